Source: an optimization exercise on an open RTL-to-GDS flow (aim: small area, a short achievable clock period and few clock cycles per item). Production flows keep margins and buffers that such runs may drop. At most, simulation tests tie the RTL to the original design; equivalence was not proved. The runs stand in the order in which they began. Some may have run side by side, so a run need not build on the results above it, and the first need not be the original design. Some runs may be left out. An edit can pass the tests and still lose a function that they never use. Function not checked in runs 1 to 11, 13 to 19, 26, 27 and 31: the RTL went through the layout flow alone.

<file path="flow/config.mk">
export PLATFORM = sky130hd
export DESIGN_NAME = booth_multiplier
export DESIGN_NICKNAME = booth_multiplier
export VERILOG_FILES = /design/flow/design.v
export SDC_FILE = /design/flow/constraint.sdc
export NUM_CORES = 4
export LEC_CHECK = 0
export CAP_MARGIN = 20
export CORE_MARGIN = 2
export CORE_UTILIZATION = 40
export SLEW_MARGIN = 20
</file>
<file path="flow/constraint.sdc">
create_clock -name core_clock -period 6.0 [get_ports {clk}]
set_input_delay 1.2000 -clock core_clock [delete_from_list [all_inputs] [get_ports {clk}]]
set_output_delay 1.2000 -clock core_clock [all_outputs]
set_load 0.01 [all_outputs]
</file>
<file path="flow/design.v">
module _inv(a,y);  
input a;  
output y;  
assign y = ~a;  
endmodule  
module _nand2(a,b,y);  
input a,b;  
output y;  
assign y = ~(a&b);  
endmodule  
module _and2(a,b,y);  
input a,b;  
output y;  
assign y = a & b;  
endmodule  
module _or2(a,b,y);  
input a,b;  
output y;  
assign y = a | b;  
endmodule  
module _xor2(a,b,y);  
input a,b;  
output y;  
wire inv_a, inv_b;  
wire w0, w1;  
_inv U0_inv(.a(a), .y(inv_a));  
_inv U1_inv(.a(b), .y(inv_b));  
_and2 U2_and2(.a(inv_a), .b(b), .y(w0));  
_and2 U3_and2(.a(a), .b(inv_b), .y(w1));  
_or2 U4_or2(.a(w0), .b(w1), .y(y));  
endmodule  
module _and3(a,b,c,y);  
input a,b,c;  
output y;  
assign y = a & b & c;  
endmodule  
module _and4(a,b,c,d,y);  
input a,b,c,d;  
output y;  
assign y = a & b & c & d;  
endmodule  
module _and5(a,b,c,d,e,y);  
input a,b,c,d,e;  
output y;  
assign y = a & b & c & d & e;  
endmodule  
module _or3(a,b,c,y); 
input a,b,c;  
output y;  
assign y= a | b | c;  
endmodule  
module _or4(a,b,c,d,y);  
input a,b,c,d;  
output y;  
assign y = a | b | c | d;  
endmodule  
module _or5(a,b,c,d,e,y);  
input a,b,c,d,e;  
output y;  
assign y = a | b | c | d | e;  
endmodule  
module _inv_4bits(a,y);  
input [3:0] a;  
output [3:0] y;  
assign y = ~a;  
endmodule  
module _and2_4bits(a,b,y);  
input [3:0] a,b;  
output [3:0] y;  
assign y = a&b;  
endmodule  
module _or2_4bits(a,b,y);  
input [3:0] a,b;  
output [3:0] y;  
assign y =a|b;  
endmodule  
module _xor2_4bits(a,b,y);  
input [3:0] a,b;  
output [3:0] y;  
	_xor2 U0_xor2(  
	.a(a[0]),
	.b(b[0]), 
	.y(y[0])
	);
	_xor2 U1_xor2(  
	.a(a[1]),
	.b(b[1]),
	.y(y[1])
	);
	_xor2 U2_xor2(  
	.a(a[2]),
	.b(b[2]),
	.y(y[2])
	);
	_xor2 U3_xor2(  
	.a(a[3]),
	.b(b[3]),
	.y(y[3])
	);
endmodule  
module _xnor2_4bits(a,b,y);  
input [3:0] a,b;  
output [3:0] y;  
wire [3:0] w0;  
	_xor2_4bits U0_xor2_4bits(  
	.a(a),
	.b(b),
	.y(w0)
	);
	_inv_4bits U1_inv_4bits(  
	.a(w0),
	.y(y)
	);
endmodule  
module _inv_32bits(a,y);  
input [31:0] a;  
output [31:0] y;  
assign y = ~a;  
endmodule  
module _and2_32bits(a,b,y);  
input [31:0] a,b;  
output [31:0] y;  
assign y = a&b;  
endmodule  
module _or2_32bits(a,b,y);  
input [31:0] a,b;  
output [31:0] y;  
assign y = a|b;  
endmodule  
module _xor2_32bits(a,b,y);  
input [31:0] a,b;  
output [31:0] y;  
_xor2_4bits U0_xor2_4bits(  
	.a(a[3:0]),
	.b(b[3:0]),
	.y(y[3:0])
	);
_xor2_4bits U1_xor2_4bits(  
	.a(a[7:4]),
	.b(b[3:0]),
	.y(y[7:4])
	);
_xor2_4bits U2_xor2_4bits(  
	.a(a[11:8]),
	.b(b[11:8]),
	.y(y[11:8])
	);
_xor2_4bits U3_xor2_4bits(  
	.a(a[15:12]),
	.b(b[15:12]),
	.y(y[15:12])
	);
_xor2_4bits U4_xor2_4bits(  
	.a(a[19:16]),
	.b(b[19:16]),
	.y(y[19:16])
	);
_xor2_4bits U5_xor2_4bits(  
	.a(a[23:20]),
	.b(b[23:20]),
	.y(y[23:20])
	);
_xor2_4bits U6_xor2_4bits(  
	.a(a[27:24]),
	.b(b[27:24]),
	.y(y[27:24])
	);
_xor2_4bits U7_xor2_4bits(  
	.a(a[31:28]),
	.b(b[31:28]),
	.y(y[31:28])
	);
endmodule  
module _xnor2_32bits(a,b,y);  
input [31:0] a,b;  
output [31:0] y;  
_xnor2_4bits U0_xnor2_4bits(  
	.a(a[3:0]),
	.b(b[3:0]),
	.y(y[3:0])
	);
_xnor2_4bits U1_xnor2_4bits(  
	.a(a[7:4]),
	.b(b[7:4]),
	.y(y[7:4])
	);
_xnor2_4bits U2_xnor2_4bits(  
	.a(a[11:8]),
	.b(b[11:8]),
	.y(y[11:8])
	);
_xnor2_4bits U3_xnor2_4bits(  
	.a(a[15:12]),
	.b(b[15:12]),
	.y(y[15:12])
	);
_xnor2_4bits U4_xnor2_4bits(  
	.a(a[19:16]),
	.b(b[19:16]),
	.y(y[19:16])
	);
_xnor2_4bits U5_xnor2_4bits(  
	.a(a[23:20]),
	.b(b[23:20]),
	.y(y[23:20])
	);
_xnor2_4bits U6_xnor2_4bits(  
	.a(a[27:24]),
	.b(b[27:24]),
	.y(y[27:24])
	);
_xnor2_4bits U7_xnor2_4bits(  
	.a(a[31:28]),
	.b(b[31:28]),
	.y(y[31:28])
	);
endmodule  
module fa_v2(a,b,ci,s);  
input a,b,ci;  
output s;  
wire w0;  
	_xor2 U0_xor2(  
	.a(a),  
	.b(b),  
	.y(w0)  
	);
	_xor2 U1_xor2(  
	.a(w0),  
	.b(ci),  
	.y(s)  
	);
endmodule  
module clb4(a,b,ci,c1,c2,c3,co);  
input [3:0] a,b;  
input ci;  
output c1,c2,c3,co;  
wire [3:0] g,p;  
wire w0_c1;  
wire w0_c2, w1_c2;  
wire w0_c3, w1_c3, w2_c3;  
wire w0_co, w1_co, w2_co, w3_co;  
	_and2 U0_and2(  
	.a(a[0]),
	.b(b[0]),
	.y(g[0])
	);
	_and2 U1_and2(  
	.a(a[1]),
	.b(b[1]),
	.y(g[1])
	);
	_and2 U2_and2(  
	.a(a[2]),
	.b(b[2]),
	.y(g[2])
	);
	_and2 U3_and2(  
	.a(a[3]),
	.b(b[3]),
	.y(g[3])
	);
	_or2 U4_or2(  
	.a(a[0]),
	.b(b[0]),
	.y(p[0])
	);
	_or2 U5_or2(  
	.a(a[1]),
	.b(b[1]),
	.y(p[1])
	);
	_or2 U6_or2(  
	.a(a[2]),
	.b(b[2]),
	.y(p[2])
	);
	_or2 U7_or2(  
	.a(a[3]),
	.b(b[3]),
	.y(p[3])
	);
	_and2 U8_and2(  
	.a(p[0]),
	.b(ci),
	.y(w0_c1)
	);
	_or2 U9_or2(  
	.a(g[0]),
	.b(w0_c1),
	.y(c1)
	);
	_and2 U10_and2(  
	.a(p[1]),
	.b(g[0]),
	.y(w0_c2)
	);
	_and3 U11_and3(  
	.a(p[1]),
	.b(p[0]),
	.c(ci),
	.y(w1_c2)
	);
	_or3 U12_or3(  
	.a(g[1]),
	.b(w0_c2),
	.c(w1_c2),
	.y(c2)
	);
	_and2 U13_and2(  
	.a(p[2]),
	.b(g[1]),
	.y(w0_c3)
	);
	_and3 U14_and3(  
	.a(p[2]),
	.b(p[1]),
	.c(g[0]),
	.y(w1_c3)
	);
	_and4 U15_and4(  
	.a(p[2]),
	.b(p[1]),
	.c(p[0]),
	.d(ci),
	.y(w2_c3)
	);
	_or4 U16_or4(  
	.a(g[2]),
	.b(w0_c3),
	.c(w1_c3),
	.d(w2_c3),
	.y(c3)
	);
	_and2 U17_and2(  
	.a(p[3]),
	.b(g[2]),
	.y(w0_co)
	);
	_and3 U18_and3(  
	.a(p[3]),
	.b(p[2]),
	.c(g[1]),
	.y(w1_co)
	);
	_and4 U19_and4(  
	.a(p[3]),
	.b(p[2]),
	.c(p[1]),
	.d(g[0]),
	.y(w2_co)
	);
	_and5 U20_and5(  
	.a(p[3]),
	.b(p[2]),
	.c(p[1]),
	.d(p[0]),
	.e(ci),
	.y(w3_co)
	);
	_or5 U21_or5(  
	.a(g[3]),
	.b(w0_co),
	.c(w1_co),
	.d(w2_co),
	.e(w3_co),
	.y(co)
	);
endmodule  
module cla4(a,b,ci,s,co);  
input [3:0] a,b;  
input ci;  
output [3:0] s;  
output co;  
wire c1, c2, c3;  
	fa_v2 U0_fa_v2(  
	.a(a[0]),  
	.b(b[0]),  
	.ci(ci),  
	.s(s[0])  
	);
	fa_v2 U1_fa_v2(  
	.a(a[1]),  
	.b(b[1]),  
	.ci(c1),  
	.s(s[1])  
	);
	fa_v2 U2_fa_v2(  
	.a(a[2]),  
	.b(b[2]),  
	.ci(c2),  
	.s(s[2])  
	);
	fa_v2 U3_fa_v2(  
	.a(a[3]),  
	.b(b[3]),  
	.ci(c3),  
	.s(s[3])  
	);
	clb4 U4_clb4(  
	.a(a),  
	.b(b),  
	.ci(ci),  
	.c1(c1),  
	.c2(c2),  
	.c3(c3),  
	.co(co)  
	);
endmodule  
module cla8(a,b,ci,s,co);  
input [7:0] a,b;  
input ci;
output [7:0] s;  
output co;  
wire c1;  
assign {co, s} = a + b + ci;
endmodule  
module cla64(a,b,ci,s,co);  
input [63:0] a,b;  
input ci;  
output [63:0] s;  
output co;  
wire c1, c2, c3, c4, c5, c6, c7;  
assign {co, s} = a + b + ci;
endmodule  
module ns_logic(clk, reset_n, op_start, op_clear, op_done, state, counter);  
input clk, reset_n;  
input op_start, op_clear, op_done;  
output [1:0] state;  
output [6:0] counter;  
parameter start_state = 2'b00;  
parameter multiple_state = 2'b01;  
parameter clear_state = 2'b10;  
reg [1:0] state, next_state;  
reg [6:0] counter, next_counter;  
reg [6:0] temp;  
wire [6:0] temp_counter;  
wire co;  
cla8 U0_cla8(  
	.a({1'b0, next_counter}),  
	.b(8'b00000001),
	.ci(1'b0),
	.s(temp_counter),
	.co(co)
	);
always @(posedge clk or negedge reset_n)
begin
	if(reset_n == 1'b0) 
	begin
		temp = 7'b0000000;
		state <= start_state;
		counter <= 7'b0000000;
	end
	else
	begin
		temp = temp_counter[6:0];
		state <= next_state;
		counter <= next_counter;
	end
end
always @(op_start, op_clear, op_done, state, counter, temp)
begin
	if(op_clear == 1'b1)  
	begin
		next_state <= start_state;
		next_counter <= 7'b0000000;
	end
	else
	begin
		case(state)
			start_state:  
			begin
				if(op_start == 1'b1 && op_clear == 1'b0 && op_done == 1'b0)  
				begin
					next_state <= multiple_state;
					next_counter <= counter;
				end
				else
				begin
					next_state <= start_state;
					next_counter <= counter;
				end
			end
			multiple_state:  
			begin
				if(counter == 7'b1000000)  
				begin
					next_state <= clear_state;
					next_counter <= counter;
				end
				else if(op_clear == 1'b1)
				begin
					next_state <= start_state;
					next_counter <= 7'b0000000;
				end
				else
				begin
					next_state <= multiple_state;
					next_counter <= temp; 
				end
			end
			clear_state:  
			begin
				if(op_clear == 1'b1)  
				begin
					next_state <= start_state; 
					next_counter <= 7'b0000000;
				end
				else  
				begin
					next_state <= clear_state;
					next_counter <= counter;
				end
			end
			default:
			begin
				next_state <= 2'bx;
				next_counter <= 7'bx;
			end
		endcase  
	end
end
endmodule  
module o_logic(clk, reset_n, multiplier, multiplicand, counter, state, op_done, result);  
	input clk, reset_n;  
	input [63:0] multiplier;  
	input [63:0] multiplicand;  
	input [6:0] counter;  
	input [1:0] state;  
	output op_done;  
	output [127:0] result;  
	parameter start_state = 2'b00;  
	parameter multiple_state = 2'b01;  
	parameter clear_state = 2'b10;  
	reg op_done;  
	reg [127:0] result;  
	reg [127:0] next_result;  
	reg [127:0] temp;  
	reg [63:0] addition_store, subtraction_store;  
	reg last_result;  
	reg last_q;  
	wire [63:0] addition, subtraction;  
	always @(posedge clk or negedge reset_n)
	begin
		if(reset_n == 1'b0)  
		begin
			addition_store = 64'b0;
			subtraction_store = 64'b0;
			result = 128'b0;
			last_q <= 1'b0;
		end
		else
		begin
			addition_store = addition;
			subtraction_store = subtraction;
			result <= next_result;
			last_q <= last_result;
		end
	end
	always @(multiplier, multiplicand, counter, state, result, last_q, addition_store, subtraction_store)
	begin
		case(state)
			start_state:  
			begin
				next_result = {64'b0,multiplier}; 
				op_done = 1'b0;
				last_result = 1'b0;
				temp = 128'b0;
			end
			multiple_state:  
			begin
				if(counter == 7'b1000000)  
				begin 
					op_done = 1'b1;
					next_result = result;
					last_result = 1'b0;
					temp = 128'b0; 
				end
				else
				begin
					op_done = 1'b0;
					if(result[0] == 1'b0 && last_q == 1'b0)  
					begin
						temp = result;
						last_result = result[0];
						next_result = {result[127], result[127:1]};  
					end
					else if(result[0] == 1'b0 && last_q == 1'b1)  
					begin
						temp[127:64] = addition_store;
						temp[63:0] = result[63:0];
						last_result = result[0];
						next_result = {((result[127] == multiplicand[63]) ? result[127] : temp[127]), temp[127:1]};  
					end
					else if(result[0] == 1'b1 && last_q == 1'b0)  
					begin
						temp[127:64] = subtraction_store;
						temp[63:0] = result[63:0];
						last_result = result[0];
						next_result = {((result[127] != multiplicand[63]) ? result[127] : temp[127]), temp[127:1]};  
					end
					else if(result[0] == 1'b1 && last_q == 1'b1)  
					begin
						temp = result;
						last_result = result[0];
						next_result = {result[127], result[127:1]};  
					end
					else 
					begin
						temp = result;
						next_result = 128'b0;
						op_done = 1'b0;
						last_result = 1'b0;
					end
				end
			end
			clear_state:  
			begin
				next_result = result;
				op_done = 1'b1;
				last_result = 1'b0;
				temp = 128'b0;
			end
			default:
			begin
				next_result = 128'bx;
				op_done = 1'bx;
				last_result = 1'bx;
				temp = 128'bx;
			end
		endcase  
	end
	cla64 U0_cla64(  
		.a(next_result[127:64]),
		.b(multiplicand[63:0]),
		.ci(1'b0),
		.s(addition),
		.co()
		);
	cla64 U1_cla64(  
		.a(next_result[127:64]),
		.b(~multiplicand[63:0]),
		.ci(1'b1),
		.s(subtraction),
		.co()
		);
endmodule  
module booth_multiplier(clk, reset_n, multiplier, multiplicand, op_start, op_clear, op_done, result);
	input clk, reset_n;  
	input [63:0] multiplier;  
	input [63:0] multiplicand;  
	input op_start, op_clear;  
	output op_done;  
	output [127:0] result;  
	wire [1:0] state;
	wire [6:0] cycle_counter;
	wire [63:0] addition ,subtraction;
	ns_logic U0_ns_logic(  
		.clk(clk),
		.reset_n(reset_n),
		.op_start(op_start),
		.op_clear(op_clear),
		.op_done(op_done),
		.state(state),
		.counter(cycle_counter)
		);
	o_logic U1_o_logic(  
		.clk(clk),
		.reset_n(reset_n),
		.multiplier(multiplier),
		.multiplicand(multiplicand),
		.state(state),
		.counter(cycle_counter),
		.op_done(op_done),
		.result(result)
		);
	endmodule  
</file>
<file path="flow/run.sh">
#!/bin/bash
# synth_recipe.tcl (not shown) runs the flow's synth.tcl, then flattens the netlist and writes it again
# the make line also repeats each setting of config.mk as NAME=value (left out here)
make -C /OpenROAD-flow-scripts/flow DESIGN_CONFIG=/design/flow/config.mk WORK_HOME=/design/flow/orfs CLKGATE_MAP_FILE= SYNTH_SCRIPT=/design/flow/synth_recipe.tcl finish
</file>
==> results.txt, run 1 <==
outcome - finished clean
CTS sink cnt - 272
Final TNS setup - 0 ns
clock transition at the registers of the reported paths - 0.06 ns
Mapped Avg Cell Area - 8.890 um2
Post-DP HPWL - 46150 um
Die X - 222.0 um
type of the worst setup path - reg -> reg
total vias in the final route - 16870
Netlist cell types - 83
Worst Path Buf+Inv - 3
Die Span Y - 222.0 um
Clk Latency, worst-skew pair - 0.56 ns
die area - 0.04928 mm2
CP peak stage delay - 0.89 ns
Fin. Hold Viols - 0
GRT Overall Usage - 24.54%
Crit Path Max Fanout - 13
Period Utilization, post-route - 91.65%
initial DRC count - 1188
Area Overhead vs Synth - 23.20%
FP Rows - 79
CTS buffer count - 35
Slew Viols, Final - 0
routed len/inst - 20.59 um
Hold Path Depth - 2
WP data required - 6.43 ns
first-pass GRT wire length - 96270 um
Setup Fix Bufs, Post-CTS - 0
Routed Antenna Nets - 0
I/O pins - 261
PortBufs - 260
CP Depth - 18
CTS Buffer Depth - 3
RePlAce Congestion - 0.9080
routed wire length - 61270 um
Post-synth ARST share - 100.0%
number of max-cap violations - 0
Area contributors post-synth - dfrtp_1 (36%), ha_1 (10%), a21oi_1 (7.5%)
Setup Skew - 0.02008 ns
vias in the first global route - 16740
Max Fclk - 181.9 MHz
core area - 0.04675 mm2
time the worst path needs with I/O delays and setup - 5.499 ns
Crit. End Element - flop
root buf cell - clkbuf_16
register area - 0.006814 mm2
Fillers - 4456
total congestion overflow - 0
YS warnings - 3
residual DRC count - 0
Final nets - 2634
layout cells sized above 1 - 5.572%
Synth top area share - 35.81%
Slew @ Worst Pin - 1.004 ns
Syn Inst Count - 2138
final core utilization - 50.08%
hold crit path type - reg -> reg
Arr. time, crit path - 5.93 ns
CTS tree - yes
Hold Buf Count CTS - 0
CTS-repair resized insts - 0
cell mode on critical path - inv_1
ANT cells - 0
FF+latch count, synth - 272
multi-input logic area - 0.01118 mm2
critical path cell sequence - nor4b_1, nand2_1, inv_1, a21oi_4, nor2_4, buf_4, a22o_1, ha_1, inv_1, a21oi_1, a211oi_1, a2111oi_0, a211oi_2, nor3_2, nor2_1, a31oi_1, o311ai_0, xnor2_1
Critical Path Source Type - flop
EDFF count, synth - 0
R2R cell count - 18
Slew HR - 31.33%
Via density - 5.669
RSZ-0062 raised after global routing - false
endpoints failing setup - 0
Initial Util - 40.65%
Initial DRT Pass Iterations - 6
ys flop type - dfrtp_1
register area share after synthesis - 35.81%
largest area contributor in the netlist - dfrtp_1
Top Family by Delay on Critical Path - compound AO/OA/AOI/OAI gates
Mapped Area - 0.01901 mm2
H-tree Lvls - 2
pin count of the biggest net entering global routing - 106
initial antenna violation count - 1
slowest stage cell, crit path - a2111oi_0
[stage by stage]
step | hold slack (ns) | setup slack, ns | cells | area (um2)
global route | 0.5718 | 0.03114 | 2976 | 23420
global placement | 0.5413 | 0.6095 | 2917 | 22250
floorplan | 0.5264 | 1.433 | 2138 | 19010
CTS | 0.5595 | 0.4183 | 2976 | 23420
finish | 0.5531 | 0.5010 | 2976 | 23420
detailed placement | 0.5475 | 0.4460 | 2917 | 22250
[placed cells by master (no fill, tap or decap), types with 66 or more instances in the layout]
master,synthesis,routed
a22oi_1,66,66
a211oi_1,67,67
mux2i_1,66,66
dfrtp_1,272,270
inv_1,141,140
nor2_1,179,178
a21oi_1,285,284
clkdlybuf4s50_1,0,259
nand2_1,76,76
nor2b_1,86,86
ha_1,153,153
xnor2_1,100,100
[state kept, by name, summed over array words and instances, names as in the netlist]
name	flops
U0_ns_logic.state	2
U0_ns_logic.temp	7
U0_ns_logic.counter	7
U1_o_logic.addition_store	64
U1_o_logic.subtraction_store	63
U1_o_logic.result	128
U1_o_logic.last_q	1
[metal layers]
metal  track usage, %  part of all wire [%]  up-vias
li1                 -                     -     8097
met1            33.56                    46     8194
met2            40.05                    46      494
met3            4.413                   5.2       84
met4            6.430                   2.4        2
met5                0                 0.021        -
[logic make-up after synthesis]
group	share of synthesized area, %
compound gates	25.69
simple gates	13.33
flops	35.81
mux	3.535
buf+inv	5.503
fa+ha+maj	10.28
xor+xnor	5.852
[final cells by class]
type | count | share of cell area [%]
Multi-Input combinational cell | 1594 | 47.74
Sequential cell | 272 | 29.10
Inverter | 142 | 2.276
Timing Repair Buffer | 302 | 12.64
Clock inverter | 10 | 0.8229
Tap cell | 607 | 3.243
Clock buffer | 49 | 4.178
[tightest hold or removal path: stages, from the launching register on]
cell and delay, ns:
dfrtp_1 0.36, nor2_1 0.05, a21oi_1 0.10
[worst paths after layout]
| path | slack [ns] | endpoint | start |
|---|---|---|---|
| max in group asynchronous | 4.22 | U1_o_logic.subtraction_store[36]$_DFF_PN0_ | reset_n |
| min in group asynchronous | 0.62 | U1_o_logic.result[30]$_DFFE_PN0P_ | reset_n |
| min reg2reg | 0.55 | U1_o_logic.result[47]$_DFFE_PN0P_ | U1_o_logic.result[47]$_DFFE_PN0P_ |
| min | 0.55 | U1_o_logic.result[47]$_DFFE_PN0P_ | U1_o_logic.result[47]$_DFFE_PN0P_ |
| max reg2reg | 0.50 | U1_o_logic.addition_store[63]$_DFF_PN0_ | U0_ns_logic.counter[3]$_DFF_PN0_ |
| max | 0.50 | U1_o_logic.addition_store[63]$_DFF_PN0_ | U0_ns_logic.counter[3]$_DFF_PN0_ |
[cell usage after synthesis (6+ instances only)]
| library cell | n |
|---|---|
| a21oi_1 | 285 |
| dfrtp_1 | 272 |
| nor2_1 | 179 |
| ha_1 | 153 |
| inv_1 | 141 |
| clkbuf_1 | 105 |
| xnor2_1 | 100 |
| nor2b_1 | 86 |
| nand2_1 | 76 |
| a211oi_1 | 67 |
| a22oi_1 | 66 |
| mux2i_1 | 66 |
| o21ai_0 | 65 |
| a22o_1 | 58 |
| o21bai_1 | 39 |
| nor3_1 | 35 |
| nand4_1 | 27 |
| xor2_1 | 27 |
| a21o_1 | 25 |
| nand3_1 | 25 |
| nor4_1 | 18 |
| o31ai_1 | 16 |
| and3_1 | 15 |
| a31oi_1 | 13 |
| nand2b_1 | 12 |
| buf_1 | 11 |
| buf_2 | 10 |
| o211ai_1 | 10 |
| or2_2 | 9 |
| o21a_1 | 8 |
| o31a_1 | 7 |
| or4_1 | 7 |
| o311ai_0 | 6 |
Power of run 1 is not shown: the default activity estimate is doubtful for this run.
==> inputs of run 2 (changes only) <==
--- a/flow/design.v
+++ b/flow/design.v
@@ -646,31 +646,102 @@
 endmodule  
 module booth_multiplier(clk, reset_n, multiplier, multiplicand, op_start, op_clear, op_done, result);
-	input clk, reset_n;  
-	input [63:0] multiplier;  
-	input [63:0] multiplicand;  
-	input op_start, op_clear;  
-	output op_done;  
-	output [127:0] result;  
-	wire [1:0] state;
-	wire [6:0] cycle_counter;
-	wire [63:0] addition ,subtraction;
-	ns_logic U0_ns_logic(  
-		.clk(clk),
-		.reset_n(reset_n),
-		.op_start(op_start),
-		.op_clear(op_clear),
-		.op_done(op_done),
-		.state(state),
-		.counter(cycle_counter)
-		);
-	o_logic U1_o_logic(  
-		.clk(clk),
-		.reset_n(reset_n),
-		.multiplier(multiplier),
-		.multiplicand(multiplicand),
-		.state(state),
-		.counter(cycle_counter),
-		.op_done(op_done),
-		.result(result)
-		);
-	endmodule  
+	input clk, reset_n;
+	input [63:0] multiplier;
+	input [63:0] multiplicand;
+	input op_start, op_clear;
+	output op_done;
+	output [127:0] result;
+	localparam IDLE = 2'd0, BUSY = 2'd1, DONE = 2'd2;
+	reg [1:0] state;
+	reg [3:0] cnt;
+	reg op_done;
+	reg [63:0] m;       
+	reg [63:0] lo;      
+	reg        xprev;   
+	reg [64:0] acc_s, acc_c;   
+	reg [7:0]  pend_s, pend_c;  
+	reg        pend_n;   
+	reg [1:0]  cin;      
+	wire [8:0] xb = {lo[7:0], xprev};
+	wire [72:0] row [0:3];
+	wire [3:0] neg;
+	genvar t;
+	generate
+		for (t = 0; t < 4; t = t + 1) begin : g_row
+			wire b0 = xb[2*t];
+			wire b1 = xb[2*t+1];
+			wire b2 = xb[2*t+2];
+			wire one = b1 ^ b0;
+			wire two = (b2 & ~b1 & ~b0) | (~b2 & b1 & b0);
+			wire ng = b2 & ~(b1 & b0);
+			wire [64:0] mag = ({65{one}} & {m[63], m}) | ({65{two}} & {m, 1'b0});
+			wire [64:0] pat = mag ^ {65{ng}};
+			assign neg[t] = ng;
+			assign row[t] = {{(73-66-2*t){1'b0}}, 1'b1, ~pat[64], pat[63:0], {(2*t){1'b0}}};
+		end
+	endgenerate
+	wire [72:0] r0 = row[0];
+	wire [72:0] r1 = row[1] | {72'b0, neg[0]};
+	wire [72:0] r2 = row[2] | {70'b0, neg[1], 2'b0};
+	wire [72:0] r3 = row[3] | {68'b0, neg[2], 4'b0};
+	wire [72:0] as = {8'b0, acc_s};
+	wire [72:0] ac = {8'b0, acc_c};
+	wire [72:0] l1a_s = as ^ ac ^ r0;
+	wire [72:0] l1a_c = {((as & ac) | (as & r0) | (ac & r0)), 1'b0};
+	wire [72:0] l1b_s = r1 ^ r2 ^ r3;
+	wire [72:0] l1b_c = {((r1 & r2) | (r1 & r3) | (r2 & r3)), 1'b0};
+	wire [72:0] l2_s = l1a_s ^ l1a_c ^ l1b_s;
+	wire [72:0] l2_c = {((l1a_s & l1a_c) | (l1a_s & l1b_s) | (l1a_c & l1b_s)), 1'b0};
+	wire [72:0] l3_s = l2_s ^ l2_c ^ l1b_c;
+	wire [72:0] l3_c = {((l2_s & l2_c) | (l2_s & l1b_c) | (l2_c & l1b_c)), 1'b0};
+	wire [9:0] lsum = {2'b0, pend_s} + {2'b0, pend_c} + {3'b0, pend_n, 6'b0} + {8'b0, cin};
+	wire [63:0] hsum = acc_s[63:0] + acc_c[63:0] + {62'b0, lsum[9:8]};
+	wire start = (state == IDLE) & op_start & ~op_clear;
+	wire step = (state == BUSY) & ~cnt[3];
+	wire fin = (state == BUSY) & cnt[3];
+	always @(posedge clk or negedge reset_n) begin
+		if (!reset_n) begin
+			state <= IDLE;
+			cnt <= 4'd0;
+			op_done <= 1'b0;
+		end else if (op_clear) begin
+			state <= IDLE;
+			op_done <= 1'b0;
+		end else begin
+			case (state)
+				IDLE: if (op_start) begin state <= BUSY; cnt <= 4'd0; end
+				BUSY: begin
+					cnt <= cnt + 4'd1;
+					if (cnt[3]) begin state <= DONE; op_done <= 1'b1; end
+				end
+				default: ;
+			endcase
+		end
+	end
+	always @(posedge clk) begin
+		m <= multiplicand;
+		if (state == IDLE) begin
+			lo <= multiplier;
+			xprev <= 1'b0;
+			acc_s <= {1'b1, 64'b0};
+			acc_c <= 65'b0;
+			pend_s <= 8'b0;
+			pend_c <= 8'b0;
+			pend_n <= 1'b0;
+			cin <= 2'b0;
+		end else if (step) begin
+			lo <= {lsum[7:0], lo[63:8]};
+			xprev <= lo[7];
+			acc_s <= l3_s[72:8];
+			acc_c <= l3_c[72:8];
+			pend_s <= l3_s[7:0];
+			pend_c <= l3_c[7:0];
+			pend_n <= neg[3];
+			cin <= lsum[9:8];
+		end else if (fin) begin
+			lo <= {lsum[7:0], lo[63:8]};
+			acc_s[63:0] <= hsum;
+		end
+	end
+	assign result = {acc_s[63:0], lo};
+endmodule
==> run 2 against run 1 <==
Compared with the run above:
- routed wire length rose by 28%
- fmax shrank 0.34%
- cell area up 29%
- clock skew increased by 0.0091 ns
- critical endpoint is now acc_s[55]$_SDFFE_PP0P_
- core utilization decreased by 3.5 points
- register-to-register slack got worse by 0.02 ns
- sequential cell count is 10 higher
- global-route usage is 1.2 points lower
==> results.txt, run 2 <==
endpoints failing setup - 0
routed wire length - 78380 um
RSZ-0062 raised after global routing - false
Area Overhead vs Synth - 14.74%
Worst Path Buf+Inv - 3
H-tree Lvls - 2
Arr. time, crit path - 6.02 ns
PortBufs - 260
clock transition at the registers of the reported paths - 0.06 ns
layout cells sized above 1 - 6.267%
routed len/inst - 20.76 um
Initial DRT Pass Iterations - 6
Initial Util - 40.56%
vias in the first global route - 21760
CTS Buffer Depth - 3
total vias in the final route - 20650
CP peak stage delay - 0.50 ns
commonest non-fill, non-tap cell in the layout - inv_1
WP data required - 6.50 ns
Synth top area share - 19.53%
initial antenna violation count - 1
die area - 0.06766 mm2
Syn Inst Count - 2861
ys flop type - dfxtp_1
Via density - 5.469
Fin. Hold Viols - 0
Post-synth ARST share - 2.482%
Post-DP HPWL - 60750 um
pin count of the biggest net entering global routing - 151
Area contributors post-synth - fa_1 (20%), dfxtp_1 (16%), a22oi_1 (7.9%)
Fillers - 6232
residual DRC count - 0
core area - 0.06470 mm2
CTS tree - yes
initial DRC count - 1728
Critical Path Source Type - flop
first-pass GRT wire length - 124700 um
ANT cells - 0
Die X - 260.1 um
YS warnings - 1
type of the worst setup path - reg -> reg
outcome - finished clean
Hold Buf Count CTS - 0
root buf cell - clkbuf_16
Final TNS setup - 0 ns
Netlist cell types - 71
crit path from - pend_s[1]$_SDFFE_PP0P_
total congestion overflow - 0
hold crit path type - reg -> reg
max reg flops - 65
Crit. End Element - flop
Slew HR - 25.70%
most common cell in the netlist - inv_1
register area share after synthesis - 24.09%
CTS buffer count - 39
Mapped Avg Cell Area - 9.171 um2
Period Utilization, post-route - 91.97%
time the worst path needs with I/O delays and setup - 5.518 ns
FF+latch count, synth - 282
CTS sink cnt - 282
RePlAce Congestion - 0.8977
Slew Viols, Final - 0
GRT Overall Usage - 23.37%
I/O pins - 261
Die Span Y - 260.1 um
slowest stage cell, crit path - fa_1
Crit Path Max Fanout - 4
FP Rows - 93
largest area contributor in the netlist - fa_1
commonest non-fill, non-tap cells in the layout - inv_1 (347), nand2_1 (275), a22oi_1 (275), clkdlybuf4s50_1 (260), fa_1 (256)
Top reg by flops - acc_s
number of max-cap violations - 0
Clk Latency, worst-skew pair - 0.59 ns
Top Family by Delay on Critical Path - compound AO/OA/AOI/OAI gates
Setup Skew - 0.02922 ns
most frequent cells after synthesis - inv_1 (347), nand2_1 (276), a22oi_1 (275), fa_1 (256), xor2_1 (214)
Slew @ Worst Pin - 1.110 ns
Mapped Area - 0.02624 mm2
Max Fclk - 181.2 MHz
reg2reg start - pend_s[1]$_SDFFE_PP0P_
Worst Hold Launch - acc_s[64]$_SDFFE_PP1P_
Final nets - 3435
Routed Antenna Nets - 0
EDFF count, synth - 64
-- run 2: worst reg2reg max path, delay by kind of cell, from the launching register on --
family	cells	cell delay, ns
AOI/OAI and AO/OA	11	2.20
xor gates and xnor gates	1	0.17
and+or+nand+nor	5	0.69
DFF	1	0.32
buffers and inverters	3	0.21
adders and majority gates	6	1.84
-- run 2: layout make-up --
type,instances,area (um2),area share (%)
Multi-Input combinational cell,1930,17220,57.20
Sequential cell,282,6324,21.00
Timing Repair Buffer,287,2868,9.525
Inverter,350,1315,4.368
Clock buffer,49,1074,3.566
Tap cell,855,1070,3.553
Clock inverter,22,236.5,0.7854
-- run 2: worst paths after layout --
kind	endpoint	slack (ns)	cells past startpoint
setup / recovery	acc_s[55]$_SDFFE_PP0P_	0.48	26
hold / removal	acc_s[64]$_SDFFE_PP1P_	0.46	2
setup reg to reg	acc_s[55]$_SDFFE_PP0P_	0.48	26
hold reg to reg	acc_s[64]$_SDFFE_PP1P_	0.46	2
max in group asynchronous	cnt[3]$_DFFE_PN0P_	4.84	1
min in group asynchronous	op_done$_DFFE_PN0P_	0.88	1
-- run 2: through the flow --
step                setup WS (ns)  instances  hold slack [ns]  cell area (um2)  utilization (%)
finish                     0.4821       3775           0.4553            30110            46.54
global route              0.01170       3775           0.4794            30110            46.54
CTS                        0.3728       3775           0.4586            30100            46.53
detailed placement         0.4018       3704           0.4495            28790            44.51
global placement           0.4190       3704           0.4388            28790            44.51
floorplan                   1.118       2861           0.4268            26240                -
-- run 2: routing by layer --
metal	track usage (%)	wire length, um
met5	0	0
met2	38.19	36870
met4	6.540	1923
met3	3.509	4455
met1	32.16	35130
-- run 2: cells by family after synthesis --
| family | after synthesis | synth area share (%) |
|---|---|---|
| fa+ha+maj | 413 | 27.02 |
| flops | 282 | 24.09 |
| buf+inv | 649 | 10.67 |
| simple gates | 432 | 7.062 |
| mux | 79 | 3.295 |
| xor+xnor | 319 | 10.65 |
| compound gates | 687 | 17.21 |
-- run 2: timing repair --
| item | 4_1_cts | 5_1_grt |
|---|---|---|
| resized for setup | 0 | 1 |
| setup buffers | 0 | 0 |
| endpoints found under the setup margin | 0 | 5 |
Power of run 2 is not shown: the default activity estimate is doubtful for this run.
==> inputs of run 3 (changes only) <==
--- a/flow/design.v
+++ b/flow/design.v
@@ -656,33 +656,45 @@
 	reg [3:0] cnt;
 	reg op_done;
-	reg [63:0] m;       
-	reg [63:0] lo;      
-	reg        xprev;   
-	reg [64:0] acc_s, acc_c;   
+	reg [63:0] m;               
+	reg [63:0] lo;              
+	reg [64:0] acc_s, acc_c;    
 	reg [7:0]  pend_s, pend_c;  
-	reg        pend_n;   
-	reg [1:0]  cin;      
-	wire [8:0] xb = {lo[7:0], xprev};
-	wire [72:0] row [0:3];
-	wire [3:0] neg;
+	reg        cin;             
+	reg [3:0]  sel1, sel2, neg;  
+	wire [8:0] win_ld = {multiplier[7:0], 1'b0};
+	wire [8:0] win_nx = lo[15:7];
+	wire [8:0] win = (state == IDLE) ? win_ld : win_nx;
+	wire [3:0] e1, e2, en;
 	genvar t;
 	generate
+		for (t = 0; t < 4; t = t + 1) begin : g_enc
+			wire b0 = win[2*t];
+			wire b1 = win[2*t+1];
+			wire b2 = win[2*t+2];
+			assign e1[t] = b1 ^ b0;
+			assign e2[t] = (b2 & ~b1 & ~b0) | (~b2 & b1 & b0);
+			assign en[t] = b2 & ~(b1 & b0);
+		end
+	endgenerate
+	wire [63:0] nvec;
+	generate
+		for (t = 0; t < 32; t = t + 1) begin : g_neg
+			wire xm1 = (t == 0) ? 1'b0 : multiplier[2*t-1];
+			assign nvec[2*t] = multiplier[2*t+1] & ~(multiplier[2*t] & xm1);
+			assign nvec[2*t+1] = 1'b0;
+		end
+	endgenerate
+	wire [72:0] row [0:3];
+	generate
 		for (t = 0; t < 4; t = t + 1) begin : g_row
-			wire b0 = xb[2*t];
-			wire b1 = xb[2*t+1];
-			wire b2 = xb[2*t+2];
-			wire one = b1 ^ b0;
-			wire two = (b2 & ~b1 & ~b0) | (~b2 & b1 & b0);
-			wire ng = b2 & ~(b1 & b0);
-			wire [64:0] mag = ({65{one}} & {m[63], m}) | ({65{two}} & {m, 1'b0});
-			wire [64:0] pat = mag ^ {65{ng}};
-			assign neg[t] = ng;
+			wire [64:0] mag = ({65{sel1[t]}} & {m[63], m}) | ({65{sel2[t]}} & {m, 1'b0});
+			wire [64:0] pat = mag ^ {65{neg[t]}};
 			assign row[t] = {{(73-66-2*t){1'b0}}, 1'b1, ~pat[64], pat[63:0], {(2*t){1'b0}}};
 		end
 	endgenerate
 	wire [72:0] r0 = row[0];
-	wire [72:0] r1 = row[1] | {72'b0, neg[0]};
-	wire [72:0] r2 = row[2] | {70'b0, neg[1], 2'b0};
-	wire [72:0] r3 = row[3] | {68'b0, neg[2], 4'b0};
+	wire [72:0] r1 = row[1];
+	wire [72:0] r2 = row[2];
+	wire [72:0] r3 = row[3];
 	wire [72:0] as = {8'b0, acc_s};
 	wire [72:0] ac = {8'b0, acc_c};
@@ -695,7 +707,7 @@
 	wire [72:0] l3_s = l2_s ^ l2_c ^ l1b_c;
 	wire [72:0] l3_c = {((l2_s & l2_c) | (l2_s & l1b_c) | (l2_c & l1b_c)), 1'b0};
-	wire [9:0] lsum = {2'b0, pend_s} + {2'b0, pend_c} + {3'b0, pend_n, 6'b0} + {8'b0, cin};
-	wire [63:0] hsum = acc_s[63:0] + acc_c[63:0] + {62'b0, lsum[9:8]};
-	wire start = (state == IDLE) & op_start & ~op_clear;
+	wire [72:0] sum = {acc_s[64:0], pend_s} + {acc_c[64:0], pend_c} + {72'b0, cin};
+	wire c8 = sum[8] ^ acc_s[0] ^ acc_c[0];
+	wire idle = (state == IDLE);
 	wire step = (state == BUSY) & ~cnt[3];
 	wire fin = (state == BUSY) & cnt[3];
@@ -721,25 +733,26 @@
 	always @(posedge clk) begin
 		m <= multiplicand;
-		if (state == IDLE) begin
+		if (idle | step) begin
+			sel1 <= e1;
+			sel2 <= e2;
+			neg <= en;
+		end
+		if (idle) begin
 			lo <= multiplier;
-			xprev <= 1'b0;
 			acc_s <= {1'b1, 64'b0};
-			acc_c <= 65'b0;
+			acc_c <= {1'b0, nvec};
 			pend_s <= 8'b0;
 			pend_c <= 8'b0;
-			pend_n <= 1'b0;
-			cin <= 2'b0;
+			cin <= 1'b0;
 		end else if (step) begin
-			lo <= {lsum[7:0], lo[63:8]};
-			xprev <= lo[7];
+			lo <= {sum[7:0], lo[63:8]};
 			acc_s <= l3_s[72:8];
 			acc_c <= l3_c[72:8];
 			pend_s <= l3_s[7:0];
 			pend_c <= l3_c[7:0];
-			pend_n <= neg[3];
-			cin <= lsum[9:8];
+			cin <= c8;
 		end else if (fin) begin
-			lo <= {lsum[7:0], lo[63:8]};
-			acc_s[63:0] <= hsum;
+			lo <= {sum[7:0], lo[63:8]};
+			acc_s[63:0] <= sum[71:8];
 		end
 	end
==> run 3 against run 2 <==
Compared with the run above:
- cell area shrank 1.2%
- sequential cell count grew 8
- non-clock buffer count grew 8
- worst hold slack gained 0.0049 ns
- critical endpoint is now acc_c[54]$_DFFE_PP_
- clock skew shrank 0.010 ns
- setup slack gained 1.8 ns
- fmax grew 49%
- sequential share of layout area grew 2.3 points
- via count grew 2.2%
- synthesized cell count shrank 6.0%
- routed wire length grew 18%
- count of clock-buffer cells in the layout is the same
==> results.txt, run 3 <==
layout cells sized above 1 - 6.623%
RePlAce Congestion - 0.9784
Mapped Area - 0.02580 mm2
number of max-cap violations - 0
Slew HR - 25.26%
Slew @ Worst Pin - 1.121 ns
time the worst path needs with I/O delays and setup - 3.705 ns
CTS-repair resized insts - 0
pin count of the biggest net entering global routing - 69
register area share after synthesis - 26.83%
PortBufs - 260
CTS tree - yes
Initial Util - 40.24%
Syn Inst Count - 2688
WP data required - 6.33 ns
routed wire length - 92180 um
Initial DRT Pass Iterations - 6
routed len/inst - 25.47 um
total vias in the final route - 21100
initial antenna violation count - 4
Fin. Hold Viols - 0
Mapped Avg Cell Area - 9.597 um2
Die Span Y - 258.0 um
H-tree Lvls - 2
Max Fclk - 269.9 MHz
CTS Buffer Depth - 3
Final nets - 3204
total congestion overflow - 0
Netlist cell types - 70
EDFF count, synth - 108
FP Rows - 93
Post-synth ARST share - 2.414%
type of the worst setup path - reg -> reg
Period Utilization, post-route - 61.75%
Post-DP HPWL - 69650 um
FF+latch count, synth - 290
root buf cell - clkbuf_16
Top reg by flops - acc_s
Arr. time, crit path - 4.03 ns
placed cells - 3545
final core utilization - 46.38%
Via density - 5.829
die area - 0.06654 mm2
most frequent cells after synthesis - a22oi_1 (291), inv_1 (261), fa_1 (250), nand2_1 (222), xor2_1 (217)
CTS sink cnt - 290
clock transition at the registers of the reported paths - 0.06 ns
ys flop type - dfxtp_1
Clk Latency, worst-skew pair - 0.58 ns
vias in the first global route - 21790
RSZ-0062 raised after global routing - false
Crit Path Max Fanout - 35
GRT Overall Usage - 27.57%
post-route cell area - 0.02974 mm2
largest area contributor in the netlist - fa_1
endpoints failing setup - 0
Die X - 258.0 um
post-route insts no fill - 3619
Area contributors post-synth - fa_1 (19%), dfxtp_1 (14%), edfxtp_1 (13%)
placed cell area - 0.02844 mm2
Routed Antenna Nets - 0
Slew Viols, Final - 0
Hold Buf Count CTS - 0
core area - 0.06412 mm2
commonest non-fill, non-tap cells in the layout - a22oi_1 (291), inv_1 (260), clkdlybuf4s50_1 (260), fa_1 (250), nand2_1 (221)
first-pass GRT wire length - 139200 um
YS warnings - 1
Crit. End Element - flop
initial DRC count - 2293
residual DRC count - 0
Area Overhead vs Synth - 15.27%
Synth top area share - 19.40%
most common cell in the netlist - a22oi_1
Critical Path Source Type - flop
Final TNS setup - 0 ns
commonest non-fill, non-tap cell in the layout - a22oi_1
I/O pins - 261
Setup Skew - 0.01925 ns
max reg flops - 65
CTS buffer count - 40
Fillers - 6002
outcome - finished clean
Setup Fix Bufs, Post-CTS - 0
hold crit path type - reg -> reg
-- run 3: changes by cell type in the layout (fill, tap and decap cells not counted), moves of 11 or more --
cell,before,now
nand2_1,275,221
ha_1,153,90
a211oi_1,15,4
a32o_1,1,32
o21ai_0,93,113
a21oi_1,165,143
nand4_1,21,32
dfxtp_1,211,175
inv_1,347,260
edfxtp_1,64,108
a22oi_1,275,291
-- run 3: stage by stage --
step | hold WS [ns] | worst slack, ns
4_1_cts | 0.4606 | 2.388
3_3_place_gp | 0.4472 | 2.401
2_1_floorplan | 0.4333 | 2.333
3_5_place_dp | 0.4536 | 2.398
5_1_grt | 0.4796 | 2.220
6_report | 0.4601 | 2.295
-- run 3: cell families after synthesis --
| kind of cell | Yosys count | synth area share [%] |
|---|---|---|
| fa+ha+maj | 340 | 23.77 |
| mux | 82 | 3.448 |
| buf+inv | 554 | 9.390 |
| flops | 290 | 26.83 |
| compound gates | 711 | 18.73 |
| simple gates | 380 | 6.601 |
| xor+xnor | 331 | 11.24 |
-- run 3: path summary, 6_finish.rpt --
kind                                         from                endpoint  slack (ns)  cells past startpoint
min reg2reg                pend_c[5]$_SDFFE_PP0P_  pend_c[5]$_SDFFE_PP0P_        0.46                      2
max reg2reg                     sel1[1]$_DFFE_PP_     acc_c[54]$_DFFE_PP_        2.29                      8
max                             sel1[1]$_DFFE_PP_     acc_c[54]$_DFFE_PP_        2.29                      8
min in group asynchronous                 reset_n      cnt[2]$_DFFE_PN0P_        0.93                      1
max in group asynchronous                 reset_n    state[1]$_DFFE_PN0P_        4.74                      1
min                        pend_c[5]$_SDFFE_PP0P_  pend_c[5]$_SDFFE_PP0P_        0.46                      2
-- run 3: cell type report --
type	count	area [um2]	area share [%]
antenna	1	2.502	0.008415
clock buffer	49	1095	3.682
clock inverter	24	193.9	0.6522
inverter	261	980.9	3.299
multi-input combinational	1844	16480	55.44
sequential	290	6924	23.29
tap	855	1070	3.598
timing repair buffer	295	2985	10.04
-- run 3: critical path: stages (launching register included) --
cell,delay (ns)
edfxtp_1,0.65
buf_4,0.59
a22oi_1,0.18
xor2_1,0.19
fa_1,0.51
fa_1,0.55
inv_1,0.05
fa_1,0.44
a32o_1,0.26
-- run 3: metal layers --
metal  track usage [%]  share of wire [%]  routed length [um]
met2             43.87                 46               42220
met5                 0              0.046                  42
met4             10.20                3.7                3428
met3             5.997                9.5                8749
met1             36.86                 41               37730
Power of run 3 is not shown: the default activity estimate is doubtful for this run.
==> inputs of run 4 (changes only) <==
--- a/flow/config.mk
+++ b/flow/config.mk
@@ -9,3 +9,4 @@
 export CORE_MARGIN = 2
 export CORE_UTILIZATION = 40
+export SETUP_SLACK_MARGIN = 3.6
 export SLEW_MARGIN = 20
==> run 4 against run 3 <==
Compared with the run above:
- still clean
- count of clock-buffer cells in the layout is 3 higher
- routed wire length rose by 12%
- via count grew 7.8%
- fmax increased by 16%
- non-clock buffer count increased by 237
- core utilization increased by 8.6 points
- cell area up 19%
- synthesized area stayed put
- largest cell class unchanged
==> results.txt, run 4 <==
Max Fclk - 312.0 MHz
layout cells sized above 1 - 38.26%
Arr. time, crit path - 3.64 ns
FF+latch count, synth - 290
Initial Util - 40.24%
RSZ-0062 raised after global routing - true
Area contributors post-synth - fa_1 (19%), dfxtp_1 (14%), edfxtp_1 (13%)
Fin. Hold Viols - 0
routed wire length - 103000 um
number of max-cap violations - 0
Via density - 5.896
root buf cell - clkbuf_16
Setup Skew - 0.01579 ns
Mapped Area - 0.02580 mm2
Crit Path Max Fanout - 11
Synth top area share - 19.40%
Final nets - 3440
post-route cell area - 0.03526 mm2
die area - 0.06654 mm2
vias in the first global route - 22770
Period Utilization, post-route - 53.42%
core area - 0.06412 mm2
PortBufs - 260
initial DRC count - 2421
most frequent cells after synthesis - a22oi_1 (291), inv_1 (261), fa_1 (250), nand2_1 (222), xor2_1 (217)
commonest non-fill, non-tap cell in the layout - inv_1
clock transition at the registers of the reported paths - 0.06 ns
Die Span Y - 258.0 um
ys flop type - dfxtp_1
worst hold slack - 0.4641 ns
outcome - finished clean
hold crit path type - reg -> reg
residual DRC count - 0
Slew HR - 41.16%
Syn Inst Count - 2688
Initial DRT Pass Iterations - 8
pin count of the biggest net entering global routing - 68
initial antenna violation count - 5
CTS buffer count - 38
CTS tree - yes
Mapped Avg Cell Area - 9.597 um2
register area - 0.007164 mm2
Area Overhead vs Synth - 36.66%
multi-input logic area - 0.01936 mm2
H-tree Lvls - 2
Clk Latency, worst-skew pair - 0.58 ns
RePlAce Congestion - 0.9636
Critical Path Source Type - flop
Die X - 258.0 um
Post-DP HPWL - 70970 um
largest area contributor in the netlist - fa_1
Fillers - 5422
Final TNS setup - 0 ns
FP Rows - 93
EDFF count, synth - 108
YS warnings - 1
most common cell in the netlist - a22oi_1
I/O pins - 261
Place WS - 2.272 ns
placed cell area - 0.02935 mm2
endpoints failing setup - 0
max reg flops - 65
register area share after synthesis - 26.83%
commonest non-fill, non-tap cells in the layout - inv_1 (230), a22oi_2 (223), nand2_1 (197), xor2_1 (194), fa_1 (183)
time the worst path needs with I/O delays and setup - 3.205 ns
total vias in the final route - 22730
WP data required - 6.44 ns
Post-synth ARST share - 2.414%
routed len/inst - 26.72 um
Slew Viols, Final - 0
Crit. End Element - flop
GRT Overall Usage - 29.05%
first-pass GRT wire length - 146300 um
CTS Buffer Depth - 3
Routed Antenna Nets - 0
Top reg by flops - acc_s
min setup slack post-route - 2.795 ns
total congestion overflow - 0
Hold Buf Count CTS - 0
Slew @ Worst Pin - 0.8767 ns
R2R cell count - 11
type of the worst setup path - reg -> reg
Hold Path Depth - 1
Netlist cell types - 70
CTS sink cnt - 290
==> run 4: cell families after synthesis <==
group / synth area share (%)
buf+inv: 9.390
flops: 26.83
fa+ha+maj: 23.77
simple gates: 6.601
mux: 3.448
xor+xnor: 11.24
compound gates: 18.73
==> run 4: routing by layer <==
| layer | share of wire [%] | GRT usage, % |
|---|---|---|
| met1 | 41 | 40.18 |
| met2 | 45 | 45.59 |
| met3 | 10 | 6.311 |
| met4 | 3.9 | 8.751 |
| met5 | 0.031 | 0 |
==> run 4: final cells by class <==
class | instances | share of cell area (%)
timing repair inverter | 1 | 0.01420
clock inverter | 18 | 0.4010
multi-input combinational | 1844 | 54.91
sequential | 290 | 20.32
tap | 855 | 3.034
timing repair buffer | 532 | 15.44
clock buffer | 52 | 3.077
inverter | 261 | 2.790
antenna | 2 | 0.01420
==> run 4: worst paths after layout <==
path | from | end | slack [ns]
worst max-delay path | sel1[2]$_DFFE_PP_ | acc_s[30]$_SDFFE_PP0P_ | 2.79
worst min-delay path | acc_s[64]$_SDFFE_PP1P_ | acc_s[64]$_SDFFE_PP1P_ | 0.46
worst max register to register | sel1[2]$_DFFE_PP_ | acc_s[30]$_SDFFE_PP0P_ | 2.79
worst min register to register | acc_s[64]$_SDFFE_PP1P_ | acc_s[64]$_SDFFE_PP1P_ | 0.46
max in group asynchronous | reset_n | state[1]$_DFFE_PN0P_ | 4.83
min in group asynchronous | reset_n | cnt[2]$_DFFE_PN0P_ | 0.90
==> run 4: metrics by stage <==
stage | util [%] | instances
final | 54.99 | 3855
after global placement | 45.78 | 3548
after detailed placement | 45.78 | 3548
after floorplan | - | 2688
after global routing | 54.98 | 3853
after CTS | 51.93 | 3781
==> run 4: timing repair <==
item / 4_1_cts / 5_1_grt
buffers inserted: 157 / 53
gates cloned: 6 / 19
pin swaps: 129 / 186
endpoints found under the hold margin: 0 / 0
gates resized for setup: 1010 / 274
endpoints found under the setup margin: 312 / 199
==> run 4: worst max-delay path, stage by stage, from the launching register on <==
cell	delay (ns)
edfxtp_1	0.50
buf_12	0.21
buf_12	0.15
buf_4	0.13
a22oi_2	0.16
xor2_1	0.11
fa_1	0.52
inv_1	0.05
fa_1	0.55
fa_2	0.46
a22oi_2	0.13
o21ai_1	0.10
Power of run 4 is not shown: the default activity estimate is doubtful for this run.
==> inputs of run 5 (changes only) <==
--- a/flow/design.v
+++ b/flow/design.v
@@ -733,23 +733,24 @@
 	always @(posedge clk) begin
 		m <= multiplicand;
-		if (idle | step) begin
-			sel1 <= e1;
-			sel2 <= e2;
-			neg <= en;
-		end
+		sel1 <= e1;
+		sel2 <= e2;
+		neg <= en;
 		if (idle) begin
-			lo <= multiplier;
-			acc_s <= {1'b1, 64'b0};
 			acc_c <= {1'b0, nvec};
 			pend_s <= 8'b0;
 			pend_c <= 8'b0;
 			cin <= 1'b0;
-		end else if (step) begin
-			lo <= {sum[7:0], lo[63:8]};
-			acc_s <= l3_s[72:8];
+		end else begin
 			acc_c <= l3_c[72:8];
 			pend_s <= l3_s[7:0];
 			pend_c <= l3_c[7:0];
 			cin <= c8;
+		end
+		if (idle) begin
+			lo <= multiplier;
+			acc_s <= {1'b1, 64'b0};
+		end else if (step) begin
+			lo <= {sum[7:0], lo[63:8]};
+			acc_s <= l3_s[72:8];
 		end else if (fin) begin
 			lo <= {sum[7:0], lo[63:8]};
--- a/flow/config.mk
+++ b/flow/config.mk
@@ -9,4 +9,3 @@
 export CORE_MARGIN = 2
 export CORE_UTILIZATION = 40
-export SETUP_SLACK_MARGIN = 3.6
 export SLEW_MARGIN = 20
==> run 5 against run 4 <==
Compared with the run above:
- core utilization decreased by 8.7 points
- synthesized area decreased by 1.0%
- die area decreased by 1.0%
- non-clock buffer count decreased by 245
- critical path type unchanged
- critical endpoint is now acc_s[39]$_SDFFE_PP0P_
==> results.txt, run 5 <==
slowest stage cell, crit path - dfxtp_2
CP peak stage delay - 1.02 ns
Clk Latency, worst-skew pair - 0.58 ns
most frequent cells after synthesis - nand2_1 (372), inv_1 (342), a22oi_1 (290), fa_1 (250), dfxtp_1 (219)
outcome - finished clean
total congestion overflow - 0
Post-DP HPWL - 66610 um
CTS tree - yes
Synth top area share - 19.60%
pin count of the biggest net entering global routing - 72
register area share after synthesis - 25.38%
Die X - 256.7 um
GRT Overall Usage - 26.65%
routed wire length - 87510 um
hold crit path type - reg -> reg
core area - 0.06308 mm2
Syn Inst Count - 2856
Via density - 5.511
worst hold path endpoint - acc_s[64]$_SDFFE_PP1P_
CTS Buffer Depth - 3
initial DRC count - 1607
Period Utilization, post-route - 66.04%
Initial Util - 40.48%
Max Fclk - 252.4 MHz
Top reg by flops - acc_s
Final TNS setup - 0 ns
type of the worst setup path - reg -> reg
Hold Buf Count CTS - 0
EDFF count, synth - 64
layout cells sized above 1 - 4.463%
Fin. Hold Viols - 0
Arr. time, crit path - 4.37 ns
Area contributors post-synth - fa_1 (20%), dfxtp_1 (17%), a22oi_1 (8.5%)
first-pass GRT wire length - 135800 um
Slew HR - 29.79%
RePlAce Congestion - 0.9461
time the worst path needs with I/O delays and setup - 3.963 ns
Slew @ Worst Pin - 1.053 ns
post-route insts no fill - 3760
residual DRC count - 0
Crit. End Element - flop
Routed Antenna Nets - 0
initial antenna violation count - 7
Mapped Area - 0.02554 mm2
CTS-repair resized insts - 0
largest area contributor in the netlist - fa_1
FF+latch count, synth - 290
Die Span Y - 256.7 um
root buf cell - clkbuf_16
endpoints failing setup - 0
worst r2r dst - acc_s[39]$_SDFFE_PP0P_
Setup Fix Bufs, Post-CTS - 0
post-route cell area - 0.02923 mm2
cell mode on critical path - fa_1
Area Overhead vs Synth - 14.45%
placed cell area - 0.02793 mm2
YS warnings - 1
final core utilization - 46.33%
CTS sink cnt - 290
R2R cell count - 9
RSZ-0062 raised after global routing - false
Mapped Avg Cell Area - 8.941 um2
commonest non-fill, non-tap cells in the layout - nand2_1 (371), inv_1 (341), a22oi_1 (290), clkdlybuf4s50_1 (260), fa_1 (250)
R2R setup slack - 2.04 ns
Hold Path Depth - 2
die area - 0.06588 mm2
Worst Hold Launch - acc_s[64]$_SDFFE_PP1P_
vias in the first global route - 21700
WP data required - 6.41 ns
Netlist cell types - 80
critical path cell sequence - buf_4, a22oi_1, xor2_1, fa_1, fa_1, inv_1, fa_1, a22oi_1, o21ai_0
commonest non-fill, non-tap cell in the layout - nand2_1
reg2reg start - sel1[3]$_DFF_P_
CTS buffer count - 38
Setup Skew - 0.02144 ns
Slew Viols, Final - 0
number of max-cap violations - 0
max reg flops - 65
FP Rows - 92
most common cell in the netlist - nand2_1
Post-synth ARST share - 2.414%
Critical Path Source Type - flop
placed cells - 3691
routed len/inst - 23.27 um
Initial DRT Pass Iterations - 5
H-tree Lvls - 2
ys flop type - dfxtp_1
Crit Path Max Fanout - 37
clock transition at the registers of the reported paths - 0.06 ns
I/O pins - 261
Final nets - 3357
PortBufs - 260
total vias in the final route - 20720
==> run 5: cell types whose count changed after synthesis, sizes merged, moves of 44 or more <==
cell,delta
mux2,-55
nand2,+149
dfxtp,+44
and2,+48
edfxtp,-44
a21oi,-58
inv,+81
==> run 5: critical path, delay by kind of cell, from the launching register on <==
family                     cells  cell delay [ns]
buffers and inverters          2             0.51
DFF                            1             1.02
AOI/OAI and AO/OA              3             0.45
xor gates and xnor gates       1             0.21
adders and majority gates      3             1.60
==> run 5: worst max path at each step <==
stage | start | end
CTS | sel1[3]$_DFF_P_ | acc_s[39]$_SDFFE_PP0P_
global placement | sel1[3]$_DFF_P_ | acc_s[39]$_SDFFE_PP0P_
floorplan | neg[2]$_DFF_P_ | acc_s[3]$_SDFFE_PP0P_
detailed placement | sel1[3]$_DFF_P_ | acc_s[39]$_SDFFE_PP0P_
finish | sel1[3]$_DFF_P_ | acc_s[39]$_SDFFE_PP0P_
global route | sel1[3]$_DFF_P_ | acc_s[39]$_SDFFE_PP0P_
==> run 5: through the flow <==
| stage | hold slack, ns | setup slack [ns] |
|---|---|---|
| floorplan | 0.4441 | 2.828 |
| global placement | 0.4560 | 2.174 |
| detailed placement | 0.4592 | 2.144 |
| CTS | 0.4688 | 2.107 |
| global route | 0.5468 | 1.880 |
| finish | 0.4707 | 2.037 |
==> run 5: final cells by class <==
type | count | area, um2
diodes | 1 | 2.502
repair buffers | 287 | 2818
clock inverters | 12 | 190.2
fillers | 6153 | 33860
inverters | 342 | 1285
multi-input cells | 1926 | 16260
well taps | 846 | 1059
flip-flops and latches | 290 | 6507
clock buffers | 56 | 1104
==> run 5: kinds of logic (layout without fill, tap and decap cells) <==
group                      Yosys count  count (layout)  synth area share, %
buffers and inverters              640             697                11.02
and+or+nand+nor                    597             597                10.46
muxes                               21              21               0.8232
AOI/OAI and AO/OA                  640             640                17.06
xor gates and xnor gates           328             328                11.25
adders and majority gates          340             340                24.01
other                                0               1                    0
DFF                                290             290                25.38
==> run 5: routing by layer <==
| layer | up-vias | track usage (%) | part of all wire [%] |
|---|---|---|---|
| met4 | 10 | 7.865 | 2.9 |
| li1 | 9411 | - | - |
| met3 | 147 | 5.368 | 7.3 |
| met5 | - | 0 | 0.073 |
| met2 | 838 | 43.11 | 46 |
| met1 | 10310 | 35.99 | 44 |
Power of run 5 is not shown: the default activity estimate is doubtful for this run.
==> inputs of run 6 (changes only) <==
==> flow/flow/run.sh (new file) <==
#!/bin/bash
# Standard ORFS layout, with the port buffers made of the smallest buffer cell.
set -euo pipefail
cd "$(dirname "$0")/.."
bash standard.sh 'BUFFER_PORTS_ARGS=-buffer_cell sky130_fd_sc_hd__buf_1' finish > standard_flow.log 2>&1
==> flow/standard.sh (new file) <==
#!/bin/bash
# synth_recipe.tcl (not shown) runs the flow's synth.tcl, then flattens the netlist and writes it again
# the make line also repeats each setting of config.mk as NAME=value (left out here)
make -C /OpenROAD-flow-scripts/flow DESIGN_CONFIG=/design/flow/config.mk WORK_HOME=/design/flow/orfs CLKGATE_MAP_FILE= SYNTH_SCRIPT=/design/flow/synth_recipe.tcl "${@:-finish}"
--- a/flow/config.mk
+++ b/flow/config.mk
@@ -9,3 +9,4 @@
 export CORE_MARGIN = 2
 export CORE_UTILIZATION = 40
+export CTS_BUF_LIST = sky130_fd_sc_hd__clkbuf_4 sky130_fd_sc_hd__clkbuf_8
 export SLEW_MARGIN = 20
removed: flow/run.sh
==> run 6 against run 5 <==
Compared with the run above:
- still clean on timing, DRC and antenna
- first-iteration DRC count rose by 21%
- worst hold slack improved by 0.0098 ns
- global-route usage is 0.41 points lower
- sequential cell count is the same
- routed wire length is essentially flat
- synthesized area is the same
- clock skew grew 0.032 ns
- cell count up 0.72%
- critical path type unchanged
- highest routed layer unchanged
==> results.txt, run 6 <==
endpoints failing setup - 0
root buf cell - clkbuf_8
first-pass GRT wire length - 133300 um
H-tree Lvls - 2
EDFF count, synth - 64
R2R cell count - 10
routed wire length - 87420 um
WP data required - 6.60 ns
register area share after synthesis - 25.38%
RSZ-0062 raised after global routing - false
Max Fclk - 248.2 MHz
I/O pins - 261
Initial DRT Pass Iterations - 5
Synth top area share - 19.60%
Final TNS setup - 0 ns
Crit Path Max Fanout - 37
layout cells sized above 1 - 5.712%
ANT cells - 0
routed len/inst - 23.09 um
Mapped Area - 0.02554 mm2
die area - 0.06588 mm2
worst r2r dst - acc_s[0]$_SDFFE_PP0P_
CTS buffer count - 55
CTS-repair resized insts - 0
Die X - 256.7 um
post-route insts no fill - 3787
Arr. time, crit path - 4.63 ns
Fin. Hold Viols - 0
Setup Skew - 0.05379 ns
YS warnings - 1
CTS tree - yes
Slew Viols, Final - 0
routing usage on met3 - 7.048%
Post-synth ARST share - 2.414%
type of the worst setup path - reg -> reg
Slew @ Worst Pin - 1.149 ns
Via density - 5.568
core area - 0.06308 mm2
hold crit path type - in -> async
Slew HR - 23.40%
reg2reg start - sel1[0]$_DFF_P_
RePlAce Congestion - 0.9365
commonest non-fill, non-tap cell in the layout - nand2_1
Hold Buf Count CTS - 0
initial DRC count - 1944
ys flop type - dfxtp_1
outcome - finished clean
PortBufs - 260
total congestion overflow - 0
Netlist cell types - 80
Area Overhead vs Synth - 8.090%
R2R setup slack - 1.97 ns
Critical Path Source Type - flop
Syn Inst Count - 2856
residual DRC count - 0
GR Util met1 - 34.85%
max reg flops - 65
GR Util met2 - 40.57%
placed cell area - 0.02625 mm2
total vias in the final route - 21090
Top reg by flops - acc_s
Crit. End Element - flop
vias in the first global route - 21670
most common cell in the netlist - nand2_1
Post-DP HPWL - 65890 um
Clk Latency, worst-skew pair - 0.68 ns
CTS sink cnt - 290
post-route cell area - 0.02760 mm2
Initial Util - 40.48%
number of max-cap violations - 0
Final nets - 3369
largest area contributor in the netlist - fa_1
time the worst path needs with I/O delays and setup - 4.029 ns
Die Span Y - 256.7 um
Setup Fix Bufs, Post-CTS - 0
initial antenna violation count - 4
Mapped Avg Cell Area - 8.941 um2
Routed Antenna Nets - 0
placed cells - 3686
CTS Buffer Depth - 3
commonest non-fill, non-tap cells in the layout - nand2_1 (371), inv_1 (341), a22oi_1 (290), buf_1 (260), fa_1 (250)
GRT Overall Usage - 26.24%
busiest grt layer - met2
pin count of the biggest net entering global routing - 76
FF+latch count, synth - 290
most frequent cells after synthesis - nand2_1 (372), inv_1 (342), a22oi_1 (290), fa_1 (250), dfxtp_1 (219)
clock transition at the registers of the reported paths - 0.07 ns
Period Utilization, post-route - 67.15%
Area contributors post-synth - fa_1 (20%), dfxtp_1 (17%), a22oi_1 (8.5%)
FP Rows - 92
-- run 6: cell counts after synthesis --
Identical to the previous run, type by type.
-- run 6: kinds of logic after synthesis --
| kind of cell | count (synthesis) | synth area share (%) |
|---|---|---|
| buf+inv | 640 | 11.02 |
| compound gates | 640 | 17.06 |
| flops | 290 | 25.38 |
| fa+ha+maj | 340 | 24.01 |
| simple gates | 597 | 10.46 |
| mux | 21 | 0.8232 |
| xor+xnor | 328 | 11.25 |
-- run 6: worst max-delay path by stage --
| stage | start | to | slack (ns) | depth (start not counted) |
|---|---|---|---|---|
| 3_3_place_gp | sel1[0]$_DFF_P_ | acc_s[1]$_SDFFE_PP0P_ | 2.18 | 10 |
| 5_1_grt | sel2[2]$_DFF_P_ | acc_s[18]$_SDFFE_PP0P_ | 1.85 | 9 |
| 3_5_place_dp | sel1[0]$_DFF_P_ | acc_s[1]$_SDFFE_PP0P_ | 2.14 | 10 |
| 4_1_cts | sel2[3]$_DFF_P_ | acc_s[17]$_SDFFE_PP0P_ | 2.07 | 9 |
| 2_1_floorplan | neg[2]$_DFF_P_ | acc_s[3]$_SDFFE_PP0P_ | 2.83 | 9 |
| 6_report | sel1[0]$_DFF_P_ | acc_s[0]$_SDFFE_PP0P_ | 1.97 | 10 |
-- run 6: layout make-up --
cell class                 count  area, um2
clock buffer                  82       1054
clock inverter                19      295.3
fill                        6340      35480
inverter                     342       1285
multi-input combinational   1926      16260
sequential                   290       6507
tap                          846       1059
timing repair buffer         282       1141
-- run 6: stage by stage --
step	hold WS (ns)	worst slack (ns)	utilization [%]
final	0.4805	1.971	43.76
after global routing	0.4748	1.854	43.76
after CTS	0.4255	2.074	43.76
after detailed placement	0.4876	2.144	41.62
after global placement	0.4551	2.180	41.62
after floorplan	0.4441	2.828	-
-- run 6: worst max-delay path, stage by stage, from the launching register on --
cell	delay, ns
dfxtp_2	1.07
buf_4	0.52
a22oi_1	0.18
xnor2_1	0.17
fa_1	0.56
inv_1	0.06
fa_1	0.48
inv_1	0.06
fa_1	0.54
mux2i_1	0.08
o21ai_0	0.20
-- run 6: layer usage --
layer  wire [um]  vias to the layer above  share of wire [%]
li1            -                     9445                  -
met1       35890                    10310                 41
met2       38910                     1143                 45
met3        9190                      186                 11
met4        3400                        6                3.9
met5          29                        -              0.033
Power of run 6 is not shown: the default activity estimate is doubtful for this run.
==> inputs of run 7 (changes only) <==
--- a/flow/config.mk
+++ b/flow/config.mk
@@ -9,4 +9,5 @@
 export CORE_MARGIN = 2
 export CORE_UTILIZATION = 40
-export CTS_BUF_LIST = sky130_fd_sc_hd__clkbuf_4 sky130_fd_sc_hd__clkbuf_8
+export SETUP_SLACK_MARGIN = 2.8
 export SLEW_MARGIN = 20
+export TNS_END_PERCENT = 5
==> run 7 against run 6 <==
Compared with the run above:
- cell area rose by 4.3%
- clock skew shrank 0.014 ns
- core utilization increased by 1.9 points
- fmax grew 24%
- still clean
- critical path depth rose by 1
- routed wire length rose by 8.4%
- largest cell class unchanged
==> results.txt, run 7 <==
FF+latch count, synth - 290
most frequent cells after synthesis - nand2_1 (372), inv_1 (342), a22oi_1 (290), fa_1 (250), dfxtp_1 (219)
critical path cell sequence - ha_1, and2_1, nand4_1, or4_1, o221ai_2, and3_4, o21ai_0, and2b_1, o31ai_2, xnor2_1, o21ai_1
CTS tree - yes
RSZ-0062 raised after global routing - true
commonest non-fill, non-tap cell in the layout - nand2_1
Final nets - 3408
Slew @ Worst Pin - 1.048 ns
register area share after synthesis - 25.38%
Post-DP HPWL - 65890 um
ys flop type - dfxtp_1
slowest stage cell, crit path - ha_1
Die Span Y - 256.7 um
endpoints failing setup - 0
commonest non-fill, non-tap cells in the layout - nand2_1 (371), inv_1 (341), a22oi_1 (288), buf_1 (260), fa_1 (250)
Period Utilization, post-route - 53.96%
vias in the first global route - 22210
number of max-cap violations - 0
CTS buffer count - 37
YS warnings - 1
clock transition at the registers of the reported paths - 0.07 ns
Initial DRT Pass Iterations - 5
Mapped Area - 0.02554 mm2
GRT Overall Usage - 28.35%
Arr. time, crit path - 3.66 ns
routed wire length - 94730 um
Slew Viols, Final - 0
WP data required - 6.43 ns
Fillers - 6216
Netlist cell types - 80
Mapped Avg Cell Area - 8.941 um2
layout cells sized above 1 - 8.668%
PortBufs - 260
initial antenna violation count - 0
EDFF count, synth - 64
CTS Buffer Depth - 3
CP peak stage delay - 0.50 ns
most common cell in the netlist - nand2_1
ANT cells - 0
Hold Buf Count CTS - 0
initial DRC count - 2121
routed len/inst - 24.86 um
Slew HR - 30.13%
Initial Util - 40.48%
Fin. Hold Viols - 0
die area - 0.06588 mm2
Setup Skew - 0.03954 ns
largest area contributor in the netlist - fa_1
type of the worst setup path - reg -> reg
RePlAce Congestion - 0.9365
Synth top area share - 19.60%
Crit Path Max Fanout - 7
first-pass GRT wire length - 141900 um
Syn Inst Count - 2856
Critical Path Source Type - flop
pin count of the biggest net entering global routing - 76
Area contributors post-synth - fa_1 (20%), dfxtp_1 (17%), a22oi_1 (8.5%)
Routed Antenna Nets - 0
Area Overhead vs Synth - 12.70%
outcome - finished clean
time the worst path needs with I/O delays and setup - 3.237 ns
H-tree Lvls - 2
max reg flops - 65
FP Rows - 92
Max Fclk - 308.9 MHz
Via density - 5.683
total vias in the final route - 21660
Die X - 256.7 um
Clk Latency, worst-skew pair - 0.60 ns
I/O pins - 261
Crit. End Element - flop
core area - 0.06308 mm2
Final TNS setup - 0 ns
residual DRC count - 0
total congestion overflow - 0
Post-synth ARST share - 2.414%
R2R setup slack - 2.76 ns
CTS sink cnt - 290
Top reg by flops - acc_s
root buf cell - clkbuf_16
hold crit path type - reg -> reg
-- run 7: cell counts after synthesis --
Identical to the previous run, type by type.
-- run 7: critical path, delay by kind of cell (launching register included) --
kind / cells / cell delay (ns)
AO/OA/AOI/OAI: 4 / 0.70
XOR/XNOR: 1 / 0.16
AND/OR/NAND/NOR: 5 / 1.34
adder cells (fa/ha/maj): 1 / 0.50
flip-flops: 1 / 0.39
-- run 7: worst paths after layout --
kind / from / depth (start not counted) / to
min in group asynchronous: reset_n / 1 / cnt[2]$_DFFE_PN0P_
min: acc_s[64]$_SDFFE_PP1P_ / 2 / acc_s[64]$_SDFFE_PP1P_
min reg2reg: acc_s[64]$_SDFFE_PP1P_ / 2 / acc_s[64]$_SDFFE_PP1P_
max: acc_s[21]$_SDFFE_PP0P_ / 11 / acc_s[56]$_SDFFE_PP0P_
max reg2reg: acc_s[21]$_SDFFE_PP0P_ / 11 / acc_s[56]$_SDFFE_PP0P_
max in group asynchronous: reset_n / 1 / state[1]$_DFFE_PN0P_
-- run 7: cell families after synthesis --
| family | synth area share [%] |
|---|---|
| DFF | 25.38 |
| and+or+nand+nor | 10.46 |
| xor gates and xnor gates | 11.25 |
| muxes | 0.8232 |
| buffers and inverters | 11.02 |
| AOI/OAI and AO/OA | 17.06 |
| adders and majority gates | 24.01 |
-- run 7: layout make-up --
| class | instances | area, um2 | share of cell area [%] |
|---|---|---|---|
| clock buffer | 46 | 979.7 | 3.404 |
| clock inverter | 22 | 287.8 | 1.000 |
| inverter | 342 | 1285 | 4.465 |
| multi-input combinational | 1926 | 16690 | 57.99 |
| sequential | 290 | 6544 | 22.74 |
| tap | 846 | 1059 | 3.678 |
| timing repair buffer | 339 | 1936 | 6.726 |
-- run 7: timing repair --
action                     in CTS  in global routing
hold endpoints to repair        0                  0
setup endpoints to repair     132                 58
gates resized for setup        64                 73
buffers inserted               40                 17
pin swaps                       6                 20
-- run 7: stage by stage --
step | worst slack (ns) | instances | hold WS [ns] | utilization, % | area [um2]
2_1_floorplan | 2.828 | 2856 | 0.4441 | - | 25540
3_3_place_gp | 2.180 | 3686 | 0.4551 | 41.62 | 26250
3_5_place_dp | 2.144 | 3686 | 0.4876 | 41.62 | 26250
4_1_cts | 2.759 | 3794 | 0.4886 | 44.91 | 28330
5_1_grt | 2.675 | 3811 | 0.5047 | 45.62 | 28780
6_report | 2.763 | 3811 | 0.4931 | 45.62 | 28780
-- run 7: routing by layer --
layer	global-route usage, %	routed length (um)	up-vias
li1	-	-	9534
met1	37.59	38230	10660
met2	44.11	42440	1257
met3	7.028	9947	213
met4	11.79	4116	0
met5	0	0	-
Power of run 7 is not shown: the default activity estimate is doubtful for this run.
==> inputs of run 8 (changes only) <==
--- a/flow/config.mk
+++ b/flow/config.mk
@@ -9,5 +9,5 @@
 export CORE_MARGIN = 2
 export CORE_UTILIZATION = 40
-export SETUP_SLACK_MARGIN = 2.8
+export SETUP_SLACK_MARGIN = 2.2
 export SLEW_MARGIN = 20
 export TNS_END_PERCENT = 5
==> run 8 against run 7 <==
Compared with the run above:
- register-to-register slack lost 0.64 ns
- routed wire length shrank 7.7%
- critical path depth grew 1
- highest routed layer unchanged
- cell count shrank 1.5%
- critical endpoint is now acc_s[63]$_SDFFE_PP0P_
- first-iteration DRC count shrank 8.7%
==> results.txt, run 8 <==
Top reg by flops - acc_s
routed wire length - 87400 um
RSZ-0062 raised after global routing - true
PortBufs - 260
core area - 0.06308 mm2
R2R cell count - 12
vias in the first global route - 21480
Fin. Hold Viols - 0
Arr. time, crit path - 4.27 ns
Area contributors post-synth - fa_1 (20%), dfxtp_1 (17%), a22oi_1 (8.5%)
number of max-cap violations - 0
placed cells - 3686
pin count of the biggest net entering global routing - 76
Mapped Area - 0.02554 mm2
outcome - finished clean
max reg flops - 65
largest area contributor in the netlist - fa_1
Setup Fix Bufs, Post-CTS - 0
Routed Antenna Nets - 0
initial DRC count - 1937
FP Rows - 92
commonest non-fill, non-tap cells in the layout - nand2_1 (371), inv_1 (341), a22oi_1 (290), buf_1 (260), fa_1 (250)
CTS sink cnt - 290
layout cells sized above 1 - 4.367%
Via density - 5.564
reg2reg start - acc_s[24]$_SDFFE_PP0P_
ANT cells - 0
Max Fclk - 258.1 MHz
worst hold slack - 0.4889 ns
Hold Buf Count CTS - 0
Initial DRT Pass Iterations - 8
Period Utilization, post-route - 64.59%
RePlAce Congestion - 0.9365
Final TNS setup - 0 ns
total congestion overflow - 0
Area Overhead vs Synth - 7.840%
clock transition at the registers of the reported paths - 0.07 ns
ys flop type - dfxtp_1
YS warnings - 1
Die X - 256.7 um
Critical Path Source Type - flop
CTS Buffer Depth - 3
Synth top area share - 19.60%
worst r2r dst - acc_s[63]$_SDFFE_PP0P_
Slew Viols, Final - 0
Hold Path Depth - 2
CTS buffer count - 37
CTS tree - yes
most common cell in the netlist - nand2_1
register area share after synthesis - 25.38%
GRT Overall Usage - 26.30%
placed cell area - 0.02625 mm2
hold crit path type - reg -> reg
die area - 0.06588 mm2
first-pass GRT wire length - 133800 um
commonest non-fill, non-tap cell in the layout - nand2_1
FF+latch count, synth - 290
post-route cell area - 0.02754 mm2
Die Span Y - 256.7 um
I/O pins - 261
residual DRC count - 0
Worst Hold Launch - acc_s[64]$_SDFFE_PP1P_
endpoints failing setup - 0
post-route insts no fill - 3754
Slew HR - 30.17%
Netlist cell types - 80
Final nets - 3351
WP data required - 6.39 ns
Mapped Avg Cell Area - 8.941 um2
Post-DP HPWL - 65890 um
worst hold path endpoint - acc_s[64]$_SDFFE_PP1P_
R2R setup slack - 2.12 ns
Initial Util - 40.48%
Crit Path Max Fanout - 11
initial antenna violation count - 1
Setup Skew - 0.03169 ns
total vias in the final route - 20890
slowest stage cell, crit path - a311oi_1
time the worst path needs with I/O delays and setup - 3.875 ns
H-tree Lvls - 2
Post-synth ARST share - 2.414%
Syn Inst Count - 2856
routed len/inst - 23.28 um
cell mode on critical path - o21ai_1
Slew @ Worst Pin - 1.047 ns
most frequent cells after synthesis - nand2_1 (372), inv_1 (342), a22oi_1 (290), fa_1 (250), dfxtp_1 (219)
root buf cell - clkbuf_16
Clk Latency, worst-skew pair - 0.59 ns
CP peak stage delay - 0.70 ns
EDFF count, synth - 64
Crit. End Element - flop
critical path cell sequence - ha_1, a21o_1, a31oi_1, a311oi_1, a311oi_1, nand3_1, o21ai_1, o21ai_1, a221oi_1, o21ai_1, xnor2_1, a31oi_1
type of the worst setup path - reg -> reg
-- run 8: cell counts after synthesis --
No cell type changed its count.
-- run 8: logic make-up after synthesis --
kind of cell	count (synthesis)	synth area share, %
AND/OR/NAND/NOR	597	10.46
adder cells (fa/ha/maj)	340	24.01
XOR/XNOR	328	11.25
AO/OA/AOI/OAI	640	17.06
buffers and inverters	640	11.02
multiplexers	21	0.8232
flip-flops	290	25.38
-- run 8: repair_timing --
action / CTS / global route
gates resized for setup: 4 / 3
setup endpoints to repair: 22 / 54
gates cloned: 0 / 0
-- run 8: area by class of cell --
| type | count | area, um2 |
|---|---|---|
| Clock buffer | 46 | 979.7 |
| Clock inverter | 22 | 287.8 |
| Fill cell | 6321 | 35540 |
| Inverter | 342 | 1285 |
| Multi-Input combinational cell | 1926 | 16260 |
| Sequential cell | 290 | 6525 |
| Tap cell | 846 | 1059 |
| Timing Repair Buffer | 282 | 1141 |
-- run 8: through the flow --
stage	setup WS [ns]	utilization, %
floorplan	2.828	-
global placement	2.180	41.62
detailed placement	2.144	41.62
CTS	2.157	43.64
global route	1.975	43.65
finish	2.125	43.65
-- run 8: how the worst max path moves through the flow --
stage / start / endpoint / slack (ns) / cells past startpoint
floorplan: neg[2]$_DFF_P_ / acc_s[3]$_SDFFE_PP0P_ / 2.83 / 9
global placement: sel1[0]$_DFF_P_ / acc_s[1]$_SDFFE_PP0P_ / 2.18 / 10
detailed placement: sel1[0]$_DFF_P_ / acc_s[1]$_SDFFE_PP0P_ / 2.14 / 10
CTS: sel1[1]$_DFF_P_ / acc_s[42]$_SDFFE_PP0P_ / 2.16 / 9
global route: acc_s[24]$_SDFFE_PP0P_ / acc_s[63]$_SDFFE_PP0P_ / 1.97 / 12
finish: acc_s[24]$_SDFFE_PP0P_ / acc_s[63]$_SDFFE_PP0P_ / 2.12 / 12
-- run 8: worst max-delay path: cells and delay by family (launching register included) --
family          cells  cell delay (ns)
simple gates        1             0.16
flops               1             0.47
fa+ha+maj           1             0.41
xor+xnor            1             0.15
compound gates      9             2.51
-- run 8: metal layers --
| metal | share of wire [%] | vias up | wire length [um] | GRT usage (%) |
|---|---|---|---|---|
| li1 | - | 9408 | - | - |
| met1 | 42 | 10250 | 36940 | 35.84 |
| met2 | 45 | 1080 | 39720 | 41.64 |
| met3 | 9.2 | 153 | 8004 | 5.645 |
| met4 | 3.1 | 0 | 2735 | 8.349 |
| met5 | 0 | - | 0 | 0 |
Power of run 8 is not shown: the default activity estimate is doubtful for this run.
==> inputs of run 9 (changes only) <==
--- a/flow/config.mk
+++ b/flow/config.mk
@@ -9,5 +9,5 @@
 export CORE_MARGIN = 2
 export CORE_UTILIZATION = 40
-export SETUP_SLACK_MARGIN = 2.2
+export SETUP_SLACK_MARGIN = 3.2
 export SLEW_MARGIN = 20
 export TNS_END_PERCENT = 5
==> run 9 against run 8 <==
Compared with the run above:
- setup slack improved by 0.74 ns
- clock skew down 0.0014 ns
- routed wire length rose by 9.7%
- count of clock-buffer cells in the layout rose by 6
- fmax up 24%
- die area did not move
- worst hold slack worse by 0.014 ns
- sequential share of layout area down 1.4 points
- core utilization up 3.1 points
- register-to-register slack better by 0.74 ns
- largest cell class unchanged
==> results.txt, run 9 <==
GRT Overall Usage - 28.88%
Slew HR - 27.84%
CTS buffer count - 37
Area contributors post-synth - fa_1 (20%), dfxtp_1 (17%), a22oi_1 (8.5%)
largest area contributor in the netlist - fa_1
R2R setup slack - 2.87 ns
Period Utilization, post-route - 52.23%
cell mode on critical path - fa_1
worst r2r dst - acc_s[0]$_SDFFE_PP0P_
residual DRC count - 0
CTS sink cnt - 290
CTS Buffer Depth - 3
Critical Path Source Type - flop
Final TNS setup - 0 ns
vias in the first global route - 22630
total congestion overflow - 0
first-pass GRT wire length - 143900 um
CTS tree - yes
Initial Util - 40.48%
Synth top area share - 19.60%
core area - 0.06308 mm2
number of max-cap violations - 0
Crit. End Element - flop
die area - 0.06588 mm2
Syn Inst Count - 2856
Post-synth ARST share - 2.414%
clock transition at the registers of the reported paths - 0.06 ns
slowest stage cell, crit path - fa_1
initial DRC count - 1875
FP Rows - 92
register area share after synthesis - 25.38%
PortBufs - 260
Top reg by flops - acc_s
ys flop type - dfxtp_1
Die Span Y - 256.7 um
EDFF count, synth - 64
routed len/inst - 25.06 um
hold crit path type - reg -> reg
Arr. time, crit path - 3.63 ns
total vias in the final route - 21730
root buf cell - clkbuf_16
Post-DP HPWL - 66250 um
critical path cell sequence - bufbuf_16, a22oi_1, xor2_1, fa_1, fa_1, inv_1, fa_1, mux2i_1, o21ai_0
H-tree Lvls - 2
Fin. Hold Viols - 0
Max Fclk - 319.1 MHz
Area Overhead vs Synth - 15.53%
most frequent cells after synthesis - nand2_1 (372), inv_1 (342), a22oi_1 (290), fa_1 (250), dfxtp_1 (219)
ANT cells - 0
endpoints failing setup - 0
Netlist cell types - 80
layout cells sized above 1 - 11.27%
RePlAce Congestion - 0.9048
FF+latch count, synth - 290
commonest non-fill, non-tap cell in the layout - nand2_1
reg2reg start - sel1[1]$_DFF_P_
pin count of the biggest net entering global routing - 71
routed wire length - 95890 um
Hold Path Depth - 2
Setup Skew - 0.03032 ns
time the worst path needs with I/O delays and setup - 3.134 ns
worst setup path end - acc_s[0]$_SDFFE_PP0P_
Routed Antenna Nets - 0
Slew @ Worst Pin - 1.082 ns
Crit Path Max Fanout - 15
Worst Hold Launch - acc_s[64]$_SDFFE_PP1P_
initial antenna violation count - 4
RSZ-0062 raised after global routing - true
Mapped Avg Cell Area - 8.941 um2
Slew Viols, Final - 0
CP peak stage delay - 0.56 ns
commonest non-fill, non-tap cells in the layout - nand2_1 (370), inv_1 (341), buf_1 (260), a22oi_1 (253), fa_1 (250)
Final nets - 3424
crit path from - sel1[1]$_DFF_P_
R2R cell count - 9
I/O pins - 261
Clk Latency, worst-skew pair - 0.58 ns
type of the worst setup path - reg -> reg
outcome - finished clean
Via density - 5.679
Hold Buf Count CTS - 0
max reg flops - 65
WP data required - 6.49 ns
Initial DRT Pass Iterations - 6
Die X - 256.7 um
most common cell in the netlist - nand2_1
Mapped Area - 0.02554 mm2
YS warnings - 1
==> run 9: worst min-delay path by stage <==
stage	end	slack, ns
floorplan	acc_s[64]$_SDFFE_PP1P_	0.44
global placement	acc_s[64]$_SDFFE_PP1P_	0.46
detailed placement	acc_s[64]$_SDFFE_PP1P_	0.47
CTS	acc_s[64]$_SDFFE_PP1P_	0.48
global route	acc_s[10]$_SDFFE_PP0P_	0.53
finish	acc_s[64]$_SDFFE_PP1P_	0.48
==> run 9: cell type report <==
| cell class | count | area, um2 |
|---|---|---|
| Fill cell | 6163 | 33580 |
| Multi-Input combinational cell | 1926 | 17080 |
| Sequential cell | 290 | 6578 |
| Timing Repair Buffer | 355 | 2316 |
| Inverter | 342 | 1287 |
| Tap cell | 846 | 1059 |
| Clock buffer | 52 | 1044 |
| Clock inverter | 16 | 136.4 |
==> run 9: what timing repair did <==
action                                 in CTS  in global routing
gates resized for setup                   189                 64
endpoints found under the hold margin       0                  0
setup buffers                              59                  8
cloned                                      6                  0
setup endpoints to repair                 136                129
pin swaps                                  45                 54
==> run 9: logic make-up after synthesis <==
kind of cell             Yosys count  synth area share (%)
AO/OA/AOI/OAI                    640                 17.06
buffers and inverters            640                 11.02
AND/OR/NAND/NOR                  597                 10.46
adder cells (fa/ha/maj)          340                 24.01
XOR/XNOR                         328                 11.25
flip-flops                       290                 25.38
multiplexers                      21                0.8232
==> run 9: layer usage <==
layer  vias up  track usage [%]  part of all wire, %
met3       208            7.088                  9.6
met5         -                0                0.021
li1       9567                -                    -
met4         2            11.68                  4.3
met1     10850            37.45                   40
met2      1107            46.16                   46
==> run 9: critical path, delay by kind of cell (launching register included) <==
kind | cells | cell delay (ns)
fa+ha+maj | 3 | 1.63
buf+inv | 2 | 0.39
flops | 1 | 0.45
mux | 1 | 0.09
compound gates | 2 | 0.29
xor+xnor | 1 | 0.19
==> run 9: per-stage QoR <==
| step | setup slack, ns | hold WS (ns) | utilization, % | area [um2] | std cells |
|---|---|---|---|---|---|
| floorplan | 3.165 | 0.4441 | - | 25650 | 2856 |
| finish | 2.866 | 0.4754 | 46.77 | 29500 | 3827 |
| global route | 2.760 | 0.5322 | 46.77 | 29500 | 3827 |
| CTS | 2.894 | 0.4755 | 46.32 | 29220 | 3819 |
| detailed placement | 1.999 | 0.4669 | 41.66 | 26280 | 3686 |
| global placement | 2.037 | 0.4583 | 41.66 | 26280 | 3686 |
Power of run 9 is not shown: the default activity estimate is doubtful for this run.
==> inputs of run 10 (changes only) <==
--- a/flow/config.mk
+++ b/flow/config.mk
@@ -9,5 +9,5 @@
 export CORE_MARGIN = 2
 export CORE_UTILIZATION = 40
-export SETUP_SLACK_MARGIN = 3.2
+export SETUP_SLACK_MARGIN = 3.6
 export SLEW_MARGIN = 20
 export TNS_END_PERCENT = 5
==> run 10 against run 9 <==
Compared with the run above:
- critical endpoint is now acc_s[61]$_SDFFE_PP0P_
- clock skew shrank 0.0068 ns
- die area is the same
- sequential cell count is the same
- synthesized cell count is the same
- cell area grew 3.6%
- via count grew 3.2%
- highest routed layer unchanged
- worst hold slack gained 0.020 ns
- critical path type unchanged
- cell count grew 0.97%
==> results.txt, run 10 <==
Setup Skew - 0.02352 ns
vias in the first global route - 22710
max reg flops - 65
endpoints failing setup - 0
Die X - 256.7 um
Period Utilization, post-route - 53.83%
R2R cell count - 13
Crit. End Element - flop
Slew HR - 28.62%
Slew @ Worst Pin - 1.071 ns
FF+latch count, synth - 290
Initial Util - 40.48%
Hold Buf Count CTS - 0
routed len/inst - 26.40 um
total congestion overflow - 0
Critical Path Source Type - flop
Slew Viols, Final - 0
layout cells sized above 1 - 15.68%
CTS buffer count - 38
Final nets - 3459
worst r2r dst - acc_s[61]$_SDFFE_PP0P_
Area Overhead vs Synth - 19.72%
Via density - 5.804
Die Span Y - 256.7 um
root buf cell - clkbuf_16
routed wire length - 102000 um
Area contributors post-synth - fa_1 (20%), dfxtp_1 (17%), a22oi_1 (8.5%)
pin count of the biggest net entering global routing - 70
CTS Buffer Depth - 3
Clk Latency, worst-skew pair - 0.59 ns
placed cell area - 0.02662 mm2
Top reg by flops - acc_s
Final TNS setup - 0 ns
most common cell in the netlist - nand2_1
post-route cell area - 0.03057 mm2
Fin. Hold Viols - 0
register area share after synthesis - 25.38%
reg2reg start - pend_s[3]$_SDFF_PP0_
initial DRC count - 2564
Post-synth ARST share - 2.414%
CTS tree - yes
largest area contributor in the netlist - fa_1
CTS sink cnt - 290
die area - 0.06588 mm2
RSZ-0062 raised after global routing - true
time the worst path needs with I/O delays and setup - 3.230 ns
Post-DP HPWL - 69210 um
Mapped Area - 0.02554 mm2
initial antenna violation count - 2
ys flop type - dfxtp_1
clock transition at the registers of the reported paths - 0.06 ns
GR Util met2 - 46.93%
first-pass GRT wire length - 149400 um
commonest non-fill, non-tap cells in the layout - nand2_1 (369), inv_1 (341), buf_1 (260), fa_1 (248), a22oi_1 (216)
post-route insts no fill - 3864
Routed Antenna Nets - 0
hold crit path type - in -> async
GRT Overall Usage - 30.16%
number of max-cap violations - 0
R2R setup slack - 2.77 ns
Syn Inst Count - 2856
FP Rows - 92
Crit Path Max Fanout - 3
outcome - finished clean
most frequent cells after synthesis - nand2_1 (372), inv_1 (342), a22oi_1 (290), fa_1 (250), dfxtp_1 (219)
Mapped Avg Cell Area - 8.941 um2
H-tree Lvls - 2
Netlist cell types - 80
RePlAce Congestion - 0.9469
total vias in the final route - 22430
core area - 0.06308 mm2
YS warnings - 1
Initial DRT Pass Iterations - 6
type of the worst setup path - reg -> reg
Synth top area share - 19.60%
busiest grt layer - met2
Arr. time, crit path - 3.66 ns
Max Fclk - 309.6 MHz
residual DRC count - 0
Fillers - 5951
commonest non-fill, non-tap cell in the layout - nand2_1
PortBufs - 260
routing usage on met3 - 7.177%
placed cells - 3688
worst hold slack - 0.4952 ns
I/O pins - 261
WP data required - 6.43 ns
GR Util met1 - 39.52%
EDFF count, synth - 64
## run 10: cell count changes in the layout (fill, tap and decap cells not counted), moves of 8 or more
cell,before,now
a22oi_1,253,216
buf_4,48,60
ha_4,19,34
dfxtp_1,175,151
a22oi_2,37,74
ha_1,61,48
dfxtp_2,28,46
a21oi_1,84,76
buf_6,5,20
## run 10: layout make-up
class                           instances  area [um2]  area share, %
Clock buffer                           51        1040          3.401
Sequential cell                       290        6623          21.66
Tap cell                              846        1059          3.462
Timing Repair Buffer                  389        2685          8.783
Inverter                              342        1287          4.211
Multi-Input combinational cell       1926       17660          57.77
Clock inverter                         19       214.0         0.6998
Antenna cell                            1       2.502       0.008185
## run 10: worst max-delay path by stage
stage                         startpoint                endpoint
detailed placement       sel1[3]$_DFF_P_  acc_s[31]$_SDFFE_PP0P_
global route        pend_s[3]$_SDFF_PP0_  acc_s[61]$_SDFFE_PP0P_
CTS                 pend_s[0]$_SDFF_PP0_  acc_s[56]$_SDFFE_PP0P_
floorplan                sel2[2]$_DFF_P_  acc_s[35]$_SDFFE_PP0P_
finish              pend_s[3]$_SDFF_PP0_  acc_s[61]$_SDFFE_PP0P_
global placement         sel1[1]$_DFF_P_  acc_s[29]$_SDFFE_PP0P_
## run 10: per-stage QoR
stage / utilization, % / worst slack (ns)
after floorplan: - / 3.224
after global placement: 42.19 / 1.955
after detailed placement: 42.20 / 1.948
after CTS: 47.11 / 2.913
after global routing: 48.46 / 2.726
final: 48.46 / 2.770
## run 10: routing by layer
metal,wire length (um),vias to the layer above
li1,-,9642
met1,39730,11130
met2,45380,1316
met3,10780,332
met4,6115,2
met5,9,-
## run 10: cell families after synthesis
| family | Yosys count | synth area share [%] |
|---|---|---|
| compound gates | 640 | 17.06 |
| buf+inv | 640 | 11.02 |
| simple gates | 597 | 10.46 |
| fa+ha+maj | 340 | 24.01 |
| xor+xnor | 328 | 11.25 |
| flops | 290 | 25.38 |
| mux | 21 | 0.8232 |
## run 10: critical path, cell delays in order (launching register included)
cell      delay (ns)
dfxtp_2         0.33
ha_4            0.27
nand4_1         0.21
a211oi_4        0.32
o211ai_1        0.13
buf_4           0.18
a32oi_4         0.28
a221o_2         0.32
nand2b_4        0.17
a31oi_4         0.14
buf_6           0.17
o31ai_4         0.29
xnor2_1         0.16
o21ai_1         0.07
## run 10: what timing repair did
item / CTS / global route
endpoints found under the setup margin: 224 / 229
gates cloned: 4 / 4
pin swaps: 48 / 53
gates resized for setup: 179 / 139
buffers inserted: 78 / 19
Power of run 10 is not shown: the default activity estimate is doubtful for this run.
==> inputs of run 11 (changes only) <==
--- a/flow/design.v
+++ b/flow/design.v
@@ -685,26 +685,13 @@
 		end
 	endgenerate
-	wire [72:0] row [0:3];
+	wire [64:0] pat [0:3];
 	generate
 		for (t = 0; t < 4; t = t + 1) begin : g_row
 			wire [64:0] mag = ({65{sel1[t]}} & {m[63], m}) | ({65{sel2[t]}} & {m, 1'b0});
-			wire [64:0] pat = mag ^ {65{neg[t]}};
-			assign row[t] = {{(73-66-2*t){1'b0}}, 1'b1, ~pat[64], pat[63:0], {(2*t){1'b0}}};
+			assign pat[t] = mag ^ {65{neg[t]}};
 		end
 	endgenerate
-	wire [72:0] r0 = row[0];
-	wire [72:0] r1 = row[1];
-	wire [72:0] r2 = row[2];
-	wire [72:0] r3 = row[3];
-	wire [72:0] as = {8'b0, acc_s};
-	wire [72:0] ac = {8'b0, acc_c};
-	wire [72:0] l1a_s = as ^ ac ^ r0;
-	wire [72:0] l1a_c = {((as & ac) | (as & r0) | (ac & r0)), 1'b0};
-	wire [72:0] l1b_s = r1 ^ r2 ^ r3;
-	wire [72:0] l1b_c = {((r1 & r2) | (r1 & r3) | (r2 & r3)), 1'b0};
-	wire [72:0] l2_s = l1a_s ^ l1a_c ^ l1b_s;
-	wire [72:0] l2_c = {((l1a_s & l1a_c) | (l1a_s & l1b_s) | (l1a_c & l1b_s)), 1'b0};
-	wire [72:0] l3_s = l2_s ^ l2_c ^ l1b_c;
-	wire [72:0] l3_c = {((l2_s & l2_c) | (l2_s & l1b_c) | (l2_c & l1b_c)), 1'b0};
+	wire [72:0] l3_s, l3_c;
+	csa_tree u_tree(.as(acc_s), .ac(acc_c), .p0(pat[0]), .p1(pat[1]), .p2(pat[2]), .p3(pat[3]), .s(l3_s), .c(l3_c));
 	wire [72:0] sum = {acc_s[64:0], pend_s} + {acc_c[64:0], pend_c} + {72'b0, cin};
 	wire c8 = sum[8] ^ acc_s[0] ^ acc_c[0];
@@ -760,2 +747,20 @@
 	assign result = {acc_s[63:0], lo};
 endmodule
+module csa_tree(as, ac, p0, p1, p2, p3, s, c);
+	input [64:0] as, ac, p0, p1, p2, p3;
+	output [72:0] s, c;
+	wire [72:0] a0 = {8'b0, as};
+	wire [72:0] a1 = {8'b0, ac};
+	wire [72:0] r0 = {7'b0, 1'b1, ~p0[64], p0[63:0]};
+	wire [72:0] r1 = {5'b0, 1'b1, ~p1[64], p1[63:0], 2'b0};
+	wire [72:0] r2 = {3'b0, 1'b1, ~p2[64], p2[63:0], 4'b0};
+	wire [72:0] r3 = {1'b0, 1'b1, ~p3[64], p3[63:0], 6'b0};
+	wire [72:0] l1a_s = a0 ^ a1 ^ r0;
+	wire [72:0] l1a_c = {((a0 & a1) | (a0 & r0) | (a1 & r0)), 1'b0};
+	wire [72:0] l1b_s = r1 ^ r2 ^ r3;
+	wire [72:0] l1b_c = {((r1 & r2) | (r1 & r3) | (r2 & r3)), 1'b0};
+	wire [72:0] l2_s = l1a_s ^ l1a_c ^ l1b_s;
+	wire [72:0] l2_c = {((l1a_s & l1a_c) | (l1a_s & l1b_s) | (l1a_c & l1b_s)), 1'b0};
+	assign s = l2_s ^ l2_c ^ l1b_c;
+	assign c = {((l2_s & l2_c) | (l2_s & l1b_c) | (l2_c & l1b_c)), 1'b0};
+endmodule
--- a/flow/config.mk
+++ b/flow/config.mk
@@ -9,5 +9,6 @@
 export CORE_MARGIN = 2
 export CORE_UTILIZATION = 40
-export SETUP_SLACK_MARGIN = 3.6
+export SETUP_SLACK_MARGIN = 3.2
 export SLEW_MARGIN = 20
+export SYNTH_HIERARCHICAL = 1
 export TNS_END_PERCENT = 5
==> run 11 against run 10 <==
Compared with the run above:
- synthesized cell count decreased by 8.7%
- highest routed layer is now met4
- first-iteration DRC count decreased by 16%
- setup slack improved by 0.11 ns
- non-clock buffer count decreased by 11
- still clean on timing, DRC and antenna
- clock skew increased by 0.012 ns
- sequential share of layout area increased by 1.4 points
- critical path depth decreased by 4
- count of clock-buffer cells in the layout increased by 1
- die area decreased by 3.6%
- critical path type unchanged
- cell area decreased by 5.7%
- routed wire length decreased by 7.8%
- synthesized area decreased by 3.6%
==> results.txt, run 11 <==
PortBufs - 260
type of the worst setup path - reg -> reg
routed len/inst - 26.61 um
Mapped Avg Cell Area - 9.436 um2
root buf cell - clkbuf_16
time the worst path needs with I/O delays and setup - 3.124 ns
Fin. Hold Viols - 0
Syn Inst Count - 2608
Initial DRT Pass Iterations - 6
Die Span Y - 252.0 um
Crit. End Element - flop
commonest non-fill, non-tap cells in the layout - nand2_1 (361), xnor2_1 (292), a22oi_1 (282), buf_1 (260), fa_1 (249)
endpoints failing setup - 0
RSZ-0062 raised after global routing - true
Fillers - 5654
initial antenna violation count - 1
Synth top area share - 20.58%
register area share after synthesis - 26.66%
CTS sink cnt - 294
largest area contributor in the netlist - fa_1
Final TNS setup - 0 ns
Place WS - 2.143 ns
hold crit path type - reg -> reg
Area Overhead vs Synth - 17.17%
initial DRC count - 2160
Clk Latency, worst-skew pair - 0.58 ns
pin count of the biggest net entering global routing - 71
Slew @ Worst Pin - 1.053 ns
Area contributors post-synth - fa_1 (21%), dfxtp_1 (18%), xnor2_1 (10%)
Initial Util - 40.62%
Setup Skew - 0.03559 ns
YS warnings - 7
min setup slack post-route - 2.876 ns
H-tree Lvls - 2
GRT Overall Usage - 29.00%
ANT cells - 0
Slew Viols, Final - 0
Routed Antenna Nets - 0
Netlist cell types - 74
WP data required - 6.43 ns
EDFF count, synth - 64
outcome - finished clean
Period Utilization, post-route - 52.07%
Crit Path Max Fanout - 8
vias in the first global route - 21310
final core utilization - 47.59%
first-pass GRT wire length - 137500 um
Post-synth ARST share - 2.381%
clock transition at the registers of the reported paths - 0.06 ns
total congestion overflow - 0
most common cell in the netlist - nand2_1
FP Rows - 90
number of max-cap violations - 0
core area - 0.06058 mm2
Via density - 5.948
Slew HR - 29.83%
CTS buffer count - 38
I/O pins - 261
Mapped Area - 0.02461 mm2
Arr. time, crit path - 3.55 ns
Final nets - 3197
CTS Buffer Depth - 3
RePlAce Congestion - 0.9709
die area - 0.06352 mm2
commonest non-fill, non-tap cell in the layout - nand2_1
most frequent cells after synthesis - nand2_1 (362), xnor2_1 (295), a22oi_1 (293), fa_1 (253), dfxtp_1 (223)
Critical Path Source Type - flop
Die X - 252.0 um
CTS tree - yes
Max Fclk - 320.1 MHz
routed wire length - 94100 um
ys flop type - dfxtp_1
residual DRC count - 0
total vias in the final route - 21030
FF+latch count, synth - 294
layout cells sized above 1 - 12.67%
Post-DP HPWL - 64080 um
==> run 11: cell count changes after synthesis, sizes merged, moves of 6 or more <==
cell	previous run	this run
o211ai	2	8
a21oi	90	99
nand2	372	362
inv	342	67
xnor2	113	295
nor2	47	64
nor3	7	13
clkbuf	176	183
xor2	215	33
==> run 11: per-module statistics from Yosys, one instance, submodules excluded <==
| module | cells inside | flops+latches | times used | cell area (um2) |
|---|---|---|---|---|
| booth_multiplier | 2299 | 294 | 1 | 19230 |
| csa_tree | 309 | 0 | 1 | 5379 |
==> run 11: final cells by class <==
class	count	area, um2	share of cell area, %
repair buffers	378	2599	9.013
inverters	67	255.2	0.8852
multi-input cells	1945	17020	59.02
clock buffers	52	1110	3.849
clock inverters	18	216.5	0.7507
well taps	782	978.4	3.393
flip-flops and latches	294	6656	23.09
==> run 11: final timing paths <==
kind                            slack [ns]  depth (start not counted)                   from                endpoint
min in group asynchronous             0.52                          1                reset_n     op_done$_DFFE_PN0P_
worst max register to register        2.88                          9        sel1[1]$_DFF_P_  acc_s[13]$_SDFFE_PP0P_
worst max-delay path                  2.88                          9        sel1[1]$_DFF_P_  acc_s[13]$_SDFFE_PP0P_
worst min register to register        0.50                          2  acc_s[4]$_SDFFE_PP0P_   acc_s[4]$_SDFFE_PP0P_
max in group asynchronous             5.18                          1                reset_n    state[1]$_DFFE_PN0P_
worst min-delay path                  0.50                          2  acc_s[4]$_SDFFE_PP0P_   acc_s[4]$_SDFFE_PP0P_
==> run 11: cells by family after synthesis <==
logic type / after synthesis / share of synthesized area [%]
mux: 19 / 0.7779
buf+inv: 373 / 7.123
compound gates: 646 / 17.83
fa+ha+maj: 341 / 25.06
flops: 294 / 26.66
other cells: 2 / 0.03052
simple gates: 605 / 10.85
xor+xnor: 328 / 11.67
==> run 11: worst max-delay path, stage by stage, from the launching register on <==
cell	delay, ns
dfxtp_4	0.49
buf_12	0.19
clkbuf_16	0.18
a22oi_1	0.10
xnor2_1	0.26
fa_1	0.46
fa_1	0.59
fa_1	0.45
mux2i_1	0.14
o21ai_0	0.08
==> run 11: per-stage QoR <==
| stage | std cells | area [um2] | hold slack (ns) |
|---|---|---|---|
| final | 3536 | 28830 | 0.4992 |
| after detailed placement | 3373 | 25320 | 0.4828 |
| after global placement | 3373 | 25320 | 0.4744 |
| after floorplan | 2612 | 24720 | 0.4648 |
| after global routing | 3536 | 28830 | 0.5254 |
| after CTS | 3518 | 28140 | 0.5001 |
==> run 11: per-layer routing <==
metal / up-vias / GRT usage (%) / routed length, um
met4: 0 / 12.97 / 4563
met1: 10430 / 38.20 / 37490
met2: 1232 / 45.78 / 42620
met3: 246 / 6.293 / 9417
met5: - / 0 / 0
li1: 9124 / - / -
==> run 11: repair_timing <==
action,in CTS,in global routing
gates resized for setup,126,121
endpoints found under the setup margin,135,132
setup buffers,67,14
gates cloned,8,4
pin swaps,43,97
hold buffers,0,0
Power of run 11 is not shown: the default activity estimate is doubtful for this run.
==> inputs of run 12 (changes only) <==
--- a/flow/design.v
+++ b/flow/design.v
@@ -656,5 +656,4 @@
 	reg [3:0] cnt;
 	reg op_done;
-	reg [63:0] m;               
 	reg [63:0] lo;              
 	reg [64:0] acc_s, acc_c;    
@@ -688,5 +687,5 @@
 	generate
 		for (t = 0; t < 4; t = t + 1) begin : g_row
-			wire [64:0] mag = ({65{sel1[t]}} & {m[63], m}) | ({65{sel2[t]}} & {m, 1'b0});
+			wire [64:0] mag = ({65{sel1[t]}} & {multiplicand[63], multiplicand}) | ({65{sel2[t]}} & {multiplicand, 1'b0});
 			assign pat[t] = mag ^ {65{neg[t]}};
 		end
@@ -719,5 +718,4 @@
 	end
 	always @(posedge clk) begin
-		m <= multiplicand;
 		sel1 <= e1;
 		sel2 <= e2;
==> run 12 against run 11 <==
Compared with the run above:
- sequential share of layout area decreased by 2.9 points
- die area decreased by 4.6%
- worst hold slack improved by 0.012 ns
- global-route usage decreased by 0.49 points
==> results.txt, run 12 <==
EDFF count, synth - 64
RePlAce Congestion - 0.8899
vias in the first global route - 20300
WP data required - 6.44 ns
Via density - 5.872
Die Span Y - 246.1 um
critical path cell sequence - buf_1, a22oi_1, xnor2_1, fa_1, fa_1, fa_1, a22oi_1, o21ai_0
ys flop type - dfxtp_1
commonest non-fill, non-tap cell in the layout - nand2_1
H-tree Lvls - 1
YS warnings - 7
die area - 0.06058 mm2
root buf cell - clkbuf_16
worst r2r dst - acc_s[42]$_SDFFE_PP0P_
initial DRC count - 1795
clock transition at the registers of the reported paths - 0.06 ns
Slew @ Worst Pin - 1.108 ns
endpoints failing setup - 0
Period Utilization, post-route - 53.00%
CTS tree - yes
type of the worst setup path - in -> reg
ANT cells - 0
Max Fclk - 314.5 MHz
pin count of the biggest net entering global routing - 71
Hold Path Depth - 2
GRT Overall Usage - 28.51%
CTS buffer count - 30
Fin. Hold Viols - 0
PortBufs - 260
Clk Latency, worst-skew pair - 0.58 ns
cell mode on critical path - fa_1
Final nets - 3079
Syn Inst Count - 2531
Initial DRT Pass Iterations - 7
slowest stage cell, crit path - fa_1
worst hold path endpoint - op_done$_DFFE_PN0P_
residual DRC count - 0
number of max-cap violations - 0
Mapped Area - 0.02345 mm2
Final TNS setup - 0 ns
Post-DP HPWL - 62120 um
Initial Util - 40.56%
commonest non-fill, non-tap cells in the layout - nand2_1 (367), xnor2_1 (285), fa_1 (251), a22oi_1 (248), buf_1 (203)
Routed Antenna Nets - 0
routed len/inst - 25.65 um
Setup Skew - 0.01506 ns
Arr. time, crit path - 3.62 ns
Hold Buf Count CTS - 0
FF+latch count, synth - 230
Place WS - 2.039 ns
core area - 0.05781 mm2
outcome - finished clean
Die X - 246.1 um
Critical Path Source Type - primary input
Post-synth ARST share - 3.043%
CTS sink cnt - 230
routed wire length - 87070 um
CP peak stage delay - 0.57 ns
reg2reg start - pend_s[0]$_SDFF_PP0_
Netlist cell types - 86
Slew Viols, Final - 0
Crit Path Max Fanout - 8
Top Family by Delay on Critical Path - adder cells
Synth top area share - 21.60%
Mapped Avg Cell Area - 9.265 um2
total congestion overflow - 0
initial antenna violation count - 1
FP Rows - 88
total vias in the final route - 19940
Slew HR - 25.88%
CTS Buffer Depth - 3
most frequent cells after synthesis - nand2_1 (367), xnor2_1 (295), a22oi_1 (284), fa_1 (253), dfxtp_1 (159)
layout cells sized above 1 - 12.17%
R2R cell count - 12
Crit. End Element - flop
I/O pins - 261
RSZ-0062 raised after global routing - true
largest area contributor in the netlist - fa_1
Area Overhead vs Synth - 12.98%
register area share after synthesis - 22.52%
hold crit path type - reg -> reg
Worst Path Buf+Inv - 1
Worst Hold Launch - op_done$_DFFE_PN0P_
Area contributors post-synth - fa_1 (22%), dfxtp_1 (14%), xnor2_1 (11%)
min setup slack post-route - 2.820 ns
first-pass GRT wire length - 129800 um
most common cell in the netlist - nand2_1
time the worst path needs with I/O delays and setup - 3.180 ns
R2R setup slack - 2.84 ns
==> run 12: kinds of logic (layout without fill, tap and decap cells) <==
logic type | after synthesis | after routing | share of synthesized area [%]
adders and majority gates | 341 | 341 | 26.30
and+or+nand+nor | 612 | 612 | 11.64
other | 2 | 6 | 0.03203
muxes | 31 | 31 | 1.329
xor gates and xnor gates | 326 | 326 | 12.18
buffers and inverters | 356 | 451 | 7.353
AOI/OAI and AO/OA | 633 | 633 | 18.66
DFF | 230 | 230 | 22.52
==> run 12: worst reg2reg max path, delay by kind of cell (launching register included) <==
| family | cells | cell delay, ns |
|---|---|---|
| AND/OR/NAND/NOR | 2 | 0.37 |
| AO/OA/AOI/OAI | 7 | 1.39 |
| XOR/XNOR | 1 | 0.15 |
| flip-flops | 1 | 0.32 |
| adder cells (fa/ha/maj) | 2 | 0.78 |
==> run 12: routing by layer <==
metal	up-vias	track usage, %	share of wire, %
met1	10050	38.48	42
met5	-	0	0
met2	897	45.98	46
li1	8821	-	-
met4	0	10.21	4.1
met3	167	4.749	7.5
==> run 12: worst max-delay path by stage <==
stage / startpoint / endpoint / slack, ns / cells past startpoint
6_report: multiplicand[60] / acc_s[56]$_SDFFE_PP0P_ / 2.82 / 8
4_1_cts: pend_s[0]$_SDFF_PP0_ / acc_s[38]$_SDFFE_PP0P_ / 2.82 / 12
5_1_grt: pend_s[0]$_SDFF_PP0_ / acc_s[36]$_SDFFE_PP0P_ / 2.72 / 12
3_3_place_gp: multiplicand[8] / acc_s[2]$_SDFFE_PP0P_ / 2.10 / 9
2_1_floorplan: multiplicand[48] / acc_s[40]$_SDFFE_PP0P_ / 2.50 / 8
3_5_place_dp: multiplicand[8] / acc_s[2]$_SDFFE_PP0P_ / 2.04 / 9
==> run 12: stage by stage <==
stage / hold WS [ns] / area [um2] / util [%] / instances
global placement: 0.4823 / 24200 / 41.87 / 3287
CTS: 0.5153 / 26190 / 45.30 / 3388
detailed placement: 0.5012 / 24200 / 41.87 / 3287
finish: 0.5112 / 26490 / 45.83 / 3395
global route: 0.5427 / 26490 / 45.83 / 3395
floorplan: 0.4648 / 23540 / - / 2535
==> run 12: Yosys stat by module (local to each module, per instance) <==
| module | area (um2) | copies in the design | flip-flops and latches |
|---|---|---|---|
| csa_tree | 5379 | 1 | 0 |
| booth_multiplier | 18070 | 1 | 230 |
==> run 12: area by class of cell <==
type,instances,area (um2)
Tap cell,765,957.2
Fill cell,5626,31310
Timing Repair Buffer,338,2051
Clock inverter,21,171.4
Multi-Input combinational cell,1949,16900
Inverter,57,215.2
Clock buffer,35,864.6
Sequential cell,230,5338
==> run 12: timing repair <==
action | 4_1_cts | 5_1_grt
buffers inserted | 45 | 6
pin swaps | 28 | 32
setup endpoints to repair | 135 | 138
gates resized for setup | 104 | 73
Testbench counts for the RTL of run 12, summed over its fixed seeds: cycles 5,632, items 512.
Power of run 12 is not shown: the default activity estimate is doubtful for this run.
==> inputs of run 13 (changes only) <==
--- a/flow/design.v
+++ b/flow/design.v
@@ -693,5 +693,5 @@
 	wire [72:0] l3_s, l3_c;
 	csa_tree u_tree(.as(acc_s), .ac(acc_c), .p0(pat[0]), .p1(pat[1]), .p2(pat[2]), .p3(pat[3]), .s(l3_s), .c(l3_c));
-	wire [72:0] sum = {acc_s[64:0], pend_s} + {acc_c[64:0], pend_c} + {72'b0, cin};
+	wire [72:0] sum = {acc_s[64:0], pend_s} + {acc_c[64:0], pend_c[7:1], cin};
 	wire c8 = sum[8] ^ acc_s[0] ^ acc_c[0];
 	wire idle = (state == IDLE);
==> run 13 against run 12 <==
Compared with the run above:
- still clean on timing, DRC and antenna
- synthesized area shrank 0.32%
- fmax up 1.3%
- die area shrank 0.32%
- via count rose by 1.1%
- sequential cell count fell by 1
- critical path depth unchanged
- clock skew grew 0.015 ns
- setup slack better by 0.041 ns
- core utilization grew 1.7 points
- critical endpoint is now acc_s[0]$_SDFFE_PP0P_
==> results.txt, run 13 <==
Initial DRT Pass Iterations - 8
residual DRC count - 0
Worst Hold Launch - acc_s[64]$_SDFFE_PP1P_
number of max-cap violations - 0
Syn Inst Count - 2556
routed len/inst - 25.04 um
Max Fclk - 318.6 MHz
RePlAce Congestion - 0.9106
R2R setup slack - 2.92 ns
Setup Skew - 0.03017 ns
routing usage on met3 - 6.570%
CTS buffer count - 29
worst hold slack - 0.4917 ns
cell mode on critical path - fa_1
first-pass GRT wire length - 129300 um
I/O pins - 261
Hold Path Depth - 1
critical path cell sequence - buf_2, a22oi_1, xnor2_1, fa_1, fa_1, fa_1, mux2i_1, o21ai_0
Clk Latency, worst-skew pair - 0.60 ns
H-tree Lvls - 1
clock transition at the registers of the reported paths - 0.06 ns
CTS Buffer Depth - 3
Final nets - 3114
Post-DP HPWL - 59330 um
Period Utilization, post-route - 52.31%
die area - 0.06038 mm2
total vias in the final route - 20150
layout cells sized above 1 - 15.51%
RSZ-0062 raised after global routing - true
Fin. Hold Viols - 0
Worst Path Buf+Inv - 1
GRT Overall Usage - 28.16%
ANT cells - 0
outcome - finished clean
slowest stage cell, crit path - fa_1
Hold Buf Count CTS - 0
Slew Viols, Final - 0
type of the worst setup path - in -> reg
Final TNS setup - 0 ns
Mapped Avg Cell Area - 9.145 um2
PortBufs - 260
routed wire length - 85850 um
WP data required - 6.44 ns
Top Family by Delay on Critical Path - adder cells
Die X - 245.7 um
YS warnings - 7
busiest grt layer - met2
Area Overhead vs Synth - 17.42%
Crit Path Max Fanout - 8
CP peak stage delay - 0.57 ns
total congestion overflow - 0
Initial Util - 40.51%
time the worst path needs with I/O delays and setup - 3.139 ns
Routed Antenna Nets - 0
Crit. End Element - flop
worst hold path endpoint - acc_s[64]$_SDFFE_PP1P_
vias in the first global route - 20680
Die Span Y - 245.7 um
CTS tree - yes
R2R cell count - 5
core area - 0.05770 mm2
endpoints failing setup - 0
GR Util met2 - 45.58%
root buf cell - clkbuf_16
GR Util met1 - 36.54%
pin count of the biggest net entering global routing - 89
CTS sink cnt - 229
Critical Path Source Type - primary input
Slew @ Worst Pin - 1.074 ns
worst r2r dst - acc_s[60]$_SDFFE_PP0P_
commonest non-fill, non-tap cell in the layout - nand2_1
commonest non-fill, non-tap cells in the layout - nand2_1 (364), xnor2_1 (270), fa_1 (249), a22oi_1 (201), buf_1 (196)
initial antenna violation count - 3
hold crit path type - reg -> reg
Arr. time, crit path - 3.58 ns
FP Rows - 88
Mapped Area - 0.02337 mm2
initial DRC count - 1746
Via density - 5.879
Slew HR - 28.41%
reg2reg start - state[0]$_DFFE_PN0P_
[run 13: what timing repair did]
action | CTS | global route
setup endpoints to repair | 135 | 158
cloned | 6 | 0
pin swaps | 87 | 84
resized for setup | 211 | 145
setup buffers | 55 | 7
[run 13: per-layer routing]
| metal | wire length, um | part of all wire [%] |
|---|---|---|
| met1 | 34490 | 40 |
| met2 | 39900 | 46 |
| met3 | 7657 | 8.9 |
| met4 | 3761 | 4.4 |
| met5 | 39 | 0.045 |
[run 13: cell type report]
type | instances | area, um2
Multi-Input combinational cell | 1967 | 17420
Timing Repair Buffer | 354 | 2510
Clock inverter | 14 | 191.4
Tap cell | 765 | 957.2
Inverter | 60 | 226.5
Fill cell | 5499 | 30250
Clock buffer | 39 | 814.5
Sequential cell | 229 | 5328
[run 13: worst max path at each step]
stage,start,to,cells after the start
floorplan,multiplicand[31],acc_s[23]$_SDFFE_PP0P_,9
global placement,multiplicand[50],acc_s[45]$_SDFFE_PP0P_,9
finish,multiplicand[4],acc_s[0]$_SDFFE_PP0P_,8
global route,multiplicand[4],acc_s[0]$_SDFFE_PP0P_,8
CTS,cin$_SDFF_PP0_,acc_s[60]$_SDFFE_PP0P_,13
detailed placement,multiplicand[50],acc_s[45]$_SDFFE_PP0P_,9
[run 13: metrics by stage]
step           worst slack (ns)  std cells  util, %  instance area (um2)
2_1_floorplan             2.441       2559        -                23530
3_3_place_gp              2.079       3307    41.91                24180
3_5_place_dp              2.065       3307    41.91                24180
4_1_cts                   2.905       3421    46.40                26770
5_1_grt                   2.816       3428    47.57                27450
6_report                  2.861       3428    47.57                27450
[run 13: worst reg2reg max path, delay by kind of cell (launching register included)]
kind	cells	cell delay [ns]
buffers and inverters	1	0.36
DFF	1	0.77
and+or+nand+nor	4	1.88
Power of run 13 is not shown: the default activity estimate is doubtful for this run.
==> inputs of run 14 (changes only) <==
--- a/flow/config.mk
+++ b/flow/config.mk
@@ -8,5 +8,5 @@
 export CAP_MARGIN = 20
 export CORE_MARGIN = 2
-export CORE_UTILIZATION = 40
+export CORE_UTILIZATION = 65
 export SETUP_SLACK_MARGIN = 3.2
 export SLEW_MARGIN = 20
==> run 14 against run 13 <==
Compared with the run above:
- sequential cell count unchanged
- count of clock-buffer cells in the layout is 3 lower
- non-clock buffer count fell by 15
- global-route usage increased by 13 points
- still clean
- worst hold slack gained 0.012 ns
==> results.txt, run 14 <==
Die Span Y - 193.6 um
Routed Antenna Nets - 0
FP Rows - 69
Area Overhead vs Synth - 12.32%
Slew @ Worst Pin - 1.000 ns
commonest non-fill, non-tap cells in the layout - nand2_1 (365), xnor2_1 (287), fa_1 (249), a22oi_1 (227), buf_1 (198)
Slew HR - 33.31%
type of the worst setup path - reg -> reg
Via density - 6.611
Syn Inst Count - 2556
critical path cell sequence - ha_4, inv_2, fa_2, nand2b_4, a21o_1, a31o_4, nor4_4, nor4_4, o2bb2ai_4, buf_6, o31a_1, o41ai_2, xnor2_1, o21ai_1
H-tree Lvls - 1
first-pass GRT wire length - 119800 um
Arr. time, crit path - 3.64 ns
Crit. End Element - flop
cell mode on critical path - nor4_4
WP data required - 6.43 ns
Mapped Area - 0.02337 mm2
outcome - finished clean
residual DRC count - 0
vias in the first global route - 20530
ANT cells - 0
Crit Path Max Fanout - 3
routed len/inst - 25.57 um
I/O pins - 261
register area - 0.005324 mm2
Setup Skew - 0.01911 ns
hold crit path type - reg -> reg
YS warnings - 7
total congestion overflow - 0
Die X - 193.6 um
RSZ-0062 raised after global routing - true
Max Fclk - 310.6 MHz
Post-DP HPWL - 54350 um
PortBufs - 260
time the worst path needs with I/O delays and setup - 3.220 ns
CP peak stage delay - 0.40 ns
Final nets - 3095
initial antenna violation count - 3
CTS buffer count - 25
Top Family by Delay on Critical Path - compound AO/OA/AOI/OAI gates
Critical Path Source Type - flop
final core utilization - 73.99%
Initial Util - 65.87%
Period Utilization, post-route - 53.66%
clock transition at the registers of the reported paths - 0.06 ns
Worst Path Buf+Inv - 2
multi-input logic area - 0.01717 mm2
CTS tree - yes
Fin. Hold Viols - 0
core area - 0.03548 mm2
slowest stage cell, crit path - fa_2
initial DRC count - 2124
number of max-cap violations - 0
Clk Latency, worst-skew pair - 0.55 ns
endpoints failing setup - 0
Hold Buf Count CTS - 0
layout cells sized above 1 - 13.10%
root buf cell - clkbuf_16
total vias in the final route - 20510
CTS Buffer Depth - 3
CTS sink cnt - 229
routed wire length - 79320 um
Initial DRT Pass Iterations - 6
pin count of the biggest net entering global routing - 78
die area - 0.03749 mm2
commonest non-fill, non-tap cell in the layout - nand2_1
Final TNS setup - 0 ns
RePlAce Congestion - 0.9695
Mapped Avg Cell Area - 9.145 um2
Slew Viols, Final - 0
Fillers - 2661
GRT Overall Usage - 41.30%
## run 14: tightest hold or removal path: stages (launching register included)
cell     delay [ns]
dfxtp_2        0.35
nand2_1        0.06
o21ai_1        0.05
## run 14: what timing repair did
item	4_1_cts	5_1_grt
endpoints found under the setup margin	135	135
resized for setup	168	96
pin swaps	62	33
setup buffers	43	14
## run 14: stage by stage
stage	area, um2	std cells	hold slack, ns	setup WS, ns
after detailed placement	23770	2999	0.4940	2.104
after CTS	25710	3088	0.5099	2.841
after floorplan	23530	2559	0.4467	2.441
after global routing	26250	3102	0.5240	2.696
after global placement	23770	2999	0.4625	2.128
final	26250	3102	0.5040	2.781
## run 14: worst paths after layout
check                                  startpoint                endpoint  slack [ns]  depth (start not counted)
min                        acc_s[36]$_SDFFE_PP0P_  acc_s[36]$_SDFFE_PP0P_        0.50                          2
max reg2reg                  pend_s[0]$_SDFF_PP0_  acc_s[52]$_SDFFE_PP0P_        2.78                         14
max                          pend_s[0]$_SDFF_PP0_  acc_s[52]$_SDFFE_PP0P_        2.78                         14
max in group asynchronous                 reset_n    state[1]$_DFFE_PN0P_        5.03                          1
min reg2reg                acc_s[36]$_SDFFE_PP0P_  acc_s[36]$_SDFFE_PP0P_        0.50                          2
min in group asynchronous                 reset_n      cnt[1]$_DFFE_PN0P_        0.59                          1
## run 14: layout make-up
| class | count | area share, % |
|---|---|---|
| Multi-Input combinational cell | 1967 | 65.42 |
| Sequential cell | 229 | 20.28 |
| Timing Repair Buffer | 339 | 8.240 |
| Clock buffer | 36 | 2.659 |
| Tap cell | 461 | 2.197 |
| Inverter | 60 | 0.8578 |
| Clock inverter | 10 | 0.3527 |
## run 14: metal layers
layer | vias up | share of wire (%) | track usage (%)
met5 | - | 0 | 0
li1 | 8888 | - | -
met4 | 0 | 5.3 | 18.89
met3 | 214 | 11 | 10.77
met1 | 10050 | 38 | 53.94
met2 | 1361 | 45 | 64.79
Power of run 14 is not shown: the default activity estimate is doubtful for this run.
==> inputs of run 15 (changes only) <==
--- a/flow/design.v
+++ b/flow/design.v
@@ -660,4 +660,5 @@
 	reg [7:0]  pend_s, pend_c;  
 	reg        cin;             
+	reg        first;           
 	reg [3:0]  sel1, sel2, neg;  
 	wire [8:0] win_ld = {multiplier[7:0], 1'b0};
@@ -691,6 +692,7 @@
 		end
 	endgenerate
+	wire [64:0] as_in = first ? {1'b1, 64'b0} : acc_s;
 	wire [72:0] l3_s, l3_c;
-	csa_tree u_tree(.as(acc_s), .ac(acc_c), .p0(pat[0]), .p1(pat[1]), .p2(pat[2]), .p3(pat[3]), .s(l3_s), .c(l3_c));
+	csa_tree u_tree(.as(as_in), .ac(acc_c), .p0(pat[0]), .p1(pat[1]), .p2(pat[2]), .p3(pat[3]), .s(l3_s), .c(l3_c));
 	wire [72:0] sum = {acc_s[64:0], pend_s} + {acc_c[64:0], pend_c[7:1], cin};
 	wire c8 = sum[8] ^ acc_s[0] ^ acc_c[0];
@@ -721,27 +723,21 @@
 		sel2 <= e2;
 		neg <= en;
-		if (idle) begin
-			acc_c <= {1'b0, nvec};
-			pend_s <= 8'b0;
-			pend_c <= 8'b0;
-			cin <= 1'b0;
-		end else begin
+		first <= idle;
+		acc_s <= l3_s[72:8];
+		pend_s <= l3_s[7:0];
+		pend_c <= l3_c[7:0];
+		cin <= c8 & ~first;
+		if (step)
 			acc_c <= l3_c[72:8];
-			pend_s <= l3_s[7:0];
-			pend_c <= l3_c[7:0];
-			cin <= c8;
-		end
-		if (idle) begin
+		else if (idle)
+			acc_c <= {1'b0, nvec};
+		else if (fin)
+			acc_c[63:0] <= sum[71:8];
+		if (idle)
 			lo <= multiplier;
-			acc_s <= {1'b1, 64'b0};
-		end else if (step) begin
-			lo <= {sum[7:0], lo[63:8]};
-			acc_s <= l3_s[72:8];
-		end else if (fin) begin
+		else if (step | fin)
 			lo <= {sum[7:0], lo[63:8]};
-			acc_s[63:0] <= sum[71:8];
-		end
 	end
-	assign result = {acc_s[63:0], lo};
+	assign result = {acc_c[63:0], lo};
 endmodule
 module csa_tree(as, ac, p0, p1, p2, p3, s, c);
--- a/flow/config.mk
+++ b/flow/config.mk
@@ -8,5 +8,5 @@
 export CAP_MARGIN = 20
 export CORE_MARGIN = 2
-export CORE_UTILIZATION = 65
+export CORE_UTILIZATION = 40
 export SETUP_SLACK_MARGIN = 3.2
 export SLEW_MARGIN = 20
==> run 15 against run 14 <==
Compared with the run above:
- still clean
- fmax down 1.6%
- synthesized area increased by 0.85%
- global-route usage fell by 14 points
==> results.txt, run 15 <==
root buf cell - clkbuf_16
Area Overhead vs Synth - 17.97%
Final TNS setup - 0 ns
Initial Util - 40.62%
Setup Skew - 0.01198 ns
outcome - finished clean
Slew Viols, Final - 0
Max Fclk - 305.5 MHz
Period Utilization, post-route - 54.56%
hold crit path type - reg -> reg
Via density - 5.891
Fillers - 5315
pin count of the biggest net entering global routing - 70
RePlAce Congestion - 0.8892
Critical Path Source Type - primary input
R2R setup slack - 2.75 ns
Fin. Hold Viols - 0
commonest non-fill, non-tap cells in the layout - nand2_1 (313), xnor2_1 (288), fa_1 (234), buf_1 (212), a22oi_1 (204)
residual DRC count - 0
Final nets - 3055
post-route cell area - 0.02781 mm2
commonest non-fill, non-tap cell in the layout - nand2_1
layout cells sized above 1 - 17.06%
worst r2r dst - acc_c[62]$_DFFE_PP_
Syn Inst Count - 2451
clock transition at the registers of the reported paths - 0.06 ns
initial antenna violation count - 2
Clk Latency, worst-skew pair - 0.57 ns
initial DRC count - 1863
CTS tree - yes
FP Rows - 88
number of max-cap violations - 0
Die Span Y - 246.8 um
critical path cell sequence - buf_1, a22oi_1, xnor2_1, fa_1, fa_1, fa_1, nor2_1, a31oi_1
time the worst path needs with I/O delays and setup - 3.273 ns
cell mode on critical path - fa_1
type of the worst setup path - in -> reg
Die X - 246.8 um
reg2reg start - pend_s[0]$_DFF_P_
Worst Path Buf+Inv - 1
H-tree Lvls - 1
routed wire length - 85480 um
CTS sink cnt - 230
multi-input logic area - 0.01712 mm2
Top Family by Delay on Critical Path - adder cells
Slew @ Worst Pin - 1.110 ns
PortBufs - 260
CP peak stage delay - 0.55 ns
total vias in the final route - 19840
Hold Path Depth - 2
Initial DRT Pass Iterations - 6
CTS buffer count - 28
YS warnings - 7
register area - 0.005982 mm2
die area - 0.06089 mm2
R2R cell count - 14
core area - 0.05803 mm2
Slew HR - 26.01%
Crit. End Element - flop
Post-DP HPWL - 60210 um
Worst Hold Launch - op_done$_DFFE_PN0P_
routed len/inst - 25.38 um
Mapped Avg Cell Area - 9.617 um2
slowest stage cell, crit path - fa_1
endpoints failing setup - 0
RSZ-0062 raised after global routing - true
WP data required - 6.26 ns
GRT Overall Usage - 27.18%
worst hold path endpoint - op_done$_DFFE_PN0P_
CTS Buffer Depth - 3
first-pass GRT wire length - 125300 um
vias in the first global route - 19990
total congestion overflow - 0
placed cell area - 0.02446 mm2
Crit Path Max Fanout - 8
Routed Antenna Nets - 0
I/O pins - 261
Arr. time, crit path - 3.53 ns
Mapped Area - 0.02357 mm2
[run 15: layout make-up]
type                    instances  share of cell area (%)
flip-flops and latches        230                   21.51
multi-input cells            1871                   61.57
repair buffers                382                   9.058
diodes                          1                0.008999
inverters                      69                  0.9404
clock inverters                 7                  0.2970
well taps                     765                   3.442
clock buffers                  43                   3.172
[run 15: worst max path at each step]
stage	startpoint	end	slack [ns]	cells past startpoint
after floorplan	multiplicand[7]	acc_c[0]$_DFFE_PP_	2.46	7
after global placement	multiplicand[49]	acc_c[44]$_DFFE_PP_	1.99	8
after detailed placement	multiplicand[48]	acc_c[44]$_DFFE_PP_	1.97	8
after CTS	acc_c[22]$_DFFE_PP_	acc_c[63]$_DFFE_PP_	2.69	12
after global routing	multiplicand[19]	acc_c[18]$_DFFE_PP_	2.61	8
final	multiplicand[20]	acc_c[18]$_DFFE_PP_	2.73	8
[run 15: worst reg2reg max path, cell delays in order, from the launching register on]
cell and delay [ns]:
dfxtp_2 0.34, ha_4 0.14, inv_2 0.04, fa_2 0.38, nor2b_4 0.17, o2111ai_4 0.16
a311oi_4 0.24, buf_6 0.16, o21ai_4 0.07, nor3b_4 0.25, a21oi_4 0.13, a211oi_4 0.36
o311ai_4 0.15, mux2i_1 0.17, a221o_1 0.27
[run 15: through the flow]
stage	hold slack [ns]	util, %	worst slack, ns	std cells
final	0.5035	47.92	2.727	3368
after global routing	0.5297	47.92	2.611	3367
after CTS	0.5082	45.75	2.687	3316
after detailed placement	0.4932	42.15	1.973	3218
after global placement	0.4853	42.15	1.994	3218
after floorplan	0.4854	-	2.459	2454
[run 15: repair_timing]
action                                  4_1_cts  5_1_grt
resized for setup                           135      188
hold buffers                                  0        0
pin swaps                                    35       54
buffers inserted                             48       50
endpoints found under the setup margin      136      142
cloned                                        0        1
[run 15: metal layers]
metal / GRT usage, % / routed length, um / vias to the layer above
met1: 37.17 / 35780 / 9984
met4: 8.257 / 3160 / 2
met2: 43.86 / 39390 / 984
met3: 4.830 / 7135 / 187
met5: 0 / 13 / -
li1: - / - / 8683
Power of run 15 is not shown: the default activity estimate is doubtful for this run.
==> inputs of run 16 (changes only) <==
--- a/flow/config.mk
+++ b/flow/config.mk
@@ -9,4 +9,6 @@
 export CORE_MARGIN = 2
 export CORE_UTILIZATION = 40
+export CTS_CLUSTER_DIAMETER = 70
+export CTS_CLUSTER_SIZE = 24
 export SETUP_SLACK_MARGIN = 3.2
 export SLEW_MARGIN = 20
==> run 16 against run 15 <==
Compared with the run above:
- critical endpoint is now acc_c[62]$_DFFE_PP_
- still clean
- first-iteration DRC count is 1.5% lower
- sequential share of layout area is 0.34 points higher
- worst hold slack better by 0.0051 ns
- cell area is 1.6% lower
==> results.txt, run 16 <==
Mapped Area - 0.02357 mm2
type of the worst setup path - reg -> reg
commonest non-fill, non-tap cells in the layout - nand2_1 (313), xnor2_1 (294), fa_1 (236), buf_1 (221), a22oi_1 (212)
worst r2r dst - acc_c[62]$_DFFE_PP_
Area Overhead vs Synth - 16.12%
RSZ-0062 raised after global routing - true
Hold Buf Count CTS - 0
PortBufs - 260
CTS tree - yes
Fin. Hold Viols - 0
Critical Path Source Type - flop
Die X - 246.8 um
Syn Inst Count - 2451
Period Utilization, post-route - 54.71%
die area - 0.06089 mm2
Final TNS setup - 0 ns
Via density - 5.887
core area - 0.05803 mm2
R2R cell count - 14
H-tree Lvls - 1
number of max-cap violations - 0
Setup Skew - 0.01927 ns
crit path from - pend_s[0]$_DFF_P_
hold crit path type - reg -> reg
Arr. time, crit path - 3.59 ns
time the worst path needs with I/O delays and setup - 3.283 ns
routed wire length - 85330 um
Slew HR - 33.86%
initial antenna violation count - 4
vias in the first global route - 19960
Clk Latency, worst-skew pair - 0.56 ns
first-pass GRT wire length - 125200 um
CTS buffer count - 24
Initial Util - 40.62%
outcome - finished clean
WP data required - 6.31 ns
clock transition at the registers of the reported paths - 0.08 ns
Post-DP HPWL - 60210 um
routed len/inst - 25.35 um
Die Span Y - 246.8 um
Crit. End Element - flop
endpoints failing setup - 0
pin count of the biggest net entering global routing - 70
root buf cell - clkbuf_16
Routed Antenna Nets - 0
initial DRC count - 1835
YS warnings - 7
Initial DRT Pass Iterations - 7
layout cells sized above 1 - 15.86%
Final nets - 3053
register area - 0.005982 mm2
total congestion overflow - 0
GRT Overall Usage - 27.13%
RePlAce Congestion - 0.8892
Crit Path Max Fanout - 4
CTS sink cnt - 230
CTS Buffer Depth - 3
commonest non-fill, non-tap cell in the layout - nand2_1
Mapped Avg Cell Area - 9.617 um2
worst setup path end - acc_c[62]$_DFFE_PP_
I/O pins - 261
Fillers - 5352
R2R setup slack - 2.72 ns
residual DRC count - 0
multi-input logic area - 0.01690 mm2
Slew @ Worst Pin - 0.9921 ns
Slew Viols, Final - 0
reg2reg start - pend_s[0]$_DFF_P_
total vias in the final route - 19810
Max Fclk - 304.6 MHz
FP Rows - 88
-- run 16: layout make-up --
class                           count  share of cell area [%]
Timing Repair Buffer              384                   8.869
Antenna cell                        3                 0.02743
Tap cell                          765                   3.497
Sequential cell                   230                   21.86
Clock inverter                     16                  0.7269
Clock buffer                       28                   2.327
Inverter                           69                  0.9600
Multi-Input combinational cell   1871                   61.74
-- run 16: worst max-delay path: stages, from the launching register on --
cell	delay, ns
dfxtp_2	0.34
ha_4	0.14
inv_2	0.04
fa_2	0.38
nor2b_4	0.17
o2111ai_4	0.16
a311oi_4	0.24
buf_6	0.16
o21ai_4	0.07
nor3b_4	0.25
a21oi_4	0.13
a211oi_4	0.37
o311ai_4	0.15
mux2i_1	0.17
a221o_1	0.27
-- run 16: worst min-delay path by stage --
stage	start	to	cells after the start
2_1_floorplan	cnt[0]$_DFFE_PN0P_	cnt[0]$_DFFE_PN0P_	1
3_3_place_gp	op_done$_DFFE_PN0P_	op_done$_DFFE_PN0P_	2
3_5_place_dp	op_done$_DFFE_PN0P_	op_done$_DFFE_PN0P_	2
4_1_cts	op_done$_DFFE_PN0P_	op_done$_DFFE_PN0P_	2
5_1_grt	reset_n	cnt[2]$_DFFE_PN0P_	1
6_report	op_done$_DFFE_PN0P_	op_done$_DFFE_PN0P_	2
-- run 16: repair_timing --
item,CTS,global route
pin swaps,32,36
gates resized for setup,125,144
cloned,0,1
setup buffers,49,51
setup endpoints to repair,137,147
-- run 16: stage by stage --
step           util, %  cell area [um2]  hold WS, ns  cells  setup WS (ns)
6_report         47.17            27370       0.5086   3366          2.717
2_1_floorplan        -            23750       0.4854   2454          2.459
3_3_place_gp     42.15            24460       0.4853   3218          1.994
4_1_cts          45.44            26370       0.5125   3311          2.674
3_5_place_dp     42.15            24460       0.4932   3218          1.973
5_1_grt          47.16            27360       0.5340   3363          2.637
-- run 16: layer usage --
metal	track usage (%)	routed length (um)	share of wire, %
met4	8.044	3214	3.8
met5	0	42	0.049
met3	4.580	7208	8.4
met1	37.19	35680	42
met2	43.97	39180	46
Power of run 16 is not shown: the default activity estimate is doubtful for this run.
==> inputs of run 17 (changes only) <==
--- a/flow/design.v
+++ b/flow/design.v
@@ -660,5 +660,4 @@
 	reg [7:0]  pend_s, pend_c;  
 	reg        cin;             
-	reg        first;           
 	reg [3:0]  sel1, sel2, neg;  
 	wire [8:0] win_ld = {multiplier[7:0], 1'b0};
@@ -692,7 +691,6 @@
 		end
 	endgenerate
-	wire [64:0] as_in = first ? {1'b1, 64'b0} : acc_s;
 	wire [72:0] l3_s, l3_c;
-	csa_tree u_tree(.as(as_in), .ac(acc_c), .p0(pat[0]), .p1(pat[1]), .p2(pat[2]), .p3(pat[3]), .s(l3_s), .c(l3_c));
+	csa_tree u_tree(.as(acc_s), .ac(acc_c), .p0(pat[0]), .p1(pat[1]), .p2(pat[2]), .p3(pat[3]), .s(l3_s), .c(l3_c));
 	wire [72:0] sum = {acc_s[64:0], pend_s} + {acc_c[64:0], pend_c[7:1], cin};
 	wire c8 = sum[8] ^ acc_s[0] ^ acc_c[0];
@@ -723,21 +721,27 @@
 		sel2 <= e2;
 		neg <= en;
-		first <= idle;
-		acc_s <= l3_s[72:8];
-		pend_s <= l3_s[7:0];
-		pend_c <= l3_c[7:0];
-		cin <= c8 & ~first;
-		if (step)
-			acc_c <= l3_c[72:8];
-		else if (idle)
+		if (idle) begin
 			acc_c <= {1'b0, nvec};
-		else if (fin)
-			acc_c[63:0] <= sum[71:8];
-		if (idle)
+			pend_s <= 8'b0;
+			pend_c <= 8'b0;
+			cin <= 1'b0;
+		end else begin
+			acc_c <= l3_c[72:8];
+			pend_s <= l3_s[7:0];
+			pend_c <= l3_c[7:0];
+			cin <= c8;
+		end
+		if (idle) begin
 			lo <= multiplier;
-		else if (step | fin)
+			acc_s <= {1'b1, 64'b0};
+		end else if (step) begin
+			lo <= {sum[7:0], lo[63:8]};
+			acc_s <= l3_s[72:8];
+		end else if (fin) begin
 			lo <= {sum[7:0], lo[63:8]};
+			acc_s[63:0] <= sum[71:8];
+		end
 	end
-	assign result = {acc_c[63:0], lo};
+	assign result = {acc_s[63:0], lo};
 endmodule
 module csa_tree(as, ac, p0, p1, p2, p3, s, c);
==> run 17 against run 16 <==
Compared with the run above:
- synthesized area down 0.84%
- sequential cell count fell by 1
- first-iteration DRC count shrank 4.6%
- clock skew up 0.018 ns
- sequential share of layout area is 2.1 points lower
- critical path type unchanged
==> results.txt, run 17 <==
Fin. Hold Viols - 0
YS warnings - 7
CP peak stage delay - 0.44 ns
Mapped Area - 0.02337 mm2
GR Util met1 - 36.04%
Worst Path Buf+Inv - 2
Period Utilization, post-route - 53.41%
GRT Overall Usage - 27.41%
core area - 0.05770 mm2
total congestion overflow - 0
initial DRC count - 1751
Slew @ Worst Pin - 1.070 ns
RSZ-0062 raised after global routing - true
routing usage on met3 - 5.533%
placed cell area - 0.02418 mm2
Crit. End Element - flop
busiest grt layer - met2
number of max-cap violations - 0
hold crit path type - reg -> reg
Slew HR - 28.69%
Crit Path Max Fanout - 3
type of the worst setup path - reg -> reg
Syn Inst Count - 2556
Via density - 5.861
die area - 0.06038 mm2
CTS buffer count - 22
CTS sink cnt - 229
slowest stage cell, crit path - o41ai_2
Arr. time, crit path - 3.66 ns
Max Fclk - 312.1 MHz
outcome - finished clean
Mapped Avg Cell Area - 9.145 um2
root buf cell - clkbuf_16
post-route cell area - 0.02686 mm2
pin count of the biggest net entering global routing - 89
PortBufs - 260
H-tree Lvls - 1
ANT cells - 0
WP data required - 6.45 ns
total vias in the final route - 20000
vias in the first global route - 20460
Initial DRT Pass Iterations - 6
Routed Antenna Nets - 0
first-pass GRT wire length - 126300 um
Slew Viols, Final - 0
Die X - 245.7 um
initial antenna violation count - 5
Final TNS setup - 0 ns
CTS Buffer Depth - 3
I/O pins - 261
commonest non-fill, non-tap cell in the layout - nand2_1
residual DRC count - 0
Setup Skew - 0.03744 ns
cell mode on critical path - nor4_4
Post-DP HPWL - 59330 um
Die Span Y - 245.7 um
Top Family by Delay on Critical Path - compound AO/OA/AOI/OAI gates
clock transition at the registers of the reported paths - 0.08 ns
Critical Path Source Type - flop
layout cells sized above 1 - 13.26%
Initial Util - 40.51%
R2R setup slack - 2.80 ns
endpoints failing setup - 0
Area Overhead vs Synth - 14.90%
FP Rows - 88
routed len/inst - 24.75 um
GR Util met2 - 44.32%
time the worst path needs with I/O delays and setup - 3.205 ns
Final nets - 3104
critical path cell sequence - ha_4, inv_2, fa_2, nand2b_4, a21o_1, a31o_4, nor4_4, nor4_4, o2bb2ai_4, buf_6, o31a_1, o41ai_2, xnor2_1, o21ai_1
Hold Buf Count CTS - 0
commonest non-fill, non-tap cells in the layout - nand2_1 (364), xnor2_1 (277), fa_1 (249), a22oi_1 (224), buf_1 (200)
Clk Latency, worst-skew pair - 0.56 ns
CTS tree - yes
RePlAce Congestion - 0.9106
routed wire length - 84450 um
==> run 17: worst paths after layout <==
path	from	to	depth (start not counted)
worst max-delay path	pend_s[0]$_SDFF_PP0_	acc_s[52]$_SDFFE_PP0P_	14
worst min-delay path	acc_s[64]$_SDFFE_PP1P_	acc_s[64]$_SDFFE_PP1P_	1
worst max register to register	pend_s[0]$_SDFF_PP0_	acc_s[52]$_SDFFE_PP0P_	14
worst min register to register	acc_s[64]$_SDFFE_PP1P_	acc_s[64]$_SDFFE_PP1P_	1
max in group asynchronous	reset_n	cnt[3]$_DFFE_PN0P_	1
min in group asynchronous	reset_n	op_done$_DFFE_PN0P_	1
==> run 17: cell type report <==
class	count	area (um2)
clock inverter	15	168.9
tap	765	957.2
clock buffer	25	583.1
sequential	229	5316
fill	5579	30840
inverter	60	226.5
timing repair buffer	351	2461
multi-input combinational	1967	17140
==> run 17: timing repair <==
item / CTS / global route
resized for setup: 176 / 143
gates cloned: 1 / 3
setup endpoints to repair: 134 / 165
pin swaps: 67 / 75
setup buffers: 53 / 8
==> run 17: layer usage <==
layer / vias up / wire [um]
met2: 991 / 38950
met5: - / 50
li1: 8887 / -
met1: 9921 / 34350
met3: 190 / 7245
met4: 8 / 3851
==> run 17: through the flow <==
step,util (%),hold WS (ns),worst slack [ns],instances
floorplan,-,0.4467,2.441,2559
global placement,41.91,0.4656,2.079,3307
detailed placement,41.91,0.4703,2.065,3307
CTS,45.43,0.4952,2.782,3401
global route,46.55,0.5266,2.684,3412
finish,46.55,0.4943,2.795,3412
==> run 17: worst register-to-register path, stage by stage (launching register included) <==
cell and delay [ns]:
dfxtp_2 0.35, ha_4 0.14, inv_2 0.04, fa_2 0.36, nand2b_4 0.15, a21o_1 0.20, a31o_4 0.25, nor4_4 0.18
nor4_4 0.10, o2bb2ai_4 0.15, buf_6 0.13, o31a_1 0.33, o41ai_2 0.44, xnor2_1 0.19, o21ai_1 0.09
Power of run 17 is not shown: the default activity estimate is doubtful for this run.
==> inputs of run 18 (changes only) <==
--- a/flow/config.mk
+++ b/flow/config.mk
@@ -11,4 +11,5 @@
 export CTS_CLUSTER_DIAMETER = 70
 export CTS_CLUSTER_SIZE = 24
+export GPL_TIMING_DRIVEN = 1
 export SETUP_SLACK_MARGIN = 3.2
 export SLEW_MARGIN = 20
==> run 18 against run 17 <==
Compared with the run above:
- via count stayed put
- largest cell class unchanged
- global-route usage stayed put
- critical path depth stayed put
- register-to-register slack hardly changed
- worst hold slack stayed put
- die area stayed put
- synthesized cell count stayed put
==> results.txt, run 18 <==
CTS sink cnt - 229
Initial DRT Pass Iterations - 6
Via density - 5.861
routed len/inst - 24.75 um
Clk Latency, worst-skew pair - 0.56 ns
CTS tree - yes
worst hold slack - 0.4943 ns
Slew HR - 28.69%
WP data required - 6.45 ns
total congestion overflow - 0
R2R cell count - 14
Hold Buf Count CTS - 0
CTS buffer count - 22
root buf cell - clkbuf_16
initial antenna violation count - 5
Crit. End Element - flop
Place WS - 2.065 ns
FP Rows - 88
register area - 0.005316 mm2
Routed Antenna Nets - 0
initial DRC count - 1751
number of max-cap violations - 0
die area - 0.06038 mm2
core area - 0.05770 mm2
Crit Path Max Fanout - 3
post-route cell area - 0.02686 mm2
outcome - finished clean
Mapped Avg Cell Area - 9.145 um2
Die Span Y - 245.7 um
Arr. time, crit path - 3.66 ns
layout cells sized above 1 - 13.26%
total vias in the final route - 20000
placed cell area - 0.02418 mm2
routed wire length - 84450 um
residual DRC count - 0
Period Utilization, post-route - 53.41%
Setup Skew - 0.03744 ns
endpoints failing setup - 0
Slew Viols, Final - 0
RSZ-0062 raised after global routing - true
Mapped Area - 0.02337 mm2
Die X - 245.7 um
Final TNS setup - 0 ns
time the worst path needs with I/O delays and setup - 3.205 ns
PortBufs - 260
H-tree Lvls - 1
GRT Overall Usage - 27.41%
CTS Buffer Depth - 3
vias in the first global route - 20460
RePlAce Congestion - 0.9106
commonest non-fill, non-tap cells in the layout - nand2_1 (364), xnor2_1 (277), fa_1 (249), a22oi_1 (224), buf_1 (200)
Syn Inst Count - 2556
YS warnings - 7
commonest non-fill, non-tap cell in the layout - nand2_1
Critical Path Source Type - flop
ANT cells - 0
Hold Path Depth - 1
pin count of the biggest net entering global routing - 89
first-pass GRT wire length - 126300 um
Area Overhead vs Synth - 14.90%
hold crit path type - reg -> reg
clock transition at the registers of the reported paths - 0.08 ns
Fin. Hold Viols - 0
Post-DP HPWL - 59330 um
Initial Util - 40.51%
Slew @ Worst Pin - 1.070 ns
Fillers - 5579
type of the worst setup path - reg -> reg
min setup slack post-route - 2.795 ns
Max Fclk - 312.1 MHz
I/O pins - 261
multi-input logic area - 0.01714 mm2
Final nets - 3104
-- run 18: cell counts in the layout (fill, tap and decap cells not counted) --
Identical to the previous run, type by type.
-- run 18: through the flow --
stage               cells  utilization (%)
CTS                  3401            45.43
finish               3412            46.55
detailed placement   3307            41.91
global placement     3307            41.91
floorplan            2559                -
global route         3412            46.55
-- run 18: per-layer routing --
layer / vias up / GRT usage (%) / part of all wire (%)
li1: 8887 / - / -
met1: 9921 / 36.04 / 41
met2: 991 / 44.32 / 46
met3: 190 / 5.533 / 8.6
met4: 8 / 10.46 / 4.6
met5: - / 0 / 0.059
-- run 18: worst max-delay path: stages (launching register included) --
cell	delay, ns
dfxtp_2	0.35
ha_4	0.14
inv_2	0.04
fa_2	0.36
nand2b_4	0.15
a21o_1	0.20
a31o_4	0.25
nor4_4	0.18
nor4_4	0.10
o2bb2ai_4	0.15
buf_6	0.13
o31a_1	0.33
o41ai_2	0.44
xnor2_1	0.19
o21ai_1	0.09
-- run 18: what timing repair did --
action | 4_1_cts | 5_1_grt
setup endpoints to repair | 134 | 165
pin swaps | 67 | 75
gates resized for setup | 176 | 143
setup buffers | 53 | 8
gates cloned | 1 | 3
-- run 18: cell type report --
type                            count  share of cell area (%)
Multi-Input combinational cell   1967                   63.83
Sequential cell                   229                   19.80
Timing Repair Buffer              351                   9.164
Tap cell                          765                   3.564
Clock buffer                       25                   2.171
Inverter                           60                  0.8433
Clock inverter                     15                  0.6290
-- run 18: worst paths after layout --
check	start	end	slack [ns]
worst max-delay path	pend_s[0]$_SDFF_PP0_	acc_s[52]$_SDFFE_PP0P_	2.80
worst min-delay path	acc_s[64]$_SDFFE_PP1P_	acc_s[64]$_SDFFE_PP1P_	0.49
worst max register to register	pend_s[0]$_SDFF_PP0_	acc_s[52]$_SDFFE_PP0P_	2.80
worst min register to register	acc_s[64]$_SDFFE_PP1P_	acc_s[64]$_SDFFE_PP1P_	0.49
max in group asynchronous	reset_n	cnt[3]$_DFFE_PN0P_	5.15
min in group asynchronous	reset_n	op_done$_DFFE_PN0P_	0.55
Power of run 18 is not shown: the default activity estimate is doubtful for this run.
==> inputs of run 19 (changes only) <==
--- a/flow/design.v
+++ b/flow/design.v
@@ -660,4 +660,6 @@
 	reg [7:0]  pend_s, pend_c;  
 	reg        cin;             
+	reg        first;           
+	reg [63:0] hi;              
 	reg [3:0]  sel1, sel2, neg;  
 	wire [8:0] win_ld = {multiplier[7:0], 1'b0};
@@ -691,6 +693,8 @@
 		end
 	endgenerate
+	wire [64:0] as_in = first ? {1'b1, 64'b0} : acc_s;
+	wire [64:0] ac_in = first ? {1'b0, nvec} : acc_c;
 	wire [72:0] l3_s, l3_c;
-	csa_tree u_tree(.as(acc_s), .ac(acc_c), .p0(pat[0]), .p1(pat[1]), .p2(pat[2]), .p3(pat[3]), .s(l3_s), .c(l3_c));
+	csa_tree u_tree(.as(as_in), .ac(ac_in), .p0(pat[0]), .p1(pat[1]), .p2(pat[2]), .p3(pat[3]), .s(l3_s), .c(l3_c));
 	wire [72:0] sum = {acc_s[64:0], pend_s} + {acc_c[64:0], pend_c[7:1], cin};
 	wire c8 = sum[8] ^ acc_s[0] ^ acc_c[0];
@@ -721,27 +725,18 @@
 		sel2 <= e2;
 		neg <= en;
-		if (idle) begin
-			acc_c <= {1'b0, nvec};
-			pend_s <= 8'b0;
-			pend_c <= 8'b0;
-			cin <= 1'b0;
-		end else begin
-			acc_c <= l3_c[72:8];
-			pend_s <= l3_s[7:0];
-			pend_c <= l3_c[7:0];
-			cin <= c8;
-		end
-		if (idle) begin
+		first <= idle;
+		acc_s <= l3_s[72:8];
+		acc_c <= l3_c[72:8];
+		pend_s <= l3_s[7:0];
+		pend_c <= l3_c[7:0];
+		cin <= c8 & ~first;
+		if (fin)
+			hi <= sum[71:8];
+		if (idle)
 			lo <= multiplier;
-			acc_s <= {1'b1, 64'b0};
-		end else if (step) begin
+		else if (step | fin)
 			lo <= {sum[7:0], lo[63:8]};
-			acc_s <= l3_s[72:8];
-		end else if (fin) begin
-			lo <= {sum[7:0], lo[63:8]};
-			acc_s[63:0] <= sum[71:8];
-		end
 	end
-	assign result = {acc_s[63:0], lo};
+	assign result = {hi, lo};
 endmodule
 module csa_tree(as, ac, p0, p1, p2, p3, s, c);
--- a/flow/config.mk
+++ b/flow/config.mk
@@ -11,5 +11,4 @@
 export CTS_CLUSTER_DIAMETER = 70
 export CTS_CLUSTER_SIZE = 24
-export GPL_TIMING_DRIVEN = 1
 export SETUP_SLACK_MARGIN = 3.2
 export SLEW_MARGIN = 20
==> run 19 against run 18 <==
Compared with the run above:
- fmax up 1.6%
- worst hold slack got worse by 0.032 ns
- sequential share of layout area is 6.3 points higher
- setup slack improved by 0.050 ns
- cell count shrank 4.7%
- critical endpoint is now hi[56]$_DFFE_PP_
- still clean
- global-route usage shrank 1.5 points
==> results.txt, run 19 <==
Top Family by Delay on Critical Path - compound AO/OA/AOI/OAI gates
Period Utilization, post-route - 52.58%
Mapped Area - 0.02411 mm2
Arr. time, crit path - 3.52 ns
CP peak stage delay - 0.51 ns
Mapped Avg Cell Area - 10.56 um2
routing usage on met3 - 5.684%
RSZ-0062 raised after global routing - true
commonest non-fill, non-tap cell in the layout - xnor2_1
cell mode on critical path - a21oi_2
Initial DRT Pass Iterations - 8
GR Util met2 - 41.88%
Via density - 5.798
commonest non-fill, non-tap cells in the layout - xnor2_1 (296), a22oi_1 (251), fa_1 (251), buf_1 (236), dfxtp_1 (133)
outcome - finished clean
Crit Path Max Fanout - 8
routed len/inst - 25.52 um
WP data required - 6.37 ns
Area Overhead vs Synth - 15.54%
initial antenna violation count - 6
Critical Path Source Type - flop
vias in the first global route - 19550
R2R cell count - 11
Post-DP HPWL - 59420 um
Worst Path Buf+Inv - 0
RePlAce Congestion - 0.8993
Routed Antenna Nets - 0
Slew @ Worst Pin - 0.8891 ns
Max Fclk - 317.0 MHz
critical path cell sequence - ha_1, a21oi_1, a21boi_0, o31ai_1, a21oi_2, nand3_2, a31oi_4, a211oi_4, o21ai_2, a21oi_2, xnor2_1
Die Span Y - 249.5 um
root buf cell - clkbuf_16
clock transition at the registers of the reported paths - 0.07 ns
YS warnings - 7
residual DRC count - 0
Slew HR - 40.18%
number of max-cap violations - 0
GR Util met1 - 34.15%
crit path from - acc_s[9]$_DFF_P_
Final nets - 2923
Initial Util - 40.62%
Setup Skew - 0.03857 ns
busiest grt layer - met2
I/O pins - 261
hold crit path type - in -> async
CTS buffer count - 31
min setup slack post-route - 2.845 ns
total vias in the final route - 18860
type of the worst setup path - reg -> reg
Die X - 249.5 um
endpoints failing setup - 0
Place WS - 2.353 ns
core area - 0.05935 mm2
R2R setup slack - 2.85 ns
Fillers - 5547
FP Rows - 89
CTS Buffer Depth - 3
worst r2r dst - hi[56]$_DFFE_PP_
slowest stage cell, crit path - o31ai_1
CTS sink cnt - 294
first-pass GRT wire length - 122200 um
layout cells sized above 1 - 13.78%
PortBufs - 260
Crit. End Element - flop
Syn Inst Count - 2282
GRT Overall Usage - 25.93%
Slew Viols, Final - 0
routed wire length - 82980 um
Fin. Hold Viols - 0
Final TNS setup - 0 ns
Clk Latency, worst-skew pair - 0.63 ns
time the worst path needs with I/O delays and setup - 3.155 ns
reg2reg start - acc_s[9]$_DFF_P_
pin count of the biggest net entering global routing - 60
die area - 0.06225 mm2
initial DRC count - 1708
CTS tree - yes
final core utilization - 46.93%
total congestion overflow - 0
H-tree Lvls - 1
-- run 19: cell types whose count changed in the layout (fill, tap and decap cells not counted), sizes merged, moves of 28 or more --
cell and change:
nor2b +99, nor2 -28, o21ai -33, mux2 +54, inv +42, edfxtp +64, a22oi -30, nand2 -268
and2 -48
-- run 19: final cells by class --
type | count | area, um2 | share of cell area (%)
clock inverter | 27 | 310.3 | 1.114
multi-input combinational | 1678 | 16210 | 58.19
antenna | 4 | 10.01 | 0.03594
sequential | 294 | 7269 | 26.10
tap | 773 | 967.2 | 3.472
inverter | 99 | 372.9 | 1.339
timing repair buffer | 346 | 1939 | 6.963
clock buffer | 31 | 775.7 | 2.785
-- run 19: worst max-delay path by stage --
stage / end / slack, ns / depth (start not counted)
floorplan: acc_s[0]$_DFF_P_ / 2.76 / 6
global placement: acc_s[22]$_DFF_P_ / 2.32 / 6
detailed placement: acc_s[22]$_DFF_P_ / 2.35 / 6
CTS: hi[58]$_DFFE_PP_ / 2.82 / 12
global route: hi[56]$_DFFE_PP_ / 2.78 / 12
finish: hi[56]$_DFFE_PP_ / 2.85 / 11
-- run 19: metrics by stage --
step | cell area, um2 | hold slack (ns) | std cells
final | 27850 | 0.4625 | 3252
after global routing | 27850 | 0.4804 | 3251
after CTS | 27210 | 0.4480 | 3225
after detailed placement | 25330 | 0.4987 | 3121
after global placement | 25330 | 0.4866 | 3121
after floorplan | 24120 | 0.4772 | 2285
-- run 19: metal layers --
layer  wire (um)  share of wire, %  vias up
li1            -                 -     8271
met1       33750                41     9417
met2       38220                46      994
met3        7390               8.9      171
met4        3608               4.3        2
met5          14             0.017        -
-- run 19: timing repair --
item,in CTS,in global routing
resized for setup,87,90
hold buffers,0,0
endpoints found under the hold margin,0,0
gates cloned,0,0
setup endpoints to repair,167,142
pin swaps,18,49
buffers inserted,46,23
Power of run 19 is not shown: the default activity estimate is doubtful for this run.
==> inputs of run 20 (changes only) <==
--- a/flow/design.v
+++ b/flow/design.v
@@ -660,6 +660,4 @@
 	reg [7:0]  pend_s, pend_c;  
 	reg        cin;             
-	reg        first;           
-	reg [63:0] hi;              
 	reg [3:0]  sel1, sel2, neg;  
 	wire [8:0] win_ld = {multiplier[7:0], 1'b0};
@@ -693,9 +691,7 @@
 		end
 	endgenerate
-	wire [64:0] as_in = first ? {1'b1, 64'b0} : acc_s;
-	wire [64:0] ac_in = first ? {1'b0, nvec} : acc_c;
 	wire [72:0] l3_s, l3_c;
-	csa_tree u_tree(.as(as_in), .ac(ac_in), .p0(pat[0]), .p1(pat[1]), .p2(pat[2]), .p3(pat[3]), .s(l3_s), .c(l3_c));
-	wire [72:0] sum = {acc_s[64:0], pend_s} + {acc_c[64:0], pend_c[7:1], cin};
+	csa_tree u_tree(.as(acc_s), .ac(acc_c), .p0(pat[0]), .p1(pat[1]), .p2(pat[2]), .p3(pat[3]), .s(l3_s), .c(l3_c));
+	wire [72:0] sum = {acc_s[64:0], pend_s} + {acc_c[64:0], pend_c} + {72'b0, cin};
 	wire c8 = sum[8] ^ acc_s[0] ^ acc_c[0];
 	wire idle = (state == IDLE);
@@ -725,18 +721,27 @@
 		sel2 <= e2;
 		neg <= en;
-		first <= idle;
-		acc_s <= l3_s[72:8];
-		acc_c <= l3_c[72:8];
-		pend_s <= l3_s[7:0];
-		pend_c <= l3_c[7:0];
-		cin <= c8 & ~first;
-		if (fin)
-			hi <= sum[71:8];
-		if (idle)
+		if (idle) begin
+			acc_c <= {1'b0, nvec};
+			pend_s <= 8'b0;
+			pend_c <= 8'b0;
+			cin <= 1'b0;
+		end else begin
+			acc_c <= l3_c[72:8];
+			pend_s <= l3_s[7:0];
+			pend_c <= l3_c[7:0];
+			cin <= c8;
+		end
+		if (idle) begin
 			lo <= multiplier;
-		else if (step | fin)
+			acc_s <= {1'b1, 64'b0};
+		end else if (step) begin
 			lo <= {sum[7:0], lo[63:8]};
+			acc_s <= l3_s[72:8];
+		end else if (fin) begin
+			lo <= {sum[7:0], lo[63:8]};
+			acc_s[63:0] <= sum[71:8];
+		end
 	end
-	assign result = {hi, lo};
+	assign result = {acc_s[63:0], lo};
 endmodule
 module csa_tree(as, ac, p0, p1, p2, p3, s, c);
--- a/flow/config.mk
+++ b/flow/config.mk
@@ -11,5 +11,5 @@
 export CTS_CLUSTER_DIAMETER = 70
 export CTS_CLUSTER_SIZE = 24
-export SETUP_SLACK_MARGIN = 3.2
+export SETUP_SLACK_MARGIN = 3.0
 export SLEW_MARGIN = 20
 export SYNTH_HIERARCHICAL = 1
==> run 20 against run 19 <==
Compared with the run above:
- still clean on timing, DRC and antenna
- worst hold slack improved by 0.049 ns
- critical path depth decreased by 3
- register-to-register slack got worse by 0.03 ns
- setup slack got worse by 0.033 ns
- cell count increased by 4.1%
- fmax decreased by 1.0%
- synthesized cell count increased by 11%
- sequential share of layout area decreased by 5.8 points
==> results.txt, run 20 <==
outcome - finished clean
CTS tree - yes
placed cells - 3287
FP Rows - 88
Setup Skew - 0.03792 ns
Final TNS setup - 0 ns
Post-DP HPWL - 62120 um
largest family of logic cells by synthesized area - adder cells
Routed Antenna Nets - 0
final core utilization - 45.60%
critical path cell sequence - buf_1, a22oi_1, xnor2_1, fa_1, fa_1, fa_1, a22oi_1, o21ai_0
Place WS - 2.039 ns
CP Depth - 8
routed len/inst - 25.52 um
CTS sink cnt - 230
GRT Overall Usage - 28.24%
Post-Synth Adder-Cell Area - 26.30%
Post-synth ARST share - 3.043%
YS warnings - 7
initial DRC count - 1846
pin count of the biggest net entering global routing - 71
Period Utilization, post-route - 53.12%
endpoints failing setup - 0
register area share after synthesis - 22.52%
routed wire length - 86390 um
die area - 0.06058 mm2
Syn Inst Count - 2531
residual DRC count - 0
number of max-cap violations - 0
Final nets - 3074
RePlAce Congestion - 0.8899
Clk Latency, worst-skew pair - 0.59 ns
largest area contributor in the netlist - fa_1
root buf cell - clkbuf_16
vias in the first global route - 20170
H-tree Lvls - 1
simple-gate share of the synthesized area - 11.64%
most common cell in the netlist - nand2_1
commonest non-fill, non-tap cells in the layout - nand2_1 (366), xnor2_1 (285), a22oi_1 (256), fa_1 (249), buf_1 (201)
Via density - 5.896
Die X - 246.1 um
Mapped Avg Cell Area - 9.265 um2
slowest stage cell, crit path - fa_1
RSZ-0062 raised after global routing - true
Netlist cell types - 86
total congestion overflow - 0
Critical Path Source Type - primary input
Slew HR - 26.55%
CTS buffer count - 25
Max Fclk - 313.8 MHz
mux share of post-synthesis cell area - 1.329%
cell mode on critical path - fa_1
Worst Path Buf+Inv - 1
Area contributors post-synth - fa_1 (22%), dfxtp_1 (14%), xnor2_1 (11%)
Arr. time, crit path - 3.63 ns
PortBufs - 260
commonest non-fill, non-tap cell in the layout - nand2_1
R2R cell count - 13
most frequent cells after synthesis - nand2_1 (367), xnor2_1 (295), a22oi_1 (284), fa_1 (253), dfxtp_1 (159)
Area Overhead vs Synth - 12.41%
WP data required - 6.45 ns
Mapped Area - 0.02345 mm2
Hold Buf Count CTS - 0
first-pass GRT wire length - 128600 um
EDFF count, synth - 64
Initial Util - 40.56%
hold crit path type - reg -> reg
Fin. Hold Viols - 0
Compound-Gate Fraction of Synth Area - 18.66%
core area - 0.05781 mm2
type of the worst setup path - in -> reg
Slew @ Worst Pin - 1.098 ns
time the worst path needs with I/O delays and setup - 3.187 ns
Top Family by Delay on Critical Path - adder cells
Synth top area share - 21.60%
Crit. End Element - flop
post-route insts no fill - 3386
FF+latch count, synth - 230
initial antenna violation count - 1
layout cells sized above 1 - 11.76%
clock transition at the registers of the reported paths - 0.07 ns
Hold Path Depth - 2
total vias in the final route - 19960
Die Span Y - 246.1 um
min setup slack post-route - 2.813 ns
xor/xnor share of the synthesized area - 12.18%
Slew Viols, Final - 0
Crit Path Max Fanout - 8
Initial DRT Pass Iterations - 6
ys flop type - dfxtp_1
CP peak stage delay - 0.57 ns
CTS Buffer Depth - 3
I/O pins - 261
==> run 20: metal layers <==
metal / global-route usage, % / wire length, um / share of wire (%)
met1: 38.15 / 36590 / 42
met2: 45.32 / 40070 / 46
met3: 4.651 / 6341 / 7.3
met4: 10.64 / 3399 / 3.9
met5: 0 / 0 / 0
==> run 20: cell type report <==
type	count	area, um2
flip-flops and latches	230	5339
fillers	5625	31450
clock buffers	29	670.6
well taps	765	957.2
clock inverters	17	176.4
multi-input cells	1949	16880
inverters	57	215.2
repair buffers	338	2116
diodes	1	2.502
==> run 20: path summary, 6_finish.rpt <==
check | end | slack [ns] | startpoint
worst max-delay path | acc_s[56]$_SDFFE_PP0P_ | 2.81 | multiplicand[60]
worst min-delay path | op_done$_DFFE_PN0P_ | 0.51 | op_done$_DFFE_PN0P_
worst max register to register | acc_s[20]$_SDFFE_PP0P_ | 2.82 | cin$_SDFF_PP0_
worst min register to register | op_done$_DFFE_PN0P_ | 0.51 | op_done$_DFFE_PN0P_
max in group asynchronous | cnt[3]$_DFFE_PN0P_ | 5.01 | reset_n
min in group asynchronous | op_done$_DFFE_PN0P_ | 0.57 | reset_n
==> run 20: worst reg2reg max path, stage by stage (launching register included) <==
cell and delay (ns):
dfxtp_2 0.33, fa_2 0.40, fa_2 0.35, a211o_1 0.35, a21oi_2 0.18, nand3_1 0.10, a41o_1 0.25, or2_4 0.27
buf_4 0.15, a21o_1 0.18, a21oi_2 0.14, xnor2_1 0.15, mux2i_1 0.10, o21ai_1 0.14
==> run 20: Yosys stat by module (local to each module, per instance) <==
module / flip-flops and latches / cells / cell area, um2 / times used
booth_multiplier: 230 / 2222 / 18070 / 1
csa_tree: 0 / 309 / 5379 / 1
==> run 20: through the flow <==
step	hold slack [ns]	instance area, um2
floorplan	0.4648	23540
detailed placement	0.5012	24200
finish	0.5117	26360
global placement	0.4823	24200
global route	0.5438	26360
CTS	0.5165	26040
==> run 20: cell families (layout without fill, tap and decap cells) <==
group	Yosys count	in the layout
AOI/OAI and AO/OA	633	633
xor gates and xnor gates	326	326
adders and majority gates	341	341
buffers and inverters	356	441
DFF	230	230
muxes	31	31
other	2	7
and+or+nand+nor	612	612
==> run 20: repair_timing <==
item,in CTS,in global routing
resized for setup,113,77
endpoints found under the setup margin,129,94
pin swaps,32,34
setup buffers,46,5
Testbench counts for the RTL of run 20, summed over its fixed seeds: cycles 5,632, items 512.
Power of run 20 is not shown: the default activity estimate is doubtful for this run.
==> inputs of run 21 (changes only) <==
--- a/flow/config.mk
+++ b/flow/config.mk
@@ -11,5 +11,5 @@
 export CTS_CLUSTER_DIAMETER = 70
 export CTS_CLUSTER_SIZE = 24
-export SETUP_SLACK_MARGIN = 3.0
+export SETUP_SLACK_MARGIN = 3.2
 export SLEW_MARGIN = 20
 export SYNTH_HIERARCHICAL = 1
==> run 21 against run 20 <==
Compared with the run above:
- clock skew shrank 0.0011 ns
- via count shrank 0.35%
- critical endpoint unchanged
- critical path type unchanged
- critical path depth is the same
- global-route usage is the same
- fmax is essentially flat
- still clean on timing, DRC and antenna
- synthesized area is the same
- setup slack lost 0.0014 ns
- die area is the same
- sequential share of layout area shrank 0.13 points
==> results.txt, run 21 <==
Period Utilization, post-route - 53.14%
Slew @ Worst Pin - 1.125 ns
Die Span Y - 246.1 um
Via density - 5.872
post-route insts no fill - 3388
CTS sink cnt - 230
die area - 0.06058 mm2
Mapped Area - 0.02345 mm2
endpoints failing setup - 0
PortBufs - 260
Final TNS setup - 0 ns
Synth top area share - 21.60%
clock transition at the registers of the reported paths - 0.07 ns
root buf cell - clkbuf_16
RePlAce Congestion - 0.8899
CTS buffer count - 25
Critical Path Source Type - primary input
Initial DRT Pass Iterations - 5
commonest non-fill, non-tap cells in the layout - nand2_1 (366), xnor2_1 (280), a22oi_1 (250), fa_1 (248), buf_1 (201)
CTS Buffer Depth - 3
worst hold slack - 0.5113 ns
routed wire length - 86650 um
ys flop type - dfxtp_1
residual DRC count - 0
core area - 0.05781 mm2
Syn Inst Count - 2531
Area contributors post-synth - fa_1 (22%), dfxtp_1 (14%), xnor2_1 (11%)
pin count of the biggest net entering global routing - 71
Crit. End Element - flop
EDFF count, synth - 64
most common cell in the netlist - nand2_1
Slew HR - 24.72%
Fin. Hold Viols - 0
placed cells - 3287
commonest non-fill, non-tap cell in the layout - nand2_1
vias in the first global route - 20170
number of max-cap violations - 0
Final nets - 3075
GRT Overall Usage - 28.24%
total congestion overflow - 0
initial DRC count - 1939
initial antenna violation count - 1
RSZ-0062 raised after global routing - true
Post-DP HPWL - 62120 um
Post-synth ARST share - 3.043%
FF+latch count, synth - 230
FP Rows - 88
register area share after synthesis - 22.52%
most frequent cells after synthesis - nand2_1 (367), xnor2_1 (295), a22oi_1 (284), fa_1 (253), dfxtp_1 (159)
WP data required - 6.45 ns
largest area contributor in the netlist - fa_1
Area Overhead vs Synth - 13.19%
routed len/inst - 25.58 um
Clk Latency, worst-skew pair - 0.59 ns
type of the worst setup path - in -> reg
hold crit path type - reg -> reg
Routed Antenna Nets - 0
CTS tree - yes
Arr. time, crit path - 3.63 ns
Hold Buf Count CTS - 0
layout cells sized above 1 - 12.29%
Die X - 246.1 um
Slew Viols, Final - 0
I/O pins - 261
first-pass GRT wire length - 128600 um
Initial Util - 40.56%
Mapped Avg Cell Area - 9.265 um2
YS warnings - 7
total vias in the final route - 19890
outcome - finished clean
Crit Path Max Fanout - 8
time the worst path needs with I/O delays and setup - 3.189 ns
Max Fclk - 313.6 MHz
H-tree Lvls - 1
Setup Skew - 0.03679 ns
Netlist cell types - 86
[run 21: cell types whose count changed in the layout (fill, tap and decap cells not counted), sizes merged]
cell    before  now
buf        324  326
clkbuf      43   42
diode        1    2
[run 21: repair_timing]
| action | CTS | global route |
|---|---|---|
| setup endpoints to repair | 135 | 138 |
| pin swaps | 32 | 61 |
| resized for setup | 113 | 133 |
| buffers inserted | 46 | 6 |
| endpoints found under the hold margin | 0 | 0 |
[run 21: worst max-delay path, cell delays in order]
cell	delay, ns
buf_1	0.29
a22oi_1	0.17
xnor2_1	0.21
fa_1	0.49
fa_1	0.57
fa_1	0.44
a22oi_1	0.15
o21ai_0	0.11
[run 21: modules after synthesis (local to each module, per instance)]
module | cells | flops+latches | copies in the design
csa_tree | 309 | 0 | 1
booth_multiplier | 2222 | 230 | 1
[run 21: path summary, 6_finish.rpt]
check / to / startpoint / slack (ns) / depth (start not counted)
hold reg to reg: op_done$_DFFE_PN0P_ / op_done$_DFFE_PN0P_ / 0.51 / 2
setup / recovery: acc_s[56]$_SDFFE_PP0P_ / multiplicand[60] / 2.81 / 8
hold / removal: op_done$_DFFE_PN0P_ / op_done$_DFFE_PN0P_ / 0.51 / 2
max in group asynchronous: cnt[3]$_DFFE_PN0P_ / reset_n / 4.99 / 1
setup reg to reg: acc_s[38]$_SDFFE_PP0P_ / cin$_SDFF_PP0_ / 2.82 / 12
min in group asynchronous: op_done$_DFFE_PN0P_ / reset_n / 0.58 / 1
[run 21: cells by family (layout without fill, tap and decap cells)]
group / count (synthesis) / after routing / share of synthesized area, %
flip-flops: 230 / 230 / 22.52
AO/OA/AOI/OAI: 633 / 633 / 18.66
AND/OR/NAND/NOR: 612 / 612 / 11.64
XOR/XNOR: 326 / 326 / 12.18
buffers and inverters: 356 / 442 / 7.353
adder cells (fa/ha/maj): 341 / 341 / 26.30
multiplexers: 31 / 31 / 1.329
other: 2 / 8 / 0.03203
[run 21: per-layer routing]
layer  routed length (um)  vias to the layer above  GRT usage [%]
met5                    0                        -              0
met4                 3625                        0          10.64
met2                39960                      920          45.32
li1                     -                     8809              -
met3                 6364                      163          4.651
met1                36700                    10000          38.15
[run 21: cell type report]
cell class / instances / area [um2]
Fill cell: 5605 / 31270
Multi-Input combinational cell: 1949 / 16960
Sequential cell: 230 / 5341
Timing Repair Buffer: 339 / 2216
Tap cell: 765 / 957.2
Clock buffer: 29 / 670.6
Inverter: 57 / 215.2
Clock inverter: 17 / 176.4
Antenna cell: 2 / 5.005
[run 21: metrics by stage]
| stage | setup WS [ns] | utilization (%) | cell area (um2) |
|---|---|---|---|
| finish | 2.811 | 45.91 | 26540 |
| global route | 2.724 | 45.90 | 26540 |
| CTS | 2.800 | 45.05 | 26040 |
| detailed placement | 2.039 | 41.87 | 24200 |
| global placement | 2.101 | 41.87 | 24200 |
| floorplan | 2.503 | - | 23540 |
Power of run 21 is not shown: the default activity estimate is doubtful for this run.
==> inputs of run 22 (changes only) <==
--- a/flow/config.mk
+++ b/flow/config.mk
@@ -8,7 +8,5 @@
 export CAP_MARGIN = 20
 export CORE_MARGIN = 2
-export CORE_UTILIZATION = 40
-export CTS_CLUSTER_DIAMETER = 70
-export CTS_CLUSTER_SIZE = 24
+export CORE_UTILIZATION = 55
 export SETUP_SLACK_MARGIN = 3.2
 export SLEW_MARGIN = 20
==> run 22 against run 21 <==
Compared with the run above:
- still clean on timing, DRC and antenna
- register-to-register slack better by 0.02 ns
- via count increased by 1.8%
- fmax is 1.4% lower
- setup slack lost 0.045 ns
- synthesized cell count unchanged
- worst hold slack gained 0.013 ns
- critical endpoint is now acc_s[2]$_SDFFE_PP0P_
==> results.txt, run 22 <==
Arr. time, crit path - 3.72 ns
Mapped Area - 0.02345 mm2
hold crit path type - reg -> reg
R2R setup slack - 2.84 ns
Hold Buf Count CTS - 0
Fin. Hold Viols - 0
RePlAce Congestion - 0.9226
residual DRC count - 0
outcome - finished clean
most frequent cells after synthesis - nand2_1 (367), xnor2_1 (295), a22oi_1 (284), fa_1 (253), dfxtp_1 (159)
initial antenna violation count - 1
clock transition at the registers of the reported paths - 0.06 ns
routed len/inst - 26.92 um
Max Fclk - 309.2 MHz
number of max-cap violations - 0
CTS Buffer Depth - 3
root buf cell - clkbuf_16
total vias in the final route - 20260
Slew @ Worst Pin - 1.139 ns
Final TNS setup - 0 ns
CTS sink cnt - 230
YS warnings - 7
worst r2r dst - acc_s[58]$_SDFFE_PP0P_
Initial Util - 55.78%
RSZ-0062 raised after global routing - true
layout cells sized above 1 - 13.86%
Syn Inst Count - 2531
critical path cell sequence - buf_2, a22oi_2, xnor2_1, fa_1, fa_1, fa_1, nand2_1, o21a_1, o21ai_0
placed cell area - 0.02390 mm2
Crit Path Max Fanout - 8
Routed Antenna Nets - 0
most common cell in the netlist - nand2_1
type of the worst setup path - in -> reg
R2R cell count - 12
routed wire length - 85210 um
CP peak stage delay - 0.55 ns
Hold Path Depth - 1
largest area contributor in the netlist - fa_1
Area contributors post-synth - fa_1 (22%), dfxtp_1 (14%), xnor2_1 (11%)
ys flop type - dfxtp_1
Via density - 6.400
CTS buffer count - 27
post-route cell area - 0.02657 mm2
H-tree Lvls - 1
vias in the first global route - 20320
core area - 0.04204 mm2
worst hold path endpoint - cnt[0]$_DFFE_PN0P_
pin count of the biggest net entering global routing - 71
commonest non-fill, non-tap cells in the layout - nand2_1 (364), xnor2_1 (286), fa_1 (248), a22oi_1 (243), buf_1 (196)
WP data required - 6.48 ns
register area share after synthesis - 22.52%
Crit. End Element - flop
PortBufs - 260
I/O pins - 261
Area Overhead vs Synth - 13.30%
Initial DRT Pass Iterations - 8
Slew HR - 23.80%
total congestion overflow - 0
reg2reg start - pend_s[0]$_SDFF_PP0_
initial DRC count - 2284
post-route insts no fill - 3165
first-pass GRT wire length - 127500 um
FF+latch count, synth - 230
Mapped Avg Cell Area - 9.265 um2
endpoints failing setup - 0
Final nets - 3079
Slew Viols, Final - 0
placed cells - 3058
FP Rows - 75
Netlist cell types - 86
Synth top area share - 21.60%
time the worst path needs with I/O delays and setup - 3.234 ns
die area - 0.04430 mm2
Die X - 210.5 um
CTS tree - yes
Die Span Y - 210.5 um
Post-synth ARST share - 3.043%
Critical Path Source Type - primary input
Setup Skew - 0.01706 ns
Period Utilization, post-route - 53.90%
GRT Overall Usage - 38.23%
commonest non-fill, non-tap cell in the layout - nand2_1
Worst Hold Launch - cnt[0]$_DFFE_PN0P_
Clk Latency, worst-skew pair - 0.57 ns
cell mode on critical path - fa_1
slowest stage cell, crit path - fa_1
crit path from - multiplicand[4]
EDFF count, synth - 64
ANT cells - 0
Post-DP HPWL - 59960 um
run 22: area by class of cell:
type	instances	area (um2)
Fill cell	3638	15470
Multi-Input combinational cell	1949	17240
Sequential cell	230	5345
Clock inverter	15	110.1
Timing Repair Buffer	341	2200
Tap cell	539	674.4
Inverter	57	215.2
Clock buffer	34	784.5
run 22: timing repair:
action | in CTS | in global routing
gates resized for setup | 128 | 151
pin swaps | 33 | 51
setup endpoints to repair | 139 | 151
setup buffers | 42 | 15
run 22: per-module statistics from Yosys, one instance, submodules excluded:
module	times used	cells inside	area, um2	flops+latches
booth_multiplier	1	2222	18070	230
csa_tree	1	309	5379	0
run 22: cell families after synthesis:
family	Yosys count	share of synthesized area (%)
compound gates	633	18.66
xor+xnor	326	12.18
fa+ha+maj	341	26.30
buf+inv	356	7.353
flops	230	22.52
mux	31	1.329
other cells	2	0.03203
simple gates	612	11.64
run 22: through the flow:
step / hold WS (ns) / util, % / worst slack, ns
finish: 0.5242 / 63.20 / 2.766
global route: 0.5519 / 63.20 / 2.677
CTS: 0.5193 / 61.29 / 2.851
detailed placement: 0.5118 / 56.85 / 2.076
global placement: 0.4924 / 56.84 / 2.094
floorplan: 0.4648 / - / 2.503
run 22: worst max path at each step:
| stage | to | slack [ns] | depth (start not counted) |
|---|---|---|---|
| CTS | acc_s[30]$_SDFFE_PP0P_ | 2.85 | 11 |
| global route | acc_s[2]$_SDFFE_PP0P_ | 2.68 | 9 |
| finish | acc_s[2]$_SDFFE_PP0P_ | 2.77 | 9 |
| global placement | acc_s[8]$_SDFFE_PP0P_ | 2.09 | 8 |
| detailed placement | acc_s[2]$_SDFFE_PP0P_ | 2.08 | 9 |
| floorplan | acc_s[40]$_SDFFE_PP0P_ | 2.50 | 8 |
run 22: routing by layer:
layer | vias to the layer above | part of all wire (%) | global-route usage (%) | wire, um
li1 | 8821 | - | - | -
met3 | 198 | 9.2 | 7.509 | 7874
met2 | 1095 | 45 | 58.62 | 38070
met1 | 10140 | 42 | 53.07 | 35370
met4 | 2 | 4.6 | 16.15 | 3880
met5 | - | 0.020 | 0 | 17
run 22: critical path: cells and delay by family:
kind	cells	cell delay, ns
buf+inv	1	0.17
compound gates	3	0.51
fa+ha+maj	3	1.57
simple gates	1	0.07
xor+xnor	1	0.18
Power of run 22 is not shown: the default activity estimate is doubtful for this run.
==> inputs of run 23 (changes only) <==
--- a/flow/config.mk
+++ b/flow/config.mk
@@ -8,7 +8,7 @@
 export CAP_MARGIN = 20
 export CORE_MARGIN = 2
-export CORE_UTILIZATION = 55
-export SETUP_SLACK_MARGIN = 3.2
+export CORE_UTILIZATION = 40
+export SETUP_SLACK_MARGIN = 3.3
 export SLEW_MARGIN = 20
 export SYNTH_HIERARCHICAL = 1
-export TNS_END_PERCENT = 5
+export TNS_END_PERCENT = 20
==> run 23 against run 22 <==
Compared with the run above:
- clock skew grew 0.0049 ns
- via count increased by 0.56%
- cell count increased by 8.6%
- critical path type is now reg -> reg
- synthesized area unchanged
- global-route usage shrank 8.0 points
- sequential cell count did not move
- core utilization decreased by 14 points
- register-to-register slack worse by 0.04 ns
- synthesized cell count is the same
- still clean
==> results.txt, run 23 <==
Slew Viols, Final - 0
Final TNS setup - 0 ns
Post-DP HPWL - 62520 um
total vias in the final route - 20370
commonest non-fill, non-tap cells in the layout - nand2_1 (364), xnor2_1 (263), fa_1 (240), buf_1 (196), a22oi_1 (143)
I/O pins - 261
endpoints failing setup - 0
Initial DRT Pass Iterations - 6
routed len/inst - 26.96 um
critical path cell sequence - fa_2, fa_2, a211o_1, a21oi_2, nand3_1, a41o_1, or2_4, a31o_4, a21boi_4, o21ai_2, xnor2_1, o21ai_1
Area contributors post-synth - fa_1 (22%), dfxtp_1 (14%), xnor2_1 (11%)
time the worst path needs with I/O delays and setup - 3.204 ns
Syn Inst Count - 2531
Final nets - 3119
Clk Latency, worst-skew pair - 0.60 ns
Hold Buf Count CTS - 0
root buf cell - clkbuf_16
initial antenna violation count - 2
Via density - 5.928
Die Span Y - 246.1 um
FF+latch count, synth - 230
RePlAce Congestion - 0.9050
Die X - 246.1 um
Synth top area share - 21.60%
core area - 0.05781 mm2
Initial Util - 40.56%
Critical Path Source Type - flop
Mapped Avg Cell Area - 9.265 um2
routed wire length - 92620 um
WP data required - 6.47 ns
most frequent cells after synthesis - nand2_1 (367), xnor2_1 (295), a22oi_1 (284), fa_1 (253), dfxtp_1 (159)
Period Utilization, post-route - 53.40%
Fin. Hold Viols - 0
ANT cells - 0
largest area contributor in the netlist - fa_1
Slew HR - 27.71%
initial DRC count - 1878
clock transition at the registers of the reported paths - 0.06 ns
CTS Buffer Depth - 3
Mapped Area - 0.02345 mm2
most common cell in the netlist - nand2_1
hold crit path type - reg -> reg
Arr. time, crit path - 3.68 ns
first-pass GRT wire length - 136000 um
Place WS - 2.039 ns
Slew @ Worst Pin - 1.080 ns
PortBufs - 260
ys flop type - dfxtp_1
layout cells sized above 1 - 20.67%
Crit. End Element - flop
total congestion overflow - 0
cell mode on critical path - fa_2
pin count of the biggest net entering global routing - 71
number of max-cap violations - 0
H-tree Lvls - 1
Routed Antenna Nets - 0
outcome - finished clean
Crit Path Max Fanout - 4
type of the worst setup path - reg -> reg
EDFF count, synth - 64
FP Rows - 88
YS warnings - 7
die area - 0.06058 mm2
residual DRC count - 0
slowest stage cell, crit path - fa_2
CP peak stage delay - 0.41 ns
Max Fclk - 312.1 MHz
CTS buffer count - 31
vias in the first global route - 20810
Area Overhead vs Synth - 21.99%
RSZ-0062 raised after global routing - true
CTS sink cnt - 230
GRT Overall Usage - 30.20%
register area share after synthesis - 22.52%
min setup slack post-route - 2.796 ns
CTS tree - yes
Setup Skew - 0.02200 ns
commonest non-fill, non-tap cell in the layout - nand2_1
Netlist cell types - 86
Post-synth ARST share - 3.043%
[run 23: cell types whose count changed in the layout (fill, tap and decap cells not counted), sizes merged]
cell    previous run  this run
buf              337       370
bufinv             0         5
clkbuf            38        45
clkinv            10        11
inv               60        59
[run 23: Yosys stat by module, one instance, submodules excluded]
module	times used	flops+latches
booth_multiplier	1	230
csa_tree	1	0
[run 23: routing by layer]
layer	vias up	GRT usage, %	part of all wire (%)	wire length, um
met1	10220	40.15	41	37800
met2	1030	47.91	45	42040
met3	196	6.198	8.8	8162
met5	-	0	0.014	13
li1	8919	-	-	-
met4	2	12.19	5.0	4612
[run 23: cells by family (layout without fill, tap and decap cells)]
logic type                 after synthesis  after routing  synth area share (%)
AOI/OAI and AO/OA                      633            633                 18.66
other                                    2              6               0.03203
and+or+nand+nor                        612            612                 11.64
buffers and inverters                  356            492                 7.353
adders and majority gates              341            341                 26.30
DFF                                    230            230                 22.52
xor gates and xnor gates               326            326                 12.18
muxes                                   31             31                 1.329
[run 23: layout make-up]
cell class                      instances  area (um2)
Fill cell                            5463       29200
Multi-Input combinational cell       1949       17880
Sequential cell                       230        5355
Timing Repair Buffer                  377        3103
Tap cell                              765       957.2
Clock buffer                           38       833.3
Clock inverter                         20       264.0
Inverter                               57       215.2
[run 23: path summary, 6_finish.rpt]
| kind | start | end | slack, ns | cells past startpoint |
|---|---|---|---|---|
| max reg2reg | pend_s[0]$_SDFF_PP0_ | acc_s[42]$_SDFFE_PP0P_ | 2.80 | 12 |
| max | pend_s[0]$_SDFF_PP0_ | acc_s[42]$_SDFFE_PP0P_ | 2.80 | 12 |
| min | acc_s[64]$_SDFFE_PP1P_ | acc_s[64]$_SDFFE_PP1P_ | 0.50 | 2 |
| min in group asynchronous | reset_n | op_done$_DFFE_PN0P_ | 0.56 | 1 |
| min reg2reg | acc_s[64]$_SDFFE_PP1P_ | acc_s[64]$_SDFFE_PP1P_ | 0.50 | 2 |
| max in group asynchronous | reset_n | state[1]$_DFFE_PN0P_ | 5.05 | 1 |
[run 23: what timing repair did]
item                       4_1_cts  5_1_grt
gates cloned                    11        1
hold endpoints to repair         0        0
setup endpoints to repair      161      167
pin swaps                      173       81
resized for setup              317      169
buffers inserted                69       10
[run 23: through the flow]
step	cells	hold slack (ns)	instance area [um2]	utilization, %
floorplan	2535	0.4648	23910	-
global placement	3287	0.4787	24510	42.40
detailed placement	3287	0.4845	24510	42.40
CTS	3425	0.5003	27840	48.15
global route	3436	0.5380	28610	49.49
finish	3436	0.4964	28610	49.49
[run 23: critical path: cells and delay by family, from the launching register on]
kind | cells | cell delay [ns]
AND/OR/NAND/NOR | 2 | 0.39
AO/OA/AOI/OAI | 7 | 1.44
XOR/XNOR | 1 | 0.14
adder cells (fa/ha/maj) | 2 | 0.77
flip-flops | 1 | 0.33
Power of run 23 is not shown: the default activity estimate is doubtful for this run.
==> inputs of run 24 (changes only) <==
--- a/flow/config.mk
+++ b/flow/config.mk
@@ -9,6 +9,6 @@
 export CORE_MARGIN = 2
 export CORE_UTILIZATION = 40
-export SETUP_SLACK_MARGIN = 3.3
+export SETUP_SLACK_MARGIN = 3.35
 export SLEW_MARGIN = 20
 export SYNTH_HIERARCHICAL = 1
-export TNS_END_PERCENT = 20
+export TNS_END_PERCENT = 5
==> run 24 against run 23 <==
Compared with the run above:
- first-iteration DRC count down 5.6%
- synthesized cell count stayed put
- worst hold slack improved by 0.012 ns
- critical path type unchanged
- cell count is 1.1% lower
==> results.txt, run 24 <==
total vias in the final route - 19970
most frequent cells after synthesis - nand2_1 (367), xnor2_1 (295), a22oi_1 (284), fa_1 (253), dfxtp_1 (159)
RSZ-0062 raised after global routing - true
initial DRC count - 1773
Crit. End Element - flop
largest area contributor in the netlist - fa_1
type of the worst setup path - reg -> reg
Synth top area share - 21.60%
ys flop type - dfxtp_1
Arr. time, crit path - 3.62 ns
Final TNS setup - 0 ns
initial antenna violation count - 1
outcome - finished clean
routed len/inst - 25.69 um
Post-synth ARST share - 3.043%
Die X - 246.1 um
commonest non-fill, non-tap cell in the layout - nand2_1
Initial Util - 40.56%
Via density - 5.877
Clk Latency, worst-skew pair - 0.58 ns
FF+latch count, synth - 230
residual DRC count - 0
register area share after synthesis - 22.52%
layout cells sized above 1 - 12.58%
Fin. Hold Viols - 0
Slew HR - 25.76%
FP Rows - 88
YS warnings - 7
total congestion overflow - 0
hold crit path type - reg -> reg
Area Overhead vs Synth - 13.25%
most common cell in the netlist - nand2_1
die area - 0.06058 mm2
CTS sink cnt - 230
pin count of the biggest net entering global routing - 71
CTS buffer count - 30
time the worst path needs with I/O delays and setup - 3.180 ns
commonest non-fill, non-tap cells in the layout - nand2_1 (367), xnor2_1 (283), fa_1 (251), a22oi_1 (243), buf_1 (202)
Mapped Area - 0.02345 mm2
Slew @ Worst Pin - 1.109 ns
endpoints failing setup - 0
Post-DP HPWL - 62120 um
Crit Path Max Fanout - 24
Final nets - 3081
H-tree Lvls - 1
RePlAce Congestion - 0.8899
Initial DRT Pass Iterations - 6
CTS tree - yes
first-pass GRT wire length - 129700 um
number of max-cap violations - 0
EDFF count, synth - 64
Routed Antenna Nets - 0
Area contributors post-synth - fa_1 (22%), dfxtp_1 (14%), xnor2_1 (11%)
Die Span Y - 246.1 um
Setup Skew - 0.01410 ns
routed wire length - 87280 um
GRT Overall Usage - 28.51%
Hold Buf Count CTS - 0
clock transition at the registers of the reported paths - 0.06 ns
CTS Buffer Depth - 3
core area - 0.05781 mm2
Period Utilization, post-route - 52.99%
PortBufs - 260
Max Fclk - 314.5 MHz
Mapped Avg Cell Area - 9.265 um2
vias in the first global route - 20270
Netlist cell types - 86
root buf cell - clkbuf_16
Critical Path Source Type - flop
I/O pins - 261
WP data required - 6.44 ns
Slew Viols, Final - 0
Syn Inst Count - 2531
## run 24: metal layers
metal | routed length, um | track usage [%]
met2 | 40160 | 45.94
met1 | 36770 | 38.48
met5 | 0 | 0
met4 | 3742 | 10.30
met3 | 6614 | 4.749
## run 24: critical path, stage by stage, from the launching register on
cell	delay (ns)
dfxtp_4	0.49
buf_4	0.20
buf_12	0.22
a22oi_1	0.13
xnor2_1	0.17
fa_1	0.53
fa_1	0.59
fa_1	0.47
mux2i_1	0.15
o21ai_0	0.09
## run 24: path summary, 6_finish.rpt
kind	startpoint	cells after the start	slack, ns	end
min in group asynchronous	reset_n	1	0.57	op_done$_DFFE_PN0P_
hold reg to reg	op_done$_DFFE_PN0P_	2	0.51	op_done$_DFFE_PN0P_
setup / recovery	sel1[1]$_DFF_P_	9	2.82	acc_s[5]$_SDFFE_PP0P_
max in group asynchronous	reset_n	1	5.04	cnt[3]$_DFFE_PN0P_
setup reg to reg	sel1[1]$_DFF_P_	9	2.82	acc_s[5]$_SDFFE_PP0P_
hold / removal	op_done$_DFFE_PN0P_	2	0.51	op_done$_DFFE_PN0P_
## run 24: Yosys stat by module, one instance, submodules excluded
module	flops+latches	area [um2]	cells	copies in the design
booth_multiplier	230	18070	2222	1
csa_tree	0	5379	309	1
## run 24: stage by stage
step / utilization [%] / hold WS (ns) / std cells / setup slack [ns] / instance area, um2
6_report: 45.94 / 0.5088 / 3398 / 2.820 / 26560
5_1_grt: 45.94 / 0.5427 / 3397 / 2.727 / 26550
4_1_cts: 45.33 / 0.5153 / 3388 / 2.816 / 26200
3_5_place_dp: 41.87 / 0.5012 / 3287 / 2.039 / 24200
3_3_place_gp: 41.87 / 0.4823 / 3287 / 2.101 / 24200
2_1_floorplan: - / 0.4648 / 2535 / 2.503 / 23540
## run 24: what timing repair did
action                                  4_1_cts  5_1_grt
gates resized for setup                     111       76
cloned                                        0        0
pin swaps                                    31       37
buffers inserted                             45        8
endpoints found under the hold margin         0        0
endpoints found under the setup margin      144      147
## run 24: kinds of logic (layout without fill, tap and decap cells)
group	after synthesis	after routing	synth area share, %
AO/OA/AOI/OAI	633	633	18.66
XOR/XNOR	326	326	12.18
adder cells (fa/ha/maj)	341	341	26.30
buffers and inverters	356	453	7.353
flip-flops	230	230	22.52
multiplexers	31	31	1.329
other	2	7	0.03203
AND/OR/NAND/NOR	612	612	11.64
## run 24: area by class of cell
cell class	instances	area, um2
Fill cell	5622	31250
Multi-Input combinational cell	1949	16940
Sequential cell	230	5338
Timing Repair Buffer	340	2069
Tap cell	765	957.2
Clock buffer	35	864.6
Inverter	57	215.2
Clock inverter	21	171.4
Antenna cell	1	2.502
Power of run 24 is not shown: the default activity estimate is doubtful for this run.
==> inputs of run 25 (changes only) <==
--- a/flow/config.mk
+++ b/flow/config.mk
@@ -9,5 +9,5 @@
 export CORE_MARGIN = 2
 export CORE_UTILIZATION = 40
-export SETUP_SLACK_MARGIN = 3.35
+export SETUP_SLACK_MARGIN = 3.1
 export SLEW_MARGIN = 20
 export SYNTH_HIERARCHICAL = 1
==> run 25 against run 24 <==
Compared with the run above:
- cell area down 0.24%
- routed wire length shrank 0.25%
- clock skew rose by 0.00097 ns
- critical path type is now in -> reg
- critical endpoint is now acc_s[56]$_SDFFE_PP0P_
- via count fell by 0.17%
- core utilization decreased by 0.11 points
- critical path depth is 1 lower
- sequential share of layout area about the same
==> results.txt, run 25 <==
Synth top area share - 21.60%
total congestion overflow - 0
Syn Inst Count - 2531
Setup Skew - 0.01506 ns
Die Span Y - 246.1 um
most common cell in the netlist - nand2_1
Via density - 5.872
residual DRC count - 0
Post-synth ARST share - 3.043%
register area share after synthesis - 22.52%
H-tree Lvls - 1
CTS buffer count - 30
CTS tree - yes
layout cells sized above 1 - 12.17%
clock transition at the registers of the reported paths - 0.06 ns
largest family of logic cells by synthesized area - adder cells
Final TNS setup - 0 ns
WP data required - 6.44 ns
Mapped Avg Cell Area - 9.265 um2
crit path from - multiplicand[60]
Routed Antenna Nets - 0
Post-Synth Adder-Cell Area - 26.30%
Fin. Hold Viols - 0
Area Overhead vs Synth - 12.98%
Slew Viols, Final - 0
first-pass GRT wire length - 129800 um
CTS Buffer Depth - 3
EDFF count, synth - 64
FF+latch count, synth - 230
type of the worst setup path - in -> reg
root buf cell - clkbuf_16
most frequent cells after synthesis - nand2_1 (367), xnor2_1 (295), a22oi_1 (284), fa_1 (253), dfxtp_1 (159)
number of max-cap violations - 0
Mapped Area - 0.02345 mm2
Hold Buf Count CTS - 0
pin count of the biggest net entering global routing - 71
Die X - 246.1 um
reg2reg start - pend_s[0]$_SDFF_PP0_
commonest non-fill, non-tap cell in the layout - nand2_1
largest area contributor in the netlist - fa_1
hold crit path type - reg -> reg
vias in the first global route - 20300
RSZ-0062 raised after global routing - true
GRT Overall Usage - 28.51%
Netlist cell types - 86
simple-gate share of the synthesized area - 11.64%
time the worst path needs with I/O delays and setup - 3.180 ns
Final nets - 3079
Clk Latency, worst-skew pair - 0.58 ns
YS warnings - 7
total vias in the final route - 19940
outcome - finished clean
Initial DRT Pass Iterations - 7
Crit Path Max Fanout - 8
FP Rows - 88
ys flop type - dfxtp_1
PortBufs - 260
Arr. time, crit path - 3.62 ns
Post-DP HPWL - 62120 um
Critical Path Source Type - primary input
Initial Util - 40.56%
Max Fclk - 314.5 MHz
die area - 0.06058 mm2
Crit. End Element - flop
I/O pins - 261
RePlAce Congestion - 0.8899
Period Utilization, post-route - 53.00%
Slew @ Worst Pin - 1.108 ns
Area contributors post-synth - fa_1 (22%), dfxtp_1 (14%), xnor2_1 (11%)
Slew HR - 25.88%
routed wire length - 87070 um
Compound-Gate Fraction of Synth Area - 18.66%
xor/xnor share of the synthesized area - 12.18%
Fillers - 5626
initial antenna violation count - 1
ANT cells - 0
commonest non-fill, non-tap cells in the layout - nand2_1 (367), xnor2_1 (285), fa_1 (251), a22oi_1 (248), buf_1 (203)
endpoints failing setup - 0
core area - 0.05781 mm2
mux share of post-synthesis cell area - 1.329%
Worst Hold Launch - op_done$_DFFE_PN0P_
CTS sink cnt - 230
initial DRC count - 1795
routed len/inst - 25.65 um
run 25: cell count changes in the layout (fill, tap and decap cells not counted), sizes merged:
cell,change
clkbuf,+3
buf,-5
diode,-1
run 25: Yosys stat by module, one instance, submodules excluded:
module	area, um2	flops+latches
csa_tree	5379	0
booth_multiplier	18070	230
run 25: layout make-up:
cell class / count / area, um2 / share of cell area, %
flip-flops and latches: 230 / 5338 / 20.15
well taps: 765 / 957.2 / 3.613
inverters: 57 / 215.2 / 0.8124
multi-input cells: 1949 / 16900 / 63.77
clock inverters: 21 / 171.4 / 0.6470
clock buffers: 35 / 864.6 / 3.264
repair buffers: 338 / 2051 / 7.741
run 25: final timing paths:
path,cells past startpoint,slack (ns),to
worst min register to register,2,0.51,op_done$_DFFE_PN0P_
worst max register to register,12,2.84,acc_s[42]$_SDFFE_PP0P_
max in group asynchronous,1,5.04,cnt[3]$_DFFE_PN0P_
worst max-delay path,8,2.82,acc_s[56]$_SDFFE_PP0P_
min in group asynchronous,1,0.57,op_done$_DFFE_PN0P_
worst min-delay path,2,0.51,op_done$_DFFE_PN0P_
run 25: cells by family after synthesis:
group                    count (synthesis)
AO/OA/AOI/OAI                          633
AND/OR/NAND/NOR                        612
buffers and inverters                  356
adder cells (fa/ha/maj)                341
XOR/XNOR                               326
flip-flops                             230
multiplexers                            31
other                                    2
run 25: worst max-delay path, stage by stage:
cell     delay [ns]
buf_1          0.29
a22oi_1        0.17
xnor2_1        0.22
fa_1           0.49
fa_1           0.57
fa_1           0.44
a22oi_1        0.14
o21ai_0        0.10
run 25: what timing repair did:
action                     4_1_cts  5_1_grt
gates resized for setup        104       73
buffers inserted                45        6
setup endpoints to repair      131      122
pin swaps                       28       32
run 25: metal layers:
layer | vias to the layer above | global-route usage, % | wire, um
met5 | - | 0 | 0
met4 | 0 | 10.21 | 3562
met3 | 167 | 4.749 | 6529
met2 | 897 | 45.98 | 40260
met1 | 10050 | 38.48 | 36720
li1 | 8821 | - | -
run 25: metrics by stage:
step / setup slack, ns / instances / utilization (%) / hold slack (ns) / cell area (um2)
floorplan: 2.503 / 2535 / - / 0.4648 / 23540
global placement: 2.101 / 3287 / 41.87 / 0.4823 / 24200
detailed placement: 2.039 / 3287 / 41.87 / 0.5012 / 24200
CTS: 2.816 / 3388 / 45.30 / 0.5153 / 26190
global route: 2.724 / 3395 / 45.83 / 0.5427 / 26490
finish: 2.820 / 3395 / 45.83 / 0.5112 / 26490
Power of run 25 is not shown: the default activity estimate is doubtful for this run.
==> inputs of run 26 (changes only) <==
--- a/flow/design.v
+++ b/flow/design.v
@@ -693,5 +693,6 @@
 	wire [72:0] l3_s, l3_c;
 	csa_tree u_tree(.as(acc_s), .ac(acc_c), .p0(pat[0]), .p1(pat[1]), .p2(pat[2]), .p3(pat[3]), .s(l3_s), .c(l3_c));
-	wire [72:0] sum = {acc_s[64:0], pend_s} + {acc_c[64:0], pend_c} + {72'b0, cin};
+	wire [72:0] sum;
+	ks_add73 u_add(.a({acc_s[64:0], pend_s}), .b({acc_c[64:0], pend_c[7:1], cin}), .s(sum));
 	wire c8 = sum[8] ^ acc_s[0] ^ acc_c[0];
 	wire idle = (state == IDLE);
@@ -763,2 +764,23 @@
 	assign c = {((l2_s & l2_c) | (l2_s & l1b_c) | (l2_c & l1b_c)), 1'b0};
 endmodule
+module ks_add73(a, b, s);
+	input [72:0] a, b;
+	output [72:0] s;
+	wire [72:0] p0 = a ^ b;
+	wire [72:0] g0 = a & b;
+	wire [72:0] g1 = g0 | (p0 & {g0[71:0], 1'b0});
+	wire [72:0] p1 = p0 & {p0[71:0], 1'b0};
+	wire [72:0] g2 = g1 | (p1 & {g1[70:0], 2'b0});
+	wire [72:0] p2 = p1 & {p1[70:0], 2'b0};
+	wire [72:0] g3 = g2 | (p2 & {g2[68:0], 4'b0});
+	wire [72:0] p3 = p2 & {p2[68:0], 4'b0};
+	wire [72:0] g4 = g3 | (p3 & {g3[64:0], 8'b0});
+	wire [72:0] p4 = p3 & {p3[64:0], 8'b0};
+	wire [72:0] g5 = g4 | (p4 & {g4[56:0], 16'b0});
+	wire [72:0] p5 = p4 & {p4[56:0], 16'b0};
+	wire [72:0] g6 = g5 | (p5 & {g5[40:0], 32'b0});
+	wire [72:0] p6 = p5 & {p5[40:0], 32'b0};
+	wire [72:0] g7 = g6 | (p6 & {g6[8:0], 64'b0});
+	wire [72:0] p7 = p6 & {p6[8:0], 64'b0};
+	assign s = p0 ^ {g7[71:0], 1'b0};
+endmodule
--- a/flow/config.mk
+++ b/flow/config.mk
@@ -9,5 +9,5 @@
 export CORE_MARGIN = 2
 export CORE_UTILIZATION = 40
-export SETUP_SLACK_MARGIN = 3.1
+export SETUP_SLACK_MARGIN = 3.2
 export SLEW_MARGIN = 20
 export SYNTH_HIERARCHICAL = 1
==> run 26 against run 25 <==
Compared with the run above:
- still clean
- cell count rose by 3.2%
- synthesized area grew 2.3%
- routed wire length shrank 3.7%
- sequential cell count decreased by 1
- register-to-register slack better by 0.11 ns
==> results.txt, run 26 <==
outcome - finished clean
WP data required - 6.43 ns
Arr. time, crit path - 3.50 ns
commonest non-fill, non-tap cells in the layout - nand2_1 (422), xnor2_1 (280), fa_1 (250), buf_1 (196), a22oi_1 (174)
critical path cell sequence - clkbuf_4, a22oi_2, xnor2_2, fa_1, fa_2, fa_1, mux2i_1, o21ai_0
initial DRC count - 1403
Die Span Y - 248.9 um
Via density - 5.761
time the worst path needs with I/O delays and setup - 3.066 ns
Initial Util - 40.58%
Mapped Area - 0.02399 mm2
Critical Path Source Type - primary input
R2R setup slack - 2.95 ns
CTS tree - yes
reg2reg start - acc_s[1]$_SDFFE_PN0P_
final core utilization - 47.28%
Slew HR - 31.60%
R2R cell count - 12
H-tree Lvls - 1
PortBufs - 260
slowest stage cell, crit path - fa_2
Routed Antenna Nets - 0
worst hold path endpoint - acc_s[34]$_SDFFE_PN0P_
ANT cells - 0
Final TNS setup - 0 ns
Final nets - 3184
routed len/inst - 23.93 um
clock transition at the registers of the reported paths - 0.06 ns
Crit. End Element - flop
FP Rows - 89
endpoints failing setup - 0
Slew @ Worst Pin - 1.026 ns
residual DRC count - 0
Clk Latency, worst-skew pair - 0.59 ns
I/O pins - 261
hold crit path type - reg -> reg
worst r2r dst - acc_s[51]$_SDFFE_PN0P_
RePlAce Congestion - 0.9226
post-route cell area - 0.02796 mm2
root buf cell - clkbuf_16
Slew Viols, Final - 0
cell mode on critical path - fa_1
total vias in the final route - 20190
Mapped Avg Cell Area - 9.112 um2
total congestion overflow - 0
number of max-cap violations - 0
commonest non-fill, non-tap cell in the layout - nand2_1
CP peak stage delay - 0.59 ns
Hold Buf Count CTS - 0
Period Utilization, post-route - 51.10%
Hold Path Depth - 2
core area - 0.05913 mm2
Setup Skew - 0.02702 ns
CTS Buffer Depth - 3
Fin. Hold Viols - 0
Syn Inst Count - 2633
Post-DP HPWL - 59620 um
Initial DRT Pass Iterations - 5
vias in the first global route - 20730
GRT Overall Usage - 26.43%
type of the worst setup path - in -> reg
Area Overhead vs Synth - 16.53%
die area - 0.06196 mm2
placed cell area - 0.02449 mm2
pin count of the biggest net entering global routing - 105
first-pass GRT wire length - 127300 um
routed wire length - 83890 um
Crit Path Max Fanout - 8
layout cells sized above 1 - 16.62%
CTS buffer count - 27
RSZ-0062 raised after global routing - true
Die X - 248.9 um
CTS sink cnt - 229
Worst Hold Launch - acc_s[34]$_SDFFE_PN0P_
Max Fclk - 326.1 MHz
YS warnings - 7
initial antenna violation count - 4
==> run 26: critical path, delay by kind of cell <==
kind                       cells  cell delay (ns)
muxes                          1             0.13
adders and majority gates      3             1.51
AOI/OAI and AO/OA              2             0.32
xor gates and xnor gates       1             0.17
buffers and inverters          1             0.17
==> run 26: worst max-delay path by stage <==
stage | from | endpoint | cells past startpoint | slack (ns)
after CTS | acc_s[1]$_SDFFE_PN0P_ | acc_s[51]$_SDFFE_PN0P_ | 12 | 2.97
after floorplan | multiplicand[32] | acc_s[28]$_SDFFE_PN0P_ | 8 | 2.57
after global placement | multiplicand[41] | acc_s[35]$_SDFFE_PN0P_ | 8 | 2.12
final | multiplicand[18] | acc_s[16]$_SDFFE_PN0P_ | 8 | 2.93
after detailed placement | multiplicand[41] | acc_s[35]$_SDFFE_PN0P_ | 8 | 2.11
after global routing | multiplicand[28] | acc_s[20]$_SDFFE_PN0P_ | 8 | 2.85
==> run 26: area by class of cell <==
cell class,count,area [um2]
flip-flops and latches,229,5371
clock inverters,11,110.1
clock buffers,37,839.6
multi-input cells,2045,18150
inverters,58,217.7
well taps,773,967.2
fillers,5582,31170
repair buffers,352,2300
==> run 26: stage by stage <==
stage / instances / worst slack (ns) / hold slack (ns)
after floorplan: 2636 / 2.571 / 0.4464
after global placement: 3384 / 2.118 / 0.4901
after detailed placement: 3384 / 2.115 / 0.5099
after CTS: 3490 / 2.967 / 0.5126
after global routing: 3505 / 2.846 / 0.5211
final: 3505 / 2.934 / 0.5002
==> run 26: timing repair <==
action | in CTS | in global routing
gates resized for setup | 296 | 137
endpoints found under the setup margin | 187 | 188
buffers inserted | 58 | 15
gates cloned | 0 | 0
pin swaps | 116 | 86
==> run 26: per-layer routing <==
metal / wire [um] / vias to the layer above / track usage (%)
met2: 39670 / 857 / 43.82
met4: 2848 / 4 / 8.087
li1: - / 9114 / -
met5: 21 / - / 0
met3: 6311 / 165 / 4.901
met1: 35030 / 10050 / 35.00
Power of run 26 is not shown: the default activity estimate is doubtful for this run.
==> inputs of run 27 (changes only) <==
--- a/flow/design.v
+++ b/flow/design.v
@@ -661,4 +661,8 @@
 	reg        cin;             
 	reg [3:0]  sel1, sel2, neg;  
+	reg [3:0]  nsel1, nsel2, nneg;  
+	reg [63:0] m;               
+	reg        first;           
+	reg [63:0] hi;              
 	wire [8:0] win_ld = {multiplier[7:0], 1'b0};
 	wire [8:0] win_nx = lo[15:7];
@@ -679,18 +683,23 @@
 	generate
 		for (t = 0; t < 32; t = t + 1) begin : g_neg
-			wire xm1 = (t == 0) ? 1'b0 : multiplier[2*t-1];
-			assign nvec[2*t] = multiplier[2*t+1] & ~(multiplier[2*t] & xm1);
+			wire xm1 = (t == 0) ? 1'b0 : lo[2*t-1];
+			assign nvec[2*t] = lo[2*t+1] & ~(lo[2*t] & xm1);
 			assign nvec[2*t+1] = 1'b0;
 		end
 	endgenerate
+	wire [64:0] mx = {m[63], m};
+	wire [64:0] m2 = {m, 1'b0};
 	wire [64:0] pat [0:3];
 	generate
 		for (t = 0; t < 4; t = t + 1) begin : g_row
-			wire [64:0] mag = ({65{sel1[t]}} & {multiplicand[63], multiplicand}) | ({65{sel2[t]}} & {multiplicand, 1'b0});
-			assign pat[t] = mag ^ {65{neg[t]}};
+			wire [32:0] mag_l = ({33{sel1[t]}} & mx[32:0]) | ({33{sel2[t]}} & m2[32:0]);
+			wire [31:0] mag_h = ({32{~nsel1[t]}} & mx[64:33]) | ({32{~nsel2[t]}} & m2[64:33]);
+			assign pat[t] = {mag_h ^ {32{~nneg[t]}}, mag_l ^ {33{neg[t]}}};
 		end
 	endgenerate
+	wire [64:0] as_in = first ? {1'b1, 64'b0} : acc_s;
+	wire [64:0] ac_in = first ? {1'b0, nvec} : acc_c;
 	wire [72:0] l3_s, l3_c;
-	csa_tree u_tree(.as(acc_s), .ac(acc_c), .p0(pat[0]), .p1(pat[1]), .p2(pat[2]), .p3(pat[3]), .s(l3_s), .c(l3_c));
+	csa_tree u_tree(.as(as_in), .ac(ac_in), .p0(pat[0]), .p1(pat[1]), .p2(pat[2]), .p3(pat[3]), .s(l3_s), .c(l3_c));
 	wire [72:0] sum;
 	ks_add73 u_add(.a({acc_s[64:0], pend_s}), .b({acc_c[64:0], pend_c[7:1], cin}), .s(sum));
@@ -719,30 +728,25 @@
 	end
 	always @(posedge clk) begin
+		m <= multiplicand;
 		sel1 <= e1;
 		sel2 <= e2;
 		neg <= en;
-		if (idle) begin
-			acc_c <= {1'b0, nvec};
-			pend_s <= 8'b0;
-			pend_c <= 8'b0;
-			cin <= 1'b0;
-		end else begin
-			acc_c <= l3_c[72:8];
-			pend_s <= l3_s[7:0];
-			pend_c <= l3_c[7:0];
-			cin <= c8;
-		end
-		if (idle) begin
+		nsel1 <= ~e1;
+		nsel2 <= ~e2;
+		nneg <= ~en;
+		first <= idle;
+		acc_s <= l3_s[72:8];
+		acc_c <= l3_c[72:8];
+		pend_s <= l3_s[7:0];
+		pend_c <= l3_c[7:0];
+		cin <= c8 & ~first;
+		if (fin)
+			hi <= sum[71:8];
+		if (idle)
 			lo <= multiplier;
-			acc_s <= {1'b1, 64'b0};
-		end else if (step) begin
+		else if (step | fin)
 			lo <= {sum[7:0], lo[63:8]};
-			acc_s <= l3_s[72:8];
-		end else if (fin) begin
-			lo <= {sum[7:0], lo[63:8]};
-			acc_s[63:0] <= sum[71:8];
-		end
 	end
-	assign result = {acc_s[63:0], lo};
+	assign result = {hi, lo};
 endmodule
 module csa_tree(as, ac, p0, p1, p2, p3, s, c);
==> run 27 against run 26 <==
Compared with the run above:
- cell count up 0.29%
- synthesized area up 9.2%
- global-route usage down 1.5 points
- worst hold slack better by 0.012 ns
- critical path type is now reg -> reg
- still clean on timing, DRC and antenna
- die area up 9.1%
- critical path depth up 2
- fmax up 2.8%
- sequential share of layout area up 10 points
- first-iteration DRC count up 27%
- highest routed layer is now met4
==> results.txt, run 27 <==
Syn Inst Count - 2467
Final TNS setup - 0 ns
Place WS - 2.175 ns
clock transition at the registers of the reported paths - 0.06 ns
Worst Hold Launch - cnt[0]$_DFFE_PN0P_
Area Overhead vs Synth - 14.09%
Initial Util - 40.58%
H-tree Lvls - 2
Clk Latency, worst-skew pair - 0.60 ns
Arr. time, crit path - 3.32 ns
GRT Overall Usage - 24.96%
Crit Path Max Fanout - 9
CTS buffer count - 46
RePlAce Congestion - 0.9321
Mapped Avg Cell Area - 10.62 um2
Period Utilization, post-route - 49.72%
initial DRC count - 1786
Final nets - 3095
CTS tree - yes
endpoints failing setup - 0
Die Span Y - 260.0 um
die area - 0.06757 mm2
Post-DP HPWL - 63100 um
slowest stage cell, crit path - or4_1
root buf cell - clkbuf_16
layout cells sized above 1 - 11.85%
Routed Antenna Nets - 0
core area - 0.06458 mm2
Hold Buf Count CTS - 0
FP Rows - 93
Max Fclk - 335.2 MHz
Die X - 260.0 um
hold crit path type - reg -> reg
Fin. Hold Viols - 0
Slew Viols, Final - 0
time the worst path needs with I/O delays and setup - 2.983 ns
Mapped Area - 0.02620 mm2
routed wire length - 85190 um
crit path from - acc_s[16]$_DFF_P_
Via density - 5.748
outcome - finished clean
Fillers - 6039
type of the worst setup path - reg -> reg
post-route cell area - 0.02989 mm2
initial antenna violation count - 4
RSZ-0062 raised after global routing - true
Setup Skew - 0.03739 ns
total congestion overflow - 0
vias in the first global route - 20850
reg2reg start - acc_s[16]$_DFF_P_
residual DRC count - 0
CTS sink cnt - 370
Slew HR - 43.38%
Critical Path Source Type - flop
WP data required - 6.34 ns
routed len/inst - 24.23 um
Crit. End Element - flop
placed cell area - 0.02730 mm2
commonest non-fill, non-tap cells in the layout - xnor2_1 (301), buf_1 (260), fa_1 (251), dfxtp_1 (212)
CTS Buffer Depth - 3
min setup slack post-route - 3.017 ns
pin count of the biggest net entering global routing - 56
total vias in the final route - 20200
Slew @ Worst Pin - 0.8493 ns
first-pass GRT wire length - 129300 um
final core utilization - 46.29%
PortBufs - 260
YS warnings - 7
commonest non-fill, non-tap cell in the layout - xnor2_1
critical path cell sequence - ha_4, nand4_1, buf_4, or4_1, a211oi_2, o2111ai_2, nand3_2, a31oi_4, buf_4, xnor2_1
CP peak stage delay - 0.56 ns
number of max-cap violations - 0
I/O pins - 261
cell mode on critical path - buf_4
Initial DRT Pass Iterations - 5
-- run 27: critical path: cells and delay by family, from the launching register on --
kind	cells	cell delay [ns]
simple gates	3	0.92
compound gates	3	0.65
flops	1	0.35
buf+inv	2	0.34
fa+ha+maj	1	0.33
xor+xnor	1	0.12
-- run 27: layer usage --
metal | wire [um] | global-route usage [%] | up-vias
met5 | 0 | 0 | -
met2 | 39180 | 39.81 | 1045
met3 | 7112 | 5.078 | 202
met1 | 35420 | 33.27 | 10130
met4 | 3475 | 9.802 | 0
li1 | - | - | 8830
-- run 27: path summary, 6_finish.rpt --
path / end / slack [ns] / depth (start not counted)
max: hi[56]$_DFFE_PP_ / 3.02 / 10
min reg2reg: cnt[0]$_DFFE_PN0P_ / 0.51 / 1
min in group asynchronous: cnt[0]$_DFFE_PN0P_ / 0.52 / 1
max in group asynchronous: cnt[3]$_DFFE_PN0P_ / 5.20 / 1
max reg2reg: hi[56]$_DFFE_PP_ / 3.02 / 10
min: cnt[0]$_DFFE_PN0P_ / 0.51 / 1
-- run 27: timing repair --
| action | in CTS | in global routing |
|---|---|---|
| hold endpoints to repair | 0 | 0 |
| gates resized for setup | 104 | 47 |
| setup endpoints to repair | 173 | 167 |
| pin swaps | 27 | 31 |
| buffers inserted | 27 | 13 |
-- run 27: final cells by class --
| class | count | area [um2] | share of cell area, % |
|---|---|---|---|
| antenna | 1 | 2.502 | 0.008371 |
| clock buffer | 62 | 1295 | 4.332 |
| clock inverter | 23 | 244.0 | 0.8161 |
| inverter | 124 | 465.4 | 1.557 |
| multi-input combinational | 1758 | 16500 | 55.18 |
| sequential | 370 | 8777 | 29.36 |
| tap | 855 | 1070 | 3.578 |
| timing repair buffer | 322 | 1545 | 5.169 |
-- run 27: stage by stage --
stage / hold slack, ns / cells
2_1_floorplan: 0.4649 / 2470
3_3_place_gp: 0.4824 / 3389
3_5_place_dp: 0.5058 / 3389
4_1_cts: 0.5072 / 3501
5_1_grt: 0.5286 / 3514
6_report: 0.5125 / 3515
Power of run 27 is not shown: the default activity estimate is doubtful for this run.
==> inputs of run 28 (changes only) <==
==> flow/design.v: back to that of run 12 <==
==> flow/flow/run.sh (replaced) <==
#!/bin/bash
# Standard ORFS layout, with the port buffers made of the smallest buffer
# cell and timing repair free to resize cells across footprints.
set -euo pipefail
cd "$(dirname "$0")/.."
bash standard.sh 'BUFFER_PORTS_ARGS=-buffer_cell sky130_fd_sc_hd__buf_1' MATCH_CELL_FOOTPRINT=0 finish > standard_flow.log 2>&1
==> run 28 against run 27 <==
Compared with the run above:
- still clean
- sequential cell count fell by 140
- synthesized area fell by 11%
- core utilization rose by 1.1 points
- critical path depth fell by 2
- setup slack got worse by 0.26 ns
- worst hold slack got worse by 0.0094 ns
- die area fell by 10%
- global-route usage rose by 3.6 points
- non-clock buffer count rose by 19
- via count fell by 0.43%
- cell count fell by 3.4%
- register-to-register slack got worse by 0.17 ns
- highest routed layer unchanged
==> results.txt, run 28 <==
most common cell in the netlist - nand2_1
CTS buffer count - 28
layout cells sized above 1 - 15.63%
Syn Inst Count - 2531
FF+latch count, synth - 230
I/O pins - 261
Max Fclk - 308.6 MHz
Slew @ Worst Pin - 1.067 ns
R2R cell count - 9
Mapped Avg Cell Area - 9.265 um2
root buf cell - clkbuf_16
routed len/inst - 25.79 um
Worst Hold Launch - op_done$_DFFE_PN0P_
FP Rows - 88
Crit. End Element - flop
first-pass GRT wire length - 129500 um
vias in the first global route - 20460
Post-synth ARST share - 3.043%
most frequent cells after synthesis - nand2_1 (367), xnor2_1 (295), a22oi_1 (284), fa_1 (253), dfxtp_1 (159)
Final TNS setup - 0 ns
reg2reg start - sel1[2]$_DFF_P_
CTS tree - yes
H-tree Lvls - 1
CTS sink cnt - 230
commonest non-fill, non-tap cell in the layout - nand2_1
die area - 0.06058 mm2
Post-DP HPWL - 62300 um
crit path from - multiplicand[33]
RePlAce Congestion - 0.9190
Hold Path Depth - 2
Die Span Y - 246.1 um
Critical Path Source Type - primary input
GRT Overall Usage - 28.52%
commonest non-fill, non-tap cells in the layout - nand2_1 (364), xnor2_1 (278), fa_1 (249), a22oi_1 (223), buf_1 (197)
placed cell area - 0.02421 mm2
time the worst path needs with I/O delays and setup - 3.240 ns
WP data required - 6.43 ns
outcome - finished clean
Crit Path Max Fanout - 8
hold crit path type - reg -> reg
total vias in the final route - 20120
residual DRC count - 0
Slew Viols, Final - 0
final core utilization - 47.36%
Slew HR - 28.58%
YS warnings - 7
initial antenna violation count - 1
Period Utilization, post-route - 54.00%
pin count of the biggest net entering global routing - 68
Via density - 5.924
post-route cell area - 0.02738 mm2
register area share after synthesis - 22.52%
Area Overhead vs Synth - 16.75%
largest area contributor in the netlist - fa_1
clock transition at the registers of the reported paths - 0.07 ns
number of max-cap violations - 0
Netlist cell types - 86
min setup slack post-route - 2.760 ns
ys flop type - dfxtp_1
total congestion overflow - 0
type of the worst setup path - in -> reg
Clk Latency, worst-skew pair - 0.57 ns
PortBufs - 260
Routed Antenna Nets - 0
routed wire length - 87580 um
Fillers - 5462
Area contributors post-synth - fa_1 (22%), dfxtp_1 (14%), xnor2_1 (11%)
Arr. time, crit path - 3.67 ns
core area - 0.05781 mm2
Die X - 246.1 um
Final nets - 3081
Mapped Area - 0.02345 mm2
endpoints failing setup - 0
Place WS - 2.050 ns
CTS Buffer Depth - 3
EDFF count, synth - 64
Synth top area share - 21.60%
Initial Util - 40.56%
RSZ-0062 raised after global routing - true
Setup Skew - 0.02919 ns
Initial DRT Pass Iterations - 6
Fin. Hold Viols - 0
initial DRC count - 1753
run 28: layout make-up:
class,instances,area (um2),area share [%]
antenna,1,2.502,0.009141
clock buffer,46,872.1,3.186
clock inverter,6,83.83,0.3062
inverter,57,215.2,0.7861
multi-input combinational,1950,17510,63.96
sequential,230,5366,19.60
tap,765,957.2,3.496
timing repair buffer,341,2369,8.652
run 28: worst max-delay path, stage by stage:
cell and delay, ns:
clkbuf_2 0.16, a22oi_1 0.32, xnor2_1 0.20, fa_1 0.52, fa_1 0.58, fa_1 0.43, a22oi_1 0.16, o21ai_0 0.10
run 28: per-stage QoR:
step / instances / hold slack (ns)
6_report: 3396 / 0.5031
5_1_grt: 3396 / 0.5361
4_1_cts: 3377 / 0.5086
3_5_place_dp: 3284 / 0.4927
3_3_place_gp: 3284 / 0.4820
2_1_floorplan: 2535 / 0.4648
run 28: per-module statistics from Yosys (local to each module, per instance):
module            flip-flops and latches  cells  copies in the design
booth_multiplier                     230   2222                     1
csa_tree                               0    309                     1
run 28: what timing repair did:
| item | 4_1_cts | 5_1_grt |
|---|---|---|
| resized for setup | 288 | 173 |
| setup endpoints to repair | 164 | 184 |
| pin swaps | 85 | 57 |
| buffers inserted | 41 | 16 |
| cloned | 0 | 1 |
| hold buffers | 0 | 0 |
run 28: cells by family (layout without fill, tap and decap cells):
logic type	Yosys count	in the layout	share of synthesized area [%]
AO/OA/AOI/OAI	633	633	18.66
XOR/XNOR	326	326	12.18
adder cells (fa/ha/maj)	341	341	26.30
buffers and inverters	356	450	7.353
flip-flops	230	230	22.52
multiplexers	31	31	1.329
other	2	7	0.03203
AND/OR/NAND/NOR	612	613	11.64
run 28: path summary, 6_finish.rpt:
kind | end | slack, ns
worst min-delay path | op_done$_DFFE_PN0P_ | 0.50
min in group asynchronous | cnt[2]$_DFFE_PN0P_ | 0.59
worst max-delay path | acc_s[29]$_SDFFE_PP0P_ | 2.76
worst max register to register | acc_s[29]$_SDFFE_PP0P_ | 2.85
worst min register to register | op_done$_DFFE_PN0P_ | 0.50
max in group asynchronous | state[1]$_DFFE_PN0P_ | 5.00
run 28: metal layers:
metal	vias to the layer above	track usage [%]	share of wire, %
li1	8829	-	-
met2	1050	45.14	46
met1	10060	37.95	41
met4	0	10.77	3.9
met3	182	6.416	9.3
met5	-	0	0
Testbench counts for the RTL of run 28, summed over its fixed seeds: cycles 5,632, items 512.
Power of run 28 is not shown: the default activity estimate is doubtful for this run.
==> inputs of run 29 (changes only) <==
==> flow/flow/run.sh (replaced) <==
#!/bin/bash
# Standard ORFS layout, with the port buffers made of the smallest buffer cell.
set -euo pipefail
cd "$(dirname "$0")/.."
bash standard.sh 'BUFFER_PORTS_ARGS=-buffer_cell sky130_fd_sc_hd__buf_1' finish > standard_flow.log 2>&1
--- a/flow/config.mk
+++ b/flow/config.mk
@@ -9,4 +9,5 @@
 export CORE_MARGIN = 2
 export CORE_UTILIZATION = 40
+export PLACE_DENSITY = 0.8
 export SETUP_SLACK_MARGIN = 3.2
 export SLEW_MARGIN = 20
==> run 29 against run 28 <==
Compared with the run above:
- highest routed layer is now met5
- worst hold slack better by 0.0059 ns
- via count up 1.0%
- first-iteration DRC count up 14%
- register-to-register slack worse by 0.11 ns
- sequential cell count unchanged
- fmax down 0.59%
- cell area down 3.2%
- cell count about the same
- critical path depth up 4
- sequential share of layout area up 0.49 points
- critical path type is now reg -> reg
- count of clock-buffer cells in the layout down 5
==> results.txt, run 29 <==
Area contributors post-synth - fa_1 (22%), dfxtp_1 (14%), xnor2_1 (11%)
CTS buffer count - 28
hold crit path type - reg -> reg
total vias in the final route - 20320
YS warnings - 7
FF+latch count, synth - 230
Slew @ Worst Pin - 1.046 ns
residual DRC count - 0
Place WS - 2.109 ns
Max Fclk - 306.8 MHz
largest area contributor in the netlist - fa_1
routed wire length - 84630 um
WP data required - 6.46 ns
Slew Viols, Final - 0
slowest stage cell, crit path - fa_2
Die Span Y - 246.1 um
Crit Path Max Fanout - 3
Period Utilization, post-route - 54.32%
CP peak stage delay - 0.40 ns
total congestion overflow - 0
Clk Latency, worst-skew pair - 0.58 ns
Crit. End Element - flop
Mapped Avg Cell Area - 9.265 um2
CTS tree - yes
vias in the first global route - 20520
Initial Util - 40.56%
PortBufs - 260
Synth top area share - 21.60%
CTS Buffer Depth - 3
most common cell in the netlist - nand2_1
reg2reg start - pend_s[0]$_SDFF_PP0_
commonest non-fill, non-tap cells in the layout - nand2_1 (367), xnor2_1 (281), fa_1 (247), a22oi_1 (238), buf_1 (205)
post-route insts no fill - 3393
RePlAce Congestion - 0.9246
Post-DP HPWL - 61330 um
Arr. time, crit path - 3.72 ns
Critical Path Source Type - flop
Mapped Area - 0.02345 mm2
routed len/inst - 24.94 um
worst hold slack - 0.5090 ns
worst setup path end - acc_s[34]$_SDFFE_PP0P_
crit path from - pend_s[0]$_SDFF_PP0_
Slew HR - 30.26%
R2R setup slack - 2.74 ns
clock transition at the registers of the reported paths - 0.07 ns
core area - 0.05781 mm2
Final nets - 3075
number of max-cap violations - 0
FP Rows - 88
Syn Inst Count - 2531
Area Overhead vs Synth - 13.04%
ys flop type - dfxtp_1
type of the worst setup path - reg -> reg
pin count of the biggest net entering global routing - 68
H-tree Lvls - 1
Netlist cell types - 86
time the worst path needs with I/O delays and setup - 3.259 ns
Setup Skew - 0.01715 ns
die area - 0.06058 mm2
worst r2r dst - acc_s[34]$_SDFFE_PP0P_
Final TNS setup - 0 ns
Via density - 5.989
RSZ-0062 raised after global routing - true
root buf cell - clkbuf_16
CTS sink cnt - 230
Fin. Hold Viols - 0
Routed Antenna Nets - 0
outcome - finished clean
Die X - 246.1 um
placed cells - 3287
cell mode on critical path - fa_2
min setup slack post-route - 2.741 ns
first-pass GRT wire length - 125600 um
register area share after synthesis - 22.52%
initial antenna violation count - 5
layout cells sized above 1 - 12.00%
EDFF count, synth - 64
initial DRC count - 2007
R2R cell count - 12
Post-synth ARST share - 3.043%
most frequent cells after synthesis - nand2_1 (367), xnor2_1 (295), a22oi_1 (284), fa_1 (253), dfxtp_1 (159)
Initial DRT Pass Iterations - 6
critical path cell sequence - fa_2, fa_2, a211o_1, a21oi_2, nand3_2, a41o_1, or2_4, a31o_4, buf_12, a31oi_4, xnor2_1, o21ai_1
I/O pins - 261
endpoints failing setup - 0
commonest non-fill, non-tap cell in the layout - nand2_1
GRT Overall Usage - 27.23%
==> run 29: cell counts after synthesis <==
Identical to the previous run, type by type.
==> run 29: repair_timing <==
item / 4_1_cts / 5_1_grt
pin swaps: 38 / 49
endpoints found under the setup margin: 135 / 131
resized for setup: 102 / 143
hold buffers: 0 / 0
hold endpoints to repair: 0 / 0
setup buffers: 26 / 23
==> run 29: modules after synthesis (local to each module, per instance) <==
module | area (um2) | flops+latches
booth_multiplier | 18070 | 230
csa_tree | 5379 | 0
==> run 29: stage by stage <==
step / area, um2 / util, %
after floorplan: 23540 / -
after global placement: 24200 / 41.87
after detailed placement: 24200 / 41.87
after CTS: 25830 / 44.69
after global routing: 26500 / 45.85
final: 26510 / 45.86
==> run 29: logic make-up (layout without fill, tap and decap cells) <==
group,count (synthesis),in the layout,share of synthesized area (%)
compound gates,633,633,18.66
xor+xnor,326,326,12.18
fa+ha+maj,341,341,26.30
buf+inv,356,445,7.353
flops,230,230,22.52
mux,31,31,1.329
other cells,2,10,0.03203
simple gates,612,612,11.64
==> run 29: per-layer routing <==
metal / share of wire [%] / global-route usage (%)
met5: 0.028 / 0
met4: 5.2 / 11.89
met3: 11 / 6.993
met2: 44 / 42.18
met1: 40 / 35.82
==> run 29: cell type report <==
class                           instances  area (um2)
Antenna cell                            4       10.01
Clock buffer                           41       828.3
Clock inverter                         11       92.59
Fill cell                            5388       31300
Inverter                               57       215.2
Multi-Input combinational cell       1949       16990
Sequential cell                       230        5325
Tap cell                              765       957.2
Timing Repair Buffer                  336        2091
==> run 29: critical path: cells and delay by family, from the launching register on <==
family                     cells  cell delay [ns]
AOI/OAI and AO/OA              6             1.32
xor gates and xnor gates       1             0.19
adders and majority gates      2             0.78
buffers and inverters          1             0.13
DFF                            1             0.32
and+or+nand+nor                2             0.38
==> run 29: worst min-delay path by stage <==
stage	startpoint	endpoint	slack, ns	cells past startpoint
floorplan	acc_s[64]$_SDFFE_PP1P_	acc_s[64]$_SDFFE_PP1P_	0.46	2
global placement	acc_s[4]$_SDFFE_PP0P_	acc_s[4]$_SDFFE_PP0P_	0.49	2
detailed placement	acc_s[64]$_SDFFE_PP1P_	acc_s[64]$_SDFFE_PP1P_	0.50	2
CTS	acc_s[64]$_SDFFE_PP1P_	acc_s[64]$_SDFFE_PP1P_	0.51	2
global route	acc_s[64]$_SDFFE_PP1P_	acc_s[64]$_SDFFE_PP1P_	0.52	2
finish	acc_s[64]$_SDFFE_PP1P_	acc_s[64]$_SDFFE_PP1P_	0.51	2
Power of run 29 is not shown: the default activity estimate is doubtful for this run.
==> inputs of run 30 (changes only) <==
--- a/flow/config.mk
+++ b/flow/config.mk
@@ -8,6 +8,7 @@
 export CAP_MARGIN = 20
 export CORE_MARGIN = 2
-export CORE_UTILIZATION = 40
-export PLACE_DENSITY = 0.8
+export CORE_UTILIZATION = 50
+export GPL_ROUTABILITY_DRIVEN = 0
+export PLACE_DENSITY = 0.7
 export SETUP_SLACK_MARGIN = 3.2
 export SLEW_MARGIN = 20
==> run 30 against run 29 <==
Compared with the run above:
- still clean on timing, DRC and antenna
- synthesized cell count unchanged
- synthesized area stayed put
- global-route usage up 6.2 points
- cell count down 4.8%
- cell area decreased by 0.55%
- routed wire length decreased by 3.2%
- die area is 20% lower
- critical path depth down 1
- highest routed layer is now met4
==> results.txt, run 30 <==
largest area contributor in the netlist - fa_1
vias in the first global route - 20580
R2R cell count - 11
routed wire length - 81930 um
PortBufs - 260
Mapped Area - 0.02345 mm2
Period Utilization, post-route - 54.30%
Syn Inst Count - 2531
Final TNS setup - 0 ns
Die X - 220.6 um
EDFF count, synth - 64
multi-input logic area - 0.01696 mm2
commonest non-fill, non-tap cell in the layout - nand2_1
outcome - finished clean
most common cell in the netlist - nand2_1
type of the worst setup path - reg -> reg
layout cells sized above 1 - 12.01%
WP data required - 6.47 ns
Fin. Hold Viols - 0
commonest non-fill, non-tap cells in the layout - nand2_1 (366), xnor2_1 (283), fa_1 (250), a22oi_1 (234), buf_1 (199)
final core utilization - 56.74%
most frequent cells after synthesis - nand2_1 (367), xnor2_1 (295), a22oi_1 (284), fa_1 (253), dfxtp_1 (159)
Synth top area share - 21.60%
post-route insts no fill - 3229
CTS Buffer Depth - 3
Fillers - 4021
Setup Skew - 0.01486 ns
CTS tree - yes
residual DRC count - 0
CTS buffer count - 29
Netlist cell types - 86
root buf cell - clkbuf_16
initial DRC count - 2353
Slew Viols, Final - 0
total vias in the final route - 20410
R2R setup slack - 2.74 ns
Max Fclk - 306.9 MHz
ys flop type - dfxtp_1
CTS sink cnt - 230
Arr. time, crit path - 3.72 ns
register area share after synthesis - 22.52%
Post-DP HPWL - 57980 um
die area - 0.04865 mm2
slowest stage cell, crit path - dfxtp_1
core area - 0.04646 mm2
FP Rows - 79
Worst Path Buf+Inv - 0
time the worst path needs with I/O delays and setup - 3.258 ns
Initial DRT Pass Iterations - 7
Hold Buf Count CTS - 0
ANT cells - 0
Top Family by Delay on Critical Path - compound AO/OA/AOI/OAI gates
YS warnings - 7
Final nets - 3072
Slew HR - 25.11%
Die Span Y - 220.6 um
GRT Overall Usage - 33.46%
clock transition at the registers of the reported paths - 0.07 ns
Critical Path Source Type - flop
Post-synth ARST share - 3.043%
worst r2r dst - acc_s[41]$_SDFFE_PP0P_
routed len/inst - 25.37 um
critical path cell sequence - ha_1, a21o_2, a31oi_1, a21boi_0, o21ai_0, a31oi_1, a21boi_2, o21ai_0, a21oi_1, mux2i_1, nand2_1
H-tree Lvls - 1
number of max-cap violations - 0
Clk Latency, worst-skew pair - 0.59 ns
FF+latch count, synth - 230
endpoints failing setup - 0
CP Depth - 11
Crit. End Element - flop
Via density - 6.322
worst hold slack - 0.5036 ns
hold crit path type - in -> async
placed cells - 3124
I/O pins - 261
first-pass GRT wire length - 123500 um
reg2reg start - acc_s[12]$_SDFFE_PP0P_
Mapped Avg Cell Area - 9.265 um2
register area - 0.005329 mm2
RSZ-0062 raised after global routing - true
crit path from - acc_s[12]$_SDFFE_PP0P_
CP peak stage delay - 0.47 ns
Area contributors post-synth - fa_1 (22%), dfxtp_1 (14%), xnor2_1 (11%)
initial antenna violation count - 0
Initial Util - 50.47%
Slew @ Worst Pin - 1.121 ns
Area Overhead vs Synth - 12.42%
total congestion overflow - 0
pin count of the biggest net entering global routing - 71
Crit Path Max Fanout - 8
Routed Antenna Nets - 0
worst setup path end - acc_s[41]$_SDFFE_PP0P_
-- run 30: worst reg2reg max path: cells and delay by family, from the launching register on --
family	cells	cell delay [ns]
compound gates	8	1.96
fa+ha+maj	1	0.38
flops	1	0.47
mux	1	0.27
simple gates	1	0.06
-- run 30: metal layers --
layer  wire length [um]  vias to the layer above  GRT usage, %
met1              31500                    10070         43.56
met2              36430                     1289         51.76
met4               4158                        0         14.64
met5                  0                        -             0
li1                   -                     8812             -
met3               9840                      246         9.897
-- run 30: metrics by stage --
stage / setup slack [ns] / instance area (um2)
6_report: 2.742 / 26360
3_3_place_gp: 2.139 / 23970
3_5_place_dp: 2.063 / 23970
5_1_grt: 2.674 / 26360
2_1_floorplan: 2.503 / 23540
4_1_cts: 2.837 / 26040
-- run 30: cell type report --
cell class	instances	area share (%)
Tap cell	607	2.881
Inverter	57	0.8164
Sequential cell	230	20.21
Multi-Input combinational cell	1949	64.35
Timing Repair Buffer	332	8.088
Clock buffer	42	3.327
Clock inverter	12	0.3227
-- run 30: worst min-delay path by stage --
stage | slack [ns] | endpoint | cells past startpoint
final | 0.50 | cnt[2]$_DFFE_PN0P_ | 1
after global routing | 0.53 | cnt[2]$_DFFE_PN0P_ | 1
after CTS | 0.51 | op_done$_DFFE_PN0P_ | 2
after detailed placement | 0.50 | op_done$_DFFE_PN0P_ | 2
after global placement | 0.48 | op_done$_DFFE_PN0P_ | 2
after floorplan | 0.46 | acc_s[64]$_SDFFE_PP1P_ | 2
-- run 30: per-module statistics from Yosys, one instance, submodules excluded --
module	flops+latches	area (um2)
booth_multiplier	230	18070
csa_tree	0	5379
-- run 30: cell families after synthesis --
kind of cell	count (synthesis)	share of synthesized area, %
other cells	2	0.03203
mux	31	1.329
xor+xnor	326	12.18
flops	230	22.52
simple gates	612	11.64
fa+ha+maj	341	26.30
buf+inv	356	7.353
compound gates	633	18.66
-- run 30: what timing repair did --
item / 4_1_cts / 5_1_grt
buffers inserted: 42 / 9
resized for setup: 158 / 66
pin swaps: 56 / 47
endpoints found under the setup margin: 161 / 201
hold endpoints to repair: 0 / 0
Power of run 30 is not shown: the default activity estimate is doubtful for this run.
==> inputs of run 31 (changes only) <==
--- a/flow/design.v
+++ b/flow/design.v
@@ -693,5 +693,6 @@
 	wire [72:0] l3_s, l3_c;
 	csa_tree u_tree(.as(acc_s), .ac(acc_c), .p0(pat[0]), .p1(pat[1]), .p2(pat[2]), .p3(pat[3]), .s(l3_s), .c(l3_c));
-	wire [72:0] sum = {acc_s[64:0], pend_s} + {acc_c[64:0], pend_c} + {72'b0, cin};
+	wire [72:0] sum;
+	bk_add73 u_add(.a({acc_s[64:0], pend_s}), .b({acc_c[64:0], pend_c[7:1], cin}), .s(sum));
 	wire c8 = sum[8] ^ acc_s[0] ^ acc_c[0];
 	wire idle = (state == IDLE);
@@ -763,2 +764,282 @@
 	assign c = {((l2_s & l2_c) | (l2_s & l1b_c) | (l2_c & l1b_c)), 1'b0};
 endmodule
+module bk_add73(a, b, s);
+	input [72:0] a, b;
+	output [72:0] s;
+	wire [72:0] p = a ^ b;
+	wire [72:0] g = a & b;
+	wire G1 = g[1] | (p[1] & g[0]);
+	wire P1 = p[1] & p[0];
+	wire G2 = g[3] | (p[3] & g[2]);
+	wire P2 = p[3] & p[2];
+	wire G3 = g[5] | (p[5] & g[4]);
+	wire P3 = p[5] & p[4];
+	wire G4 = g[7] | (p[7] & g[6]);
+	wire P4 = p[7] & p[6];
+	wire G5 = g[9] | (p[9] & g[8]);
+	wire P5 = p[9] & p[8];
+	wire G6 = g[11] | (p[11] & g[10]);
+	wire P6 = p[11] & p[10];
+	wire G7 = g[13] | (p[13] & g[12]);
+	wire P7 = p[13] & p[12];
+	wire G8 = g[15] | (p[15] & g[14]);
+	wire P8 = p[15] & p[14];
+	wire G9 = g[17] | (p[17] & g[16]);
+	wire P9 = p[17] & p[16];
+	wire G10 = g[19] | (p[19] & g[18]);
+	wire P10 = p[19] & p[18];
+	wire G11 = g[21] | (p[21] & g[20]);
+	wire P11 = p[21] & p[20];
+	wire G12 = g[23] | (p[23] & g[22]);
+	wire P12 = p[23] & p[22];
+	wire G13 = g[25] | (p[25] & g[24]);
+	wire P13 = p[25] & p[24];
+	wire G14 = g[27] | (p[27] & g[26]);
+	wire P14 = p[27] & p[26];
+	wire G15 = g[29] | (p[29] & g[28]);
+	wire P15 = p[29] & p[28];
+	wire G16 = g[31] | (p[31] & g[30]);
+	wire P16 = p[31] & p[30];
+	wire G17 = g[33] | (p[33] & g[32]);
+	wire P17 = p[33] & p[32];
+	wire G18 = g[35] | (p[35] & g[34]);
+	wire P18 = p[35] & p[34];
+	wire G19 = g[37] | (p[37] & g[36]);
+	wire P19 = p[37] & p[36];
+	wire G20 = g[39] | (p[39] & g[38]);
+	wire P20 = p[39] & p[38];
+	wire G21 = g[41] | (p[41] & g[40]);
+	wire P21 = p[41] & p[40];
+	wire G22 = g[43] | (p[43] & g[42]);
+	wire P22 = p[43] & p[42];
+	wire G23 = g[45] | (p[45] & g[44]);
+	wire P23 = p[45] & p[44];
+	wire G24 = g[47] | (p[47] & g[46]);
+	wire P24 = p[47] & p[46];
+	wire G25 = g[49] | (p[49] & g[48]);
+	wire P25 = p[49] & p[48];
+	wire G26 = g[51] | (p[51] & g[50]);
+	wire P26 = p[51] & p[50];
+	wire G27 = g[53] | (p[53] & g[52]);
+	wire P27 = p[53] & p[52];
+	wire G28 = g[55] | (p[55] & g[54]);
+	wire P28 = p[55] & p[54];
+	wire G29 = g[57] | (p[57] & g[56]);
+	wire P29 = p[57] & p[56];
+	wire G30 = g[59] | (p[59] & g[58]);
+	wire P30 = p[59] & p[58];
+	wire G31 = g[61] | (p[61] & g[60]);
+	wire P31 = p[61] & p[60];
+	wire G32 = g[63] | (p[63] & g[62]);
+	wire P32 = p[63] & p[62];
+	wire G33 = g[65] | (p[65] & g[64]);
+	wire P33 = p[65] & p[64];
+	wire G34 = g[67] | (p[67] & g[66]);
+	wire P34 = p[67] & p[66];
+	wire G35 = g[69] | (p[69] & g[68]);
+	wire P35 = p[69] & p[68];
+	wire G36 = g[71] | (p[71] & g[70]);
+	wire P36 = p[71] & p[70];
+	wire G37 = G2 | (P2 & G1);
+	wire P37 = P2 & P1;
+	wire G38 = G4 | (P4 & G3);
+	wire P38 = P4 & P3;
+	wire G39 = G6 | (P6 & G5);
+	wire P39 = P6 & P5;
+	wire G40 = G8 | (P8 & G7);
+	wire P40 = P8 & P7;
+	wire G41 = G10 | (P10 & G9);
+	wire P41 = P10 & P9;
+	wire G42 = G12 | (P12 & G11);
+	wire P42 = P12 & P11;
+	wire G43 = G14 | (P14 & G13);
+	wire P43 = P14 & P13;
+	wire G44 = G16 | (P16 & G15);
+	wire P44 = P16 & P15;
+	wire G45 = G18 | (P18 & G17);
+	wire P45 = P18 & P17;
+	wire G46 = G20 | (P20 & G19);
+	wire P46 = P20 & P19;
+	wire G47 = G22 | (P22 & G21);
+	wire P47 = P22 & P21;
+	wire G48 = G24 | (P24 & G23);
+	wire P48 = P24 & P23;
+	wire G49 = G26 | (P26 & G25);
+	wire P49 = P26 & P25;
+	wire G50 = G28 | (P28 & G27);
+	wire P50 = P28 & P27;
+	wire G51 = G30 | (P30 & G29);
+	wire P51 = P30 & P29;
+	wire G52 = G32 | (P32 & G31);
+	wire P52 = P32 & P31;
+	wire G53 = G34 | (P34 & G33);
+	wire P53 = P34 & P33;
+	wire G54 = G36 | (P36 & G35);
+	wire P54 = P36 & P35;
+	wire G55 = G38 | (P38 & G37);
+	wire P55 = P38 & P37;
+	wire G56 = G40 | (P40 & G39);
+	wire P56 = P40 & P39;
+	wire G57 = G42 | (P42 & G41);
+	wire P57 = P42 & P41;
+	wire G58 = G44 | (P44 & G43);
+	wire P58 = P44 & P43;
+	wire G59 = G46 | (P46 & G45);
+	wire P59 = P46 & P45;
+	wire G60 = G48 | (P48 & G47);
+	wire P60 = P48 & P47;
+	wire G61 = G50 | (P50 & G49);
+	wire P61 = P50 & P49;
+	wire G62 = G52 | (P52 & G51);
+	wire P62 = P52 & P51;
+	wire G63 = G54 | (P54 & G53);
+	wire P63 = P54 & P53;
+	wire G64 = G56 | (P56 & G55);
+	wire P64 = P56 & P55;
+	wire G65 = G58 | (P58 & G57);
+	wire P65 = P58 & P57;
+	wire G66 = G60 | (P60 & G59);
+	wire P66 = P60 & P59;
+	wire G67 = G62 | (P62 & G61);
+	wire P67 = P62 & P61;
+	wire G68 = G65 | (P65 & G64);
+	wire P68 = P65 & P64;
+	wire G69 = G67 | (P67 & G66);
+	wire P69 = P67 & P66;
+	wire G70 = G69 | (P69 & G68);
+	wire P70 = P69 & P68;
+	wire G71 = G66 | (P66 & G68);
+	wire P71 = P66 & P68;
+	wire G72 = G57 | (P57 & G64);
+	wire P72 = P57 & P64;
+	wire G73 = G59 | (P59 & G68);
+	wire P73 = P59 & P68;
+	wire G74 = G61 | (P61 & G71);
+	wire P74 = P61 & P71;
+	wire G75 = G63 | (P63 & G70);
+	wire P75 = P63 & P70;
+	wire G76 = G39 | (P39 & G55);
+	wire P76 = P39 & P55;
+	wire G77 = G41 | (P41 & G64);
+	wire P77 = P41 & P64;
+	wire G78 = G43 | (P43 & G72);
+	wire P78 = P43 & P72;
+	wire G79 = G45 | (P45 & G68);
+	wire P79 = P45 & P68;
+	wire G80 = G47 | (P47 & G73);
+	wire P80 = P47 & P73;
+	wire G81 = G49 | (P49 & G71);
+	wire P81 = P49 & P71;
+	wire G82 = G51 | (P51 & G74);
+	wire P82 = P51 & P74;
+	wire G83 = G53 | (P53 & G70);
+	wire P83 = P53 & P70;
+	wire G84 = G3 | (P3 & G37);
+	wire P84 = P3 & P37;
+	wire G85 = G5 | (P5 & G55);
+	wire P85 = P5 & P55;
+	wire G86 = G7 | (P7 & G76);
+	wire P86 = P7 & P76;
+	wire G87 = G9 | (P9 & G64);
+	wire P87 = P9 & P64;
+	wire G88 = G11 | (P11 & G77);
+	wire P88 = P11 & P77;
+	wire G89 = G13 | (P13 & G72);
+	wire P89 = P13 & P72;
+	wire G90 = G15 | (P15 & G78);
+	wire P90 = P15 & P78;
+	wire G91 = G17 | (P17 & G68);
+	wire P91 = P17 & P68;
+	wire G92 = G19 | (P19 & G79);
+	wire P92 = P19 & P79;
+	wire G93 = G21 | (P21 & G73);
+	wire P93 = P21 & P73;
+	wire G94 = G23 | (P23 & G80);
+	wire P94 = P23 & P80;
+	wire G95 = G25 | (P25 & G71);
+	wire P95 = P25 & P71;
+	wire G96 = G27 | (P27 & G81);
+	wire P96 = P27 & P81;
+	wire G97 = G29 | (P29 & G74);
+	wire P97 = P29 & P74;
+	wire G98 = G31 | (P31 & G82);
+	wire P98 = P31 & P82;
+	wire G99 = G33 | (P33 & G70);
+	wire P99 = P33 & P70;
+	wire G100 = G35 | (P35 & G83);
+	wire P100 = P35 & P83;
+	wire G101 = g[2] | (p[2] & G1);
+	wire P101 = p[2] & P1;
+	wire G102 = g[4] | (p[4] & G37);
+	wire P102 = p[4] & P37;
+	wire G103 = g[6] | (p[6] & G84);
+	wire P103 = p[6] & P84;
+	wire G104 = g[8] | (p[8] & G55);
+	wire P104 = p[8] & P55;
+	wire G105 = g[10] | (p[10] & G85);
+	wire P105 = p[10] & P85;
+	wire G106 = g[12] | (p[12] & G76);
+	wire P106 = p[12] & P76;
+	wire G107 = g[14] | (p[14] & G86);
+	wire P107 = p[14] & P86;
+	wire G108 = g[16] | (p[16] & G64);
+	wire P108 = p[16] & P64;
+	wire G109 = g[18] | (p[18] & G87);
+	wire P109 = p[18] & P87;
+	wire G110 = g[20] | (p[20] & G77);
+	wire P110 = p[20] & P77;
+	wire G111 = g[22] | (p[22] & G88);
+	wire P111 = p[22] & P88;
+	wire G112 = g[24] | (p[24] & G72);
+	wire P112 = p[24] & P72;
+	wire G113 = g[26] | (p[26] & G89);
+	wire P113 = p[26] & P89;
+	wire G114 = g[28] | (p[28] & G78);
+	wire P114 = p[28] & P78;
+	wire G115 = g[30] | (p[30] & G90);
+	wire P115 = p[30] & P90;
+	wire G116 = g[32] | (p[32] & G68);
+	wire P116 = p[32] & P68;
+	wire G117 = g[34] | (p[34] & G91);
+	wire P117 = p[34] & P91;
+	wire G118 = g[36] | (p[36] & G79);
+	wire P118 = p[36] & P79;
+	wire G119 = g[38] | (p[38] & G92);
+	wire P119 = p[38] & P92;
+	wire G120 = g[40] | (p[40] & G73);
+	wire P120 = p[40] & P73;
+	wire G121 = g[42] | (p[42] & G93);
+	wire P121 = p[42] & P93;
+	wire G122 = g[44] | (p[44] & G80);
+	wire P122 = p[44] & P80;
+	wire G123 = g[46] | (p[46] & G94);
+	wire P123 = p[46] & P94;
+	wire G124 = g[48] | (p[48] & G71);
+	wire P124 = p[48] & P71;
+	wire G125 = g[50] | (p[50] & G95);
+	wire P125 = p[50] & P95;
+	wire G126 = g[52] | (p[52] & G81);
+	wire P126 = p[52] & P81;
+	wire G127 = g[54] | (p[54] & G96);
+	wire P127 = p[54] & P96;
+	wire G128 = g[56] | (p[56] & G74);
+	wire P128 = p[56] & P74;
+	wire G129 = g[58] | (p[58] & G97);
+	wire P129 = p[58] & P97;
+	wire G130 = g[60] | (p[60] & G82);
+	wire P130 = p[60] & P82;
+	wire G131 = g[62] | (p[62] & G98);
+	wire P131 = p[62] & P98;
+	wire G132 = g[64] | (p[64] & G70);
+	wire P132 = p[64] & P70;
+	wire G133 = g[66] | (p[66] & G99);
+	wire P133 = p[66] & P99;
+	wire G134 = g[68] | (p[68] & G83);
+	wire P134 = p[68] & P83;
+	wire G135 = g[70] | (p[70] & G100);
+	wire P135 = p[70] & P100;
+	wire G136 = g[72] | (p[72] & G75);
+	wire P136 = p[72] & P75;
+	wire [72:0] c = {G75, G135, G100, G134, G83, G133, G99, G132, G70, G131, G98, G130, G82, G129, G97, G128, G74, G127, G96, G126, G81, G125, G95, G124, G71, G123, G94, G122, G80, G121, G93, G120, G73, G119, G92, G118, G79, G117, G91, G116, G68, G115, G90, G114, G78, G113, G89, G112, G72, G111, G88, G110, G77, G109, G87, G108, G64, G107, G86, G106, G76, G105, G85, G104, G55, G103, G84, G102, G37, G101, G1, g[0], 1'b0};
+	assign s = p ^ c;
+endmodule
--- a/flow/config.mk
+++ b/flow/config.mk
@@ -8,7 +8,5 @@
 export CAP_MARGIN = 20
 export CORE_MARGIN = 2
-export CORE_UTILIZATION = 50
-export GPL_ROUTABILITY_DRIVEN = 0
-export PLACE_DENSITY = 0.7
+export CORE_UTILIZATION = 40
 export SETUP_SLACK_MARGIN = 3.2
 export SLEW_MARGIN = 20
==> run 31 against run 30 <==
Compared with the run above:
- sequential share of layout area increased by 0.68 points
- cell area decreased by 3.4%
- first-iteration DRC count decreased by 22%
- core utilization decreased by 11 points
- global-route usage decreased by 5.8 points
- die area increased by 20%
- count of clock-buffer cells in the layout decreased by 7
- setup slack got worse by 0.21 ns
- sequential cell count decreased by 1
- cell count decreased by 0.71%
- worst hold slack got worse by 0.010 ns
- critical path depth increased by 5
- highest routed layer unchanged
==> results.txt, run 31 <==
Final TNS setup - 0 ns
RSZ-0062 raised after global routing - true
vias in the first global route - 19060
CTS tree - yes
Routed Antenna Nets - 0
Via density - 5.741
Hold Buf Count CTS - 0
residual DRC count - 0
Die Span Y - 241.7 um
Post-DP HPWL - 54060 um
Crit Path Max Fanout - 3
Setup Skew - 0.02490 ns
H-tree Lvls - 1
Initial Util - 40.24%
Period Utilization, post-route - 57.79%
hold crit path type - reg -> reg
min setup slack post-route - 2.533 ns
routed wire length - 81940 um
time the worst path needs with I/O delays and setup - 3.467 ns
commonest non-fill, non-tap cells in the layout - nand2_1 (387), fa_1 (285), xnor2_1 (278), a22oi_1 (241), buf_1 (227)
RePlAce Congestion - 0.8865
core area - 0.05617 mm2
FP Rows - 87
Clk Latency, worst-skew pair - 0.60 ns
Area Overhead vs Synth - 12.62%
total vias in the final route - 18410
PortBufs - 260
Mapped Avg Cell Area - 9.713 um2
CTS sink cnt - 229
CTS buffer count - 30
clock transition at the registers of the reported paths - 0.06 ns
routed len/inst - 25.56 um
commonest non-fill, non-tap cell in the layout - nand2_1
Place WS - 2.045 ns
Die X - 241.7 um
Fillers - 5396
layout cells sized above 1 - 8.950%
CTS Buffer Depth - 3
Syn Inst Count - 2327
initial antenna violation count - 2
Crit. End Element - flop
outcome - finished clean
endpoints failing setup - 0
YS warnings - 7
Slew Viols, Final - 0
Initial DRT Pass Iterations - 6
pin count of the biggest net entering global routing - 127
first-pass GRT wire length - 122600 um
root buf cell - clkbuf_16
Max Fclk - 288.4 MHz
I/O pins - 261
Fin. Hold Viols - 0
die area - 0.05842 mm2
Critical Path Source Type - flop
Slew @ Worst Pin - 1.114 ns
total congestion overflow - 0
GRT Overall Usage - 27.70%
Arr. time, crit path - 3.96 ns
Slew HR - 25.77%
initial DRC count - 1838
Final nets - 2927
type of the worst setup path - reg -> reg
WP data required - 6.49 ns
Mapped Area - 0.02260 mm2
number of max-cap violations - 0
-- run 31: per-layer routing --
| metal | up-vias | routed length (um) | track usage, % |
|---|---|---|---|
| met5 | - | 0 | 0 |
| met4 | 0 | 3615 | 11.04 |
| met3 | 201 | 8366 | 6.038 |
| met2 | 1054 | 36710 | 43.15 |
| met1 | 9250 | 33250 | 37.52 |
| li1 | 7902 | - | - |
-- run 31: worst max-delay path, cell delays in order (launching register included) --
cell and delay (ns):
dfxtp_1 0.30, ha_1 0.33, o211ai_1 0.10, o21a_2 0.25
a2111o_1 0.49, nand2_2 0.12, inv_2 0.05, o21ai_4 0.16
buf_4 0.14, buf_4 0.13, a21o_1 0.15, a21o_1 0.12
a21oi_1 0.08, fa_1 0.39, xnor2_1 0.26, mux2i_1 0.11
o21ai_0 0.17
-- run 31: repair_timing --
action                                  CTS  global route
gates resized for setup                  90            16
pin swaps                                27            16
endpoints found under the setup margin  147           181
setup buffers                            53             2
-- run 31: final timing paths --
| kind | startpoint | to | slack (ns) | cells after the start |
|---|---|---|---|---|
| setup reg to reg | pend_s[5]$_SDFF_PN0_ | acc_s[23]$_SDFFE_PN0P_ | 2.53 | 16 |
| max in group asynchronous | reset_n | cnt[3]$_DFFE_PN0P_ | 5.18 | 1 |
| setup / recovery | pend_s[5]$_SDFF_PN0_ | acc_s[23]$_SDFFE_PN0P_ | 2.53 | 16 |
| min in group asynchronous | reset_n | cnt[1]$_DFFE_PN0P_ | 0.51 | 1 |
| hold / removal | acc_s[64]$_SDFFE_PN1P_ | acc_s[64]$_SDFFE_PN1P_ | 0.49 | 1 |
| hold reg to reg | acc_s[64]$_SDFFE_PN1P_ | acc_s[64]$_SDFFE_PN1P_ | 0.49 | 1 |
-- run 31: layout make-up --
type	count	area [um2]	share of cell area [%]
flip-flops and latches	229	5318	20.89
inverters	101	380.4	1.494
multi-input cells	1730	15710	61.73
clock inverters	21	239.0	0.9389
well taps	756	945.9	3.716
clock buffers	35	769.5	3.023
diodes	3	7.507	0.02949
repair buffers	331	2081	8.174
-- run 31: stage by stage --
stage / area (um2) / utilization (%) / instances / hold slack (ns)
final: 25450 / 45.32 / 3206 / 0.4934
after global placement: 23280 / 41.45 / 3092 / 0.4662
after floorplan: 22620 / - / 2330 / 0.4464
after global routing: 25450 / 45.30 / 3203 / 0.5108
after detailed placement: 23280 / 41.45 / 3092 / 0.4761
after CTS: 25370 / 45.18 / 3201 / 0.4858
Power of run 31 is not shown: the default activity estimate is doubtful for this run.
==> inputs of run 32 (changes only) <==
==> flow/design.v: back to that of run 12 <==
--- a/flow/config.mk
+++ b/flow/config.mk
@@ -12,3 +12,3 @@
 export SLEW_MARGIN = 20
 export SYNTH_HIERARCHICAL = 1
-export TNS_END_PERCENT = 5
+export TNS_END_PERCENT = 0
==> run 32 against run 31 <==
Compared with the run above:
- cell area up 1.9%
- global-route usage up 0.30 points
- setup slack better by 0.16 ns
- synthesized cell count up 8.8%
- routed wire length up 5.6%
- die area up 3.7%
- core utilization down 0.46 points
- sequential cell count up 1
- critical path depth down 8
- sequential share of layout area down 0.35 points
- worst hold slack worse by 0.0030 ns
- critical endpoint is now acc_s[49]$_SDFFE_PP0P_
- highest routed layer is now met5
==> results.txt, run 32 <==
initial antenna violation count - 3
Synth top area share - 21.60%
WP data required - 6.46 ns
Die X - 246.1 um
Slew HR - 24.00%
residual DRC count - 0
pin count of the biggest net entering global routing - 72
commonest non-fill, non-tap cell in the layout - nand2_1
PortBufs - 260
ys flop type - dfxtp_1
Crit Path Max Fanout - 8
Crit. End Element - flop
Area contributors post-synth - fa_1 (22%), dfxtp_1 (14%), xnor2_1 (11%)
RSZ-0062 raised after global routing - true
Post-DP HPWL - 62180 um
Setup Skew - 0.01396 ns
Mapped Avg Cell Area - 9.265 um2
Initial Util - 40.56%
worst hold slack - 0.4905 ns
routing usage on met3 - 6.765%
Routed Antenna Nets - 0
GRT Overall Usage - 28.00%
I/O pins - 261
register area - 0.005328 mm2
Clk Latency, worst-skew pair - 0.59 ns
outcome - finished clean
Critical Path Source Type - primary input
vias in the first global route - 19930
multi-input logic area - 0.01662 mm2
Slew Viols, Final - 0
CTS buffer count - 31
Die Span Y - 246.1 um
Max Fclk - 302.7 MHz
most frequent cells after synthesis - nand2_1 (367), xnor2_1 (295), a22oi_1 (284), fa_1 (253), dfxtp_1 (159)
type of the worst setup path - in -> reg
FP Rows - 88
Mapped Area - 0.02345 mm2
first-pass GRT wire length - 127500 um
total congestion overflow - 0
H-tree Lvls - 1
FF+latch count, synth - 230
CTS sink cnt - 230
CTS Buffer Depth - 3
routed wire length - 86510 um
Via density - 5.914
GR Util met1 - 37.29%
RePlAce Congestion - 0.9151
clock transition at the registers of the reported paths - 0.06 ns
Syn Inst Count - 2531
register area share after synthesis - 22.52%
Final nets - 3059
Arr. time, crit path - 3.77 ns
die area - 0.06058 mm2
busiest grt layer - met2
endpoints failing setup - 0
Period Utilization, post-route - 55.05%
Area Overhead vs Synth - 10.59%
commonest non-fill, non-tap cells in the layout - nand2_1 (367), xnor2_1 (295), a22oi_1 (278), fa_1 (251), buf_1 (239)
Initial DRT Pass Iterations - 6
YS warnings - 7
Final TNS setup - 0 ns
Fillers - 5688
initial DRC count - 1821
GR Util met2 - 45.25%
routed len/inst - 25.62 um
CTS tree - yes
number of max-cap violations - 0
hold crit path type - in -> async
Netlist cell types - 86
layout cells sized above 1 - 7.468%
R2R setup slack - 2.73 ns
core area - 0.05781 mm2
Fin. Hold Viols - 0
total vias in the final route - 19970
Post-synth ARST share - 3.043%
most common cell in the netlist - nand2_1
EDFF count, synth - 64
Slew @ Worst Pin - 1.136 ns
Hold Buf Count CTS - 0
time the worst path needs with I/O delays and setup - 3.303 ns
root buf cell - clkbuf_16
largest area contributor in the netlist - fa_1
## run 32: final timing paths
path	from	end	cells past startpoint
max	multiplicand[49]	acc_s[49]$_SDFFE_PP0P_	8
min	reset_n	cnt[2]$_DFFE_PN0P_	1
max reg2reg	sel2[3]$_DFF_P_	acc_s[37]$_SDFFE_PP0P_	8
min reg2reg	op_done$_DFFE_PN0P_	op_done$_DFFE_PN0P_	2
max in group asynchronous	reset_n	cnt[3]$_DFFE_PN0P_	1
min in group core_clock	op_done$_DFFE_PN0P_	op_done$_DFFE_PN0P_	2
## run 32: area by class of cell
type                            instances  share of cell area (%)
Antenna cell                            1                0.009650
Clock buffer                           40                   3.319
Clock inverter                         18                  0.5935
Inverter                               57                  0.8299
Multi-Input combinational cell       1949                   64.10
Sequential cell                       230                   20.54
Tap cell                              765                   3.691
Timing Repair Buffer                  317                   6.909
## run 32: per-stage QoR
step	setup slack (ns)	instance area [um2]	util [%]	instances
2_1_floorplan	2.503	23510	-	2535
3_3_place_gp	2.039	24150	41.78	3283
3_5_place_dp	2.007	24170	41.82	3284
4_1_cts	2.760	25810	44.65	3370
5_1_grt	2.651	25930	44.86	3376
6_report	2.697	25930	44.86	3377
## run 32: modules after synthesis (local to each module, per instance)
| module | flops+latches | copies in the design |
|---|---|---|
| csa_tree | 0 | 1 |
| booth_multiplier | 230 | 1 |
## run 32: logic make-up after synthesis
logic type                 count (synthesis)  synth area share (%)
AOI/OAI and AO/OA                        633                 18.66
and+or+nand+nor                          612                 11.64
buffers and inverters                    356                 7.353
adders and majority gates                341                 26.30
xor gates and xnor gates                 326                 12.18
DFF                                      230                 22.52
muxes                                     31                 1.329
other                                      2               0.03203
## run 32: repair_timing
action                                  CTS  global route
pin swaps                                 7             8
gates resized for setup                  43            24
setup buffers                            28             6
endpoints found under the setup margin  159           181
cloned                                    0             0
## run 32: routing by layer
metal  up-vias  part of all wire [%]
met5         -                 0.031
met4         4                   3.1
met3       155                   9.4
met2      1013                    46
met1     10010                    41
li1       8787                     -
## run 32: worst max-delay path, stage by stage
cell,delay [ns]
buf_1,0.31
a22oi_1,0.14
xnor2_1,0.23
fa_1,0.49
fa_1,0.46
fa_1,0.51
a32oi_1,0.32
o21ai_1,0.10
Testbench counts for the RTL of run 32, summed over its fixed seeds: cycles 5,632, items 512.
Power of run 32 is not shown: the default activity estimate is doubtful for this run.
==> inputs of run 33 (changes only) <==
--- a/flow/config.mk
+++ b/flow/config.mk
@@ -8,7 +8,7 @@
 export CAP_MARGIN = 20
 export CORE_MARGIN = 2
-export CORE_UTILIZATION = 40
+export CORE_UTILIZATION = 45
 export SETUP_SLACK_MARGIN = 3.2
 export SLEW_MARGIN = 20
 export SYNTH_HIERARCHICAL = 1
-export TNS_END_PERCENT = 0
+export TNS_END_PERCENT = 10
==> run 33 against run 32 <==
Compared with the run above:
- still clean
- synthesized area did not move
- core utilization rose by 8.7 points
- cell count fell by 1.4%
- routed wire length fell by 1.3%
- global-route usage rose by 2.9 points
- clock skew rose by 0.0067 ns
- fmax rose by 1.2%
- critical path type is now reg -> reg
==> results.txt, run 33 <==
Slew HR - 28.22%
FP Rows - 83
register area share after synthesis - 22.52%
residual DRC count - 0
Hold Path Depth - 2
worst r2r dst - cin$_SDFF_PP0_
Clk Latency, worst-skew pair - 0.60 ns
type of the worst setup path - reg -> reg
I/O pins - 261
Final nets - 3101
number of max-cap violations - 0
placed cell area - 0.02413 mm2
initial DRC count - 1980
YS warnings - 7
Mapped Avg Cell Area - 9.265 um2
Area Overhead vs Synth - 17.38%
slowest stage cell, crit path - fa_2
Arr. time, crit path - 3.71 ns
Final TNS setup - 0 ns
Crit Path Max Fanout - 2
total congestion overflow - 0
Post-DP HPWL - 59800 um
layout cells sized above 1 - 16.67%
vias in the first global route - 20050
CP peak stage delay - 0.39 ns
GRT Overall Usage - 30.94%
H-tree Lvls - 1
initial antenna violation count - 3
first-pass GRT wire length - 126000 um
clock transition at the registers of the reported paths - 0.06 ns
pin count of the biggest net entering global routing - 77
Slew @ Worst Pin - 1.074 ns
Syn Inst Count - 2531
CTS Buffer Depth - 3
worst hold path endpoint - op_done$_DFFE_PN0P_
most frequent cells after synthesis - nand2_1 (367), xnor2_1 (295), a22oi_1 (284), fa_1 (253), dfxtp_1 (159)
Area contributors post-synth - fa_1 (22%), dfxtp_1 (14%), xnor2_1 (11%)
ANT cells - 0
routed len/inst - 25.62 um
commonest non-fill, non-tap cells in the layout - nand2_1 (363), xnor2_1 (273), fa_1 (248), a22oi_1 (222), buf_1 (197)
Mapped Area - 0.02345 mm2
time the worst path needs with I/O delays and setup - 3.263 ns
Initial DRT Pass Iterations - 6
Max Fclk - 306.4 MHz
post-route cell area - 0.02753 mm2
Synth top area share - 21.60%
reg2reg start - cin$_SDFF_PP0_
CTS sink cnt - 230
largest area contributor in the netlist - fa_1
critical path cell sequence - fa_2, fa_2, a211o_1, a21oi_2, buf_4, buf_4, buf_4, buf_4, buf_4, buf_4, buf_4, buf_4, buf_4, buf_4, o21ai_1, xor2_1, xnor2_1, nor2_1
Initial Util - 45.62%
Die Span Y - 232.3 um
outcome - finished clean
hold crit path type - reg -> reg
Period Utilization, post-route - 54.39%
total vias in the final route - 20190
Fin. Hold Viols - 0
RSZ-0062 raised after global routing - true
CTS tree - yes
R2R setup slack - 2.74 ns
RePlAce Congestion - 0.9298
root buf cell - clkbuf_16
most common cell in the netlist - nand2_1
WP data required - 6.45 ns
ys flop type - dfxtp_1
EDFF count, synth - 64
Critical Path Source Type - flop
endpoints failing setup - 0
Die X - 232.3 um
commonest non-fill, non-tap cell in the layout - nand2_1
Top Family by Delay on Critical Path - buffers and inverters
Slew Viols, Final - 0
Netlist cell types - 86
Via density - 6.061
Routed Antenna Nets - 0
Worst Path Buf+Inv - 10
cell mode on critical path - buf_4
core area - 0.05141 mm2
die area - 0.05395 mm2
Post-synth ARST share - 3.043%
PortBufs - 260
routed wire length - 85360 um
Crit. End Element - flop
CTS buffer count - 31
R2R cell count - 18
FF+latch count, synth - 230
Setup Skew - 0.02070 ns
Worst Hold Launch - op_done$_DFFE_PN0P_
-- run 33: cell counts after synthesis --
No cell type changed its count.
-- run 33: cells by family after synthesis --
kind of cell / count (synthesis) / synth area share, %
compound gates: 633 / 18.66
simple gates: 612 / 11.64
fa+ha+maj: 341 / 26.30
xor+xnor: 326 / 12.18
mux: 31 / 1.329
buf+inv: 356 / 7.353
flops: 230 / 22.52
other cells: 2 / 0.03203
-- run 33: per-module statistics from Yosys (local to each module, per instance) --
module            flip-flops and latches  copies in the design  cells inside  cell area [um2]
booth_multiplier                     230                     1          2222            18070
csa_tree                               0                     1           309             5379
-- run 33: cell type report --
| class | count | area, um2 |
|---|---|---|
| Multi-Input combinational cell | 1949 | 17610 |
| Timing Repair Buffer | 359 | 2467 |
| Fill cell | 4679 | 23880 |
| Inverter | 57 | 215.2 |
| Tap cell | 680 | 850.8 |
| Clock buffer | 45 | 945.9 |
| Sequential cell | 230 | 5359 |
| Clock inverter | 11 | 77.57 |
-- run 33: worst max-delay path by stage --
stage,from,end,slack (ns),cells after the start
3_3_place_gp,multiplicand[38],acc_s[32]$_SDFFE_PP0P_,2.04,8
4_1_cts,pend_s[0]$_SDFF_PP0_,acc_s[26]$_SDFFE_PP0P_,2.83,12
2_1_floorplan,multiplicand[48],acc_s[40]$_SDFFE_PP0P_,2.50,8
3_5_place_dp,multiplicand[38],acc_s[32]$_SDFFE_PP0P_,1.99,8
6_report,cin$_SDFF_PP0_,cin$_SDFF_PP0_,2.74,18
5_1_grt,cin$_SDFF_PP0_,cin$_SDFF_PP0_,2.58,18
-- run 33: worst reg2reg max path, stage by stage, from the launching register on --
cell and delay [ns]:
dfxtp_2 0.33, fa_2 0.39, fa_2 0.35, a211o_1 0.35, a21oi_2 0.22, buf_4 0.15
buf_4 0.09, buf_4 0.09, buf_4 0.09, buf_4 0.09, buf_4 0.09, buf_4 0.09
buf_4 0.08, buf_4 0.09, buf_4 0.11, o21ai_1 0.08, xor2_1 0.23, xnor2_1 0.15
nor2_1 0.06
-- run 33: what timing repair did --
item / CTS / global route
pin swaps: 89 / 54
setup endpoints to repair: 137 / 129
hold buffers: 0 / 0
setup buffers: 56 / 21
resized for setup: 190 / 176
gates cloned: 0 / 2
-- run 33: through the flow --
stage	util, %	hold WS, ns	setup slack (ns)	std cells
2_1_floorplan	-	0.4648	2.503	2535
3_3_place_gp	46.94	0.4820	2.041	3196
3_5_place_dp	46.94	0.4992	1.995	3196
4_1_cts	51.68	0.5122	2.834	3308
5_1_grt	53.55	0.5497	2.577	3331
6_report	53.55	0.5096	2.737	3331
-- run 33: routing by layer --
metal	up-vias	wire, um	global-route usage [%]
met2	1042	38860	49.14
met1	10080	34910	42.40
met4	2	3541	9.736
met3	197	8025	6.115
met5	-	12	0
li1	8869	-	-
Power of run 33 is not shown: the default activity estimate is doubtful for this run.
==> inputs of run 34 (changes only) <==
--- a/flow/config.mk
+++ b/flow/config.mk
@@ -6,9 +6,10 @@
 export NUM_CORES = 4
 export LEC_CHECK = 0
+export ABC_AREA = 1
 export CAP_MARGIN = 20
 export CORE_MARGIN = 2
-export CORE_UTILIZATION = 45
+export CORE_UTILIZATION = 40
 export SETUP_SLACK_MARGIN = 3.2
 export SLEW_MARGIN = 20
 export SYNTH_HIERARCHICAL = 1
-export TNS_END_PERCENT = 10
+export TNS_END_PERCENT = 5
==> run 34 against run 33 <==
Compared with the run above:
- worst hold slack got worse by 0.046 ns
- routed wire length increased by 19%
- sequential share of layout area decreased by 1.6 points
- cell area increased by 8.3%
- still clean
- critical path depth decreased by 7
- clock skew increased by 0.0099 ns
- global-route usage decreased by 2.3 points
- core utilization decreased by 6.2 points
==> results.txt, run 34 <==
outcome - finished clean
Area Overhead vs Synth - 17.40%
register area share after synthesis - 20.80%
PortBufs - 260
Mapped Avg Cell Area - 7.511 um2
multi-input logic area - 0.01828 mm2
FF+latch count, synth - 230
vias in the first global route - 23340
Clk Latency, worst-skew pair - 0.60 ns
Area contributors post-synth - fa_1 (20%), nand2_1 (14%), dfxtp_1 (13%)
Syn Inst Count - 3380
initial DRC count - 2203
RePlAce Congestion - 0.9690
layout cells sized above 1 - 12.82%
Initial Util - 40.32%
Slew Viols, Final - 0
Synth top area share - 19.95%
commonest non-fill, non-tap cells in the layout - nand2_1 (925), inv_1 (381), fa_1 (250), xor2_1 (242), buf_1 (242)
CTS buffer count - 28
Critical Path Source Type - primary input
FP Rows - 92
initial antenna violation count - 4
total congestion overflow - 0
ys flop type - dfxtp_1
GRT Overall Usage - 28.64%
CTS tree - yes
Mapped Area - 0.02539 mm2
residual DRC count - 0
Final nets - 4031
Fin. Hold Viols - 0
commonest non-fill, non-tap cell in the layout - nand2_1
die area - 0.06550 mm2
RSZ-0062 raised after global routing - true
Setup Skew - 0.03064 ns
Worst Hold Launch - acc_s[64]$_SDFFE_PP1P_
most common cell in the netlist - nand2_1
time the worst path needs with I/O delays and setup - 3.179 ns
Routed Antenna Nets - 0
total vias in the final route - 23630
EDFF count, synth - 64
type of the worst setup path - in -> reg
Netlist cell types - 48
reg2reg start - sel1[3]$_DFF_P_
largest area contributor in the netlist - fa_1
Arr. time, crit path - 3.65 ns
CTS sink cnt - 230
first-pass GRT wire length - 142800 um
Max Fclk - 314.5 MHz
Post-synth ARST share - 3.043%
core area - 0.06297 mm2
Via density - 5.338
pin count of the biggest net entering global routing - 71
routed len/inst - 22.86 um
Initial DRT Pass Iterations - 5
Die Span Y - 255.9 um
Fillers - 6514
WP data required - 6.47 ns
Crit Path Max Fanout - 8
Slew @ Worst Pin - 0.9126 ns
CTS Buffer Depth - 3
number of max-cap violations - 0
most frequent cells after synthesis - nand2_1 (925), inv_1 (444), xor2_1 (273), fa_1 (253), o22ai_1 (253)
hold crit path type - reg -> reg
register area - 0.005326 mm2
Crit. End Element - flop
endpoints failing setup - 0
crit path from - multiplicand[33]
Die X - 255.9 um
Slew HR - 39.16%
routed wire length - 101200 um
YS warnings - 7
Period Utilization, post-route - 52.99%
root buf cell - clkbuf_16
H-tree Lvls - 1
clock transition at the registers of the reported paths - 0.06 ns
Final TNS setup - 0 ns
I/O pins - 261
Post-DP HPWL - 71840 um
## run 34: metrics by stage
step	utilization (%)	worst slack [ns]	hold slack, ns	instance area [um2]	cells
2_1_floorplan	-	2.470	0.4289	25400	3384
3_3_place_gp	42.20	2.121	0.4461	26570	4316
3_5_place_dp	42.25	2.092	0.4556	26600	4317
4_1_cts	45.01	2.853	0.4693	28340	4389
5_1_grt	47.33	2.767	0.4988	29800	4425
6_report	47.33	2.821	0.4636	29800	4426
## run 34: layer usage
layer  wire (um)  up-vias  GRT usage (%)
li1            -    11000              -
met2       46100     1041          46.15
met3        9072      185          6.625
met4        3689        2          9.178
met1       42300    11400          38.02
met5          13        -              0
## run 34: path summary, 6_finish.rpt
| path | slack [ns] | cells after the start | end |
|---|---|---|---|
| max | 2.82 | 11 | acc_s[27]$_SDFFE_PP0P_ |
| min | 0.46 | 2 | acc_s[64]$_SDFFE_PP1P_ |
| max reg2reg | 2.84 | 11 | acc_s[27]$_SDFFE_PP0P_ |
| min reg2reg | 0.46 | 2 | acc_s[64]$_SDFFE_PP1P_ |
| max in group asynchronous | 5.19 | 1 | state[1]$_DFFE_PN0P_ |
| min in group asynchronous | 0.50 | 1 | cnt[1]$_DFFE_PN0P_ |
## run 34: area by class of cell
| class | instances | area share [%] |
|---|---|---|
| diodes | 1 | 0.008396 |
| clock buffers | 42 | 2.628 |
| clock inverters | 9 | 0.4912 |
| inverters | 471 | 6.713 |
| multi-input cells | 2489 | 61.33 |
| flip-flops and latches | 230 | 17.87 |
| well taps | 846 | 3.552 |
| repair buffers | 329 | 7.103 |
| repair inverters | 9 | 0.2981 |
## run 34: critical path, stage by stage
cell and delay, ns:
buf_6 0.08, clkinv_4 0.09, o22ai_2 0.19, xor2_1 0.25
fa_1 0.49, fa_2 0.60, fa_1 0.44, nand2_1 0.10
nand2_1 0.07, nand2_1 0.09, nand2_1 0.05
## run 34: cells by family after synthesis
kind of cell / after synthesis / synth area share (%)
and+or+nand+nor: 1337 / 21.71
other: 2 / 0.02958
xor gates and xnor gates: 288 / 9.936
adders and majority gates: 341 / 24.29
buffers and inverters: 665 / 11.05
DFF: 230 / 20.80
AOI/OAI and AO/OA: 517 / 12.19
## run 34: modules after synthesis, one instance, submodules excluded
| module | copies in the design | cell area, um2 | flops+latches |
|---|---|---|---|
| booth_multiplier | 1 | 20010 | 230 |
| csa_tree | 1 | 5379 | 0 |
## run 34: what timing repair did
action / CTS / global route
endpoints found under the setup margin: 132 / 147
resized for setup: 144 / 237
hold buffers: 0 / 0
pin swaps: 38 / 111
gates cloned: 5 / 15
buffers inserted: 16 / 21
Power of run 34 is not shown: the default activity estimate is doubtful for this run.
==> inputs of run 35 (changes only) <==
--- a/flow/config.mk
+++ b/flow/config.mk
@@ -10,6 +10,6 @@
 export CORE_MARGIN = 2
 export CORE_UTILIZATION = 40
-export SETUP_SLACK_MARGIN = 3.2
+export SETUP_SLACK_MARGIN = 3.4
 export SLEW_MARGIN = 20
 export SYNTH_HIERARCHICAL = 1
-export TNS_END_PERCENT = 5
+export TNS_END_PERCENT = 20
==> run 35 against run 34 <==
Compared with the run above:
- largest cell class unchanged
- synthesized area unchanged
- critical path depth shrank 2
- count of clock-buffer cells in the layout fell by 2
==> results.txt, run 35 <==
WP data required - 6.45 ns
critical path cell sequence - buf_6, clkinvlp_4, o22ai_2, xor2_1, fa_1, fa_1, fa_1, o211ai_1, nand2_1
die area - 0.06550 mm2
pin count of the biggest net entering global routing - 73
vias in the first global route - 23660
outcome - finished clean
clock transition at the registers of the reported paths - 0.06 ns
CTS tree - yes
RSZ-0062 raised after global routing - true
ANT cells - 0
Worst Path Buf+Inv - 2
largest family of logic cells by synthesized area - adder cells
initial antenna violation count - 2
Synth top area share - 19.95%
commonest non-fill, non-tap cells in the layout - nand2_1 (925), inv_1 (380), fa_1 (247), xor2_1 (246), buf_1 (241)
GRT Overall Usage - 29.37%
slowest stage cell, crit path - fa_1
Post-synth ARST share - 3.043%
Slew @ Worst Pin - 0.9439 ns
R2R setup slack - 2.76 ns
CTS Buffer Depth - 3
Initial Util - 40.32%
Final nets - 4052
mux share of post-synthesis cell area - 0%
Die Span Y - 255.9 um
CTS sink cnt - 230
Syn Inst Count - 3380
Compound-Gate Fraction of Synth Area - 12.19%
simple-gate share of the synthesized area - 21.71%
Slew HR - 37.07%
Crit. End Element - flop
FF+latch count, synth - 230
Post-DP HPWL - 72510 um
Mapped Avg Cell Area - 7.511 um2
I/O pins - 261
Final TNS setup - 0 ns
EDFF count, synth - 64
residual DRC count - 0
Clk Latency, worst-skew pair - 0.62 ns
RePlAce Congestion - 0.9757
type of the worst setup path - in -> reg
routed wire length - 98660 um
xor/xnor share of the synthesized area - 9.936%
Crit Path Max Fanout - 8
Post-Synth Adder-Cell Area - 24.29%
Top Family by Delay on Critical Path - adder cells
core area - 0.06297 mm2
hold crit path type - reg -> reg
first-pass GRT wire length - 146700 um
time the worst path needs with I/O delays and setup - 3.252 ns
initial DRC count - 1854
root buf cell - clkbuf_16
ys flop type - dfxtp_1
Area contributors post-synth - fa_1 (20%), nand2_1 (14%), dfxtp_1 (13%)
Area Overhead vs Synth - 18.44%
routed len/inst - 22.19 um
Mapped Area - 0.02539 mm2
Fillers - 6435
Routed Antenna Nets - 0
register area share after synthesis - 20.80%
most common cell in the netlist - nand2_1
Slew Viols, Final - 0
Critical Path Source Type - primary input
endpoints failing setup - 0
Fin. Hold Viols - 0
total vias in the final route - 23590
Arr. time, crit path - 3.70 ns
largest area contributor in the netlist - fa_1
Setup Skew - 0.06414 ns
Initial DRT Pass Iterations - 5
CP peak stage delay - 0.58 ns
Die X - 255.9 um
commonest non-fill, non-tap cell in the layout - nand2_1
Netlist cell types - 48
PortBufs - 260
Via density - 5.305
YS warnings - 7
Period Utilization, post-route - 54.20%
most frequent cells after synthesis - nand2_1 (925), inv_1 (444), xor2_1 (273), fa_1 (253), o22ai_1 (253)
number of max-cap violations - 0
CTS buffer count - 28
H-tree Lvls - 1
FP Rows - 92
layout cells sized above 1 - 14.19%
total congestion overflow - 0
Max Fclk - 307.5 MHz
cell mode on critical path - fa_1
run 35: tightest hold or removal path: stages, from the launching register on:
cell and delay (ns):
dfxtp_1 0.32, nand2_1 0.05, nand3_1 0.06
run 35: per-module statistics from Yosys (local to each module, per instance):
module            flip-flops and latches  times used  cells
booth_multiplier                     230           1   3071
csa_tree                               0           1    309
run 35: what timing repair did:
action / CTS / global route
endpoints found under the setup margin: 145 / 197
hold buffers: 0 / 0
gates resized for setup: 212 / 142
gates cloned: 7 / 2
pin swaps: 116 / 120
setup buffers: 39 / 28
run 35: cell type report:
| type | count | area [um2] | area share (%) |
|---|---|---|---|
| clock buffer | 40 | 835.8 | 2.780 |
| clock inverter | 12 | 165.2 | 0.5493 |
| inverter | 471 | 2014 | 6.699 |
| multi-input combinational | 2489 | 18370 | 61.10 |
| sequential | 230 | 5324 | 17.71 |
| tap | 846 | 1059 | 3.520 |
| timing repair buffer | 353 | 2246 | 7.469 |
| timing repair inverter | 6 | 52.55 | 0.1748 |
run 35: final timing paths:
| check | startpoint | endpoint | cells past startpoint |
|---|---|---|---|
| setup / recovery | multiplicand[30] | acc_s[24]$_SDFFE_PP0P_ | 9 |
| hold / removal | acc_s[64]$_SDFFE_PP1P_ | acc_s[64]$_SDFFE_PP1P_ | 2 |
| setup reg to reg | sel1[3]$_DFF_P_ | acc_s[29]$_SDFFE_PP0P_ | 11 |
| hold reg to reg | acc_s[64]$_SDFFE_PP1P_ | acc_s[64]$_SDFFE_PP1P_ | 2 |
| max in group asynchronous | reset_n | state[1]$_DFFE_PN0P_ | 1 |
| min in group asynchronous | reset_n | cnt[1]$_DFFE_PN0P_ | 1 |
run 35: stage by stage:
stage	std cells	utilization [%]	setup WS, ns	hold WS, ns	cell area [um2]
4_1_cts	4417	46.37	2.777	0.4689	29200
3_3_place_gp	4319	42.57	2.117	0.4435	26810
6_report	4447	47.75	2.748	0.4630	30070
2_1_floorplan	3384	-	2.470	0.4289	25600
3_5_place_dp	4319	42.57	2.057	0.4524	26810
5_1_grt	4447	47.75	2.632	0.4933	30070
run 35: cell families after synthesis:
group,after synthesis
AO/OA/AOI/OAI,517
XOR/XNOR,288
adder cells (fa/ha/maj),341
buffers and inverters,665
flip-flops,230
other,2
AND/OR/NAND/NOR,1337
run 35: layer usage:
| metal | wire (um) | GRT usage, % |
|---|---|---|
| met1 | 42140 | 40.30 |
| met2 | 44690 | 46.91 |
| met3 | 7881 | 5.011 |
| met4 | 3958 | 9.877 |
| met5 | 0 | 0 |
Power of run 35 is not shown: the default activity estimate is doubtful for this run.

## afterwards: timing with drivers on the ports
Ports are ideal in the flow. The routed layouts listed here were re-timed in OpenROAD.
Step 1 (the two cells are an assumption about what drives the block):
set clk [get_ports {clk}]
set_driving_cell -lib_cell sky130_fd_sc_hd__clkbuf_16 $clk
set_driving_cell -lib_cell sky130_fd_sc_hd__buf_2 [delete_from_list [all_inputs] $clk]
Step 2, shift: input delay + t, output delay - t, t = (earliest + latest rising clock arrival at the registers) / 2. This alone moves slack from input paths to output paths.
Three values: no drivers, after step 1, after step 2; two values: the first two.
| run | t (ns) | setup slack, ns | slew at the worst register clock pin (ns) |
|---|---|---|---|
| run 1 | 0.608 | 0.501 / 0.501 / 0.501 | 0.06 / 0.06 |
| run 2 | 0.635 | 0.482 / 0.482 / 0.482 | 0.06 / 0.06 |
| run 3 | 0.633 | 2.295 / 2.295 / 2.295 | 0.06 / 0.06 |
| run 4 | 0.635 | 2.795 / 2.795 / 2.795 | 0.07 / 0.07 |
| run 5 | 0.633 | 2.037 / 2.037 / 2.037 | 0.06 / 0.06 |
| run 6 | 0.714 | 1.971 / 1.971 / 1.971 | 0.07 / 0.07 |
| run 7 | 0.644 | 2.763 / 2.763 / 2.763 | 0.07 / 0.07 |
| run 8 | 0.634 | 2.125 / 2.125 / 2.125 | 0.07 / 0.07 |
| run 9 | 0.629 | 2.866 / 2.866 / 2.866 | 0.07 / 0.07 |
| run 10 | 0.645 | 2.770 / 2.770 / 2.770 | 0.07 / 0.07 |
| run 11 | 0.622 | 2.876 / 2.876 / 2.876 | 0.07 / 0.07 |
| run 12 | 0.635 | 2.820 / 2.840 / 2.205 | 0.07 / 0.07 |
| run 13 | 0.643 | 2.861 / 2.895 / 2.252 | 0.07 / 0.07 |
| run 14 | 0.599 | 2.780 / 2.780 / 2.238 | 0.07 / 0.07 |
| run 15 | 0.627 | 2.727 / 2.746 / 2.119 | 0.06 / 0.06 |
| run 16 | 0.614 | 2.717 / 2.717 / 2.145 | 0.08 / 0.08 |
| run 17 | 0.605 | 2.795 / 2.795 / 2.214 | 0.09 / 0.09 |
| run 18 | 0.605 | 2.795 / 2.795 / 2.214 | 0.09 / 0.09 |
| run 19 | 0.667 | 2.845 / 2.845 / 2.334 | 0.08 / 0.08 |
| run 20 | 0.628 | 2.813 / 2.822 / 2.203 | 0.07 / 0.07 |
| run 21 | 0.628 | 2.811 / 2.821 / 2.202 | 0.08 / 0.08 |
| run 22 | 0.617 | 2.766 / 2.802 / 2.186 | 0.07 / 0.07 |
| run 23 | 0.653 | 2.796 / 2.796 / 2.292 | 0.07 / 0.07 |
| run 24 | 0.635 | 2.820 / 2.820 / 2.222 | 0.07 / 0.07 |
| run 25 | 0.635 | 2.820 / 2.840 / 2.205 | 0.07 / 0.07 |
| run 26 | 0.627 | 2.934 / 2.945 / 2.335 | 0.06 / 0.06 |
| run 27 | 0.644 | 3.017 / 3.017 / 3.017 | 0.07 / 0.07 |
| run 28 | 0.619 | 2.760 / 2.786 / 2.167 | 0.07 / 0.07 |
| run 29 | 0.630 | 2.741 / 2.741 / 2.148 | 0.07 / 0.07 |
| run 30 | 0.637 | 2.742 / 2.742 / 2.149 | 0.07 / 0.07 |
| run 31 | 0.651 | 2.533 / 2.533 / 2.019 | 0.06 / 0.06 |
| run 32 | 0.646 | 2.697 / 2.718 / 2.072 | 0.07 / 0.07 |
| run 33 | 0.652 | 2.737 / 2.737 / 2.236 | 0.06 / 0.06 |
| run 34 | 0.647 | 2.821 / 2.841 / 2.194 | 0.07 / 0.07 |
| run 35 | 0.647 | 2.748 / 2.763 / 2.118 | 0.07 / 0.07 |
After both steps setup and hold are still met in every run listed. For run 35, which loses most, drivers alone change the setup slack by +0.015 ns; drivers and shift together by -0.630 ns.
